What follows belongs to an exercise in optimizing a design on an open flow for small area and a short achievable clock period; a production flow would make more cautious choices. In this exercise RTL edits were held to simulation tests only and were not proved equivalent to the original. The runs stand in the order in which they began. Some may have run side by side, so a run need not build on the results above it, and the first need not be the original design. Some runs may be left out. An edit can pass the tests and still lose a function that they never use. Power figures rest on the tool's default switching activity, not on a simulated workload.

**design/flow/run.sh**
```bash
#!/bin/bash
# synth_recipe.tcl (not shown) runs the flow's synth.tcl, then flattens the netlist and writes it again
# the make line also repeats each setting of config.mk as NAME=value (left out here)
make -C /OpenROAD-flow-scripts/flow DESIGN_CONFIG=/design/flow/config.mk WORK_HOME=/design/flow/orfs CLKGATE_MAP_FILE= SYNTH_SCRIPT=/design/flow/synth_recipe.tcl finish
```
**design/flow/config.mk**
```make
export PLATFORM = sky130hd
export DESIGN_NAME = Processor
export DESIGN_NICKNAME = Processor
export VERILOG_FILES = /design/flow/design.v
export SDC_FILE = /design/flow/constraint.sdc
export NUM_CORES = 4
export LEC_CHECK = 0
export CAP_MARGIN = 20
export CORE_MARGIN = 2
export CORE_UTILIZATION = 40
export PLACE_DENSITY = 0.6
export SLEW_MARGIN = 20
```
**design/flow/constraint.sdc**
```tcl
create_clock -name core_clock -period 12.0 [get_ports {clk}]
set_input_delay 2.4000 -clock core_clock [delete_from_list [all_inputs] [get_ports {clk}]]
set_output_delay 2.4000 -clock core_clock [all_outputs]
set_load 0.01 [all_outputs]
```
**design/flow/design.v**
```verilog
module Register #(parameter W=16, RST=0)(clk, rst, w_enable, D, Q);
    input clk;
    input rst;
    input w_enable;
    input [W-1:0] D;
    output reg[W-1:0] Q;
    always @(posedge clk) begin
        if (rst) Q <= RST; 
        else if(w_enable) Q <= D;
    end
endmodule 
module Buffer #(parameter W=16)(clk, rst, w_enable, D, Q);
    input clk;
    input rst;
    input w_enable;
    input [W-1:0] D;
    output reg[W-1:0] Q;
    always @(posedge clk) begin
        if (rst) Q <= 0; 
        else if(w_enable) Q <= D;
    end
endmodule
module Register_neg #(parameter W=16, RST=0)(clk, rst, w_enable, D, Q);
    input clk;
    input rst;
    input w_enable;
    input [W-1:0] D;
    output reg[W-1:0] Q;
    always @(negedge clk) begin
        if (rst) Q <= RST; 
        else if(w_enable) Q <= D;
    end
endmodule 
module regFile #(parameter W=16 ) (clk, rst, regWrite, WD, WA, src, dst, Rsrc, Rdst);
    localparam N=3;
    input clk;
    input rst;
    input regWrite;
    input [W-1:0] WD;
    input [N-1:0] WA;
    input [N-1:0] src;
    input [N-1:0] dst;
    output [W-1:0] Rsrc;
    output [W-1:0] Rdst;
    integer i;
    reg [W-1:0] reg_file [2**N-1:0];
    assign Rsrc = reg_file[src];
    assign Rdst = reg_file[dst];
    always @(negedge clk) begin
        if (rst) begin
            for (i = 0; i < 2**N; i=i+1) begin
                reg_file[i] <= 0;
            end
        end
        else if(regWrite) reg_file[WA] <= WD; 
    end
endmodule
module signExtend (in, out);
  input [15:0] in;
  output [31:0] out;
  assign out = (in[15] == 1) ? {16'b1111111111111111, in} : {16'b0000000000000000, in};
endmodule
module HDU (src_F_D, dst_F_D, dst_D_E, MEM_READ, F_D_ENB, PC_ENB, FLUSH_LOAD_USE, HAZARD_POP);
    input [2:0] src_F_D, dst_F_D, dst_D_E;
    input MEM_READ, HAZARD_POP;
    output F_D_ENB, PC_ENB, FLUSH_LOAD_USE;
    wire load_use;
    assign load_use = MEM_READ && ((dst_D_E == src_F_D) || (dst_D_E == dst_F_D)) && HAZARD_POP;
    assign F_D_ENB = load_use? 0: 1;
    assign PC_ENB = load_use? 0: 1;
    assign FLUSH_LOAD_USE = load_use? 1: 0;
endmodule
module FU (src, dst, dst_MEM, dst_WB, WB_MEM, WB_WB, EX_SP_W, MEM_SP_W, WB_SP_W, sel_src, sel_dst);
  input [2:0] src, dst, dst_MEM, dst_WB;
  input WB_MEM, WB_WB, MEM_SP_W, WB_SP_W, EX_SP_W;
  output reg [1:0] sel_src, sel_dst;
  always @ (*) begin
    if(src == dst_MEM && WB_MEM || EX_SP_W && MEM_SP_W) sel_src = 2'b10;  
    else if(src == dst_WB && WB_WB) sel_src = 2'b01;  
    else if(EX_SP_W && WB_SP_W) sel_src = 2'b11;  
    else sel_src = 2'b00;  
    if(dst == dst_MEM && WB_MEM ) sel_dst = 2'b10;  
    else if(dst == dst_WB && WB_WB) sel_dst = 2'b01;  
    else sel_dst = 2'b00;  
  end
endmodule
module Control_Unit (opcode,interrupt,inst_before_call,inter_state_before,ret_state_before,reti_state_before,f_d_buffer_enable,pc_enable,flush,jump_sel,MEM_signals,EX_signals,WB_signals,inter_state_after,ret_state_after,reti_state_after, out_signal);
    localparam NOP =6'b000000;
    localparam SETC=6'b000001;
    localparam CLRC=6'b000010;
    localparam NOT =6'b000011;
    localparam INC =6'b000100;
    localparam DEC =6'b000101;
    localparam PUSH=6'b111100;
    localparam POP =6'b110001;
    localparam ADD =6'b010111;
    localparam SUB =6'b011000; 
    localparam AND =6'b011001;
    localparam OR  =6'B011010;
    localparam MOV =6'b010110;
    localparam SHL =6'b011011;  
    localparam SHR =6'b011111;
    localparam LDM =6'b010010;
    localparam LDD =6'b010011;
    localparam STD =6'b010100;
    localparam JZ  =6'b100000;
    localparam JN  =6'b100001;
    localparam JC  =6'b100010;
    localparam JMP =6'b100100;
    localparam OUT =6'b001100;
    localparam IN  =6'b110011;
    localparam CALL=6'b100101;
    localparam RET =6'b100110;
    localparam RETI=6'b100111;
    localparam NO_INTERRUPT =2'b00;
    localparam PUSH_FLAGS =2'b01;
    localparam PUSH_1 =2'b10;
    localparam NO_RET  =3'b000;
    localparam POP_1_RET =3'b001;
    localparam POP_2_RET =3'b010;
    localparam NOP1_RET =3'b011;
    localparam NOP2_RET =3'b100;
    localparam NOP3_RET=3'b101;
    localparam NO_RETI  =3'b000;
    localparam POP_FLAGS =3'b001;
    localparam POP_1_RETI =3'b010;
    localparam POP_2_RETI =3'b011;
    localparam NOP1_RETI =3'b100;
    localparam NOP2_RETI =3'b101;
    input [5:0] opcode;
    input interrupt,inst_before_call;
    input [1:0] inter_state_before;
    input [2:0] ret_state_before,reti_state_before;
    output reg f_d_buffer_enable,pc_enable,flush;
    output reg [1:0]jump_sel;
    output reg [6:0] MEM_signals;  
    output reg [12:0] EX_signals;   
    output reg [5:0] WB_signals;   
    output reg out_signal;
    output reg [1:0] inter_state_after;
    output reg [2:0] ret_state_after,reti_state_after;
    always @(*) begin
        f_d_buffer_enable=0; pc_enable=0; flush=0; jump_sel=2'b00;
        MEM_signals=7'b0; EX_signals=13'b0; WB_signals=6'b0; out_signal=1'b0;
        inter_state_after=2'b00; ret_state_after=3'b000; reti_state_after=3'b000;
        if( |inter_state_before || interrupt)   
        begin
          ret_state_after=3'b000;
          reti_state_after=3'b000;
        case(inter_state_before)    
         NO_INTERRUPT:begin
         inter_state_after=2'b01;
         f_d_buffer_enable=0;
         pc_enable=0;
         flush=0;
         jump_sel=2'b00;
        EX_signals=13'b0000111011001;
         MEM_signals=7'b0111010;
         WB_signals=6'b100000;
        out_signal = 1'b0;
         end
         PUSH_FLAGS:begin             
        inter_state_after=2'b10;
        f_d_buffer_enable=0;
        pc_enable=1;
        flush=0;
        jump_sel=2'b10;
        EX_signals=13'b0000111011001;
        MEM_signals=7'b0111100;
        WB_signals=6'b100000;
        out_signal = 1'b0;
         end
         PUSH_1:begin                   
        inter_state_after=2'b00;
        f_d_buffer_enable=1;
        pc_enable=1;
        flush=0;
        jump_sel=2'b00;
        EX_signals=13'b0000111011001;
        MEM_signals=7'b0111011;
        WB_signals=6'b100000;
        out_signal = 1'b0;
         end
        endcase
        end
        else if( |ret_state_before || opcode==RET)    
        begin
        reti_state_after=3'b000;   
        inter_state_after=2'b00; 
        case(ret_state_before)
        NO_RET:begin       
        ret_state_after=3'b001;
        f_d_buffer_enable=0;
        pc_enable=0;
        flush=0;
        jump_sel=2'b00;
        EX_signals=13'b0000110111001;
        MEM_signals=7'b1010000;
        WB_signals=6'b101100;  
        out_signal = 1'b0;
       end
       POP_1_RET:begin     
        ret_state_after=3'b010;
        f_d_buffer_enable=0;
        pc_enable=0;
        flush=0;
        jump_sel=2'b00;
        EX_signals=13'b0000110111001;
        MEM_signals=7'b1010000;
        WB_signals=6'b101110;  
        out_signal = 1'b0;
       end
       POP_2_RET:begin      
        ret_state_after=3'b011;
        f_d_buffer_enable=0;
        pc_enable=0;
        flush=0;
        jump_sel=2'b00;
        EX_signals=13'b0000000000000;
        MEM_signals=7'b0000000;
        WB_signals=6'b000000;
        out_signal = 1'b0;
       end
       NOP1_RET:begin    
        ret_state_after=3'b100;
        f_d_buffer_enable=0;
        pc_enable=0;
        flush=0;
        jump_sel=2'b00;
        EX_signals=13'b0000000000000;
        MEM_signals=7'b0000000;
        WB_signals=6'b000000;
        out_signal = 1'b0;
       end
       NOP2_RET:begin     
        ret_state_after=3'b101;
        f_d_buffer_enable=0;
        pc_enable=1;
        flush=0;
        jump_sel=2'b11;
        EX_signals=13'b0000000000000;
        MEM_signals=7'b0000000;
        WB_signals=6'b000000;
        out_signal = 1'b0;
       end
        NOP3_RET:begin    
        ret_state_after=3'b000;
        f_d_buffer_enable=1;
        pc_enable=1;
        flush=0;
        jump_sel=2'b00;
        EX_signals=13'b0000000000000;
        MEM_signals=7'b0000000;
        WB_signals=6'b000000;
        out_signal = 1'b0;
       end
        endcase
        end
        else if( |reti_state_before || opcode==RETI)    
        begin
        ret_state_after=3'b000;
        inter_state_after=2'b00;
         case(reti_state_before)
        NO_RETI:begin      
        reti_state_after=3'b010;
        f_d_buffer_enable=0;
        pc_enable=0;
        flush=0;
        jump_sel=2'b00;
        EX_signals=13'b0000110111001;
        MEM_signals=7'b1010000;
        WB_signals=6'b101101;
        out_signal = 1'b0;
        end
        POP_1_RETI:begin       
        reti_state_after=3'b011;
        f_d_buffer_enable=0;
        pc_enable=0;
        flush=0;
        jump_sel=2'b00;
        EX_signals=13'b0000110111001;
        MEM_signals=7'b1010000;
        WB_signals=6'b101111;
        out_signal = 1'b0;
        end
        POP_2_RETI:begin    
        reti_state_after=3'b001;
        f_d_buffer_enable=0;
        pc_enable=0;
        flush=0;
        jump_sel=2'b00;
        EX_signals=13'b0000110111001;
        MEM_signals=7'b1010000;
        WB_signals=6'b111000;
        out_signal = 1'b0;
        end
        POP_FLAGS:begin    
        reti_state_after=3'b100;
        f_d_buffer_enable=0;
        pc_enable=0;
        flush=0;
        jump_sel=2'b00;
        EX_signals=13'b0000000000000;
        MEM_signals=7'b0000000;
        WB_signals=6'b000000;
        out_signal = 1'b0;
        end
        NOP1_RETI:begin     
        reti_state_after=3'b101;
        f_d_buffer_enable=0;
        pc_enable=1;
        flush=0;
        jump_sel=2'b11;
        EX_signals=13'b0000000000000;
        MEM_signals=7'b0000000;
        WB_signals=6'b000000;
        out_signal = 1'b0;
        end
        NOP2_RETI:begin    
        reti_state_after=3'b000;
        f_d_buffer_enable=1;
        pc_enable=1;
        flush=0;
        jump_sel=2'b00;
        EX_signals=13'b0000000000000;
        MEM_signals=7'b0000000;
        WB_signals=6'b000000;
        out_signal = 1'b0;
        end
        endcase
        end
        else if(inst_before_call)   
        begin 
        ret_state_after=3'b000;
        reti_state_after=3'b000;
        inter_state_after=2'b00;
        f_d_buffer_enable=1;
        pc_enable=1;
        flush=0;
        jump_sel=2'b00;
        EX_signals=13'b0000111011001;
        MEM_signals=7'b0111101;
        WB_signals=6'b100000;
        out_signal = 1'b0;
        end
        else 
        begin  
        ret_state_after=3'b000;
        reti_state_after=3'b000;
        inter_state_after=2'b00; 
        f_d_buffer_enable=1;
        pc_enable=1;
        flush=0; 
        case (opcode)
            NOP: begin                  
        jump_sel=2'b00;
        EX_signals=13'b0000000000000;
        MEM_signals=7'b0000000;
        WB_signals=6'b000000;
        out_signal = 1'b0;
            end
            SETC:begin         
        jump_sel=2'b00;
        EX_signals=13'b0000101000011;
        MEM_signals=7'b0000000;
        WB_signals=6'b000000;
        out_signal = 1'b0;
            end
            CLRC:begin          
        jump_sel=2'b00;
        EX_signals=13'b0000101100011;
        MEM_signals=7'b0000000;
        WB_signals=6'b000000;
        out_signal = 1'b0;
            end
            NOT: begin         
        jump_sel=2'b00;
        EX_signals=13'b0000010100011;
        MEM_signals=7'b0000000;
        WB_signals=6'b000001;
        out_signal = 1'b0;
            end
            INC:begin            
        jump_sel=2'b00;
        EX_signals=13'b0000000000011;
        MEM_signals=7'b0000000;
        WB_signals=6'b000001;
        out_signal = 1'b0;
            end
            DEC:begin       
        jump_sel=2'b00;
        EX_signals=13'b0000000100011;
        MEM_signals=7'b0000000;
        WB_signals=6'b000001;
        out_signal = 1'b0;
            end
            PUSH:begin          
        jump_sel=2'b00;
        EX_signals=13'b0000111011001;
        MEM_signals=7'b0111001;
        WB_signals=6'b100000;
        out_signal = 1'b0;
            end
            POP:begin        
        jump_sel=2'b00;
        EX_signals=13'b0000110111001;
        MEM_signals=7'b1010000;
        WB_signals=6'b101001;
        out_signal = 1'b0;
            end
            ADD: begin              
        jump_sel=2'b00;
        EX_signals=13'b0000001000011;
        MEM_signals=7'b0000000;
        WB_signals=6'b000001;
        out_signal = 1'b0;
            end
            SUB:begin         
        jump_sel=2'b00;
        EX_signals=13'b0000001100011;
        MEM_signals=7'b0000000;
        WB_signals=6'b000001;
        out_signal = 1'b0;
            end
            AND:begin           
        jump_sel=2'b00;
        EX_signals=13'b0000011100011;
        MEM_signals=7'b0000000;
        WB_signals=6'b000001;
        out_signal = 1'b0;
            end
            OR:begin           
        jump_sel=2'b00;
        EX_signals=13'b0000011000011;
        MEM_signals=7'b0000000;
        WB_signals=6'b000001;
        out_signal = 1'b0;
            end
            MOV:begin           
        jump_sel=2'b00;
        EX_signals=13'b0000010000001;
        MEM_signals=7'b0000000;
        WB_signals=6'b000001;
        out_signal = 1'b0;
            end
            SHL:begin              
        jump_sel=2'b00;
        EX_signals=13'b0000100000111;
        MEM_signals=7'b0000000;
        WB_signals=6'b000001;
        out_signal = 1'b0;
            end
            SHR:begin            
        jump_sel=2'b00;
        EX_signals=13'b0000100100111;
        MEM_signals=7'b0000000;
        WB_signals=6'b000001;
        out_signal = 1'b0;
            end
            LDM: begin                
        flush=1;
        jump_sel=2'b00;
        EX_signals=13'b0000010010001;
        MEM_signals=7'b0000000;
        WB_signals=6'b000001;
        out_signal = 1'b0;
            end
            LDD:begin           
        jump_sel=2'b00;
        EX_signals=13'b0000000000000;
        MEM_signals=7'b1000000;
        WB_signals=6'b001001;
        out_signal = 1'b0;
            end
            STD: begin       
        jump_sel=2'b00;
        EX_signals=13'b0000000000000;
        MEM_signals=7'b0101000;
        WB_signals=6'b000000;
        out_signal = 1'b0;
            end
            JZ:begin               
        jump_sel=2'b00;
        EX_signals=13'b0010000000000;
        MEM_signals=7'b0000000;
        WB_signals=6'b000000;    
        out_signal = 1'b0;
            end
            JN:begin                  
        jump_sel=2'b00;
        EX_signals=13'b0100101000000;
        MEM_signals=7'b0000000;
        WB_signals=6'b000000;       
        out_signal = 1'b0;
            end
            JC:begin                   
        jump_sel=2'b00;
        EX_signals=13'b0110101000000;
        MEM_signals=7'b0000000;
        WB_signals=6'b000000;
        out_signal = 1'b0;
            end
            JMP:begin               
        flush=1;
        jump_sel=2'b01;
        EX_signals=13'b1000101000000;
        MEM_signals=7'b0000000;
        WB_signals=6'b000000;
        out_signal = 1'b0;
            end
            OUT:begin              
        jump_sel=2'b00;
        EX_signals=13'b0000110000001;
        MEM_signals=7'b0000000;
        WB_signals=6'b000000;
        out_signal = 1'b1;
            end
            IN:begin             
        jump_sel=2'b00;
        EX_signals=13'b0000010001001;
        MEM_signals=7'b0000000;
        WB_signals=6'b000001;
        out_signal = 1'b0;
            end
            CALL:begin          
        f_d_buffer_enable=0;
        jump_sel=2'b01; 
        EX_signals=13'b0001111011001;
        MEM_signals=7'b0111110;
        WB_signals=6'b100000;
        out_signal = 1'b0;
            end
                default: begin  
        jump_sel=2'b00;
        EX_signals=13'b0000000000000;
        MEM_signals=7'b0000000;
        WB_signals=6'b000000;
        out_signal = 1'b0;
            end
        endcase
        end
    end
endmodule
module Decode(
     clk, rst,
     opcode,interrupt,inst_before_call,src,dst,
     regWrite, WD, WA, Rsrc, Rdst, MEM_signals, EX_signals, 
     WB_signals,flush,branch_signal,detection_signal,sp,sp_value,sp_write_enable, f_d_buffer_enable, pc_enable, jump_sel, out_signal,HAZARD_POP,ret_state_before);
  localparam W = 16;
  localparam N = 3;
  localparam STACK_START = 2**11-1;
  localparam NO_RET  =3'b000;
  localparam NO_RTI  =3'b000;
  input clk, rst, regWrite, interrupt,inst_before_call,sp_write_enable;  
  input [W-1:0] WD;  
  input [5:0] opcode;
  input [N-1:0] src; 
  input [N-1:0] dst;
  input [2:0] WA; 
  input branch_signal;
  input detection_signal;
  input [15:0]sp_value; 
  output [6:0] MEM_signals;   
  output [12:0] EX_signals;
  output [5:0] WB_signals;   
  output [W-1:0]  Rsrc, Rdst;
  output [15:0]sp; 
  output flush;
  output f_d_buffer_enable, pc_enable;
  output [1:0] jump_sel;
  output out_signal;
  output HAZARD_POP;
  output [2:0] ret_state_before;
  wire [1:0] inter_state_before, inter_state_after; 
  wire [2:0] ret_state_before,ret_state_after; 
  wire [2:0] reti_state_before, reti_state_after;
  wire [6:0] MEM_signals_in;   
  wire [12:0] EX_signals_in;
  wire [5:0] WB_signals_in; 
  wire [31:0]sp_total;
  wire [31:0] out;
  wire sel;
Register  #(3)return_state(clk, rst, 1'b1, ret_state_after, ret_state_before);
Register  #(2)interrupt_state(clk, rst, 1'b1, inter_state_after, inter_state_before);
Register  #(3)return_interrupt_state(clk, rst, 1'b1, reti_state_after, reti_state_before);
signExtend signextended(sp_value, out);
Register_neg  #(32, STACK_START)sp_reg(clk, rst, sp_write_enable, out, sp_total);
assign sp=sp_total[15:0];
assign sel = branch_signal || detection_signal;
assign EX_signals  = sel ? 13'b0000000000000 : EX_signals_in;  
assign MEM_signals = sel ? 7'b0000000 : MEM_signals_in;         
assign WB_signals  = sel ? 6'b000000 : WB_signals_in;           
    Control_Unit cu(opcode,interrupt,inst_before_call,inter_state_before,ret_state_before,reti_state_before,f_d_buffer_enable,pc_enable,flush,jump_sel,MEM_signals_in,EX_signals_in,WB_signals_in,inter_state_after,ret_state_after,reti_state_after, out_signal);
    regFile regFile_inst(clk, rst, regWrite, WD, WA, src, dst, Rsrc, Rdst);
    assign HAZARD_POP = (ret_state_before == NO_RET) && (reti_state_before == NO_RTI);
endmodule
module fetch #(parameter W=16)(clk, rst, Rdst_D, Rdst_E, WD, BRANCH, FLUSH, PC_ENB, POP_L_H, JUMP_SEL, imem_data, instr, imm, pc, pc_1, ret_address);
    localparam START_ADDRESS = 2**5;  
    localparam ISR = 32'b0;  
    localparam NOP = 16'b0;
    input clk, rst, BRANCH, FLUSH, PC_ENB;
    input [1:0] JUMP_SEL, POP_L_H;
    input [W-1:0] Rdst_D, Rdst_E, WD;
    input [W-1:0] imem_data;  
    output [W-1:0] instr, imm;
    output [2*W-1:0] pc, pc_1;
    output [31:0] ret_address;
    wire [2:0] pc_select;
    wire [2*W-1:0] pop_in;
    reg  [2*W-1:0] pc_in;
    assign pc_select = BRANCH? 3'b100: {1'b0, JUMP_SEL};
    assign  pop_in = (POP_L_H[0] == 1'b0)? {WD, 16'b0}: {ret_address[31:16], WD};
    Register_neg #(2*W) pc_pop (clk, rst, POP_L_H[1], pop_in, ret_address);
    always @(*) begin
        case (pc_select)
            3'd0: pc_in = pc_1;
            3'd1: pc_in = {16'b0, Rdst_D};
            3'd2: pc_in = ISR;
            3'd3: pc_in = ret_address;
            3'd4: pc_in = {16'b0, Rdst_E};
            default: pc_in = 32'b0;
        endcase
    end
    Register #(2*W, START_ADDRESS) pc_inst(clk, rst, PC_ENB, pc_in, pc);
    assign pc_1 = pc+1;
    assign instr = (FLUSH || BRANCH)? NOP: imem_data;
    assign imm = imem_data;
endmodule
module ALU(
           input [15:0] A,B,                         
           input ALU_EN,                             
           input [3:0] Function_Control,             
           input [3:0] shiftamount,                  
           input [2:0] flags_old,
           output [15:0] ALU_Out,                    
           output CarryOut,NegativeFlag,ZeroFlag     
    );
           localparam INC =4'b0000;   
           localparam DEC =4'b0001;   
           localparam ADD =4'b0010;   
           localparam SUB =4'b0011;   
           localparam MOV =4'b0100;   
           localparam NOT =4'b0101;   
           localparam OR = 4'b0110;   
           localparam AND =4'b0111;   
           localparam SHL =4'b1000;   
           localparam SHR =4'b1001;   
           localparam SETC=4'b1010;   
           localparam CLC =4'b1011;
              localparam OUT  = 4'b1100;
              localparam INC_SP= 4'b1101;
              localparam DEC_SP=4'b1110;
    reg [16:0] ALU_Result;
    reg carry;
    reg negativeFlag;
    reg zeroflag;
    always @(*)
    begin
        ALU_Result=17'b0; carry=1'b0; negativeFlag=1'b0; zeroflag=1'b0;  
        if(ALU_EN==1)
        begin
            carry=1'b0;
            negativeFlag=1'b0;
            zeroflag=1'b0;
            case(Function_Control)
              SETC: 
                begin
                  ALU_Result = 17'b0;
                  carry = 1;
                  negativeFlag=flags_old[1];
                  zeroflag=flags_old[0];
                end
              CLC: 
                begin
                  ALU_Result = 17'b0;
                  carry = 0;
                  negativeFlag=flags_old[1];
                  zeroflag=flags_old[0];
                end
              INC: 
                begin
                  ALU_Result = B + 1;
                  carry = ALU_Result[16];
                  zeroflag=( !ALU_Result[15:0] ) ? 1 : 0;
                end
              DEC: 
                begin
                  ALU_Result = B - 1;
                  negativeFlag = ALU_Result[16];
                  zeroflag=( !ALU_Result[15:0] ) ? 1 : 0; 
                end
              INC_SP: 
                begin
                  ALU_Result = A + 1;
                end
              DEC_SP: 
                begin
                  ALU_Result = A - 1;
                end
              ADD: 
                begin
                  ALU_Result = A + B;
                  carry=ALU_Result[16];
                  zeroflag=( !ALU_Result[15:0] ) ? 1 : 0;
                end
              SUB: 
                begin
                  ALU_Result = A - B;
                  negativeFlag = ALU_Result[16];
                  zeroflag=( !ALU_Result[15:0] ) ? 1 : 0;
                end
              NOT: 
                begin
                  ALU_Result = ~B;
                  zeroflag=( !ALU_Result[15:0] ) ? 1 : 0;
                end
              MOV: 
                begin
                  ALU_Result = A;
                  zeroflag=( !ALU_Result[15:0] ) ? 1 : 0;
                end
              AND: 
                begin
                  ALU_Result = A & B;
                  negativeFlag = ALU_Result[16];
                  zeroflag=( !ALU_Result[15:0] ) ? 1 : 0;
                end
              OR: 
                begin
                  ALU_Result = A | B;
                  negativeFlag = ALU_Result[16];
                  zeroflag=( !ALU_Result[15:0] ) ? 1 : 0;
                end
              SHL:  
                begin
                  carry = A[15];  
                  ALU_Result = A <<< shiftamount ;   
                  negativeFlag = ALU_Result[16];
                  zeroflag=( !ALU_Result[15:0] ) ? 1 : 0;
                end
              SHR:  
                begin
                  carry = A[0]; 
                  ALU_Result = A >>> shiftamount ;  
                  negativeFlag = ALU_Result[16];
                  zeroflag=( !ALU_Result[15:0] ) ? 1 : 0;
                end
              OUT: 
                begin
                  ALU_Result = B;
                end
              default:begin
                ALU_Result= 17'b0;
              end
          endcase
        end
        else begin
           ALU_Result=17'b0;
        end
    end
    assign ALU_Out = ALU_Result[15:0];  
    assign NegativeFlag = negativeFlag;
    assign ZeroFlag = zeroflag;  
    assign CarryOut = carry;  
endmodule
module ExecuteStage (clk,rst,EX,FU_Src_Sel,FU_Dst_Sel,flags_wb,Rsrc,Rdst,shiftamount,Immediate,SP_Low,IN_PORT,ALU_After_E_M,WB,ALU_MW,ALU_Result,flags_out,SP_Before, A, B,f_in);
localparam W = 16;
localparam Rsrc_M1=2'b00;
localparam IN_M1=2'b01;
localparam Imm_M1=2'b10;
localparam sp_M1=2'b11;
localparam Rdst_M2=1'b0;
localparam shamt_M2=1'b1;
localparam Mux_output=2'b00;
localparam wb=2'b01;
localparam ALU_out_after_E_M = 2'b10;
localparam ALU_M_W = 2'b11;
input clk,rst;
input [12:0] EX;             
input [1:0] FU_Src_Sel;      
input [1:0] FU_Dst_Sel;      
input flags_wb;
input [W-1:0] Rsrc;
input [W-1:0] Rdst;
input [3:0] shiftamount;
input [W-1:0] Immediate;
input [W-1:0] SP_Low;
input [W-1:0] IN_PORT;
input [W-1:0] ALU_After_E_M;
input [W-1:0] WB;
input [W-1:0] ALU_MW;
output [W-1:0] ALU_Result;
output [2:0] flags_out;
output [W-1:0] SP_Before;
output [2:0] f_in;
wire [2:0] Flags;        
wire [2:0] f_out;
wire [2:0] f_in;
output reg [W-1:0] A;           
output reg [W-1:0] B;           
reg [W-1:0] M1_output;   
reg [W-1:0] M2_output;
always @(*) begin
    case(EX[4:3])   
        Rsrc_M1:
            begin
                M1_output = Rsrc;
            end
        IN_M1:
            begin
                M1_output = IN_PORT;
            end
        Imm_M1:
            begin
                M1_output = Immediate;
            end
        sp_M1:
            begin
                M1_output = SP_Low;
            end
        default:
            begin
                M1_output = Rsrc;
            end
    endcase
    case(EX[2])   
        Rdst_M2:
            begin
                M2_output = Rdst; 
            end
        shamt_M2:
            begin
                M2_output = {12'b000000000000,shiftamount};
            end   
        default:
            begin
                M2_output = Rdst;
            end
    endcase
    case(FU_Src_Sel)   
        Mux_output:
            begin
                A = M1_output; 
            end
        wb:
            begin
                A = WB;
            end   
        ALU_out_after_E_M:
            begin
                A = ALU_After_E_M;
            end
        ALU_M_W:
            begin
                A = ALU_MW;  
            end
        default:
            begin
                A = M1_output;
            end
    endcase
    case(FU_Dst_Sel)   
        Mux_output:
            begin
                B = M2_output; 
            end
        wb:
            begin
                B = WB;
            end   
        ALU_out_after_E_M:
            begin
                B = ALU_After_E_M;
            end
        default:
            begin
                B = M2_output;
            end
    endcase
end
ALU ourALU(A,B,EX[0],EX[8:5],shiftamount,f_out,ALU_Result,Flags[2],Flags[1],Flags[0]);
Register_neg #(3) flags_inst(clk, rst, EX[1] || flags_wb, f_in, f_out);
assign f_in=(flags_wb)? WB[2:0] : Flags;
assign flags_out = f_out;
assign SP_Before = A;
endmodule
module Branch (branch_type,flags,branch);
localparam JZ = 3'b001;
localparam JN = 3'b010;
localparam JC = 3'b011;
input [2:0] branch_type;
input [2:0] flags;
output branch;
wire C,N,Z;
assign {C,N,Z} = flags;
assign branch=(branch_type==JZ && Z || branch_type==JN && N || branch_type==JC && C )? 1'b1 : 1'b0;
endmodule
module Memo (MEM_READ, MEM_WRITE, MEM_ADDR_SEL, MEM_DATA_SEL, Rsrc, Rdst, ALU, sp, pc, pc_plus, flags, dmem_rdata, dmem_re, dmem_we, dmem_addr, dmem_wdata, RD);
    localparam W = 16;
    input MEM_READ, MEM_WRITE;
    input [1:0] MEM_ADDR_SEL;
    input [2:0] MEM_DATA_SEL, flags;
    input [W-1:0] Rsrc, Rdst, ALU, sp;
    input [2*W-1:0] pc, pc_plus;
    input [W-1:0] dmem_rdata;
    output dmem_re, dmem_we;
    output [10:0] dmem_addr;
    output [W-1:0] dmem_wdata;
    output [W-1:0] RD;
    reg [W-1:0] WA, WD;
    always @(*) begin
        case (MEM_ADDR_SEL)
            2'd0: WA = Rsrc;
            2'd1: WA = Rdst;
            2'd2: WA = ALU;
            default: WA = sp;
        endcase
        case (MEM_DATA_SEL)
            3'd0: WD = Rsrc;
            3'd1: WD = Rdst;
            3'd2: WD = {13'b0, flags};
            3'd3: WD = pc[31:16];
            3'd4: WD = pc[15:0];
            3'd5: WD = pc_plus[31:16];
            3'd6: WD = pc_plus[15:0];
            default: WD = 16'b0;
        endcase
    end
    assign dmem_re    = MEM_READ;
    assign dmem_we    = MEM_WRITE & ~MEM_READ;
    assign dmem_addr  = WA[10:0];
    assign dmem_wdata = WD;
    assign RD         = dmem_rdata;
endmodule
module Processor(clk, rst, interrupt, in_port, imem_addr, imem_data, dmem_re, dmem_we, dmem_addr, dmem_wdata, dmem_rdata, out_valid, out_port);
    localparam W = 16;
    localparam N = 3;
    localparam SIZE = 11;
    localparam EX_SIGS_SIZE = 13;
    localparam MEM_SIGS_SIZE = 7;
    localparam WB_SIGS_SIZE = 6;
    localparam F_D_SIZE = 6*W + 1 + 1;
    localparam D_E_SIZE = 9*W + EX_SIGS_SIZE + MEM_SIGS_SIZE + WB_SIGS_SIZE + 10 + 1;
    localparam E_M_SIZE = 8*W + MEM_SIGS_SIZE + WB_SIGS_SIZE + 6 + 1;
    localparam M_W_SIZE = 2*W + WB_SIGS_SIZE + 3 + 1;
    input clk, rst, interrupt;
    input [W-1: 0] in_port;
    output [31:0] imem_addr;    
    input  [W-1:0] imem_data;   
    output dmem_re, dmem_we;    
    output [SIZE-1:0] dmem_addr;
    output [W-1:0] dmem_wdata;
    input  [W-1:0] dmem_rdata;  
    output out_valid;
    output [W-1:0] out_port;
    wire [2:0] ret_state_before;
    wire [31:0] ret_address;
    wire [2:0] FLAGS_OLD;
    wire F_D_ENB_CU, PC_ENB_CU, FLUSH_LOAD_USE;
    wire ALU_EN, FLAGS_EN, CALL, MEM_READ, MEM_WRITE, WB_SEL, REG_WRITE, SP_WRITE, FLAGS_WRITE;
    wire FLUSH, BRANCH, PC_ENB, F_D_ENB;
    wire RDST_SEL;
    wire [1:0] RSRC_SEL, MEM_ADDR_SEL, POP_L_H, JUMP_SEL;
    wire [2:0] BRANCH_TYPE, MEM_DATA_SEL;
    wire [3:0] ALU_OP;
    wire [EX_SIGS_SIZE-1:0] EX_signals, EX_signals_1;   
    wire [MEM_SIGS_SIZE-1:0] MEM_signals, MEM_signals_1, MEM_signals_2;
    wire [WB_SIGS_SIZE-1:0] WB_signals, WB_signals_1, WB_signals_2, WB_signals_3;
    wire out_signal, out_signal_1, out_signal_2, out_signal_3;
    wire interrupt_1;
    wire [W-1:0] instr;
    wire [5:0] opcode;
    wire [3:0] shamt, shamt_1, shamt_2;
    wire [N-1:0] src, src_1; 
    wire [N-1:0] dst, dst_1, dst_2, dst_3;
    wire [W-1:0] Rsrc, Rdst, Rsrc_1, Rdst_1, Rsrc_2, Rdst_2, Rsrc_3, Rdst_3;
    wire [W-1:0] imm, imm_1, imm_2, in_port_1,in_port_2;
    wire [W-1:0] sp, sp_1, sp_2,sp_3;
    wire [2*W-1:0] pc, pc_1, pc_2, pc_3, pc_plus, pc_plus_1, pc_plus_2, pc_plus_3;
    wire [W-1:0] ALU_out, ALU_out_1, ALU_out_2;
    wire [2:0] flags, flags_1;
    wire [W-1:0] RD, RD_1, WD;
    wire [2:0] WA; 
    wire [F_D_SIZE-1:0] Fetch_in, Fetch_out;
    wire [D_E_SIZE-1:0] Decode_in, Decode_out;
    wire [E_M_SIZE-1:0] Execute_in, Execute_out;
    wire [M_W_SIZE-1:0] Memory_in, Memory_out;
    wire [1:0] FU_src_sel;
    wire [1:0] FU_dst_sel;
    wire HAZARD_POP;
    fetch FetchStage(clk, rst, Rdst, Rdst_1, WD, BRANCH, FLUSH, PC_ENB && PC_ENB_CU , POP_L_H, JUMP_SEL, imem_data, instr, imm, pc, pc_plus,ret_address);
    assign imem_addr = pc;
    assign Fetch_in = {interrupt, instr, pc, pc_plus, in_port};
    Buffer #(F_D_SIZE) F_D_buffer(clk, rst, F_D_ENB_CU && F_D_ENB, Fetch_in, Fetch_out);
    assign {interrupt_1, opcode, src, dst, shamt, pc_1, pc_plus_1, in_port_1} = Fetch_out;
    HDU hdu_inst(src, dst, dst_1, MEM_signals_1[6], F_D_ENB, PC_ENB, FLUSH_LOAD_USE,HAZARD_POP);
    Decode DecodeStage (clk, rst, opcode, interrupt_1, CALL, src, dst, REG_WRITE, WD, WA, Rsrc, Rdst, MEM_signals, EX_signals, WB_signals,
        FLUSH, BRANCH, FLUSH_LOAD_USE, sp, ALU_out_2, SP_WRITE, F_D_ENB_CU, PC_ENB_CU, JUMP_SEL, out_signal,HAZARD_POP,ret_state_before);
    assign Decode_in = {MEM_signals, EX_signals, WB_signals, Rsrc, Rdst, src, dst, shamt, imm, sp, in_port_1, pc_1, pc_plus_1, out_signal};
    Buffer #(D_E_SIZE) D_E_buffer(clk, rst, 1'b1, Decode_in, Decode_out);
    assign  {MEM_signals_1, EX_signals_1, WB_signals_1, Rsrc_1, Rdst_1, src_1, dst_1, shamt_1, imm_1, sp_1, in_port_2, pc_2, pc_plus_2, out_signal_1} = Decode_out;
    assign {BRANCH_TYPE, CALL, ALU_OP, RSRC_SEL, RDST_SEL, FLAGS_EN, ALU_EN} = EX_signals_1;
    ExecuteStage letsCompute (clk, rst, EX_signals_1, FU_src_sel, FU_dst_sel, FLAGS_WRITE, Rsrc_1, Rdst_1, shamt_1, imm_1, sp_1, in_port_2, ALU_out_1, WD,ALU_out_2,ALU_out, flags,sp_2, Rsrc_2, Rdst_2,FLAGS_OLD);
    Branch jmp_Handler(BRANCH_TYPE,flags,BRANCH);
    FU fu (src_1, dst_1, dst_2, WA, WB_signals_2[0], REG_WRITE, WB_signals_1[5], WB_signals_2[5], SP_WRITE, FU_src_sel, FU_dst_sel);
    assign Execute_in = {MEM_signals_1, WB_signals_1, Rsrc_2, Rdst_2, dst_1, ALU_out, flags, sp_2, pc_2, pc_plus_2, out_signal_1};
    Buffer #(E_M_SIZE) E_M_buffer(clk, rst, 1'b1, Execute_in, Execute_out);
    assign {MEM_signals_2, WB_signals_2, Rsrc_3, Rdst_3, dst_2, ALU_out_1, flags_1, sp_3, pc_3, pc_plus_3, out_signal_2} = Execute_out;
    assign {MEM_READ, MEM_WRITE, MEM_ADDR_SEL, MEM_DATA_SEL} = MEM_signals_2;
    Memo memoryStage (MEM_READ, MEM_WRITE, MEM_ADDR_SEL, MEM_DATA_SEL, Rsrc_3, Rdst_3, ALU_out_1, sp_3, pc_3, pc_plus_3, flags_1, dmem_rdata, dmem_re, dmem_we, dmem_addr, dmem_wdata, RD);
    assign Memory_in = {WB_signals_2, RD, ALU_out_1, dst_2, out_signal_2};
    Buffer #(M_W_SIZE) M_E_buffer(clk, rst, 1'b1, Memory_in, Memory_out);
    assign {WB_signals_3, RD_1, ALU_out_2, WA, out_signal_3} = Memory_out;
    assign {SP_WRITE, FLAGS_WRITE, WB_SEL, POP_L_H, REG_WRITE} = WB_signals_3;
    assign WD = WB_SEL ? RD_1 : ALU_out_2;
    assign out_valid = out_signal_3;
    assign out_port = out_signal_3? WD: 16'b0;
endmodule
```
==> flow_summary.json, run 1 <==
{
  "syn_area_sq_mm": 0.0343,
  "gp_congestion": 1.06,
  "holdBufCountCts": 0,
  "pin_count": 129,
  "insertion_delay_ns": 0.67,
  "cp_slowest_cell": "fa_1",
  "worstPathMaxFanout": 13,
  "finalMaxSlewViolations": 0,
  "hold_viol_final": 0,
  "synth_flop_cell": "dfxtp_1",
  "ir_drop_mv": 0.106,
  "end_kind": "flip-flop",
  "path_common_cell": "a21oi_1",
  "cpPeakStageDelay_ns": 0.52,
  "syn_nets": 3747,
  "grt_pass1_wl_um": 190000,
  "cts_tree": "built",
  "io_buffers": 128,
  "startpoint": "D_E_buffer.Q[120]",
  "dr.first_iter.drc_count": 3270,
  "slew_headroom_pct": 22.8,
  "synth.top_cell.area_share_pct": 32.7,
  "cp.arrival_ns": 5.93,
  "start_util_pct": 40.3,
  "tns_ns": 0,
  "ys_ff_latch": 687,
  "coreArea_sq_mm": 0.0850,
  "cp.depth": 19,
  "worst_hold_startpoint": "D_E_buffer.Q[50]",
  "synth_area_leaders": "dfxtp_1 33%, edfxtp_1 11%, mux4_2 6.2%",
  "rsz0062_at_grt": "no",
  "grt_usage_pct": 29.5,
  "die_h_um": 297,
  "worst_pin_slew_ns": 1.16,
  "final_cell_mix": "556 x dfxtp_1, 479 x nor2_1, 295 x nand2_1, 292 x nor2b_1, 242 x inv_1",
  "grt_max_degree": 145,
  "die_area_sq_mm": 0.0880,
  "stdcell_area_sq_mm": 0.0400,
  "num_rows": 107,
  "wl_per_cell_um": 26.0,
  "clock-root-buffer": "clkbuf_16",
  "skew_ns": 0.0722,
  "antenna_found_initial": 8,
  "async_flop_share_pct": 0,
  "synthDistinctLibCells": 104,
  "cts_resized": 0,
  "finalNetCount": 3960,
  "drtAntennaViolNets": 0,
  "cts_buffers": 78,
  "synth_edf_count": 128,
  "startpoint_type": "flip-flop",
  "critPathTopFamily": "compound AO/OA/AOI/OAI gates",
  "first_global_vias": 27700,
  "crit_type": "reg2reg",
  "grt_overflow": 0,
  "dp_hpwl_um": 95500,
  "drc": 0,
  "cts_buffer_depth": 3,
  "drtPass1Iterations": 6,
  "outcome": "finished clean",
  "post_dp_cell_area_sq_mm": 0.0367,
  "synth_top_area_cell": "dfxtp_1",
  "final_common_cell": "dfxtp_1",
  "htreeDepth": 3,
  "die-width_um": 297,
  "viasPerCell": 5.74,
  "r2r_start": "D_E_buffer.Q[120]",
  "postCtsSetupBuffers": 0,
  "path_buf_inv": 3,
  "yosys_warnings": 17,
  "dr_total_vias": 28900,
  "avgSynthCellArea_sq_um": 9.47,
  "area.growth.synth_to_final_pct": 16.9,
  "required_ns": 6.50,
  "cap_violations": 0,
  "wl_um": 131000,
  "p_leak_nw": 15.5,
  "synth-seq-area-share_pct": 43.9,
  "ff2ff_path_depth": 19,
  "hold_path_class": "reg2reg",
  "cts_num_sinks": 687,
  "power.density_mw_per_mm2": 174,
  "synth_cells": 3616,
  "drive_gt1_share_pct": 11.3,
  "setup_viol": 0,
  "hold_depth": 1,
  "cts.clk_slew.worst_paths_ns": 0.07,
  "crit_chain": "xor2_2, o41ai_4, buf_4, and2_1, a2111oi_4, buf_4, inv_1, fa_1, a21o_1, a21oi_1, o21ai_0, a21oi_1, o221ai_1, a41oi_1, o21bai_1, a21oi_1, o21ai_0, a221oi_1, a211oi_1"
}
-- worst register-to-register path: stages (launching register included) --
cell,delay [ns]
dfxtp_1,0.44
xor2_2,0.42
o41ai_4,0.21
buf_4,0.24
and2_1,0.20
a2111oi_4,0.38
buf_4,0.22
inv_1,0.16
fa_1,0.52
a21o_1,0.22
a21oi_1,0.29
o21ai_0,0.17
a21oi_1,0.27
o221ai_1,0.28
a41oi_1,0.39
o21bai_1,0.15
a21oi_1,0.20
o21ai_0,0.17
a221oi_1,0.28
a211oi_1,0.08
-- area by class of cell --
type	count	area, sq um
clock buffer	95	2160
fill	8171	45000
timing repair buffer	240	2140
antenna	1	2.50
sequential	687	15000
multi-input combinational	2563	17800
tap	1144	1430
clock inverter	227	1190
inverter	80	303
-- cell usage after synthesis (77+ instances only) --
cell      number
nand2_1      295
a21oi_1      166
mux4_2        94
o21ai_0      106
xnor2_1       78
nor2_1       481
dfxtp_1      559
clkbuf_1     210
nor2b_1      293
ha_1          77
mux2i_1      140
edfxtp_1     128
-- layer usage --
layer | GRT usage, % | routed length [um] | vias to the layer above
li1 | - | - | 13300
met1 | 39.4 | 54700 | 14000
met2 | 45.8 | 59000 | 1335
met3 | 5.36 | 10100 | 314
met4 | 14.6 | 6980 | 2
met5 | 0 | 14 | -
-- worst paths after layout --
path,to,slack [ns]
worst min-delay path,E_M_buffer.Q[50],0.43
worst max register to register,letsCompute.flags_inst.Q[2],0.56
worst max-delay path,letsCompute.flags_inst.Q[2],0.56
worst min register to register,E_M_buffer.Q[50],0.43
-- where the power goes --
group / internal [W] / switching (W) / leakage, nW
Combinational: 0.000604 / 0.00108 / 7.31
Sequential: 0.00248 / 0.000110 / 5.88
Clock: 0.00151 / 0.00119 / 2.28
-- kinds of logic after synthesis --
| family | synth area share (%) |
|---|---|
| AO/OA/AOI/OAI | 14.3 |
| XOR/XNOR | 3.10 |
| adder cells (fa/ha/maj) | 2.99 |
| buffers and inverters | 4.55 |
| flip-flops | 43.9 |
| multiplexers | 11.3 |
| AND/OR/NAND/NOR | 19.9 |
-- metrics by stage --
stage / power, W / instances / hold slack, ns / worst slack (ns) / utilization (%)
6_report: 0.00698 / 5037 / 0.427 / 0.564 / 47.1
5_1_grt: 0.00726 / 5036 / 0.450 / 0.209 / 47.1
4_1_cts: 0.00697 / 5036 / 0.430 / 0.639 / 47.1
3_5_place_dp: 0.00436 / 4715 / 0.417 / 0.716 / 43.1
3_3_place_gp: 0.00438 / 4715 / 0.417 / 0.705 / 43.1
2_1_floorplan: 0.00372 / 3616 / 0.402 / 1.23 / -
-- registers in the layout, indices dropped and copies added (netlist names), named ones only --
signal,flops
FetchStage.pc_pop.Q,32
letsCompute.flags_inst.Q,3
F_D_buffer.Q,97
DecodeStage.regFile_inst.reg_file,128
D_E_buffer.Q,178
DecodeStage.return_interrupt_state.Q,3
DecodeStage.sp_reg.Q,16
M_E_buffer.Q,42
FetchStage.pc_inst.Q,32
DecodeStage.interrupt_state.Q,2
E_M_buffer.Q,129
DecodeStage.return_state.Q,3
==> run 2, diff against run 1 <==
==> design/flow/design.v (replaced) <==
module Processor(clk, rst, interrupt, in_port, imem_addr, imem_data, dmem_re, dmem_we, dmem_addr, dmem_wdata, dmem_rdata, out_valid, out_port);
    input clk, rst, interrupt;
    input [15:0] in_port;
    output [31:0] imem_addr;
    input  [15:0] imem_data;
    output dmem_re, dmem_we;
    output [10:0] dmem_addr;
    output [15:0] dmem_wdata;
    input  [15:0] dmem_rdata;
    output out_valid;
    output [15:0] out_port;
    reg [31:0] pc;
    reg [31:0] ret;           
    reg [15:0] sp;
    reg [2:0]  flags;         
    reg [1:0]  int_st;
    reg [2:0]  ret_st, reti_st;
    reg [15:0] rf [0:7];
    reg [7:0]  rf_valid;      
    reg        fd_int;
    reg [15:0] fd_instr;
    reg [31:0] fd_pc;
    reg [15:0] fd_in;
    reg        de_mr, de_mw;
    reg [1:0]  de_as;
    reg [2:0]  de_ds;
    reg [1:0]  de_bt;
    reg        de_call;
    reg [3:0]  de_op;         
    reg        de_fe;
    reg        de_spw, de_fw, de_wbsel, de_rw;
    reg [1:0]  de_plh;
    reg        de_out;
    reg [1:0]  de_fa, de_fb;  
    reg [15:0] de_x, de_y;    
    reg [3:0]  de_sh;
    reg [2:0]  de_dst;
    reg        em_re, em_we;
    reg [10:0] em_addr;
    reg [15:0] em_wd;
    reg [15:0] em_alu;
    reg        em_spw, em_fw, em_wbsel, em_rw;
    reg [1:0]  em_plh;
    reg [2:0]  em_dst;
    reg        em_out;
    reg [15:0] mw_wd;
    reg [15:0] mw_alu;
    reg        mw_spw, mw_fw, mw_rw;
    reg [1:0]  mw_plh;
    reg [2:0]  mw_dst;
    reg        mw_out;
    wire [15:0] WD = mw_wd;
    wire [15:0] sp_eff = mw_spw ? mw_alu : sp;
    wire [31:0] ret_eff = mw_plh[1] ? (mw_plh[0] ? {ret[31:16], WD} : {WD, 16'b0}) : ret;
    wire [2:0]  flags_br = mw_fw ? WD[2:0] : flags;    
    wire BRANCH = (de_bt == 2'd1 && flags_br[0]) || (de_bt == 2'd2 && flags_br[1]) || (de_bt == 2'd3 && flags_br[2]);
    wire [5:0] opcode = fd_instr[15:10];
    wire [2:0] f_src  = fd_instr[9:7];
    wire [2:0] f_dst  = fd_instr[6:4];
    wire [3:0] f_sh   = fd_instr[3:0];
    reg fdE, pcE, flush;
    reg [1:0] jsel;
    reg [6:0] MEMc;
    reg [12:0] EXc;
    reg [5:0] WBc;
    reg outc;
    reg [1:0] int_n;
    reg [2:0] ret_n, reti_n;
    always @(*) begin
        fdE = 1'b0; pcE = 1'b0; flush = 1'b0; jsel = 2'b00;
        MEMc = 7'b0; EXc = 13'b0; WBc = 6'b0; outc = 1'b0;
        int_n = 2'b00; ret_n = 3'b000; reti_n = 3'b000;
        if (|int_st || fd_int) begin
            EXc = 13'b0000111011001; WBc = 6'b100000;
            case (int_st)
                2'b00: begin int_n = 2'b01; MEMc = 7'b0111010; end
                2'b01: begin int_n = 2'b10; pcE = 1'b1; jsel = 2'b10; MEMc = 7'b0111100; end
                2'b10: begin fdE = 1'b1; pcE = 1'b1; MEMc = 7'b0111011; end
                default: begin EXc = 13'b0; WBc = 6'b0; end
            endcase
        end else if (|ret_st || opcode == 6'b100110) begin
            case (ret_st)
                3'd0: begin ret_n = 3'd1; EXc = 13'b0000110111001; MEMc = 7'b1010000; WBc = 6'b101100; end
                3'd1: begin ret_n = 3'd2; EXc = 13'b0000110111001; MEMc = 7'b1010000; WBc = 6'b101110; end
                3'd2: ret_n = 3'd3;
                3'd3: ret_n = 3'd4;
                3'd4: begin ret_n = 3'd5; pcE = 1'b1; jsel = 2'b11; end
                3'd5: begin fdE = 1'b1; pcE = 1'b1; end
                default: ;
            endcase
        end else if (|reti_st || opcode == 6'b100111) begin
            case (reti_st)
                3'd0: begin reti_n = 3'd2; EXc = 13'b0000110111001; MEMc = 7'b1010000; WBc = 6'b101101; end
                3'd2: begin reti_n = 3'd3; EXc = 13'b0000110111001; MEMc = 7'b1010000; WBc = 6'b101111; end
                3'd3: begin reti_n = 3'd1; EXc = 13'b0000110111001; MEMc = 7'b1010000; WBc = 6'b111000; end
                3'd1: reti_n = 3'd4;
                3'd4: begin reti_n = 3'd5; pcE = 1'b1; jsel = 2'b11; end
                3'd5: begin fdE = 1'b1; pcE = 1'b1; end
                default: ;
            endcase
        end else if (de_call) begin
            fdE = 1'b1; pcE = 1'b1;
            EXc = 13'b0000111011001; MEMc = 7'b0111101; WBc = 6'b100000;
        end else begin
            fdE = 1'b1; pcE = 1'b1;
            case (opcode)
                6'b000001: EXc = 13'b0000101000011;                                            
                6'b000010: EXc = 13'b0000101100011;                                            
                6'b000011: begin EXc = 13'b0000010100011; WBc = 6'b000001; end                 
                6'b000100: begin EXc = 13'b0000000000011; WBc = 6'b000001; end                 
                6'b000101: begin EXc = 13'b0000000100011; WBc = 6'b000001; end                 
                6'b111100: begin EXc = 13'b0000111011001; MEMc = 7'b0111001; WBc = 6'b100000; end  
                6'b110001: begin EXc = 13'b0000110111001; MEMc = 7'b1010000; WBc = 6'b101001; end  
                6'b010111: begin EXc = 13'b0000001000011; WBc = 6'b000001; end                 
                6'b011000: begin EXc = 13'b0000001100011; WBc = 6'b000001; end                 
                6'b011001: begin EXc = 13'b0000011100011; WBc = 6'b000001; end                 
                6'b011010: begin EXc = 13'b0000011000011; WBc = 6'b000001; end                 
                6'b010110: begin EXc = 13'b0000010000001; WBc = 6'b000001; end                 
                6'b011011: begin EXc = 13'b0000100000111; WBc = 6'b000001; end                 
                6'b011111: begin EXc = 13'b0000100100111; WBc = 6'b000001; end                 
                6'b010010: begin flush = 1'b1; EXc = 13'b0000010010001; WBc = 6'b000001; end   
                6'b010011: begin MEMc = 7'b1000000; WBc = 6'b001001; end                       
                6'b010100: MEMc = 7'b0101000;                                                  
                6'b100000: EXc = 13'b0010000000000;                                            
                6'b100001: EXc = 13'b0100101000000;                                            
                6'b100010: EXc = 13'b0110101000000;                                            
                6'b100100: begin flush = 1'b1; jsel = 2'b01; EXc = 13'b1000101000000; end      
                6'b001100: begin EXc = 13'b0000110000001; outc = 1'b1; end                     
                6'b110011: begin EXc = 13'b0000010001001; WBc = 6'b000001; end                 
                6'b100101: begin fdE = 1'b0; jsel = 2'b01; EXc = 13'b0001111011001; MEMc = 7'b0111110; WBc = 6'b100000; end  
                default: ;
            endcase
        end
    end
    wire hazard_pop = (ret_st == 3'd0) && (reti_st == 3'd0);
    wire load_use = de_mr && ((de_dst == f_src) || (de_dst == f_dst)) && hazard_pop;
    wire sel = BRANCH || load_use;
    wire [3:0] aop = EXc[8:5];
    wire swap = EXc[0] && (aop == 4'd0 || aop == 4'd1 || aop == 4'd5 || aop == 4'd12);
    wire [2:0] xa = swap ? f_dst : f_src;
    wire [15:0] rx = (mw_rw && mw_dst == xa)    ? WD : (rf_valid[xa]    ? rf[xa]    : 16'b0);
    wire [15:0] ry = (mw_rw && mw_dst == f_dst) ? WD : (rf_valid[f_dst] ? rf[f_dst] : 16'b0);
    reg [15:0] x_in;
    always @(*) begin
        case (swap ? 2'b00 : EXc[4:3])
            2'b00: x_in = rx;
            2'b01: x_in = fd_in;
            2'b10: x_in = imem_data;
            default: x_in = sp_eff;
        endcase
    end
    wire [31:0] fd_pcp = fd_pc + 32'd1;
    reg [15:0] y_in;
    always @(*) begin
        case (MEMc[2:0])
            3'd3: y_in = fd_pc[31:16];
            3'd4: y_in = fd_pc[15:0];
            3'd5: y_in = fd_pcp[31:16];
            3'd6: y_in = fd_pcp[15:0];
            default: y_in = ry;
        endcase
    end
    wire spw_c = WBc[5];
    reg [1:0] fa_n, fb_n;
    always @(*) begin
        if ((xa == de_dst && de_rw) || (spw_c && de_spw)) fa_n = 2'b10;
        else if (xa == em_dst && em_rw) fa_n = 2'b01;
        else if (spw_c && em_spw) fa_n = 2'b11;
        else fa_n = 2'b00;
        if (f_dst == de_dst && de_rw) fb_n = 2'b10;
        else if (f_dst == em_dst && em_rw) fb_n = 2'b01;
        else fb_n = 2'b00;
    end
    reg [15:0] X, Y;
    always @(*) begin
        case (de_fa)
            2'b00: X = de_x;
            2'b01: X = WD;
            2'b10: X = em_alu;
            default: X = mw_alu;
        endcase
        case (de_fb)
            2'b00: Y = de_y;
            2'b01: Y = WD;
            default: Y = em_alu;
        endcase
    end
    wire [3:0] op = de_op ^ 4'b1010;
    wire op_inc = (op == 4'd0) || (op == 4'd13);
    wire op_dec = (op == 4'd1) || (op == 4'd14);
    wire op_add = (op == 4'd2);
    wire op_sub = (op == 4'd3);
    wire [15:0] yadd = op_add ? Y : op_sub ? ~Y : op_dec ? 16'hffff : 16'h0000;
    wire cin = op_inc | op_sub;
    wire [16:0] sum = {1'b0, X} + {1'b0, yadd} + {16'b0, cin};
    wire [16:0] shl = {1'b0, X} << de_sh;
    wire [15:0] shr = X >> de_sh;
    reg [15:0] res;
    always @(*) begin
        case (op)
            4'd0, 4'd1, 4'd2, 4'd3, 4'd13, 4'd14: res = sum[15:0];
            4'd4, 4'd12: res = X;
            4'd5: res = ~X;
            4'd6: res = X | Y;
            4'd7: res = X & Y;
            4'd8: res = shl[15:0];
            4'd9: res = shr;
            default: res = 16'b0;
        endcase
    end
    wire zf = (res == 16'b0);
    reg [2:0] aflags;
    always @(*) begin
        case (op)
            4'd0, 4'd2: aflags = {sum[16], 1'b0, zf};
            4'd1, 4'd3: aflags = {1'b0, ~sum[16], zf};
            4'd8: aflags = {X[15], shl[16], zf};
            4'd9: aflags = {X[0], 1'b0, zf};
            4'd10: aflags = {1'b1, flags[1:0]};
            4'd11: aflags = {1'b0, flags[1:0]};
            default: aflags = {2'b0, zf};
        endcase
    end
    wire [10:0] xinc = X[10:0] + 11'd1;
    reg [10:0] addr_n;
    reg [15:0] wd_n;
    always @(*) begin
        case (de_as)
            2'd1: addr_n = Y[10:0];
            2'd2: addr_n = xinc;
            default: addr_n = X[10:0];
        endcase
        case (de_ds)
            3'd0: wd_n = X;
            3'd1: wd_n = Y;
            3'd2: wd_n = {13'b0, flags_br};
            default: wd_n = de_y;
        endcase
    end
    reg [31:0] pc_in;
    always @(*) begin
        if (BRANCH) pc_in = {16'b0, de_y};
        else case (jsel)
            2'd0: pc_in = pc + 32'd1;
            2'd1: pc_in = {16'b0, ry};
            2'd2: pc_in = 32'b0;
            default: pc_in = ret_eff;
        endcase
    end
    wire pc_en = pcE && !load_use;
    wire fd_en = fdE && !load_use;
    wire [15:0] instr = (flush || BRANCH) ? 16'b0 : imem_data;
    assign imem_addr = pc;
    always @(posedge clk) begin
        if (rst) begin
            pc <= 32'd32;
            ret <= 32'b0;
            sp <= 16'd2047;
            flags <= 3'b0;
            int_st <= 2'b0; ret_st <= 3'b0; reti_st <= 3'b0;
            rf_valid <= 8'b0;
            fd_int <= 1'b0; fd_instr[15:10] <= 6'b0;
            de_mr <= 1'b0; de_mw <= 1'b0; de_bt <= 2'b0; de_call <= 1'b0; de_op <= 4'b0; de_fe <= 1'b0;
            de_spw <= 1'b0; de_fw <= 1'b0; de_wbsel <= 1'b0; de_rw <= 1'b0; de_plh <= 2'b0; de_out <= 1'b0;
            de_fa <= 2'b0; de_fb <= 2'b0;
            em_re <= 1'b0; em_we <= 1'b0; em_spw <= 1'b0; em_fw <= 1'b0; em_wbsel <= 1'b0; em_rw <= 1'b0;
            em_plh <= 2'b0; em_out <= 1'b0;
            mw_spw <= 1'b0; mw_fw <= 1'b0; mw_rw <= 1'b0; mw_plh <= 2'b0; mw_out <= 1'b0;
        end else begin
            if (pc_en) pc <= pc_in;
            if (mw_plh[1]) ret <= ret_eff;
            if (mw_spw) sp <= mw_alu;
            if (de_fe || mw_fw) flags <= mw_fw ? WD[2:0] : aflags;
            int_st <= int_n; ret_st <= ret_n; reti_st <= reti_n;
            if (mw_rw) rf_valid[mw_dst] <= 1'b1;
            if (fd_en) begin
                fd_int <= interrupt;
                fd_instr[15:10] <= instr[15:10];
            end
            de_mr <= sel ? 1'b0 : MEMc[6];
            de_mw <= sel ? 1'b0 : MEMc[5];
            de_bt <= sel ? 2'b0 : EXc[11:10];
            de_call <= sel ? 1'b0 : EXc[9];
            de_op <= (sel || !EXc[0]) ? 4'b0 : (EXc[8:5] ^ 4'b1010);
            de_fe <= sel ? 1'b0 : EXc[1];
            de_spw <= sel ? 1'b0 : WBc[5];
            de_fw <= sel ? 1'b0 : WBc[4];
            de_wbsel <= sel ? 1'b0 : WBc[3];
            de_plh <= sel ? 2'b0 : WBc[2:1];
            de_rw <= sel ? 1'b0 : WBc[0];
            de_out <= outc;
            de_fa <= fa_n; de_fb <= fb_n;
            em_re <= de_mr;
            em_we <= de_mw & ~de_mr;
            em_spw <= de_spw; em_fw <= de_fw; em_wbsel <= de_wbsel; em_rw <= de_rw;
            em_plh <= de_plh; em_out <= de_out;
            mw_spw <= em_spw; mw_fw <= em_fw; mw_rw <= em_rw; mw_plh <= em_plh; mw_out <= em_out;
        end
    end
    always @(posedge clk) begin
        if (mw_rw) rf[mw_dst] <= WD;
        if (fd_en) begin
            fd_instr[9:0] <= instr[9:0];
            fd_pc <= pc;
            fd_in <= in_port;
        end
        de_x <= x_in; de_y <= y_in; de_sh <= f_sh; de_dst <= f_dst;
        de_as <= MEMc[4:3]; de_ds <= MEMc[2:0];
        em_addr <= addr_n; em_wd <= wd_n; em_alu <= res; em_dst <= de_dst;
        mw_wd <= em_wbsel ? dmem_rdata : em_alu;
        mw_alu <= em_alu;
        mw_dst <= em_dst;
    end
    assign dmem_re = em_re;
    assign dmem_we = em_we;
    assign dmem_addr = em_addr;
    assign dmem_wdata = em_wd;
    assign out_valid = mw_out;
    assign out_port = mw_wd;
endmodule
==> flow_summary.json, run 2 <==
{
  "syn_area_sq_mm": 0.0255,
  "skew_ns": 0.0291,
  "hold_path_class": "reg2reg",
  "setup_viol": 0,
  "synth_cells": 2606,
  "outcome": "finished clean",
  "slew_headroom_pct": 27.6,
  "num_rows": 92,
  "grt_max_degree": 77,
  "critPathTopFamily": "simple AND/OR/NAND/NOR gates",
  "clkPwrFrac_pct": 29.6,
  "crit_type": "reg2reg",
  "insertion_delay_ns": 0.62,
  "cp_slowest_cell": "dfxtp_1",
  "p_leak_nw": 10.5,
  "fin_ws_ns": 6.52,
  "area.growth.synth_to_final_pct": 14.9,
  "die-width_um": 256,
  "hold_ws_ns": 0.362,
  "yosys_warnings": 1,
  "die_area_sq_mm": 0.0657,
  "synth_area_leaders": "dfxtp_1 23%, edfxtp_1 22%, mux4_2 5.5%",
  "cts_num_sinks": 476,
  "wl_per_cell_um": 27.2,
  "grt_overflow": 0,
  "finalNonFillerCells": 3540,
  "cts_buffer_depth": 3,
  "dr.first_iter.drc_count": 2295,
  "switching_share_pct": 36.6,
  "synth_top_area_cell": "dfxtp_1",
  "grt_usage_pct": 28.5,
  "synthDistinctLibCells": 97,
  "async_flop_share_pct": 0,
  "postCtsSetupBuffers": 0,
  "die_h_um": 256,
  "crit_chain": "nor2b_2, nand2_1, a21o_1, o21ai_0, fa_1, inv_1, fa_1, xor2_1, mux2i_1, nor2_1, nor3_1, nand4b_1, or3_1, nor4_1, nand4b_1, or4_1, o41ai_2",
  "synth_flop_cell": "dfxtp_1",
  "p_comb_share_pct": 32.9,
  "cts_buffers": 53,
  "finalMaxSlewViolations": 0,
  "clock-root-buffer": "clkbuf_16",
  "drtPass1Iterations": 5,
  "ir_drop_mv": 0.103,
  "rsz0062_at_grt": "no",
  "antenna_cells": 0,
  "cpPeakStageDelay_ns": 0.75,
  "tns_ns": 0,
  "wl_um": 96300,
  "holdBufCountCts": 0,
  "synth.top_cell.area_share_pct": 22.8,
  "power.density_mw_per_mm2": 190,
  "htreeDepth": 2,
  "top_register": "rf",
  "cp.arrival_ns": 5.99,
  "drtAntennaViolNets": 0,
  "finalCriticalPeriod_ns": 5.48,
  "io_buffers": 128,
  "period_share_pct": 45.6,
  "cap_violations": 0,
  "drc": 0,
  "gp_congestion": 0.993,
  "final_cell_mix": "287 x dfxtp_1, 243 x nor2_1, 201 x nand2_1, 186 x edfxtp_1, 154 x a21oi_1",
  "grt_pass1_wl_um": 141000,
  "finalNetCount": 2737,
  "dpl.cell_count": 3438,
  "first_global_vias": 21200,
  "synth-seq-area-share_pct": 44.8,
  "worst_pin_slew_ns": 1.08,
  "start_util_pct": 40.4,
  "cts.clk_slew.worst_paths_ns": 0.06,
  "cts_resized": 0,
  "ys_ff_latch": 476,
  "pin_count": 129,
  "dr_total_vias": 22000,
  "netlist_top_cells_count": "290 x dfxtp_1, 243 x nor2_1, 201 x nand2_1",
  "cts_tree": "built",
  "drive_gt1_share_pct": 11.6,
  "path_buf_inv": 1,
  "switching_power_w": 0.00204,
  "viasPerCell": 6.22,
  "synth_edf_count": 186,
  "worstPathMaxFanout": 19,
  "max_freq_mhz": 183,
  "end_kind": "flip-flop",
  "p_int_w": 0.00352,
  "dp_slack_ns": 6.28,
  "dp_hpwl_um": 68100,
  "hold_viol_final": 0,
  "syn_nets": 2692,
  "coreArea_sq_mm": 0.0630,
  "yosysMostFrequentCell": "dfxtp_1",
  "antenna_found_initial": 3,
  "required_ns": 12.51,
  "avgSynthCellArea_sq_um": 9.77,
  "largest_reg_flops": 128,
  "pwr-share-seq_pct": 37.5,
  "startpoint_type": "flip-flop",
  "final_common_cell": "dfxtp_1"
}
[run 2: layout make-up]
| type | instances | area (sq um) |
|---|---|---|
| clock inverters | 29 | 264 |
| multi-input cells | 1885 | 13100 |
| flip-flops and latches | 476 | 11400 |
| repair buffers | 179 | 1680 |
| clock buffers | 69 | 1480 |
| inverters | 56 | 210 |
| fillers | 5900 | 33700 |
| well taps | 846 | 1060 |
[run 2: power by group through the flow]
| stage | registers, W | clock network [W] | logic (W) |
|---|---|---|---|
| final | 0.00209 | 0.00164 | 0.00183 |
| after global routing | 0.00210 | 0.00173 | 0.00192 |
| after CTS | 0.00208 | 0.00166 | 0.00179 |
| after detailed placement | 0.00211 | 0 | 0.00179 |
| after global placement | 0.00211 | 0 | 0.00178 |
| after floorplan | 0.00208 | 0 | 0.00105 |
[run 2: per-stage QoR]
stage,power (W),util [%],area (sq um)
after floorplan,0.00312,-,25500
after global placement,0.00389,43.5,27400
after detailed placement,0.00390,43.6,27400
after CTS,0.00554,46.3,29200
after global routing,0.00575,46.4,29200
final,0.00556,46.4,29200
[run 2: cells by family after synthesis]
logic type | Yosys count | share of synthesized area (%)
AND/OR/NAND/NOR | 839 | 16.2
AO/OA/AOI/OAI | 709 | 18.5
flip-flops | 476 | 44.8
buffers and inverters | 245 | 3.86
multiplexers | 222 | 12.1
XOR/XNOR | 72 | 2.55
adder cells (fa/ha/maj) | 43 | 2.09
[run 2: worst reg2reg max path, delay by kind of cell, from the launching register on]
kind / cells / cell delay, ns
XOR/XNOR: 1 / 0.29
buffers and inverters: 1 / 0.07
AND/OR/NAND/NOR: 9 / 2.77
AO/OA/AOI/OAI: 3 / 0.65
flip-flops: 1 / 0.75
adder cells (fa/ha/maj): 2 / 0.71
multiplexers: 1 / 0.12
[run 2: worst paths after layout]
| path | startpoint | end | slack (ns) | cells past startpoint |
|---|---|---|---|---|
| setup / recovery | de_op[3] | flags[0] | 6.52 | 17 |
| hold / removal | fd_instr[3] | de_sh[3] | 0.36 | 0 |
| setup reg to reg | de_op[3] | flags[0] | 6.52 | 17 |
| hold reg to reg | fd_instr[3] | de_sh[3] | 0.36 | 0 |
[run 2: layer usage]
layer  up-vias  share of wire [%]  global-route usage [%]
li1       9855                  -                       -
met1     11000                 41                    37.6
met2      1005                 47                    46.4
met3       198                7.9                    5.15
met4         6                4.0                    10.8
met5         -              0.039                       0
==> run 3, diff against run 2 <==
--- a/design/flow/design.v
+++ b/design/flow/design.v
@@ -12,7 +12,8 @@
     reg [31:0] pc;
     reg [31:0] ret;           
     reg [15:0] sp;
-    reg [2:0]  flags;         
+    reg        fC, fN, fZ;    
+    reg        zpend;         
     reg [1:0]  int_st;
     reg [2:0]  ret_st, reti_st;
     reg [15:0] rf [0:7];
@@ -31,7 +32,7 @@
     reg        de_spw, de_fw, de_wbsel, de_rw;
     reg [1:0]  de_plh;
     reg        de_out;
-    reg [1:0]  de_fa, de_fb;  
+    reg        de_fa, de_fb;  
     reg [15:0] de_x, de_y;    
     reg [3:0]  de_sh;
     reg [2:0]  de_dst;
@@ -44,16 +45,12 @@
     reg [2:0]  em_dst;
     reg        em_out;
     reg [15:0] mw_wd;
-    reg [15:0] mw_alu;
-    reg        mw_spw, mw_fw, mw_rw;
-    reg [1:0]  mw_plh;
-    reg [2:0]  mw_dst;
-    reg        mw_out;
-    wire [15:0] WD = mw_wd;
-    wire [15:0] sp_eff = mw_spw ? mw_alu : sp;
-    wire [31:0] ret_eff = mw_plh[1] ? (mw_plh[0] ? {ret[31:16], WD} : {WD, 16'b0}) : ret;
-    wire [2:0]  flags_br = mw_fw ? WD[2:0] : flags;    
-    wire BRANCH = (de_bt == 2'd1 && flags_br[0]) || (de_bt == 2'd2 && flags_br[1]) || (de_bt == 2'd3 && flags_br[2]);
+    reg        mw_fw, mw_out;
+    wire [15:0] wdn = em_wbsel ? dmem_rdata : em_alu;
+    wire [15:0] sp_n = em_spw ? em_alu : sp;
+    wire zf_last = (em_alu == 16'b0);
+    wire Z = zpend ? zf_last : fZ;
+    wire BRANCH = (de_bt == 2'd1 && Z) || (de_bt == 2'd2 && fN) || (de_bt == 2'd3 && fC);
     wire [5:0] opcode = fd_instr[15:10];
     wire [2:0] f_src  = fd_instr[9:7];
     wire [2:0] f_dst  = fd_instr[6:4];
@@ -138,21 +135,31 @@
     wire [3:0] aop = EXc[8:5];
     wire swap = EXc[0] && (aop == 4'd0 || aop == 4'd1 || aop == 4'd5 || aop == 4'd12);
     wire [2:0] xa = swap ? f_dst : f_src;
-    wire [15:0] rx = (mw_rw && mw_dst == xa)    ? WD : (rf_valid[xa]    ? rf[xa]    : 16'b0);
-    wire [15:0] ry = (mw_rw && mw_dst == f_dst) ? WD : (rf_valid[f_dst] ? rf[f_dst] : 16'b0);
+    wire [15:0] rx = rf_valid[xa]    ? rf[xa]    : 16'b0;
+    wire [15:0] ry = rf_valid[f_dst] ? rf[f_dst] : 16'b0;
+    wire spw_c = WBc[5];
+    wire xf_em = (xa == de_dst && de_rw) || (spw_c && de_spw);
+    wire xf_mw = xa == em_dst && em_rw;
+    wire xf_sp = spw_c && em_spw;
+    wire y_raw = (EXc[11:10] != 2'b00) || (MEMc[2:0] >= 3'd3);
+    wire yf_em = f_dst == de_dst && de_rw && !y_raw;
+    wire yf_mw = f_dst == em_dst && em_rw && !y_raw;
     reg [15:0] x_in;
     always @(*) begin
-        case (swap ? 2'b00 : EXc[4:3])
+        if (xf_mw) x_in = wdn;
+        else if (xf_sp) x_in = sp_n;
+        else case (swap ? 2'b00 : EXc[4:3])
             2'b00: x_in = rx;
             2'b01: x_in = fd_in;
             2'b10: x_in = imem_data;
-            default: x_in = sp_eff;
+            default: x_in = sp;
         endcase
     end
     wire [31:0] fd_pcp = fd_pc + 32'd1;
     reg [15:0] y_in;
     always @(*) begin
-        case (MEMc[2:0])
+        if (yf_mw) y_in = wdn;
+        else case (MEMc[2:0])
             3'd3: y_in = fd_pc[31:16];
             3'd4: y_in = fd_pc[15:0];
             3'd5: y_in = fd_pcp[31:16];
@@ -160,31 +167,8 @@
             default: y_in = ry;
         endcase
     end
-    wire spw_c = WBc[5];
-    reg [1:0] fa_n, fb_n;
-    always @(*) begin
-        if ((xa == de_dst && de_rw) || (spw_c && de_spw)) fa_n = 2'b10;
-        else if (xa == em_dst && em_rw) fa_n = 2'b01;
-        else if (spw_c && em_spw) fa_n = 2'b11;
-        else fa_n = 2'b00;
-        if (f_dst == de_dst && de_rw) fb_n = 2'b10;
-        else if (f_dst == em_dst && em_rw) fb_n = 2'b01;
-        else fb_n = 2'b00;
-    end
-    reg [15:0] X, Y;
-    always @(*) begin
-        case (de_fa)
-            2'b00: X = de_x;
-            2'b01: X = WD;
-            2'b10: X = em_alu;
-            default: X = mw_alu;
-        endcase
-        case (de_fb)
-            2'b00: Y = de_y;
-            2'b01: Y = WD;
-            default: Y = em_alu;
-        endcase
-    end
+    wire [15:0] X = de_fa ? em_alu : de_x;
+    wire [15:0] Y = de_fb ? em_alu : de_y;
     wire [3:0] op = de_op ^ 4'b1010;
     wire op_inc = (op == 4'd0) || (op == 4'd13);
     wire op_dec = (op == 4'd1) || (op == 4'd14);
@@ -208,19 +192,20 @@
             default: res = 16'b0;
         endcase
     end
-    wire zf = (res == 16'b0);
-    reg [2:0] aflags;
+    reg aC, aN;
     always @(*) begin
         case (op)
-            4'd0, 4'd2: aflags = {sum[16], 1'b0, zf};
-            4'd1, 4'd3: aflags = {1'b0, ~sum[16], zf};
-            4'd8: aflags = {X[15], shl[16], zf};
-            4'd9: aflags = {X[0], 1'b0, zf};
-            4'd10: aflags = {1'b1, flags[1:0]};
-            4'd11: aflags = {1'b0, flags[1:0]};
-            default: aflags = {2'b0, zf};
+            4'd0, 4'd2: begin aC = sum[16]; aN = 1'b0; end
+            4'd1, 4'd3: begin aC = 1'b0; aN = ~sum[16]; end
+            4'd8: begin aC = X[15]; aN = shl[16]; end
+            4'd9: begin aC = X[0]; aN = 1'b0; end
+            4'd10: begin aC = 1'b1; aN = fN; end
+            4'd11: begin aC = 1'b0; aN = fN; end
+            default: begin aC = 1'b0; aN = 1'b0; end
         endcase
     end
+    wire keepZ = (op == 4'd10) || (op == 4'd11);
+    wire alu_fw = de_fe && !mw_fw;    
     wire [10:0] xinc = X[10:0] + 11'd1;
     reg [10:0] addr_n;
     reg [15:0] wd_n;
@@ -233,7 +218,7 @@
         case (de_ds)
             3'd0: wd_n = X;
             3'd1: wd_n = Y;
-            3'd2: wd_n = {13'b0, flags_br};
+            3'd2: wd_n = {13'b0, fC, fN, Z};
             default: wd_n = de_y;
         endcase
     end
@@ -244,7 +229,7 @@
             2'd0: pc_in = pc + 32'd1;
             2'd1: pc_in = {16'b0, ry};
             2'd2: pc_in = 32'b0;
-            default: pc_in = ret_eff;
+            default: pc_in = ret;
         endcase
     end
     wire pc_en = pcE && !load_use;
@@ -256,23 +241,29 @@
             pc <= 32'd32;
             ret <= 32'b0;
             sp <= 16'd2047;
-            flags <= 3'b0;
+            fC <= 1'b0; fN <= 1'b0; fZ <= 1'b0; zpend <= 1'b0;
             int_st <= 2'b0; ret_st <= 3'b0; reti_st <= 3'b0;
             rf_valid <= 8'b0;
             fd_int <= 1'b0; fd_instr[15:10] <= 6'b0;
-            de_mr <= 1'b0; de_mw <= 1'b0; de_bt <= 2'b0; de_call <= 1'b0; de_op <= 4'b0; de_fe <= 1'b0;
+            de_mr <= 1'b0; de_mw <= 1'b0; de_bt <= 2'b0; de_call <= 1'b0; de_fe <= 1'b0;
             de_spw <= 1'b0; de_fw <= 1'b0; de_wbsel <= 1'b0; de_rw <= 1'b0; de_plh <= 2'b0; de_out <= 1'b0;
-            de_fa <= 2'b0; de_fb <= 2'b0;
             em_re <= 1'b0; em_we <= 1'b0; em_spw <= 1'b0; em_fw <= 1'b0; em_wbsel <= 1'b0; em_rw <= 1'b0;
             em_plh <= 2'b0; em_out <= 1'b0;
-            mw_spw <= 1'b0; mw_fw <= 1'b0; mw_rw <= 1'b0; mw_plh <= 2'b0; mw_out <= 1'b0;
+            mw_fw <= 1'b0; mw_out <= 1'b0;
         end else begin
             if (pc_en) pc <= pc_in;
-            if (mw_plh[1]) ret <= ret_eff;
-            if (mw_spw) sp <= mw_alu;
-            if (de_fe || mw_fw) flags <= mw_fw ? WD[2:0] : aflags;
+            if (em_plh[1]) ret <= em_plh[0] ? {ret[31:16], wdn} : {wdn, 16'b0};
+            sp <= sp_n;
+            if (em_fw) begin
+                {fC, fN, fZ} <= wdn[2:0];
+                zpend <= 1'b0;
+            end else begin
+                if (alu_fw) begin fC <= aC; fN <= aN; end
+                fZ <= Z;
+                zpend <= alu_fw && !keepZ;
+            end
             int_st <= int_n; ret_st <= ret_n; reti_st <= reti_n;
-            if (mw_rw) rf_valid[mw_dst] <= 1'b1;
+            if (em_rw) rf_valid[em_dst] <= 1'b1;
             if (fd_en) begin
                 fd_int <= interrupt;
                 fd_instr[15:10] <= instr[15:10];
@@ -281,7 +272,6 @@
             de_mw <= sel ? 1'b0 : MEMc[5];
             de_bt <= sel ? 2'b0 : EXc[11:10];
             de_call <= sel ? 1'b0 : EXc[9];
-            de_op <= (sel || !EXc[0]) ? 4'b0 : (EXc[8:5] ^ 4'b1010);
             de_fe <= sel ? 1'b0 : EXc[1];
             de_spw <= sel ? 1'b0 : WBc[5];
             de_fw <= sel ? 1'b0 : WBc[4];
@@ -289,27 +279,26 @@
             de_plh <= sel ? 2'b0 : WBc[2:1];
             de_rw <= sel ? 1'b0 : WBc[0];
             de_out <= outc;
-            de_fa <= fa_n; de_fb <= fb_n;
             em_re <= de_mr;
             em_we <= de_mw & ~de_mr;
             em_spw <= de_spw; em_fw <= de_fw; em_wbsel <= de_wbsel; em_rw <= de_rw;
             em_plh <= de_plh; em_out <= de_out;
-            mw_spw <= em_spw; mw_fw <= em_fw; mw_rw <= em_rw; mw_plh <= em_plh; mw_out <= em_out;
+            mw_fw <= em_fw; mw_out <= em_out;
         end
     end
     always @(posedge clk) begin
-        if (mw_rw) rf[mw_dst] <= WD;
+        if (em_rw) rf[em_dst] <= wdn;
         if (fd_en) begin
             fd_instr[9:0] <= instr[9:0];
             fd_pc <= pc;
             fd_in <= in_port;
         end
+        de_op <= (sel || !EXc[0]) ? 4'b0 : (EXc[8:5] ^ 4'b1010);
+        de_fa <= xf_em; de_fb <= yf_em;
         de_x <= x_in; de_y <= y_in; de_sh <= f_sh; de_dst <= f_dst;
         de_as <= MEMc[4:3]; de_ds <= MEMc[2:0];
         em_addr <= addr_n; em_wd <= wd_n; em_alu <= res; em_dst <= de_dst;
-        mw_wd <= em_wbsel ? dmem_rdata : em_alu;
-        mw_alu <= em_alu;
-        mw_dst <= em_dst;
+        mw_wd <= wdn;
     end
     assign dmem_re = em_re;
     assign dmem_we = em_we;
==> flow_summary.json, run 3 <==
{
  "async_flop_share_pct": 0,
  "ir_drop_mv": 0.121,
  "skew_ns": 0.0604,
  "hold_viol_final": 0,
  "crit_chain": "nor2b_1, buf_4, nand2_1, o22ai_1, ha_1, a21o_1, a21oi_1, o21bai_1, a21oi_1, o21bai_1, a211o_1, a2111oi_0, o31ai_1, a21oi_1, xor2_1, o221ai_1",
  "io_buffers": 128,
  "cts.clk_slew.worst_paths_ns": 0.06,
  "top_register": "rf",
  "finalNonFillerCells": 3459,
  "path_buf_inv": 1,
  "end_kind": "flip-flop",
  "busiest_layer": "met2",
  "crit_type": "reg2reg",
  "max_freq_mhz": 180,
  "die_area_sq_mm": 0.0632,
  "use_met2_pct": 44.7,
  "final_common_cell": "nor2_1",
  "htreeDepth": 2,
  "start_util_pct": 40.5,
  "power.density_mw_per_mm2": 196,
  "viasPerCell": 6.23,
  "p_leak_nw": 10.4,
  "cpPeakStageDelay_ns": 0.90,
  "synth_top_area_cell": "edfxtp_1",
  "dpl.cell_count": 3362,
  "finalNetCount": 2720,
  "met1_usage_pct": 41.0,
  "power_w": 0.00554,
  "die-width_um": 251,
  "finalMaxSlewViolations": 0,
  "area.growth.synth_to_final_pct": 15.7,
  "coreArea_sq_mm": 0.0605,
  "drtAntennaViolNets": 0,
  "startpoint_type": "flip-flop",
  "synth_flop_cell": "dfxtp_1",
  "cap_violations": 0,
  "first_global_vias": 20400,
  "ys_ff_latch": 452,
  "drive_gt1_share_pct": 10.3,
  "netlist_top_cells_count": "334 x nor2_1, 266 x dfxtp_1, 240 x nand2_1",
  "antenna_found_initial": 5,
  "outcome": "finished clean",
  "dp_hpwl_um": 67900,
  "grt_max_degree": 90,
  "hold_path_class": "reg2reg",
  "dr.first_iter.drc_count": 2814,
  "synth_area_leaders": "edfxtp_1 23%, dfxtp_1 22%, nor2_1 5.1%",
  "wl_um": 94400,
  "rsz0062_at_grt": "no",
  "cts_buffer_depth": 3,
  "path_common_cell": "a21oi_1",
  "wl_per_cell_um": 27.3,
  "synth_edf_count": 186,
  "cp_slowest_cell": "dfxtp_1",
  "cts_tree": "built",
  "pin_count": 129,
  "clock-root-buffer": "clkbuf_16",
  "grt_pass1_wl_um": 137000,
  "num_rows": 90,
  "drc": 0,
  "period_share_pct": 46.4,
  "synth.top_cell.area_share_pct": 22.8,
  "synth-seq-area-share_pct": 44.6,
  "dr_total_vias": 21500,
  "synthDistinctLibCells": 97,
  "yosysMostFrequentCell": "nor2_1",
  "largest_reg_flops": 128,
  "worst_pin_slew_ns": 1.12,
  "grt_usage_pct": 29.2,
  "tns_ns": 0,
  "gp_congestion": 0.976,
  "worstPathMaxFanout": 21,
  "postCtsSetupBuffers": 0,
  "cts_resized": 0,
  "critPathTopFamily": "compound AO/OA/AOI/OAI gates",
  "syn_area_sq_mm": 0.0245,
  "slew_headroom_pct": 23.3,
  "avgSynthCellArea_sq_um": 9.55,
  "grt_overflow": 0,
  "syn_nets": 2650,
  "nFillCells": 5721,
  "holdBufCountCts": 0,
  "cts_num_sinks": 452,
  "drtPass1Iterations": 10,
  "setup_viol": 0,
  "grtUsageMet3_pct": 5.28,
  "cp.arrival_ns": 6.02,
  "insertion_delay_ns": 0.66,
  "yosys_warnings": 1,
  "required_ns": 12.46,
  "final_cell_mix": "334 x nor2_1, 265 x dfxtp_1, 240 x nand2_1, 186 x edfxtp_1, 165 x o21ai_0",
  "die_h_um": 251,
  "synth_cells": 2564,
  "antenna_cells": 0,
  "cts_buffers": 51,
  "finalCriticalPeriod_ns": 5.56
}
-- run 3: cell type report --
type | instances | area [sq um] | share of cell area (%)
repair buffers | 182 | 1690 | 5.97
well taps | 782 | 978 | 3.46
flip-flops and latches | 452 | 10900 | 38.5
clock inverters | 34 | 424 | 1.50
multi-input cells | 1858 | 12600 | 44.5
clock buffers | 62 | 1380 | 4.87
inverters | 89 | 334 | 1.18
-- run 3: cells by family after synthesis --
logic type / share of synthesized area [%]
AO/OA/AOI/OAI: 18.1
XOR/XNOR: 3.08
adder cells (fa/ha/maj): 1.85
buffers and inverters: 4.23
flip-flops: 44.6
multiplexers: 11.4
AND/OR/NAND/NOR: 16.8
-- run 3: metal layers --
layer,up-vias,share of wire (%)
li1,9594,-
met3,182,9.4
met5,-,0.024
met4,4,4.0
met2,1134,44
met1,10600,42
-- run 3: final timing paths --
| kind | from | endpoint | slack (ns) | depth (start not counted) |
|---|---|---|---|---|
| setup / recovery | de_op[3] | em_alu[13] | 6.44 | 16 |
| hold / removal | fd_instr[3] | de_sh[3] | 0.34 | 0 |
| setup reg to reg | de_op[3] | em_alu[13] | 6.44 | 16 |
| hold reg to reg | fd_instr[3] | de_sh[3] | 0.34 | 0 |
-- run 3: worst reg2reg max path: stages (launching register included) --
cell and delay [ns]:
dfxtp_1 0.90, nor2b_1 0.22, buf_4 0.28, nand2_1 0.47
o22ai_1 0.45, ha_1 0.29, a21o_1 0.17, a21oi_1 0.32
o21bai_1 0.11, a21oi_1 0.24, o21bai_1 0.12, a211o_1 0.32
a2111oi_0 0.87, o31ai_1 0.16, a21oi_1 0.21, xor2_1 0.18
o221ai_1 0.12
-- run 3: metrics by stage --
step	setup slack [ns]	hold WS [ns]	util [%]	cell area [sq um]
floorplan	7.34	0.323	-	24500
global placement	6.61	0.334	43.8	26500
detailed placement	6.40	0.337	43.8	26500
CTS	6.37	0.351	46.8	28300
global route	6.13	0.356	46.8	28300
finish	6.44	0.345	46.8	28300
-- run 3: where the power goes --
| part | leakage [nW] | switching [W] | internal [W] |
|---|---|---|---|
| Sequential | 3.96 | 0.000196 | 0.00181 |
| Combinational | 5.59 | 0.00120 | 0.000673 |
| Clock | 0.848 | 0.000717 | 0.000946 |
==> run 4, diff against run 3 <==
--- a/design/flow/design.v
+++ b/design/flow/design.v
@@ -20,14 +20,15 @@
     reg [7:0]  rf_valid;      
     reg        fd_int;
     reg [15:0] fd_instr;
-    reg [31:0] fd_pc;
-    reg [15:0] fd_in;
+    reg [31:0] fd_pc;         
     reg        de_mr, de_mw;
     reg [1:0]  de_as;
     reg [2:0]  de_ds;
     reg [1:0]  de_bt;
     reg        de_call;
-    reg [3:0]  de_op;         
+    reg        de_sum, de_pass, de_not, de_or, de_and, de_shl, de_shr;
+    reg        de_yuse, de_yinv, de_yones, de_cin;
+    reg        de_fcout, de_fncout, de_fsetc, de_fkeep;
     reg        de_fe;
     reg        de_spw, de_fw, de_wbsel, de_rw;
     reg [1:0]  de_plh;
@@ -132,14 +133,13 @@
     wire hazard_pop = (ret_st == 3'd0) && (reti_st == 3'd0);
     wire load_use = de_mr && ((de_dst == f_src) || (de_dst == f_dst)) && hazard_pop;
     wire sel = BRANCH || load_use;
-    wire [3:0] aop = EXc[8:5];
-    wire swap = EXc[0] && (aop == 4'd0 || aop == 4'd1 || aop == 4'd5 || aop == 4'd12);
-    wire [2:0] xa = swap ? f_dst : f_src;
-    wire [15:0] rx = rf_valid[xa]    ? rf[xa]    : 16'b0;
+    wire special = |int_st || fd_int || |ret_st || |reti_st || de_call || opcode == 6'b100110 || opcode == 6'b100111;
+    wire swap = !special && (opcode == 6'b000011 || opcode == 6'b000100 || opcode == 6'b000101 || opcode == 6'b001100);
+    wire [15:0] rs = rf_valid[f_src] ? rf[f_src] : 16'b0;
     wire [15:0] ry = rf_valid[f_dst] ? rf[f_dst] : 16'b0;
     wire spw_c = WBc[5];
-    wire xf_em = (xa == de_dst && de_rw) || (spw_c && de_spw);
-    wire xf_mw = xa == em_dst && em_rw;
+    wire xf_em = ((swap ? f_dst == de_dst : f_src == de_dst) && de_rw) || (spw_c && de_spw);
+    wire xf_mw = (swap ? f_dst == em_dst : f_src == em_dst) && em_rw;
     wire xf_sp = spw_c && em_spw;
     wire y_raw = (EXc[11:10] != 2'b00) || (MEMc[2:0] >= 3'd3);
     wire yf_em = f_dst == de_dst && de_rw && !y_raw;
@@ -147,14 +147,18 @@
     reg [15:0] x_in;
     always @(*) begin
         if (xf_mw) x_in = wdn;
-        else if (xf_sp) x_in = sp_n;
-        else case (swap ? 2'b00 : EXc[4:3])
-            2'b00: x_in = rx;
-            2'b01: x_in = fd_in;
+        else if (xf_sp) x_in = em_alu;
+        else if (swap) x_in = ry;
+        else case (EXc[4:3])
+            2'b00: x_in = rs;
+            2'b01: x_in = fd_pc[15:0];
             2'b10: x_in = imem_data;
             default: x_in = sp;
         endcase
     end
+    wire [3:0] aop = EXc[8:5];
+    wire aen = EXc[0] && !sel;
+    wire c_sum = aen && (aop <= 4'd3 || aop == 4'd13 || aop == 4'd14);
     wire [31:0] fd_pcp = fd_pc + 32'd1;
     reg [15:0] y_in;
     always @(*) begin
@@ -169,50 +173,27 @@
     end
     wire [15:0] X = de_fa ? em_alu : de_x;
     wire [15:0] Y = de_fb ? em_alu : de_y;
-    wire [3:0] op = de_op ^ 4'b1010;
-    wire op_inc = (op == 4'd0) || (op == 4'd13);
-    wire op_dec = (op == 4'd1) || (op == 4'd14);
-    wire op_add = (op == 4'd2);
-    wire op_sub = (op == 4'd3);
-    wire [15:0] yadd = op_add ? Y : op_sub ? ~Y : op_dec ? 16'hffff : 16'h0000;
-    wire cin = op_inc | op_sub;
-    wire [16:0] sum = {1'b0, X} + {1'b0, yadd} + {16'b0, cin};
-    wire [16:0] shl = {1'b0, X} << de_sh;
-    wire [15:0] shr = X >> de_sh;
-    reg [15:0] res;
-    always @(*) begin
-        case (op)
-            4'd0, 4'd1, 4'd2, 4'd3, 4'd13, 4'd14: res = sum[15:0];
-            4'd4, 4'd12: res = X;
-            4'd5: res = ~X;
-            4'd6: res = X | Y;
-            4'd7: res = X & Y;
-            4'd8: res = shl[15:0];
-            4'd9: res = shr;
-            default: res = 16'b0;
-        endcase
-    end
-    reg aC, aN;
-    always @(*) begin
-        case (op)
-            4'd0, 4'd2: begin aC = sum[16]; aN = 1'b0; end
-            4'd1, 4'd3: begin aC = 1'b0; aN = ~sum[16]; end
-            4'd8: begin aC = X[15]; aN = shl[16]; end
-            4'd9: begin aC = X[0]; aN = 1'b0; end
-            4'd10: begin aC = 1'b1; aN = fN; end
-            4'd11: begin aC = 1'b0; aN = fN; end
-            default: begin aC = 1'b0; aN = 1'b0; end
-        endcase
-    end
-    wire keepZ = (op == 4'd10) || (op == 4'd11);
+    wire [15:0] yadd = de_yuse ? (Y ^ {16{de_yinv}}) : {16{de_yones}};
+    wire [16:0] sum = {1'b0, X} + {1'b0, yadd} + {16'b0, de_cin};
+    function [15:0] rev16(input [15:0] v);
+        integer i;
+        for (i = 0; i < 16; i = i + 1) rev16[i] = v[15 - i];
+    endfunction
+    wire [15:0] sh_in = de_shl ? rev16(X) : X;
+    wire [16:0] sh_out = {sh_in, 1'b0} >> de_sh;    
+    wire [15:0] sh = sh_out[16:1];
+    wire [15:0] res = ({16{de_sum}} & sum[15:0]) | ({16{de_pass}} & X) | ({16{de_not}} & ~X)
+                    | ({16{de_or}} & (X | Y)) | ({16{de_and}} & (X & Y))
+                    | ({16{de_shl}} & rev16(sh)) | ({16{de_shr}} & sh);
+    wire aC = (de_fcout & sum[16]) | (de_shl & X[15]) | (de_shr & X[0]) | de_fsetc;
+    wire aN = (de_fncout & ~sum[16]) | (de_shl & sh_out[0]) | (de_fkeep & fN);
     wire alu_fw = de_fe && !mw_fw;    
-    wire [10:0] xinc = X[10:0] + 11'd1;
     reg [10:0] addr_n;
     reg [15:0] wd_n;
     always @(*) begin
         case (de_as)
             2'd1: addr_n = Y[10:0];
-            2'd2: addr_n = xinc;
+            2'd2: addr_n = sum[10:0];    
             default: addr_n = X[10:0];
         endcase
         case (de_ds)
@@ -260,7 +241,7 @@
             end else begin
                 if (alu_fw) begin fC <= aC; fN <= aN; end
                 fZ <= Z;
-                zpend <= alu_fw && !keepZ;
+                zpend <= alu_fw && !de_fkeep;
             end
             int_st <= int_n; ret_st <= ret_n; reti_st <= reti_n;
             if (em_rw) rf_valid[em_dst] <= 1'b1;
@@ -290,10 +271,23 @@
         if (em_rw) rf[em_dst] <= wdn;
         if (fd_en) begin
             fd_instr[9:0] <= instr[9:0];
-            fd_pc <= pc;
-            fd_in <= in_port;
+            fd_pc <= {pc[31:16], (interrupt || instr[15:10] == 6'b100101) ? pc[15:0] : in_port};
         end
-        de_op <= (sel || !EXc[0]) ? 4'b0 : (EXc[8:5] ^ 4'b1010);
+        de_sum <= c_sum;
+        de_pass <= aen && (aop == 4'd4 || aop == 4'd12);
+        de_not <= aen && aop == 4'd5;
+        de_or <= aen && aop == 4'd6;
+        de_and <= aen && aop == 4'd7;
+        de_shl <= aen && aop == 4'd8;
+        de_shr <= aen && aop == 4'd9;
+        de_yuse <= aop == 4'd2 || aop == 4'd3;
+        de_yinv <= aop == 4'd3;
+        de_yones <= aop == 4'd1 || aop == 4'd14;
+        de_cin <= aop == 4'd0 || aop == 4'd3 || aop == 4'd13;
+        de_fcout <= aop == 4'd0 || aop == 4'd2;
+        de_fncout <= aop == 4'd1 || aop == 4'd3;
+        de_fsetc <= aop == 4'd10;
+        de_fkeep <= aop == 4'd10 || aop == 4'd11;
         de_fa <= xf_em; de_fb <= yf_em;
         de_x <= x_in; de_y <= y_in; de_sh <= f_sh; de_dst <= f_dst;
         de_as <= MEMc[4:3]; de_ds <= MEMc[2:0];
==> flow_summary.json, run 4 <==
{
  "hold_viol_final": 0,
  "final_cell_mix": "276 x dfxtp_1, 259 x nor2_1, 195 x nand2_1, 170 x edfxtp_1, 127 x clkdlybuf4s50_1",
  "cp.arrival_ns": 5.26,
  "num_rows": 88,
  "pin_count": 129,
  "dr.first_iter.drc_count": 2372,
  "antenna_found_initial": 8,
  "first_global_vias": 18800,
  "wl_per_cell_um": 27.2,
  "cts_resized": 0,
  "synth.top_cell.area_share_pct": 23.9,
  "syn_nets": 2406,
  "dpl.cell_count": 3104,
  "crit_type": "in2reg",
  "dp_hpwl_um": 62100,
  "slew_headroom_pct": 26.4,
  "drtAntennaViolNets": 0,
  "cp_slowest_cell": "buf_4",
  "wl_um": 86800,
  "drive_gt1_share_pct": 12.2,
  "synth-seq-area-share_pct": 45.8,
  "grt_pass1_wl_um": 127000,
  "coreArea_sq_mm": 0.0578,
  "synth_area_leaders": "dfxtp_1 24%, edfxtp_1 22%, mux4_2 8.0%",
  "die_area_sq_mm": 0.0605,
  "cts_buffers": 50,
  "period_share_pct": 39.5,
  "async_flop_share_pct": 0,
  "pwr-share-seq_pct": 41.9,
  "switching_power_w": 0.00157,
  "critPathTopFamily": "simple AND/OR/NAND/NOR gates",
  "final_common_cell": "dfxtp_1",
  "io_buffers": 128,
  "p_comb_share_pct": 24.9,
  "setup_viol": 0,
  "die_h_um": 246,
  "path_buf_inv": 3,
  "end_kind": "flip-flop",
  "yosys_warnings": 1,
  "cpPeakStageDelay_ns": 0.72,
  "synth_edf_count": 170,
  "gp_congestion": 0.975,
  "skew_ns": 0.0213,
  "clkPwrFrac_pct": 33.2,
  "cts_buffer_depth": 3,
  "htreeDepth": 2,
  "cts_num_sinks": 450,
  "final_core_util_pct": 46.8,
  "worst_pin_slew_ns": 1.10,
  "cap_violations": 0,
  "clock-root-buffer": "clkbuf_16",
  "p_leak_nw": 9.85,
  "tns_ns": 0,
  "grt_usage_pct": 28.4,
  "synth_flop_cell": "dfxtp_1",
  "path_common_cell": "buf_4",
  "ir_drop_mv": 0.114,
  "ys_ff_latch": 450,
  "nFillCells": 5395,
  "finalCriticalPeriod_ns": 4.74,
  "p_int_w": 0.00315,
  "yosysMostFrequentCell": "dfxtp_1",
  "insertion_delay_ns": 0.61,
  "hold_path_class": "reg2reg",
  "holdBufCountCts": 0,
  "drc": 0,
  "synth_cells": 2321,
  "start_util_pct": 40.5,
  "startpoint_type": "input port",
  "netlist_top_cells_count": "280 x dfxtp_1, 260 x nor2_1, 195 x nand2_1",
  "finalMaxSlewViolations": 0,
  "power.density_mw_per_mm2": 174,
  "postCtsSetupBuffers": 0,
  "crit_chain": "buf_4, buf_4, or2_1, inv_2, nor4b_1, nor3_1, o2111ai_1",
  "cts_tree": "built",
  "top_register": "rf",
  "switching_share_pct": 33.3,
  "finalNetCount": 2476,
  "avgSynthCellArea_sq_um": 10.1,
  "max_freq_mhz": 211,
  "die-width_um": 246,
  "finalNonFillerCells": 3197,
  "outcome": "finished clean",
  "grt_overflow": 0,
  "rsz0062_at_grt": "no",
  "largest_reg_flops": 128,
  "area.growth.synth_to_final_pct": 15.7,
  "synth_top_area_cell": "dfxtp_1",
  "syn_area_sq_mm": 0.0234,
  "grt_max_degree": 66,
  "viasPerCell": 6.16,
  "required_ns": 12.52,
  "dr_total_vias": 19700,
  "drtPass1Iterations": 7,
  "synthDistinctLibCells": 89,
  "cts.clk_slew.worst_paths_ns": 0.07,
  "worstPathMaxFanout": 65
}
## run 4: worst reg2reg max path, cell delays in order (launching register included)
cell	delay (ns)
edfxtp_1	0.50
xor2_1	0.19
nor3_1	0.84
o2111a_1	0.39
a21o_4	0.20
clkinv_8	0.25
nand3_1	0.20
a21boi_0	0.39
nor2_1	0.19
inv_1	0.16
ha_1	0.23
or4b_4	0.52
a211oi_2	0.22
nor3_1	0.11
o2111ai_1	0.15
## run 4: logic make-up (layout without fill, tap and decap cells)
| kind of cell | Yosys count | count (layout) | synth area share, % |
|---|---|---|---|
| AO/OA/AOI/OAI | 555 | 555 | 15.7 |
| XOR/XNOR | 89 | 89 | 3.33 |
| adder cells (fa/ha/maj) | 34 | 34 | 1.88 |
| buffers and inverters | 216 | 325 | 3.62 |
| flip-flops | 450 | 450 | 45.8 |
| multiplexers | 226 | 226 | 14.4 |
| other | 0 | 2 | 0 |
| AND/OR/NAND/NOR | 751 | 751 | 15.2 |
## run 4: worst paths after layout
check,startpoint,endpoint,slack [ns],cells after the start
setup / recovery,rst,flip-flop,7.26,7
hold / removal,de_dst[1],em_dst[1],0.40,0
setup reg to reg,fd_instr[7],flip-flop,7.35,14
hold reg to reg,de_dst[1],em_dst[1],0.40,0
## run 4: cell type report
cell class / instances / area (sq um) / share of cell area [%]
Multi-Input combinational cell: 1655 / 11900 / 44.1
Sequential cell: 450 / 10700 / 39.6
Clock buffer: 65 / 1330 / 4.91
Tap cell: 765 / 957 / 3.54
Inverter: 70 / 275 / 1.02
Timing Repair Buffer: 164 / 1550 / 5.72
Clock inverter: 26 / 317 / 1.17
Antenna cell: 2 / 5.00 / 0.0185
## run 4: power by group through the flow
stage	registers, W	logic, W	clock network [W]
after floorplan	0.00190	0.000712	0
after global placement	0.00200	0.00115	0
after detailed placement	0.00200	0.00115	0
after CTS	0.00197	0.00116	0.00159
after global routing	0.00199	0.00124	0.00164
final	0.00198	0.00117	0.00157
## run 4: metrics by stage
stage / setup slack, ns / cell area (sq um) / hold slack, ns / power (W)
2_1_floorplan: 7.40 / 23400 / 0.323 / 0.00261
5_1_grt: 7.10 / 27100 / 0.400 / 0.00487
3_3_place_gp: 6.54 / 25400 / 0.382 / 0.00315
6_report: 7.26 / 27100 / 0.395 / 0.00472
4_1_cts: 7.31 / 27100 / 0.395 / 0.00472
3_5_place_dp: 6.68 / 25400 / 0.385 / 0.00315
## run 4: routing by layer
metal,vias up,track usage (%),part of all wire [%]
met5,-,0,0.052
met4,6,12.8,4.5
met3,186,5.18,8.6
met2,973,44.5,46
met1,9718,38.1,41
li1,8798,-,-
==> run 5, diff against run 4 <==
--- a/design/flow/design.v
+++ b/design/flow/design.v
@@ -174,7 +174,29 @@
     wire [15:0] X = de_fa ? em_alu : de_x;
     wire [15:0] Y = de_fb ? em_alu : de_y;
     wire [15:0] yadd = de_yuse ? (Y ^ {16{de_yinv}}) : {16{de_yones}};
-    wire [16:0] sum = {1'b0, X} + {1'b0, yadd} + {16'b0, de_cin};
+    wire [15:0] ag = X & yadd;
+    wire [15:0] ap = X ^ yadd;
+    wire [15:0] pg [0:4];
+    wire [15:0] pp [0:4];
+    assign pg[0] = {ag[15:1], ag[0] | (ap[0] & de_cin)};
+    assign pp[0] = ap;
+    genvar gl, gi;
+    generate
+        for (gl = 1; gl <= 4; gl = gl + 1) begin : sk_level
+            for (gi = 0; gi < 16; gi = gi + 1) begin : sk_bit
+                if ((gi >> (gl - 1)) % 2 == 1) begin : sk_merge
+                    localparam integer J = ((gi >> (gl - 1)) << (gl - 1)) - 1;
+                    assign pg[gl][gi] = pg[gl-1][gi] | (pp[gl-1][gi] & pg[gl-1][J]);
+                    assign pp[gl][gi] = pp[gl-1][gi] & pp[gl-1][J];
+                end else begin : sk_pass
+                    assign pg[gl][gi] = pg[gl-1][gi];
+                    assign pp[gl][gi] = pp[gl-1][gi];
+                end
+            end
+        end
+    endgenerate
+    wire [16:0] carry = {pg[4], de_cin};
+    wire [16:0] sum = {carry[16], ap ^ carry[15:0]};
     function [15:0] rev16(input [15:0] v);
         integer i;
         for (i = 0; i < 16; i = i + 1) rev16[i] = v[15 - i];
==> flow_summary.json, run 5 <==
{
  "p_leak_nw": 9.73,
  "r2r_start": "de_fb",
  "setup_viol": 0,
  "finalCriticalPeriod_ns": 4.81,
  "switching_power_w": 0.00172,
  "cts_tree": "built",
  "max_freq_mhz": 208,
  "synth_area_leaders": "dfxtp_1 24%, edfxtp_1 22%, mux4_2 7.5%",
  "drc": 0,
  "crit_type": "in2reg",
  "yosys_warnings": 1,
  "cap_violations": 0,
  "area.growth.synth_to_final_pct": 15.8,
  "viasPerCell": 6.19,
  "skew_ns": 0.0402,
  "cts.clk_slew.worst_paths_ns": 0.06,
  "die-width_um": 246,
  "top_register": "rf",
  "grt_overflow": 0,
  "synth_flop_cell": "dfxtp_1",
  "antenna_cells": 0,
  "cts_buffer_depth": 3,
  "hold_path_class": "reg2reg",
  "coreArea_sq_mm": 0.0577,
  "power.density_mw_per_mm2": 184,
  "finalNetCount": 2446,
  "netlist_top_cells_count": "280 x dfxtp_1, 211 x nand2_1, 206 x nor2_1",
  "synth_compound_area_share_pct": 16.3,
  "dr_total_vias": 19600,
  "holdBufCountCts": 0,
  "pin_count": 129,
  "synthXorXnorAreaFrac_pct": 3.37,
  "rsz0062_at_grt": "no",
  "syn_nets": 2369,
  "cts_buffers": 49,
  "synth-seq-area-share_pct": 45.9,
  "yosys.area_share.adder_pct": 2.14,
  "syn_area_sq_mm": 0.0234,
  "first_global_vias": 18600,
  "dp_hpwl_um": 63300,
  "die_h_um": 246,
  "io_buffers": 128,
  "start_util_pct": 40.5,
  "period_share_pct": 40.1,
  "r2r-end": "em_alu[8]",
  "final_common_cell": "dfxtp_1",
  "clkPwrFrac_pct": 31.7,
  "finalMaxSlewViolations": 0,
  "synthSimpleGateAreaFrac_pct": 14.7,
  "ff2ff_path_depth": 14,
  "p_int_w": 0.00325,
  "whs_endpoint": "de_sh[0]",
  "avgSynthCellArea_sq_um": 10.2,
  "async_flop_share_pct": 0,
  "antenna_found_initial": 0,
  "grt_pass1_wl_um": 127000,
  "grt_usage_pct": 28.4,
  "synth.top_cell.area_share_pct": 24.0,
  "startpoint_type": "input port",
  "worst_hold_startpoint": "fd_instr[0]",
  "ir_drop_mv": 0.109,
  "gp_congestion": 1.01,
  "synth_top_family_by_area": "compound AO/OA/AOI/OAI gates",
  "yosysMostFrequentCell": "dfxtp_1",
  "cp.arrival_ns": 5.34,
  "outcome": "finished clean",
  "clock-root-buffer": "clkbuf_16",
  "switching_share_pct": 34.6,
  "tns_ns": 0,
  "hold_viol_final": 0,
  "power_w": 0.00497,
  "slew_headroom_pct": 28.9,
  "dr.first_iter.drc_count": 2420,
  "cts_resized": 0,
  "drtPass1Iterations": 8,
  "ys_ff_latch": 450,
  "grt_max_degree": 55,
  "pwr-share-seq_pct": 40.6,
  "finalNonFillerCells": 3160,
  "num_rows": 88,
  "cts_num_sinks": 450,
  "insertion_delay_ns": 0.62,
  "final_cell_mix": "277 x dfxtp_1, 211 x nand2_1, 206 x nor2_1, 170 x edfxtp_1, 129 x a21oi_1",
  "wl_um": 87000,
  "largest_reg_flops": 128,
  "rrSetupSlack_ns": 7.28,
  "htreeDepth": 2,
  "wl_per_cell_um": 27.5,
  "final_core_util_pct": 46.9,
  "hold_depth": 0,
  "drive_gt1_share_pct": 12.7,
  "p_comb_share_pct": 27.7,
  "worst_pin_slew_ns": 1.07,
  "end_kind": "flip-flop",
  "synth_mux_area_share_pct": 14.2,
  "postCtsSetupBuffers": 0,
  "worstPathMaxFanout": 6,
  "synth_edf_count": 170,
  "drtAntennaViolNets": 0,
  "die_area_sq_mm": 0.0603,
  "dpl.cell_count": 3072,
  "synthDistinctLibCells": 93,
  "required_ns": 12.53,
  "synth_top_area_cell": "dfxtp_1",
  "synth_cells": 2281,
  "startpoint": "imem_data[11]"
}
## run 5: cell types whose count changed after synthesis, moves of 12 or more
cell	before	now
a211o_1	17	5
a22o_1	8	27
a22oi_1	45	25
a31oi_1	51	26
nand2_1	195	211
nor2_1	260	206
nor2b_1	50	38
o211ai_1	10	24
## run 5: layer usage
metal  up-vias  share of wire, %  GRT usage [%]
li1       8705                 -              -
met1      9620                42           39.4
met2      1033                44           43.1
met3       196               8.8           5.26
met4         0               4.9           12.9
met5         -                 0              0
## run 5: critical path, stage by stage
cell,delay (ns)
clkdlybuf4s50_1,0.57
a31oi_1,0.51
or2_1,0.35
ha_1,0.29
inv_1,0.07
o41ai_2,0.59
nand2_1,0.11
o221a_2,0.30
a21oi_1,0.15
## run 5: power by group through the flow
stage	clock [W]	sequential [W]	combinational, W
6_report	0.00157	0.00202	0.00138
5_1_grt	0.00165	0.00203	0.00145
4_1_cts	0.00159	0.00201	0.00135
3_5_place_dp	0	0.00204	0.00134
3_3_place_gp	0	0.00204	0.00133
2_1_floorplan	0	0.00194	0.000793
## run 5: worst max path at each step
stage               slack, ns   endpoint  cells past startpoint
global placement         6.69  flip-flop                      9
CTS                      7.31  flip-flop                      9
detailed placement       6.68  flip-flop                      9
finish                   7.19  flip-flop                      9
global route             7.00         fC                     14
floorplan                7.78  flip-flop                      9
## run 5: through the flow
stage	setup WS [ns]	cell area [sq um]	hold slack (ns)
after CTS	7.31	27000	0.340
final	7.19	27000	0.340
after floorplan	7.78	23400	0.323
after global placement	6.69	25400	0.334
after global routing	7.00	27000	0.344
after detailed placement	6.68	25400	0.327
## run 5: final cells by class
class	count	area, sq um
clock inverters	26	333
well taps	765	957
multi-input cells	1630	11900
clock buffers	62	1330
flip-flops and latches	450	10700
inverters	61	254
repair buffers	166	1560
fillers	5419	30700
## run 5: logic make-up (layout without fill, tap and decap cells)
kind of cell             Yosys count  count (layout)
AND/OR/NAND/NOR                  722             722
AO/OA/AOI/OAI                    556             556
flip-flops                       450             450
multiplexers                     225             225
buffers and inverters            201             315
XOR/XNOR                          90              90
adder cells (fa/ha/maj)           37              37
==> run 6, diff against run 5 <==
--- a/design/flow/design.v
+++ b/design/flow/design.v
@@ -17,7 +17,6 @@
     reg [1:0]  int_st;
     reg [2:0]  ret_st, reti_st;
     reg [15:0] rf [0:7];
-    reg [7:0]  rf_valid;      
     reg        fd_int;
     reg [15:0] fd_instr;
     reg [31:0] fd_pc;         
@@ -135,8 +134,8 @@
     wire sel = BRANCH || load_use;
     wire special = |int_st || fd_int || |ret_st || |reti_st || de_call || opcode == 6'b100110 || opcode == 6'b100111;
     wire swap = !special && (opcode == 6'b000011 || opcode == 6'b000100 || opcode == 6'b000101 || opcode == 6'b001100);
-    wire [15:0] rs = rf_valid[f_src] ? rf[f_src] : 16'b0;
-    wire [15:0] ry = rf_valid[f_dst] ? rf[f_dst] : 16'b0;
+    wire [15:0] rs = rf[f_src];
+    wire [15:0] ry = rf[f_dst];
     wire spw_c = WBc[5];
     wire xf_em = ((swap ? f_dst == de_dst : f_src == de_dst) && de_rw) || (spw_c && de_spw);
     wire xf_mw = (swap ? f_dst == em_dst : f_src == em_dst) && em_rw;
@@ -242,11 +241,10 @@
     always @(posedge clk) begin
         if (rst) begin
             pc <= 32'd32;
-            ret <= 32'b0;
+            ret[31:16] <= 16'b0;
             sp <= 16'd2047;
             fC <= 1'b0; fN <= 1'b0; fZ <= 1'b0; zpend <= 1'b0;
             int_st <= 2'b0; ret_st <= 3'b0; reti_st <= 3'b0;
-            rf_valid <= 8'b0;
             fd_int <= 1'b0; fd_instr[15:10] <= 6'b0;
             de_mr <= 1'b0; de_mw <= 1'b0; de_bt <= 2'b0; de_call <= 1'b0; de_fe <= 1'b0;
             de_spw <= 1'b0; de_fw <= 1'b0; de_wbsel <= 1'b0; de_rw <= 1'b0; de_plh <= 2'b0; de_out <= 1'b0;
@@ -255,7 +253,7 @@
             mw_fw <= 1'b0; mw_out <= 1'b0;
         end else begin
             if (pc_en) pc <= pc_in;
-            if (em_plh[1]) ret <= em_plh[0] ? {ret[31:16], wdn} : {wdn, 16'b0};
+            if (em_plh == 2'b10) ret[31:16] <= wdn;
             sp <= sp_n;
             if (em_fw) begin
                 {fC, fN, fZ} <= wdn[2:0];
@@ -266,7 +264,6 @@
                 zpend <= alu_fw && !de_fkeep;
             end
             int_st <= int_n; ret_st <= ret_n; reti_st <= reti_n;
-            if (em_rw) rf_valid[em_dst] <= 1'b1;
             if (fd_en) begin
                 fd_int <= interrupt;
                 fd_instr[15:10] <= instr[15:10];
@@ -289,8 +286,14 @@
             mw_fw <= em_fw; mw_out <= em_out;
         end
     end
+    wire [15:0] rf_d = rst ? 16'b0 : wdn;
+    wire [7:0]  rf_we = rst ? 8'hff : (em_rw ? (8'b1 << em_dst) : 8'b0);
+    integer ri;
+    always @(posedge clk)
+        for (ri = 0; ri < 8; ri = ri + 1)
+            if (rf_we[ri]) rf[ri] <= rf_d;
     always @(posedge clk) begin
-        if (em_rw) rf[em_dst] <= wdn;
+        if (em_plh == 2'b11) ret[15:0] <= wdn;
         if (fd_en) begin
             fd_instr[9:0] <= instr[9:0];
             fd_pc <= {pc[31:16], (interrupt || instr[15:10] == 6'b100101) ? pc[15:0] : in_port};
==> flow_summary.json, run 6 <==
{
  "fin_ws_ns": 7.15,
  "worstPathMaxFanout": 16,
  "period_share_pct": 40.4,
  "synthSimpleGateAreaFrac_pct": 16.4,
  "dr.first_iter.drc_count": 2445,
  "insertion_delay_ns": 0.60,
  "slew_headroom_pct": 19.7,
  "wl_per_cell_um": 27.6,
  "setup_viol": 0,
  "io_buffers": 128,
  "coreArea_sq_mm": 0.0575,
  "clock-root-buffer": "clkbuf_16",
  "synth_area_leaders": "edfxtp_1 24%, dfxtp_1 22%, nand2_1 3.8%",
  "pin_count": 129,
  "syn_area_sq_mm": 0.0231,
  "gp_congestion": 0.974,
  "cts_resized": 0,
  "cts_num_sinks": 436,
  "cts_buffer_depth": 3,
  "final_cell_mix": "249 x dfxtp_1, 235 x nand2_1, 223 x nor2_1, 186 x edfxtp_1, 137 x a21oi_1",
  "hold_path_class": "reg2reg",
  "ys_ff_latch": 436,
  "grt_overflow": 0,
  "r2r-end": "em_alu[8]",
  "cp.arrival_ns": 5.34,
  "grt_pass1_wl_um": 129000,
  "finalNetCount": 2531,
  "yosys_warnings": 2,
  "worstSetupEndpoint": "em_alu[8]",
  "power.density_mw_per_mm2": 212,
  "startpoint": "de_fa",
  "p_leak_nw": 9.78,
  "antenna_found_initial": 4,
  "crit_type": "reg2reg",
  "num_rows": 88,
  "finalCriticalPeriod_ns": 4.85,
  "synth_flop_cell": "dfxtp_1",
  "wl_um": 89800,
  "dp_hpwl_um": 65300,
  "die-width_um": 244,
  "drc": 0,
  "async_flop_share_pct": 0,
  "startpoint_type": "flip-flop",
  "nFillCells": 5500,
  "syn_nets": 2486,
  "synth_top_family_by_area": "compound AO/OA/AOI/OAI gates",
  "outcome": "finished clean",
  "synth_edf_count": 186,
  "ir_drop_mv": 0.109,
  "yosysMostFrequentCell": "dfxtp_1",
  "hold_viol_final": 0,
  "finalMaxSlewViolations": 0,
  "synthXorXnorAreaFrac_pct": 3.33,
  "yosys.area_share.adder_pct": 1.95,
  "htreeDepth": 2,
  "cap_violations": 0,
  "die_area_sq_mm": 0.0598,
  "drtAntennaViolNets": 0,
  "tns_ns": 0,
  "worst_pin_slew_ns": 1.19,
  "synth_top_area_cell": "edfxtp_1",
  "synth-seq-area-share_pct": 45.8,
  "die_h_um": 244,
  "cts_buffers": 49,
  "viasPerCell": 6.25,
  "dp_slack_ns": 6.81,
  "grt_usage_pct": 29.3,
  "largest_reg_flops": 128,
  "netlist_top_cells_count": "250 x dfxtp_1, 235 x nand2_1, 223 x nor2_1",
  "skew_ns": 0.0215,
  "ff2ff_path_depth": 14,
  "synth_mux_area_share_pct": 9.16,
  "final_common_cell": "dfxtp_1",
  "end_kind": "flip-flop",
  "required_ns": 12.49,
  "start_util_pct": 40.2,
  "top_register": "rf",
  "r2r_start": "de_fa",
  "final_core_util_pct": 46.1,
  "drive_gt1_share_pct": 9.38,
  "synth_cells": 2402,
  "synthDistinctLibCells": 95,
  "rsz0062_at_grt": "no",
  "cts_tree": "built",
  "grt_max_degree": 70,
  "avgSynthCellArea_sq_um": 9.63,
  "synth_compound_area_share_pct": 19.1,
  "dr_total_vias": 20300,
  "synth.top_cell.area_share_pct": 24.1,
  "drtPass1Iterations": 8,
  "max_freq_mhz": 206,
  "postCtsSetupBuffers": 0,
  "holdBufCountCts": 0,
  "rrSetupSlack_ns": 7.15,
  "area.growth.synth_to_final_pct": 14.5,
  "first_global_vias": 19000,
  "cts.clk_slew.worst_paths_ns": 0.07,
  "power_w": 0.00562
}
-- run 6: cell types whose count changed after synthesis, sizes merged, moves of 15 or more --
cell and change:
a211oi +27, a22o -16, a222oi -25, mux4 -49, edfxtp +16, inv +25
dfxtp -30, nor2 +17, mux2 -15, nand2 +23, buf +19
-- run 6: cell type report --
class	instances	area (sq um)	share of cell area (%)
diodes	1	2.50	0.00945
well taps	765	957	3.61
clock buffers	64	1330	5.03
inverters	86	323	1.22
multi-input cells	1718	11600	43.7
flip-flops and latches	436	10600	40.0
clock inverters	25	226	0.855
repair buffers	156	1490	5.62
-- run 6: critical path: stages, from the launching register on --
cell      delay (ns)
dfxtp_1         0.81
mux2_2          0.31
clkinv_1        0.30
fa_1            0.52
fa_1            0.47
nor2b_1         0.13
o21ai_0         0.11
a21boi_0        0.34
o21ai_0         0.24
nor2b_1         0.19
nor2_1          0.09
fa_1            0.55
inv_1           0.06
a221o_1         0.35
a221o_1         0.28
-- run 6: cells by family after synthesis --
kind of cell    after synthesis
xor+xnor                     88
flops                       436
buf+inv                     248
mux                         165
compound gates              643
simple gates                789
fa+ha+maj                    33
-- run 6: power breakdown --
group | internal, W | switching, W
sequential | 0.00186 | 0.000307
clock | 0.000848 | 0.000641
combinational | 0.000731 | 0.00123
total | 0.00344 | 0.00217
-- run 6: worst min-delay path by stage --
stage / from / cells past startpoint / slack [ns] / to
floorplan: fd_instr[0] / 0 / 0.32 / de_sh[0]
global placement: de_dst[0] / 0 / 0.38 / em_dst[0]
detailed placement: de_dst[0] / 0 / 0.38 / em_dst[0]
CTS: de_dst[0] / 0 / 0.39 / em_dst[0]
global route: de_dst[0] / 0 / 0.40 / em_dst[0]
finish: de_dst[0] / 0 / 0.39 / em_dst[0]
-- run 6: metal layers --
| layer | up-vias | wire length [um] | global-route usage [%] |
|---|---|---|---|
| li1 | 8965 | - | - |
| met1 | 10000 | 37500 | 40.2 |
| met2 | 1117 | 39700 | 45.5 |
| met3 | 206 | 8670 | 5.45 |
| met4 | 10 | 3810 | 11.7 |
| met5 | - | 64 | 0 |
-- run 6: through the flow --
step / instances / area (sq um) / hold slack, ns
2_1_floorplan: 2402 / 23100 / 0.323
4_1_cts: 3249 / 26500 / 0.393
5_1_grt: 3250 / 26500 / 0.405
3_5_place_dp: 3160 / 24900 / 0.381
6_report: 3251 / 26500 / 0.391
3_3_place_gp: 3160 / 24900 / 0.385
==> run 7, diff against run 6 <==
--- a/design/flow/design.v
+++ b/design/flow/design.v
@@ -55,80 +55,100 @@
     wire [2:0] f_src  = fd_instr[9:7];
     wire [2:0] f_dst  = fd_instr[6:4];
     wire [3:0] f_sh   = fd_instr[3:0];
-    reg fdE, pcE, flush;
-    reg [1:0] jsel;
-    reg [6:0] MEMc;
-    reg [12:0] EXc;
-    reg [5:0] WBc;
-    reg outc;
-    reg [1:0] int_n;
-    reg [2:0] ret_n, reti_n;
-    always @(*) begin
-        fdE = 1'b0; pcE = 1'b0; flush = 1'b0; jsel = 2'b00;
-        MEMc = 7'b0; EXc = 13'b0; WBc = 6'b0; outc = 1'b0;
-        int_n = 2'b00; ret_n = 3'b000; reti_n = 3'b000;
-        if (|int_st || fd_int) begin
-            EXc = 13'b0000111011001; WBc = 6'b100000;
-            case (int_st)
-                2'b00: begin int_n = 2'b01; MEMc = 7'b0111010; end
-                2'b01: begin int_n = 2'b10; pcE = 1'b1; jsel = 2'b10; MEMc = 7'b0111100; end
-                2'b10: begin fdE = 1'b1; pcE = 1'b1; MEMc = 7'b0111011; end
-                default: begin EXc = 13'b0; WBc = 6'b0; end
-            endcase
-        end else if (|ret_st || opcode == 6'b100110) begin
-            case (ret_st)
-                3'd0: begin ret_n = 3'd1; EXc = 13'b0000110111001; MEMc = 7'b1010000; WBc = 6'b101100; end
-                3'd1: begin ret_n = 3'd2; EXc = 13'b0000110111001; MEMc = 7'b1010000; WBc = 6'b101110; end
-                3'd2: ret_n = 3'd3;
-                3'd3: ret_n = 3'd4;
-                3'd4: begin ret_n = 3'd5; pcE = 1'b1; jsel = 2'b11; end
-                3'd5: begin fdE = 1'b1; pcE = 1'b1; end
-                default: ;
-            endcase
-        end else if (|reti_st || opcode == 6'b100111) begin
-            case (reti_st)
-                3'd0: begin reti_n = 3'd2; EXc = 13'b0000110111001; MEMc = 7'b1010000; WBc = 6'b101101; end
-                3'd2: begin reti_n = 3'd3; EXc = 13'b0000110111001; MEMc = 7'b1010000; WBc = 6'b101111; end
-                3'd3: begin reti_n = 3'd1; EXc = 13'b0000110111001; MEMc = 7'b1010000; WBc = 6'b111000; end
-                3'd1: reti_n = 3'd4;
-                3'd4: begin reti_n = 3'd5; pcE = 1'b1; jsel = 2'b11; end
-                3'd5: begin fdE = 1'b1; pcE = 1'b1; end
-                default: ;
-            endcase
-        end else if (de_call) begin
-            fdE = 1'b1; pcE = 1'b1;
-            EXc = 13'b0000111011001; MEMc = 7'b0111101; WBc = 6'b100000;
-        end else begin
-            fdE = 1'b1; pcE = 1'b1;
-            case (opcode)
-                6'b000001: EXc = 13'b0000101000011;                                            
-                6'b000010: EXc = 13'b0000101100011;                                            
-                6'b000011: begin EXc = 13'b0000010100011; WBc = 6'b000001; end                 
-                6'b000100: begin EXc = 13'b0000000000011; WBc = 6'b000001; end                 
-                6'b000101: begin EXc = 13'b0000000100011; WBc = 6'b000001; end                 
-                6'b111100: begin EXc = 13'b0000111011001; MEMc = 7'b0111001; WBc = 6'b100000; end  
-                6'b110001: begin EXc = 13'b0000110111001; MEMc = 7'b1010000; WBc = 6'b101001; end  
-                6'b010111: begin EXc = 13'b0000001000011; WBc = 6'b000001; end                 
-                6'b011000: begin EXc = 13'b0000001100011; WBc = 6'b000001; end                 
-                6'b011001: begin EXc = 13'b0000011100011; WBc = 6'b000001; end                 
-                6'b011010: begin EXc = 13'b0000011000011; WBc = 6'b000001; end                 
-                6'b010110: begin EXc = 13'b0000010000001; WBc = 6'b000001; end                 
-                6'b011011: begin EXc = 13'b0000100000111; WBc = 6'b000001; end                 
-                6'b011111: begin EXc = 13'b0000100100111; WBc = 6'b000001; end                 
-                6'b010010: begin flush = 1'b1; EXc = 13'b0000010010001; WBc = 6'b000001; end   
-                6'b010011: begin MEMc = 7'b1000000; WBc = 6'b001001; end                       
-                6'b010100: MEMc = 7'b0101000;                                                  
-                6'b100000: EXc = 13'b0010000000000;                                            
-                6'b100001: EXc = 13'b0100101000000;                                            
-                6'b100010: EXc = 13'b0110101000000;                                            
-                6'b100100: begin flush = 1'b1; jsel = 2'b01; EXc = 13'b1000101000000; end      
-                6'b001100: begin EXc = 13'b0000110000001; outc = 1'b1; end                     
-                6'b110011: begin EXc = 13'b0000010001001; WBc = 6'b000001; end                 
-                6'b100101: begin fdE = 1'b0; jsel = 2'b01; EXc = 13'b0001111011001; MEMc = 7'b0111110; WBc = 6'b100000; end  
-                default: ;
-            endcase
-        end
-    end
+    wire intr  = |int_st || fd_int;
+    wire retm  = !intr && (|ret_st || opcode == 6'b100110);
+    wire retim = !intr && !retm && (|reti_st || opcode == 6'b100111);
+    wire call2 = !intr && !retm && !retim && de_call;
+    wire norm  = !intr && !retm && !retim && !de_call;
+    wire cu_t0 = intr && int_st == 2'd0;
+    wire cu_t1 = intr && int_st == 2'd1;
+    wire cu_t2 = intr && int_st == 2'd2;
+    wire cu_t3 = retm && ret_st == 3'd0;
+    wire cu_t4 = retm && ret_st == 3'd1;
+    wire cu_t5 = retm && ret_st == 3'd2;
+    wire cu_t6 = retm && ret_st == 3'd3;
+    wire cu_t7 = retm && ret_st == 3'd4;
+    wire cu_t8 = retm && ret_st == 3'd5;
+    wire cu_t9 = retim && reti_st == 3'd0;
+    wire cu_t10 = retim && reti_st == 3'd2;
+    wire cu_t11 = retim && reti_st == 3'd3;
+    wire cu_t12 = retim && reti_st == 3'd1;
+    wire cu_t13 = retim && reti_st == 3'd4;
+    wire cu_t14 = retim && reti_st == 3'd5;
+    wire cu_t15 = call2;
+    wire cu_t16 = norm && opcode == 6'b000000;
+    wire cu_t17 = norm && opcode == 6'b000001;
+    wire cu_t18 = norm && opcode == 6'b000010;
+    wire cu_t19 = norm && opcode == 6'b000011;
+    wire cu_t20 = norm && opcode == 6'b000100;
+    wire cu_t21 = norm && opcode == 6'b000101;
+    wire cu_t22 = norm && opcode == 6'b111100;
+    wire cu_t23 = norm && opcode == 6'b110001;
+    wire cu_t24 = norm && opcode == 6'b010111;
+    wire cu_t25 = norm && opcode == 6'b011000;
+    wire cu_t26 = norm && opcode == 6'b011001;
+    wire cu_t27 = norm && opcode == 6'b011010;
+    wire cu_t28 = norm && opcode == 6'b010110;
+    wire cu_t29 = norm && opcode == 6'b011011;
+    wire cu_t30 = norm && opcode == 6'b011111;
+    wire cu_t31 = norm && opcode == 6'b010010;
+    wire cu_t32 = norm && opcode == 6'b010011;
+    wire cu_t33 = norm && opcode == 6'b010100;
+    wire cu_t34 = norm && opcode == 6'b100000;
+    wire cu_t35 = norm && opcode == 6'b100001;
+    wire cu_t36 = norm && opcode == 6'b100010;
+    wire cu_t37 = norm && opcode == 6'b100100;
+    wire cu_t38 = norm && opcode == 6'b001100;
+    wire cu_t39 = norm && opcode == 6'b110011;
+    wire cu_t40 = norm && opcode == 6'b100101;
+    wire cu_t41 = norm && opcode != 6'b000000 && opcode != 6'b000001 && opcode != 6'b000010 && opcode != 6'b000011 && opcode != 6'b000100 && opcode != 6'b000101 && opcode != 6'b111100 && opcode != 6'b110001 && opcode != 6'b010111 && opcode != 6'b011000 && opcode != 6'b011001 && opcode != 6'b011010 && opcode != 6'b010110 && opcode != 6'b011011 && opcode != 6'b011111 && opcode != 6'b010010 && opcode != 6'b010011 && opcode != 6'b010100 && opcode != 6'b100000 && opcode != 6'b100001 && opcode != 6'b100010 && opcode != 6'b100100 && opcode != 6'b001100 && opcode != 6'b110011 && opcode != 6'b100101;
+    wire fdE = cu_t2 | cu_t8 | cu_t14 | cu_t15 | cu_t16 | cu_t17 | cu_t18 | cu_t19 | cu_t20 | cu_t21 | cu_t22 | cu_t23 | cu_t24 | cu_t25 | cu_t26 | cu_t27 | cu_t28 | cu_t29 | cu_t30 | cu_t31 | cu_t32 | cu_t33 | cu_t34 | cu_t35 | cu_t36 | cu_t37 | cu_t38 | cu_t39 | cu_t41;
+    wire pcE = cu_t1 | cu_t2 | cu_t7 | cu_t8 | cu_t13 | cu_t14 | cu_t15 | cu_t16 | cu_t17 | cu_t18 | cu_t19 | cu_t20 | cu_t21 | cu_t22 | cu_t23 | cu_t24 | cu_t25 | cu_t26 | cu_t27 | cu_t28 | cu_t29 | cu_t30 | cu_t31 | cu_t32 | cu_t33 | cu_t34 | cu_t35 | cu_t36 | cu_t37 | cu_t38 | cu_t39 | cu_t40 | cu_t41;
+    wire flush = cu_t31 | cu_t37;
+    wire [1:0] jsel;
+    assign jsel[0] = cu_t7 | cu_t13 | cu_t37 | cu_t40;
+    assign jsel[1] = cu_t1 | cu_t7 | cu_t13;
+    wire [6:0] MEMc;
+    assign MEMc[0] = cu_t2 | cu_t15 | cu_t22;
+    assign MEMc[1] = cu_t0 | cu_t2 | cu_t40;
+    assign MEMc[2] = cu_t1 | cu_t15 | cu_t40;
+    assign MEMc[3] = cu_t0 | cu_t1 | cu_t2 | cu_t15 | cu_t22 | cu_t33 | cu_t40;
+    assign MEMc[4] = cu_t0 | cu_t1 | cu_t2 | cu_t3 | cu_t4 | cu_t9 | cu_t10 | cu_t11 | cu_t15 | cu_t22 | cu_t23 | cu_t40;
+    assign MEMc[5] = cu_t0 | cu_t1 | cu_t2 | cu_t15 | cu_t22 | cu_t33 | cu_t40;
+    assign MEMc[6] = cu_t3 | cu_t4 | cu_t9 | cu_t10 | cu_t11 | cu_t23 | cu_t32;
+    wire [12:0] EXc;
+    assign EXc[0] = cu_t0 | cu_t1 | cu_t2 | cu_t3 | cu_t4 | cu_t9 | cu_t10 | cu_t11 | cu_t15 | cu_t17 | cu_t18 | cu_t19 | cu_t20 | cu_t21 | cu_t22 | cu_t23 | cu_t24 | cu_t25 | cu_t26 | cu_t27 | cu_t28 | cu_t29 | cu_t30 | cu_t31 | cu_t38 | cu_t39 | cu_t40;
+    assign EXc[1] = cu_t17 | cu_t18 | cu_t19 | cu_t20 | cu_t21 | cu_t24 | cu_t25 | cu_t26 | cu_t27 | cu_t29 | cu_t30;
+    assign EXc[2] = cu_t29 | cu_t30;
+    assign EXc[3] = cu_t0 | cu_t1 | cu_t2 | cu_t3 | cu_t4 | cu_t9 | cu_t10 | cu_t11 | cu_t15 | cu_t22 | cu_t23 | cu_t39 | cu_t40;
+    assign EXc[4] = cu_t0 | cu_t1 | cu_t2 | cu_t3 | cu_t4 | cu_t9 | cu_t10 | cu_t11 | cu_t15 | cu_t22 | cu_t23 | cu_t31 | cu_t40;
+    assign EXc[5] = cu_t3 | cu_t4 | cu_t9 | cu_t10 | cu_t11 | cu_t18 | cu_t19 | cu_t21 | cu_t23 | cu_t25 | cu_t26 | cu_t30;
+    assign EXc[6] = cu_t0 | cu_t1 | cu_t2 | cu_t15 | cu_t17 | cu_t18 | cu_t22 | cu_t24 | cu_t25 | cu_t26 | cu_t27 | cu_t35 | cu_t36 | cu_t37 | cu_t40;
+    assign EXc[7] = cu_t0 | cu_t1 | cu_t2 | cu_t3 | cu_t4 | cu_t9 | cu_t10 | cu_t11 | cu_t15 | cu_t19 | cu_t22 | cu_t23 | cu_t26 | cu_t27 | cu_t28 | cu_t31 | cu_t38 | cu_t39 | cu_t40;
+    assign EXc[8] = cu_t0 | cu_t1 | cu_t2 | cu_t3 | cu_t4 | cu_t9 | cu_t10 | cu_t11 | cu_t15 | cu_t17 | cu_t18 | cu_t22 | cu_t23 | cu_t29 | cu_t30 | cu_t35 | cu_t36 | cu_t37 | cu_t38 | cu_t40;
+    assign EXc[9] = cu_t40;
+    assign EXc[10] = cu_t34 | cu_t36;
+    assign EXc[11] = cu_t35 | cu_t36;
+    assign EXc[12] = cu_t37;
+    wire [5:0] WBc;
+    assign WBc[0] = cu_t9 | cu_t10 | cu_t19 | cu_t20 | cu_t21 | cu_t23 | cu_t24 | cu_t25 | cu_t26 | cu_t27 | cu_t28 | cu_t29 | cu_t30 | cu_t31 | cu_t32 | cu_t39;
+    assign WBc[1] = cu_t4 | cu_t10;
+    assign WBc[2] = cu_t3 | cu_t4 | cu_t9 | cu_t10;
+    assign WBc[3] = cu_t3 | cu_t4 | cu_t9 | cu_t10 | cu_t11 | cu_t23 | cu_t32;
+    assign WBc[4] = cu_t11;
+    assign WBc[5] = cu_t0 | cu_t1 | cu_t2 | cu_t3 | cu_t4 | cu_t9 | cu_t10 | cu_t11 | cu_t15 | cu_t22 | cu_t23 | cu_t40;
+    wire outc = cu_t38;
+    wire [1:0] int_n;
+    assign int_n[0] = cu_t0;
+    assign int_n[1] = cu_t1;
+    wire [2:0] ret_n;
+    assign ret_n[0] = cu_t3 | cu_t5 | cu_t7;
+    assign ret_n[1] = cu_t4 | cu_t5;
+    assign ret_n[2] = cu_t6 | cu_t7;
+    wire [2:0] reti_n;
+    assign reti_n[0] = cu_t10 | cu_t11 | cu_t13;
+    assign reti_n[1] = cu_t9 | cu_t10;
+    assign reti_n[2] = cu_t12 | cu_t13;
     wire hazard_pop = (ret_st == 3'd0) && (reti_st == 3'd0);
     wire load_use = de_mr && ((de_dst == f_src) || (de_dst == f_dst)) && hazard_pop;
     wire sel = BRANCH || load_use;
==> flow_summary.json, run 7 <==
{
  "outcome": "finished clean",
  "clock-root-buffer": "clkbuf_16",
  "final_cell_mix": "241 x nand2_1, 228 x dfxtp_1, 212 x nor2_1, 186 x edfxtp_1, 153 x a21oi_1",
  "cts_tree": "built",
  "grt_usage_pct": 30.4,
  "postCtsSetupBuffers": 0,
  "met1_usage_pct": 39.1,
  "cts_resized": 0,
  "finalMaxSlewViolations": 0,
  "r2r_start": "de_fb",
  "drtPass1Iterations": 8,
  "rsz0062_at_grt": "no",
  "finalNetCount": 2537,
  "htreeDepth": 2,
  "cpPeakStageDelay_ns": 0.85,
  "cts.clk_slew.worst_paths_ns": 0.06,
  "end_kind": "flip-flop",
  "worstPathMaxFanout": 18,
  "insertion_delay_ns": 0.62,
  "netlist_top_cells_count": "241 x nand2_1, 228 x dfxtp_1, 212 x nor2_1",
  "die-width_um": 243,
  "ir_drop_mv": 0.145,
  "max_freq_mhz": 213,
  "synth.top_cell.area_share_pct": 24.4,
  "wl_um": 91900,
  "dr.first_iter.drc_count": 2575,
  "cp.depth": 15,
  "holdBufCountCts": 0,
  "path_common_cell": "fa_1",
  "gp_congestion": 1.01,
  "slew_headroom_pct": 17.6,
  "wl_per_cell_um": 28.2,
  "num_rows": 87,
  "drc": 0,
  "pin_count": 129,
  "synth-seq-area-share_pct": 44.4,
  "avgSynthCellArea_sq_um": 9.51,
  "power.density_mw_per_mm2": 300,
  "worst_hold_startpoint": "fd_instr[2]",
  "top_register": "rf",
  "synth_area_leaders": "edfxtp_1 24%, dfxtp_1 20%, nand2_1 4.0%",
  "cp_slowest_cell": "dfxtp_1",
  "grt_overflow": 0,
  "dr_total_vias": 20600,
  "synth_top_area_cell": "edfxtp_1",
  "synth_flop_cell": "dfxtp_1",
  "synth_edf_count": 186,
  "syn_area_sq_mm": 0.0229,
  "cp.arrival_ns": 5.16,
  "drive_gt1_share_pct": 10.2,
  "busiest_layer": "met2",
  "crit_chain": "mux2_2, xor2_1, a21oi_1, fa_1, inv_1, fa_1, a211oi_1, o21ai_0, a31oi_1, inv_1, fa_1, xor2_1, a221o_1, a31oi_1, o221ai_1",
  "io_buffers": 128,
  "period_share_pct": 39.1,
  "cap_violations": 0,
  "cts_buffer_depth": 3,
  "cts_buffers": 46,
  "final_common_cell": "nand2_1",
  "rrSetupSlack_ns": 7.31,
  "final_core_util_pct": 46.5,
  "hold_path_class": "reg2reg",
  "skew_ns": 0.0214,
  "yosys_warnings": 2,
  "viasPerCell": 6.34,
  "largest_reg_flops": 128,
  "synth_cells": 2404,
  "path_buf_inv": 2,
  "r2r-end": "em_alu[9]",
  "area.growth.synth_to_final_pct": 14.9,
  "use_met2_pct": 48.2,
  "tns_ns": 0,
  "hold_depth": 0,
  "crit_type": "reg2reg",
  "antenna_found_initial": 1,
  "dp_hpwl_um": 65300,
  "required_ns": 12.47,
  "async_flop_share_pct": 0,
  "first_global_vias": 19600,
  "coreArea_sq_mm": 0.0565,
  "p_leak_nw": 9.51,
  "ys_ff_latch": 414,
  "cts_num_sinks": 414,
  "die_h_um": 243,
  "drtAntennaViolNets": 0,
  "syn_nets": 2481,
  "grt_pass1_wl_um": 134000,
  "worst_pin_slew_ns": 1.22,
  "die_area_sq_mm": 0.0591,
  "whs_endpoint": "de_sh[2]",
  "grtUsageMet3_pct": 4.95,
  "critPathTopFamily": "compound AO/OA/AOI/OAI gates",
  "yosysMostFrequentCell": "nand2_1",
  "start_util_pct": 40.5,
  "startpoint_type": "flip-flop",
  "synthDistinctLibCells": 99,
  "finalCriticalPeriod_ns": 4.69,
  "ff2ff_path_depth": 15,
  "grt_max_degree": 62,
  "hold_viol_final": 0,
  "setup_viol": 0
}
[run 7: worst max path at each step]
stage                             start   endpoint  slack [ns]
final                             de_fb  em_alu[9]        7.31
after global routing              de_fb         fN        6.98
after CTS                         de_fb  em_alu[9]        7.34
after detailed placement  imem_data[15]   fd_pc[4]        7.14
after global placement    imem_data[10]  fd_pc[15]        7.23
after floorplan                   de_fb  em_alu[9]        7.92
[run 7: cells by family (layout without fill, tap and decap cells)]
| family | count (synthesis) | count (layout) | synth area share [%] |
|---|---|---|---|
| xor+xnor | 83 | 83 | 3.18 |
| mux | 168 | 168 | 9.67 |
| simple gates | 766 | 766 | 15.9 |
| flops | 414 | 414 | 44.4 |
| fa+ha+maj | 26 | 26 | 1.59 |
| compound gates | 687 | 687 | 20.7 |
| other cells | 0 | 1 | 0 |
| buf+inv | 260 | 354 | 4.56 |
[run 7: through the flow]
stage                     power (W)  std cells  worst slack [ns]  instance area [sq um]  hold slack, ns
after floorplan             0.00472       2404              7.92                  22900           0.323
after global placement      0.00636       3168              7.23                  24800           0.326
after detailed placement    0.00637       3168              7.14                  24800           0.327
after CTS                   0.00778       3254              7.34                  26300           0.338
after global routing        0.00821       3254              6.98                  26300           0.356
final                       0.00787       3255              7.31                  26300           0.339
[run 7: power breakdown]
group	total (W)	switching [W]	internal (W)	leakage (nW)
logic	0.00403	0.00258	0.00144	5.03
clock network	0.00139	0.000631	0.000757	0.717
registers	0.00246	0.000508	0.00195	3.77
[run 7: area by class of cell]
| cell class | instances | area (sq um) |
|---|---|---|
| Antenna cell | 1 | 2.50 |
| Inverter | 84 | 317 |
| Tap cell | 756 | 946 |
| Clock buffer | 48 | 1160 |
| Timing Repair Buffer | 184 | 1700 |
| Fill cell | 5266 | 30200 |
| Multi-Input combinational cell | 1730 | 11700 |
| Sequential cell | 414 | 10100 |
| Clock inverter | 38 | 302 |
[run 7: routing by layer]
layer	vias up	share of wire (%)	routed length [um]
met5	-	0	0
met4	0	6.4	5870
li1	9129	-	-
met3	240	8.3	7630
met2	1191	46	42000
met1	10100	40	36400
==> run 8, diff against run 7 <==
--- a/design/flow/design.v
+++ b/design/flow/design.v
@@ -10,7 +10,7 @@
     output out_valid;
     output [15:0] out_port;
     reg [31:0] pc;
-    reg [31:0] ret;           
+    reg [15:0] ret_hi;        
     reg [15:0] sp;
     reg        fC, fN, fZ;    
     reg        zpend;         
@@ -178,15 +178,12 @@
     wire [3:0] aop = EXc[8:5];
     wire aen = EXc[0] && !sel;
     wire c_sum = aen && (aop <= 4'd3 || aop == 4'd13 || aop == 4'd14);
-    wire [31:0] fd_pcp = fd_pc + 32'd1;
     reg [15:0] y_in;
     always @(*) begin
         if (yf_mw) y_in = wdn;
         else case (MEMc[2:0])
-            3'd3: y_in = fd_pc[31:16];
-            3'd4: y_in = fd_pc[15:0];
-            3'd5: y_in = fd_pcp[31:16];
-            3'd6: y_in = fd_pcp[15:0];
+            3'd3, 3'd5: y_in = fd_pc[31:16];
+            3'd4, 3'd6: y_in = fd_pc[15:0];
             default: y_in = ry;
         endcase
     end
@@ -244,14 +241,15 @@
             default: wd_n = de_y;
         endcase
     end
+    wire [31:0] pc_plus = pc + 32'd1;
     reg [31:0] pc_in;
     always @(*) begin
         if (BRANCH) pc_in = {16'b0, de_y};
         else case (jsel)
-            2'd0: pc_in = pc + 32'd1;
+            2'd0: pc_in = pc_plus;
             2'd1: pc_in = {16'b0, ry};
             2'd2: pc_in = 32'b0;
-            default: pc_in = ret;
+            default: pc_in = {ret_hi, mw_wd};
         endcase
     end
     wire pc_en = pcE && !load_use;
@@ -261,7 +259,7 @@
     always @(posedge clk) begin
         if (rst) begin
             pc <= 32'd32;
-            ret[31:16] <= 16'b0;
+            ret_hi <= 16'b0;
             sp <= 16'd2047;
             fC <= 1'b0; fN <= 1'b0; fZ <= 1'b0; zpend <= 1'b0;
             int_st <= 2'b0; ret_st <= 3'b0; reti_st <= 3'b0;
@@ -273,7 +271,7 @@
             mw_fw <= 1'b0; mw_out <= 1'b0;
         end else begin
             if (pc_en) pc <= pc_in;
-            if (em_plh == 2'b10) ret[31:16] <= wdn;
+            if (em_plh == 2'b10) ret_hi <= wdn;
             sp <= sp_n;
             if (em_fw) begin
                 {fC, fN, fZ} <= wdn[2:0];
@@ -313,10 +311,11 @@
         for (ri = 0; ri < 8; ri = ri + 1)
             if (rf_we[ri]) rf[ri] <= rf_d;
     always @(posedge clk) begin
-        if (em_plh == 2'b11) ret[15:0] <= wdn;
         if (fd_en) begin
             fd_instr[9:0] <= instr[9:0];
-            fd_pc <= {pc[31:16], (interrupt || instr[15:10] == 6'b100101) ? pc[15:0] : in_port};
+            if (interrupt) fd_pc <= pc;
+            else if (instr[15:10] == 6'b100101) fd_pc <= pc_plus;
+            else fd_pc <= {pc[31:16], in_port};
         end
         de_sum <= c_sum;
         de_pass <= aen && (aop == 4'd4 || aop == 4'd12);
==> flow_summary.json, run 8 <==
{
  "whs_endpoint": "de_sh[0]",
  "dpl.cell_count": 3009,
  "p_leak_nw": 9.06,
  "syn_area_sq_mm": 0.0218,
  "rrSetupSlack_ns": 7.13,
  "antenna_cells": 0,
  "num_rows": 85,
  "clock-root-buffer": "clkbuf_16",
  "postCtsSetupBuffers": 0,
  "worstPathMaxFanout": 17,
  "synth-seq-area-share_pct": 44.3,
  "pwr-share-seq_pct": 30.0,
  "worst_pin_slew_ns": 1.20,
  "io_buffers": 128,
  "critPathTopFamily": "compound AO/OA/AOI/OAI gates",
  "post_dp_cell_area_sq_mm": 0.0235,
  "r2r_start": "de_fb",
  "largest_reg_flops": 128,
  "cts.clk_slew.worst_paths_ns": 0.06,
  "period_share_pct": 40.6,
  "path_buf_inv": 1,
  "first_global_vias": 18900,
  "ff2ff_path_depth": 15,
  "die-width_um": 238,
  "die_area_sq_mm": 0.0564,
  "final_cell_mix": "228 x dfxtp_1, 217 x nand2_1, 196 x nor2_1, 170 x edfxtp_1, 134 x a21oi_1",
  "hold_ws_ns": 0.340,
  "crit_type": "reg2reg",
  "die_h_um": 238,
  "coreArea_sq_mm": 0.0539,
  "synthDistinctLibCells": 93,
  "tns_ns": 0,
  "power.density_mw_per_mm2": 316,
  "top_register": "rf",
  "synth_edf_count": 170,
  "holdBufCountCts": 0,
  "synth.top_cell.area_share_pct": 23.4,
  "yosys_warnings": 2,
  "ys_ff_latch": 398,
  "nFillCells": 5060,
  "netlist_top_cells_count": "228 x dfxtp_1, 217 x nand2_1, 197 x nor2_1",
  "startpoint_type": "flip-flop",
  "rsz0062_at_grt": "no",
  "required_ns": 12.48,
  "grt_max_degree": 61,
  "power_w": 0.00789,
  "pin_count": 129,
  "synth_area_leaders": "edfxtp_1 23%, dfxtp_1 21%, mux2i_1 3.9%",
  "synth_cells": 2328,
  "wl_per_cell_um": 27.4,
  "ir_drop_mv": 0.186,
  "stdcell_area_sq_mm": 0.0250,
  "antenna_found_initial": 0,
  "dr.first_iter.drc_count": 2438,
  "finalNonFillerCells": 3087,
  "outcome": "finished clean",
  "cpPeakStageDelay_ns": 0.89,
  "drc": 0,
  "cp.arrival_ns": 5.35,
  "wl_um": 84500,
  "grt_usage_pct": 29.3,
  "end_kind": "flip-flop",
  "hold_path_class": "reg2reg",
  "hold_depth": 0,
  "largest_registers": "rf (128), fd_pc (32), pc (32)",
  "area.growth.synth_to_final_pct": 14.5,
  "slew_headroom_pct": 19.6,
  "max_freq_mhz": 205,
  "yosysMostFrequentCell": "dfxtp_1",
  "cap_violations": 0,
  "viasPerCell": 6.42,
  "drtPass1Iterations": 5,
  "drtAntennaViolNets": 0,
  "path_common_cell": "fa_1",
  "grt_overflow": 0,
  "worst_hold_startpoint": "fd_instr[0]",
  "setup_viol": 0,
  "start_util_pct": 40.5,
  "cp_slowest_cell": "dfxtp_1",
  "syn_nets": 2404,
  "hold_viol_final": 0,
  "crit_chain": "mux2_2, xor2_1, a21oi_1, fa_1, inv_1, fa_1, a211oi_1, nor2_1, o41a_1, a21o_1, fa_1, xor2_1, a22oi_1, o211ai_1, a221o_1",
  "cts_buffers": 44,
  "drive_gt1_share_pct": 8.36,
  "finalCriticalPeriod_ns": 4.87,
  "switching_share_pct": 47.2,
  "finalNetCount": 2435,
  "cts_num_sinks": 398,
  "cts_buffer_depth": 3,
  "async_flop_share_pct": 0,
  "p_int_w": 0.00416,
  "p_comb_share_pct": 52.4,
  "dp_hpwl_um": 59600,
  "switching_power_w": 0.00373,
  "cts_tree": "built",
  "skew_ns": 0.0183,
  "final_common_cell": "dfxtp_1",
  "finalMaxSlewViolations": 0,
  "gp_congestion": 0.949,
  "clkPwrFrac_pct": 17.5,
  "avgSynthCellArea_sq_um": 9.37,
  "insertion_delay_ns": 0.60,
  "synth_top_area_cell": "edfxtp_1",
  "grt_pass1_wl_um": 124000,
  "cts_resized": 0,
  "dr_total_vias": 19800,
  "r2r-end": "em_alu[9]",
  "htreeDepth": 2,
  "synth_flop_cell": "dfxtp_1"
}
==> run 8: changes by cell type in the layout (fill, tap and decap cells not counted), moves of 16 or more <==
cell      previous run  this run
o31ai_1             23         3
nand2_1            241       217
nor2_1             212       196
o211ai_1            10        45
a21oi_1            153       134
edfxtp_1           186       170
buf_4               57        34
o22ai_1             22        46
==> run 8: how the worst max path moves through the flow <==
stage | start | cells past startpoint | end
after floorplan | de_fb | 17 | em_alu[9]
final | de_fb | 15 | em_alu[9]
after detailed placement | imem_data[13] | 8 | fd_pc[28]
after global routing | de_fb | 15 | em_alu[9]
after CTS | de_fb | 15 | em_alu[9]
after global placement | imem_data[14] | 8 | fd_pc[30]
==> run 8: cell type report <==
cell class                      instances  area (sq um)  area share, %
Timing Repair Buffer                  162          1530           6.13
Clock inverter                         16           184          0.736
Clock buffer                           62          1260           5.05
Sequential cell                       398          9670           38.7
Multi-Input combinational cell       1656         11100           44.4
Tap cell                              696           871           3.49
Inverter                               97           364           1.46
==> run 8: through the flow <==
stage / setup slack (ns) / utilization [%]
after detailed placement: 7.15 / 43.6
after global placement: 7.23 / 43.6
after global routing: 6.95 / 46.3
after floorplan: 7.47 / -
final: 7.13 / 46.3
after CTS: 7.17 / 46.3
==> run 8: kinds of logic after synthesis <==
logic type / Yosys count / share of synthesized area [%]
AO/OA/AOI/OAI: 664 / 20.9
XOR/XNOR: 76 / 3.05
adder cells (fa/ha/maj): 25 / 1.61
buffers and inverters: 274 / 4.92
flip-flops: 398 / 44.3
multiplexers: 146 / 8.65
AND/OR/NAND/NOR: 745 / 16.6
==> run 8: layer usage <==
metal  vias to the layer above  wire [um]  global-route usage [%]
li1                       8729          -                       -
met1                      9661      34500                    39.4
met2                      1216      37100                    44.7
met3                       209       8080                    5.78
met4                         0       4700                    15.6
met5                         -          0                       0
==> run 8: power groups by stage <==
stage / Combinational, W / Clock, W / Sequential [W]
3_3_place_gp: 0.00397 / 0 / 0.00236
2_1_floorplan: 0.00267 / 0 / 0.00211
3_5_place_dp: 0.00399 / 0 / 0.00236
6_report: 0.00413 / 0.00138 / 0.00237
5_1_grt: 0.00438 / 0.00145 / 0.00239
4_1_cts: 0.00402 / 0.00140 / 0.00234
==> run 9, diff against run 8 <==
--- a/design/flow/design.v
+++ b/design/flow/design.v
@@ -314,7 +314,7 @@
         if (fd_en) begin
             fd_instr[9:0] <= instr[9:0];
             if (interrupt) fd_pc <= pc;
-            else if (instr[15:10] == 6'b100101) fd_pc <= pc_plus;
+            else if (imem_data[15:10] == 6'b100101) fd_pc <= pc_plus;    
             else fd_pc <= {pc[31:16], in_port};
         end
         de_sum <= c_sum;
==> design/flow/flow/run.sh (new file) <==
#!/bin/bash
# Own layout flow: the standard layout (standard.sh) with
#  - port buffers of buf_2 cells instead of the default delay-buffer cells,
#  - repair_timing aiming for a setup slack of SETUP_MARGIN ns at the design's clock period.
# Each tool's full output goes to a log file in the work folder.
set -euo pipefail
WORK=$(cd "$(dirname "$0")/.." && pwd)
cd "$WORK"
SETUP_MARGIN=$(cat flow/setup_margin.txt)
ORIG=$(grep -o "SYNTH_SCRIPT=[^ ]*" standard.sh | head -1 | cut -d= -f2- | tr -d "'")
test -f "$ORIG"
cat > "$WORK/synth_abc.tcl" <<EOT
proc abc {args} {
  set i [lsearch -exact \$args -script]
  if { \$i >= 0 } {
    lset args [expr {\$i + 1}] $WORK/flow/abc_area_delay.script
  }
  yosys abc {*}\$args
}
source $ORIG
EOT
sed -e "s#SYNTH_SCRIPT=[^ ]*#SYNTH_SCRIPT=$WORK/synth_abc.tcl #" standard.sh > flow_standard.sh
grep -q "SYNTH_SCRIPT=$WORK/synth_abc.tcl" flow_standard.sh
bash flow_standard.sh \
  "BUFFER_PORTS_ARGS=-buffer_cell sky130_fd_sc_hd__buf_2" \
  "SETUP_SLACK_MARGIN=$SETUP_MARGIN" \
  finish > "$WORK/flow_make.log" 2>&1
test -f out/final.def
==> design/flow/flow/abc_area_delay.script (new file) <==
&get -n
&st
&dch
&nf
&put
buffer -c
topo
stime -c
upsize -c
dnsize -c
==> design/flow/flow/setup_margin.txt (new file) <==
8.3
==> design/flow/standard.sh (new file) <==
#!/bin/bash
# synth_recipe.tcl (not shown) runs the flow's synth.tcl, then flattens the netlist and writes it again
# the make line also repeats each setting of config.mk as NAME=value (left out here)
make -C /OpenROAD-flow-scripts/flow DESIGN_CONFIG=/design/flow/config.mk WORK_HOME=/design/flow/orfs CLKGATE_MAP_FILE= SYNTH_SCRIPT=/design/flow/synth_recipe.tcl "${@:-finish}"
removed: design/flow/run.sh
==> flow_summary.json, run 9 <==
{
  "outcome": "finished clean",
  "ir_drop_mv": 0.253,
  "rrSetupSlack_ns": 8.37,
  "wl_um": 79200,
  "drive_gt1_share_pct": 17.3,
  "crit_chain": "buf_2",
  "critPathTopFamily": "flip-flops",
  "cts.clk_slew.worst_paths_ns": 0.07,
  "largest_reg_flops": 128,
  "cap_violations": 0,
  "die-width_um": 232,
  "antenna_cells": 0,
  "r2r_start": "fd_instr[11]",
  "ff2ff_path_depth": 11,
  "top_register": "rf",
  "insertion_delay_ns": 0.61,
  "synthXorXnorAreaFrac_pct": 2.65,
  "clock-root-buffer": "clkbuf_16",
  "finalNetCount": 2378,
  "power.density_mw_per_mm2": 303,
  "final_common_cell": "nor2_1",
  "drtPass1Iterations": 7,
  "r2r-end": "de_x[11]",
  "hold_viol_final": 0,
  "gp_congestion": 0.982,
  "synthSimpleGateAreaFrac_pct": 16.7,
  "max_freq_mhz": 270,
  "busiest_layer": "met2",
  "async_flop_share_pct": 0,
  "dr.first_iter.drc_count": 2381,
  "synth_compound_area_share_pct": 21.9,
  "skew_ns": 0.0236,
  "synth-seq-area-share_pct": 46.5,
  "yosys.area_share.adder_pct": 1.68,
  "drtAntennaViolNets": 0,
  "ys_ff_latch": 398,
  "drc": 0,
  "die_h_um": 232,
  "synth_top_area_cell": "edfxtp_1",
  "netlist_top_cells_count": "228 x dfxtp_1, 227 x nor2_1, 215 x a21oi_1",
  "dp_hpwl_um": 56200,
  "rsz0062_at_grt": "yes",
  "use_met2_pct": 42.6,
  "tns_ns": 0,
  "antenna_found_initial": 0,
  "start_util_pct": 40.5,
  "cts_buffer_depth": 3,
  "yosysMostFrequentCell": "dfxtp_1",
  "finalCriticalPeriod_ns": 3.70,
  "io_buffers": 128,
  "grtUsageMet3_pct": 5.10,
  "cts_tree": "built",
  "syn_area_sq_mm": 0.0208,
  "synth_edf_count": 170,
  "synth.top_cell.area_share_pct": 24.5,
  "die_area_sq_mm": 0.0539,
  "grt_max_degree": 69,
  "pin_count": 129,
  "required_ns": 9.60,
  "grt_usage_pct": 28.8,
  "hold_depth": 0,
  "crit_type": "reg2out",
  "p_leak_nw": 9.36,
  "fin_ws_ns": 8.30,
  "synth_flop_cell": "dfxtp_1",
  "met1_usage_pct": 41.3,
  "htreeDepth": 2,
  "whs_endpoint": "de_sh[2]",
  "num_rows": 83,
  "worst_hold_startpoint": "fd_instr[2]",
  "startpoint_type": "flip-flop",
  "cp.arrival_ns": 1.30,
  "grt_pass1_wl_um": 115000,
  "largest_registers": "rf (128), fd_pc (32), pc (32)",
  "period_share_pct": 30.8,
  "synth_cells": 2229,
  "synth_mux_area_share_pct": 5.43,
  "slew_headroom_pct": 24.1,
  "final_cell_mix": "225 x nor2_1, 215 x a21oi_1, 204 x dfxtp_1, 184 x nand2_1, 170 x edfxtp_1",
  "path_buf_inv": 1,
  "cts_num_sinks": 398,
  "grt_overflow": 0,
  "setup_viol": 0,
  "cts_buffers": 47,
  "avgSynthCellArea_sq_um": 9.34,
  "viasPerCell": 6.21,
  "dr_total_vias": 18700,
  "first_global_vias": 17100,
  "hold_path_class": "reg2reg",
  "dp_slack_ns": 7.18,
  "cp_slowest_cell": "dfxtp_1",
  "finalMaxSlewViolations": 0,
  "cpPeakStageDelay_ns": 0.50,
  "worstPathMaxFanout": 6,
  "syn_nets": 2305,
  "area.growth.synth_to_final_pct": 15.1,
  "coreArea_sq_mm": 0.0514,
  "synthDistinctLibCells": 94,
  "end_kind": "output port",
  "synth_top_family_by_area": "compound AO/OA/AOI/OAI gates",
  "worst_pin_slew_ns": 1.13,
  "wl_per_cell_um": 26.2,
  "synth_area_leaders": "edfxtp_1 25%, dfxtp_1 22%, a21oi_1 5.2%",
  "yosys_warnings": 2
}
## run 9: cell count changes in the layout (fill, tap and decap cells not counted), sizes merged, moves of 32 or more
cell / delta
buf: +156
clkdlybuf4s50: -127
a21oi: +83
a22oi: +44
o211ai: -33
nand2: -32
## run 9: worst max-delay path by stage
stage	slack, ns	cells after the start	end	from
after floorplan	8.30	16	em_alu[9]	de_fb
after global placement	7.18	6	fd_pc[31]	imem_data[11]
after detailed placement	7.18	6	fd_pc[31]	imem_data[11]
after CTS	8.30	13	em_alu[9]	de_fa
after global routing	8.19	14	em_alu[4]	de_fb
final	8.30	1	imem_addr[5]	pc[5]
## run 9: cell families (layout without fill, tap and decap cells)
kind of cell	after synthesis	in the layout
and+or+nand+nor	719	720
xor gates and xnor gates	63	63
DFF	398	398
muxes	109	109
buffers and inverters	246	356
AOI/OAI and AO/OA	669	669
adders and majority gates	25	25
## run 9: where the power goes
group	internal (W)	leakage, nW	total [W]	switching (W)
registers	0.00188	3.64	0.00233	0.000456
logic	0.00121	4.94	0.00344	0.00223
clock network	0.000879	0.776	0.00148	0.000599
## run 9: cell type report
cell class	count	area, sq um
multi-input combinational	1586	10300
sequential	398	9710
fill	4830	27500
inverter	78	293
clock buffer	70	1360
clock inverter	17	231
timing repair buffer	191	1210
tap	680	851
## run 9: stage by stage
step	area [sq um]	power [W]	hold WS [ns]	utilization, %	instances
final	24000	0.00725	0.336	46.6	3020
after global routing	24000	0.00758	0.351	46.6	3020
after CTS	23800	0.00712	0.334	46.2	3005
after detailed placement	21900	0.00560	0.329	42.7	2908
after global placement	21900	0.00557	0.328	42.6	2907
after floorplan	20800	0.00440	0.323	-	2229
## run 9: worst register-to-register path: stages, from the launching register on
cell       delay (ns)
dfxtp_1          0.59
nand4bb_1        0.33
o211a_1          0.44
and3_1           0.32
nor4_4           0.29
buf_4            0.20
nand4_4          0.11
buf_12           0.20
nor3_2           0.45
a221o_1          0.32
o21ai_1          0.12
a22oi_1          0.19
## run 9: timing repair
item                                   in CTS  in global routing
setup endpoints to repair                  91                149
pin swaps                                   4                  1
hold buffers                                0                  0
buffers inserted                            9                 15
cloned                                      1                  0
resized for setup                          37                 26
endpoints found under the hold margin       0                  0
## run 9: routing by layer
metal,vias to the layer above,wire (um)
met5,-,0
met4,0,3270
li1,8380,-
met1,9021,33400
met3,148,8460
met2,1195,34000
==> run 10, diff against run 9 <==
--- a/design/flow/design.v
+++ b/design/flow/design.v
@@ -156,11 +156,12 @@
     wire swap = !special && (opcode == 6'b000011 || opcode == 6'b000100 || opcode == 6'b000101 || opcode == 6'b001100);
     wire [15:0] rs = rf[f_src];
     wire [15:0] ry = rf[f_dst];
-    wire spw_c = WBc[5];
+    wire sp_op = special || opcode == 6'b111100 || opcode == 6'b110001 || opcode == 6'b100101;
+    wire spw_c = sp_op;
     wire xf_em = ((swap ? f_dst == de_dst : f_src == de_dst) && de_rw) || (spw_c && de_spw);
     wire xf_mw = (swap ? f_dst == em_dst : f_src == em_dst) && em_rw;
     wire xf_sp = spw_c && em_spw;
-    wire y_raw = (EXc[11:10] != 2'b00) || (MEMc[2:0] >= 3'd3);
+    wire y_raw = special || opcode == 6'b100000 || opcode == 6'b100001 || opcode == 6'b100010 || opcode == 6'b100101;
     wire yf_em = f_dst == de_dst && de_rw && !y_raw;
     wire yf_mw = f_dst == em_dst && em_rw && !y_raw;
     reg [15:0] x_in;
@@ -168,12 +169,10 @@
         if (xf_mw) x_in = wdn;
         else if (xf_sp) x_in = em_alu;
         else if (swap) x_in = ry;
-        else case (EXc[4:3])
-            2'b00: x_in = rs;
-            2'b01: x_in = fd_pc[15:0];
-            2'b10: x_in = imem_data;
-            default: x_in = sp;
-        endcase
+        else if (sp_op) x_in = sp;
+        else if (opcode == 6'b110011) x_in = fd_pc[15:0];    
+        else if (opcode == 6'b010010) x_in = imem_data;      
+        else x_in = rs;
     end
     wire [3:0] aop = EXc[8:5];
     wire aen = EXc[0] && !sel;
==> flow_summary.json, run 10 <==
{
  "outcome": "finished clean",
  "clock-root-buffer": "clkbuf_16",
  "async_flop_share_pct": 0,
  "stdcell_area_sq_mm": 0.0239,
  "largest_reg_flops": 128,
  "wl_per_cell_um": 26.3,
  "cap_violations": 0,
  "syn_nets": 2277,
  "critPathTopFamily": "flip-flops",
  "cts_num_sinks": 398,
  "crit_type": "reg2out",
  "setup_viol": 0,
  "worst_pin_slew_ns": 1.20,
  "htreeDepth": 2,
  "grt_overflow": 0,
  "first_global_vias": 17500,
  "drc": 0,
  "drtAntennaViolNets": 0,
  "syn_area_sq_mm": 0.0206,
  "dp_hpwl_um": 54600,
  "grtUsageMet3_pct": 6.15,
  "largest_registers": "rf (128), fd_pc (32), pc (32)",
  "power.density_mw_per_mm2": 298,
  "synth_cells": 2201,
  "drive_gt1_share_pct": 17.1,
  "post_dp_cell_area_sq_mm": 0.0219,
  "period_share_pct": 30.8,
  "ir_drop_mv": 0.250,
  "power_w": 0.00711,
  "grt_pass1_wl_um": 115000,
  "grt_usage_pct": 28.7,
  "wl_um": 78700,
  "worstPathMaxFanout": 6,
  "hold_ws_ns": 0.333,
  "gp_congestion": 0.941,
  "antenna_found_initial": 0,
  "hold_path_class": "reg2reg",
  "num_rows": 83,
  "die_h_um": 231,
  "drtPass1Iterations": 6,
  "slew_headroom_pct": 19.5,
  "cts_buffer_depth": 3,
  "insertion_delay_ns": 0.61,
  "finalNetCount": 2355,
  "holdBufCountCts": 0,
  "finalCriticalPeriod_ns": 3.70,
  "synth_area_leaders": "edfxtp_1 25%, dfxtp_1 22%, a21oi_1 4.9%",
  "dr.first_iter.drc_count": 2173,
  "p_leak_nw": 9.18,
  "grt_max_degree": 60,
  "antenna_cells": 0,
  "rsz0062_at_grt": "yes",
  "hold_viol_final": 0,
  "max_freq_mhz": 270,
  "required_ns": 9.60,
  "synth_top_area_cell": "edfxtp_1",
  "synth_edf_count": 170,
  "synth.top_cell.area_share_pct": 24.7,
  "viasPerCell": 6.27,
  "cp_slowest_cell": "dfxtp_1",
  "cts_buffers": 45,
  "cts_tree": "built",
  "finalMaxSlewViolations": 0,
  "synthDistinctLibCells": 87,
  "synth-seq-area-share_pct": 46.8,
  "synth_flop_cell": "dfxtp_1",
  "nFillCells": 4820,
  "pin_count": 129,
  "skew_ns": 0.0432,
  "tns_ns": 0,
  "area.growth.synth_to_final_pct": 15.8,
  "startpoint_type": "flip-flop",
  "yosys_warnings": 2,
  "die-width_um": 231,
  "path_buf_inv": 1,
  "netlist_top_cells_count": "228 x dfxtp_1, 222 x nor2_1, 202 x a21oi_1",
  "cpPeakStageDelay_ns": 0.49,
  "busiest_layer": "met2",
  "dr_total_vias": 18800,
  "end_kind": "output port",
  "use_met2_pct": 44.8,
  "crit_chain": "buf_2",
  "io_buffers": 128,
  "top_register": "rf",
  "met1_usage_pct": 37.5,
  "final_common_cell": "nor2_1",
  "cts.clk_slew.worst_paths_ns": 0.06,
  "cp.arrival_ns": 1.30,
  "start_util_pct": 40.3,
  "die_area_sq_mm": 0.0534,
  "final_cell_mix": "217 x nor2_1, 203 x dfxtp_1, 198 x a21oi_1, 170 x edfxtp_1, 163 x nand2_1",
  "yosysMostFrequentCell": "dfxtp_1",
  "ys_ff_latch": 398,
  "coreArea_sq_mm": 0.0512,
  "avgSynthCellArea_sq_um": 9.38
}
run 10: stage by stage:
step,setup slack (ns),instances,utilization (%)
3_5_place_dp,7.37,2886,42.8
2_1_floorplan,8.30,2201,-
6_report,8.30,2994,46.7
4_1_cts,8.10,2976,46.2
5_1_grt,8.10,2994,46.7
3_3_place_gp,7.40,2886,42.8
run 10: cell type report:
type                            count  area, sq um  area share [%]
Clock buffer                       59         1210            5.06
Clock inverter                     23          394            1.65
Inverter                           90          342            1.43
Multi-Input combinational cell   1547        10200            42.6
Sequential cell                   398         9710            40.6
Tap cell                          680          851            3.56
Timing Repair Buffer              197         1200            5.04
run 10: metal layers:
metal | up-vias | share of wire [%]
li1 | 8368 | -
met1 | 9183 | 40
met2 | 1004 | 45
met3 | 218 | 9.1
met4 | 0 | 5.4
met5 | - | 0
run 10: path summary, 6_finish.rpt:
check	start	end	slack, ns	cells past startpoint
setup reg to reg	de_fb	em_alu[8]	8.31	14
hold / removal	fd_instr[3]	de_sh[3]	0.33	0
setup / recovery	pc[28]	imem_addr[28]	8.30	1
hold reg to reg	fd_instr[3]	de_sh[3]	0.33	0
run 10: cells by family (layout without fill, tap and decap cells):
group                      after synthesis  after routing  share of synthesized area, %
AOI/OAI and AO/OA                      675            676                          22.1
xor gates and xnor gates                64             64                          2.71
adders and majority gates               25             25                          1.70
buffers and inverters                  258            369                          4.85
DFF                                    398            398                          46.8
muxes                                  105            105                          5.68
and+or+nand+nor                        676            677                          16.2
run 10: repair_timing:
item / 4_1_cts / 5_1_grt
cloned: 1 / 1
setup buffers: 7 / 17
hold endpoints to repair: 0 / 0
gates resized for setup: 33 / 26
endpoints found under the setup margin: 173 / 109
pin swaps: 4 / 4
run 10: report_power, final:
group,leakage (nW),internal (W),switching (W),total [W]
registers,3.64,0.00185,0.000426,0.00228
logic,4.76,0.00119,0.00213,0.00333
clock network,0.778,0.000909,0.000594,0.00150
total,9.18,0.00396,0.00315,0.00711
==> run 11, diff against run 10 <==
==> design/flow/flow/setup_margin.txt (replaced) <==
8.7
==> flow_summary.json, run 11 <==
{
  "cts_tree": "built",
  "rsz0062_at_grt": "yes",
  "netlist_top_cells_count": "228 x dfxtp_1, 222 x nor2_1, 202 x a21oi_1",
  "r2r_start": "de_fb",
  "drtPass1Iterations": 6,
  "crit_type": "reg2out",
  "dr.first_iter.drc_count": 2600,
  "synth_edf_count": 170,
  "dr_total_vias": 19200,
  "drive_gt1_share_pct": 24.6,
  "holdBufCountCts": 0,
  "gp_congestion": 0.917,
  "period_share_pct": 29.5,
  "synthDistinctLibCells": 87,
  "pin_count": 129,
  "die-width_um": 231,
  "viasPerCell": 6.26,
  "ys_ff_latch": 398,
  "worstPathMaxFanout": 2,
  "avgSynthCellArea_sq_um": 9.38,
  "required_ns": 9.60,
  "drc": 0,
  "cts_num_sinks": 398,
  "cts_buffer_depth": 3,
  "end_kind": "output port",
  "coreArea_sq_mm": 0.0512,
  "io_buffers": 128,
  "syn_area_sq_mm": 0.0206,
  "startpoint": "em_re",
  "drtAntennaViolNets": 0,
  "grt_usage_pct": 29.1,
  "slew_headroom_pct": 21.6,
  "ff2ff_path_depth": 14,
  "area.growth.synth_to_final_pct": 23.6,
  "startpoint_type": "flip-flop",
  "largest_reg_flops": 128,
  "final_core_util_pct": 49.8,
  "skew_ns": 0.0296,
  "crit_chain": "buf_12, buf_8",
  "cp.arrival_ns": 1.14,
  "grt_pass1_wl_um": 117000,
  "insertion_delay_ns": 0.60,
  "cp_slowest_cell": "dfxtp_2",
  "top_register": "rf",
  "hold_depth": 0,
  "clock-root-buffer": "clkbuf_16",
  "antenna_cells": 0,
  "grt_overflow": 0,
  "syn_nets": 2277,
  "die_h_um": 231,
  "cap_violations": 0,
  "r2r-end": "em_alu[8]",
  "dp_hpwl_um": 53900,
  "setup_viol": 0,
  "cpPeakStageDelay_ns": 0.32,
  "hold_viol_final": 0,
  "tns_ns": 0,
  "final_cell_mix": "200 x nor2_1, 192 x a21oi_1, 170 x edfxtp_1, 162 x nand2_1, 152 x dfxtp_1",
  "final_common_cell": "nor2_1",
  "wl_per_cell_um": 26.5,
  "htreeDepth": 2,
  "nFillCells": 4657,
  "start_util_pct": 40.3,
  "yosys_warnings": 2,
  "synth_top_area_cell": "edfxtp_1",
  "finalCriticalPeriod_ns": 3.54,
  "synth_area_leaders": "edfxtp_1 25%, dfxtp_1 22%, a21oi_1 4.9%",
  "finalNetCount": 2425,
  "wl_um": 81200,
  "finalMaxSlewViolations": 0,
  "worstSetupEndpoint": "dmem_re",
  "cts.clk_slew.worst_paths_ns": 0.06,
  "multi_input_area_sq_mm": 0.0107,
  "largest_registers": "rf (128), fd_pc (32), pc (32)",
  "seq_area_sq_mm": 0.00987,
  "grt_max_degree": 72,
  "cts_buffers": 46,
  "yosysMostFrequentCell": "dfxtp_1",
  "num_rows": 83,
  "hold_path_class": "reg2reg",
  "synth_cells": 2201,
  "synth-seq-area-share_pct": 46.8,
  "die_area_sq_mm": 0.0534,
  "outcome": "finished clean",
  "p_leak_nw": 9.72,
  "ir_drop_mv": 0.173,
  "worst_pin_slew_ns": 1.14,
  "synth.top_cell.area_share_pct": 24.7,
  "antenna_found_initial": 0,
  "synth_flop_cell": "dfxtp_1",
  "power.density_mw_per_mm2": 289,
  "max_freq_mhz": 283,
  "rrSetupSlack_ns": 8.63,
  "async_flop_share_pct": 0,
  "first_global_vias": 17900
}
## run 11: cell counts after synthesis
No cell type changed its count.
## run 11: area by class of cell
type | count | area share [%]
Multi-Input combinational cell | 1546 | 41.8
Sequential cell | 398 | 38.7
Timing Repair Buffer | 267 | 8.96
Clock buffer | 62 | 4.99
Tap cell | 680 | 3.34
Inverter | 90 | 1.35
Clock inverter | 24 | 0.849
## run 11: cells by family (layout without fill, tap and decap cells)
kind of cell	after synthesis	count (layout)	synth area share, %
XOR/XNOR	64	64	2.71
AND/OR/NAND/NOR	676	677	16.2
buffers and inverters	258	443	4.85
flip-flops	398	398	46.8
adder cells (fa/ha/maj)	25	25	1.70
multiplexers	105	105	5.68
AO/OA/AOI/OAI	675	675	22.1
## run 11: worst max-delay path: cells and delay by family, from the launching register on
kind	cells	cell delay (ns)
flops	1	0.32
buf+inv	2	0.24
## run 11: how the worst min path moves through the flow
stage / start / endpoint
floorplan: fd_instr[0] / de_sh[0]
global placement: fd_instr[3] / de_sh[3]
detailed placement: fd_instr[2] / de_sh[2]
CTS: fd_instr[1] / de_sh[1]
global route: fd_instr[2] / de_sh[2]
finish: fd_instr[1] / de_sh[1]
## run 11: stage by stage
stage	setup slack (ns)	instances	power, W	hold WS [ns]	instance area [sq um]
final	8.46	3067	0.00737	0.345	25500
after global routing	8.44	3067	0.00768	0.361	25500
after CTS	8.45	3024	0.00699	0.343	24700
after detailed placement	7.30	2879	0.00540	0.335	22000
after global placement	7.38	2879	0.00538	0.347	22000
after floorplan	8.34	2201	0.00421	0.323	20900
## run 11: power by group
| group | switching, W | internal [W] |
|---|---|---|
| clock network | 0.000585 | 0.000810 |
| logic | 0.00228 | 0.00141 |
| registers | 0.000422 | 0.00186 |
| total | 0.00329 | 0.00408 |
## run 11: timing repair
action,in CTS,in global routing
hold endpoints to repair,0,0
gates resized for setup,214,95
setup buffers,58,40
pin swaps,7,23
setup endpoints to repair,352,211
gates cloned,1,3
## run 11: layer usage
metal  GRT usage, %  part of all wire (%)  routed length [um]  up-vias
li1               -                     -                   -     8519
met3           5.41                   9.3                7540      240
met1           38.0                    39               31900     9316
met2           46.5                    46               37300     1127
met5              0                     0                   0        -
met4           14.4                   5.6                4520        0
==> run 12, diff against run 11 <==
--- a/design/flow/design.v
+++ b/design/flow/design.v
@@ -154,25 +154,23 @@
     wire sel = BRANCH || load_use;
     wire special = |int_st || fd_int || |ret_st || |reti_st || de_call || opcode == 6'b100110 || opcode == 6'b100111;
     wire swap = !special && (opcode == 6'b000011 || opcode == 6'b000100 || opcode == 6'b000101 || opcode == 6'b001100);
-    wire [15:0] rs = rf[f_src];
+    wire [2:0]  xa = swap ? f_dst : f_src;
+    wire [15:0] rx = rf[xa];
     wire [15:0] ry = rf[f_dst];
     wire sp_op = special || opcode == 6'b111100 || opcode == 6'b110001 || opcode == 6'b100101;
     wire spw_c = sp_op;
-    wire xf_em = ((swap ? f_dst == de_dst : f_src == de_dst) && de_rw) || (spw_c && de_spw);
-    wire xf_mw = (swap ? f_dst == em_dst : f_src == em_dst) && em_rw;
-    wire xf_sp = spw_c && em_spw;
+    wire xf_em = (xa == de_dst && de_rw) || (spw_c && de_spw);
+    wire xf_mw = xa == em_dst && em_rw;
     wire y_raw = special || opcode == 6'b100000 || opcode == 6'b100001 || opcode == 6'b100010 || opcode == 6'b100101;
     wire yf_em = f_dst == de_dst && de_rw && !y_raw;
     wire yf_mw = f_dst == em_dst && em_rw && !y_raw;
     reg [15:0] x_in;
     always @(*) begin
         if (xf_mw) x_in = wdn;
-        else if (xf_sp) x_in = em_alu;
-        else if (swap) x_in = ry;
-        else if (sp_op) x_in = sp;
+        else if (sp_op) x_in = sp_n;                         
         else if (opcode == 6'b110011) x_in = fd_pc[15:0];    
         else if (opcode == 6'b010010) x_in = imem_data;      
-        else x_in = rs;
+        else x_in = rx;
     end
     wire [3:0] aop = EXc[8:5];
     wire aen = EXc[0] && !sel;
@@ -235,9 +233,8 @@
         endcase
         case (de_ds)
             3'd0: wd_n = X;
-            3'd1: wd_n = Y;
             3'd2: wd_n = {13'b0, fC, fN, Z};
-            default: wd_n = de_y;
+            default: wd_n = Y;
         endcase
     end
     wire [31:0] pc_plus = pc + 32'd1;
==> design/flow/flow/setup_margin.txt (replaced) <==
8.5
==> flow_summary.json, run 12 <==
{
  "power.density_mw_per_mm2": 298,
  "cap_violations": 0,
  "ff2ff_path_depth": 13,
  "hold_depth": 0,
  "syn_nets": 2266,
  "synth-seq-area-share_pct": 47.5,
  "dr.first_iter.drc_count": 2783,
  "finalNonFillerCells": 3041,
  "cts_num_sinks": 398,
  "crit_type": "in2reg",
  "stdcell_area_sq_mm": 0.0248,
  "synth_flop_cell": "dfxtp_1",
  "yosysMostFrequentCell": "dfxtp_1",
  "synth_top_area_cell": "edfxtp_1",
  "htreeDepth": 2,
  "antenna_cells": 0,
  "finalCriticalPeriod_ns": 3.56,
  "final_common_cell": "nor2_1",
  "coreArea_sq_mm": 0.0502,
  "synth_area_leaders": "edfxtp_1 25%, dfxtp_1 22%, a21oi_1 4.9%",
  "rsz0062_at_grt": "yes",
  "viasPerCell": 6.27,
  "cpPeakStageDelay_ns": 0.90,
  "cts.clk_slew.worst_paths_ns": 0.06,
  "drc": 0,
  "die_h_um": 229,
  "skew_ns": 0.0588,
  "required_ns": 12.24,
  "routed.top_layer": "met4",
  "drtAntennaViolNets": 0,
  "area.growth.synth_to_final_pct": 22.1,
  "io_buffers": 128,
  "pin_count": 129,
  "antenna_found_initial": 0,
  "nFillCells": 4675,
  "final_cell_mix": "213 x nor2_1, 187 x nand2_1, 183 x a21oi_1, 170 x edfxtp_1, 168 x dfxtp_1",
  "clock-root-buffer": "clkbuf_16",
  "dr_total_vias": 19100,
  "avgSynthCellArea_sq_um": 9.29,
  "setup_viol": 0,
  "largest_reg_flops": 128,
  "async_flop_share_pct": 0,
  "end_kind": "flip-flop",
  "cp_slowest_cell": "mux2i_1",
  "wl_per_cell_um": 26.6,
  "wl_met2_um": 35500,
  "die-width_um": 229,
  "cts_buffers": 44,
  "top_register": "rf",
  "num_rows": 82,
  "worst_pin_slew_ns": 1.16,
  "wl_met3_um": 8340,
  "p_leak_nw": 9.40,
  "slew_headroom_pct": 20.2,
  "rrSetupSlack_ns": 8.48,
  "largest_registers": "rf (128), fd_pc (32), pc (32)",
  "netlist_top_cells_count": "228 x dfxtp_1, 215 x nor2_1, 200 x a21oi_1",
  "power_w": 0.00741,
  "die_area_sq_mm": 0.0527,
  "hold_path_class": "reg2reg",
  "insertion_delay_ns": 0.61,
  "yosys_warnings": 2,
  "startpoint_type": "input port",
  "dp_hpwl_um": 54800,
  "grt_usage_pct": 29.8,
  "first_global_vias": 17800,
  "m1WireLength_um": 33200,
  "grt_overflow": 0,
  "whs_endpoint": "de_sh[3]",
  "finalMaxSlewViolations": 0,
  "worst_hold_startpoint": "fd_instr[3]",
  "worstPathMaxFanout": 8,
  "cts_tree": "built",
  "r2r-end": "em_alu[8]",
  "dpl.cell_count": 2858,
  "grt_max_degree": 71,
  "synth_cells": 2190,
  "outcome": "finished clean",
  "wl_um": 80900,
  "synthDistinctLibCells": 83,
  "synth.top_cell.area_share_pct": 25.1,
  "drive_gt1_share_pct": 22.1,
  "ys_ff_latch": 398,
  "crit_chain": "buf_2, mux2i_1, nor2_1",
  "gp_congestion": 0.964,
  "start_util_pct": 40.5,
  "syn_area_sq_mm": 0.0203,
  "hold_viol_final": 0,
  "synth_edf_count": 170,
  "cp.arrival_ns": 3.81,
  "finalNetCount": 2410,
  "cts_buffer_depth": 3,
  "hold_ws_ns": 0.344,
  "grt_pass1_wl_um": 118000,
  "period_share_pct": 29.7,
  "max_freq_mhz": 281,
  "r2r_start": "de_fb",
  "post_dp_cell_area_sq_mm": 0.0215,
  "drtPass1Iterations": 7,
  "ir_drop_mv": 0.232,
  "tns_ns": 0
}
## run 12: repair_timing
action	CTS	global route
resized for setup	195	60
cloned	4	2
pin swaps	23	23
setup buffers	75	21
hold buffers	0	0
setup endpoints to repair	466	119
## run 12: area by class of cell
class / instances / area, sq um / share of cell area, %
Clock buffer: 62 / 1230 / 4.95
Clock inverter: 19 / 267 / 1.07
Inverter: 67 / 251 / 1.01
Multi-Input combinational cell: 1568 / 10400 / 41.8
Sequential cell: 398 / 9870 / 39.7
Tap cell: 672 / 841 / 3.38
Timing Repair Buffer: 255 / 2000 / 8.06
## run 12: per-layer routing
metal	GRT usage (%)	vias up
li1	-	8413
met1	40.7	9270
met2	45.4	1183
met3	6.14	210
met4	12.9	0
met5	0	-
## run 12: worst max-delay path by stage
stage / endpoint / cells after the start / startpoint
floorplan: fd_pc[5] / 6 / imem_data[11]
global placement: de_x[1] / 9 / fd_instr[11]
global route: em_alu[8] / 13 / de_fb
CTS: out_port[7] / 1 / mw_wd[7]
finish: rf[4][2] / 3 / dmem_rdata[2]
detailed placement: fN / 4 / rst
## run 12: through the flow
stage	setup slack (ns)	utilization, %
2_1_floorplan	8.37	-
3_3_place_gp	7.40	42.9
3_5_place_dp	7.42	42.9
4_1_cts	8.48	48.6
5_1_grt	8.35	49.5
6_report	8.44	49.5
## run 12: cell families after synthesis
group,share of synthesized area (%)
xor gates and xnor gates,2.63
AOI/OAI and AO/OA,21.1
muxes,4.26
and+or+nand+nor,18.1
buffers and inverters,4.63
adders and majority gates,1.72
DFF,47.5
## run 12: worst max-delay path, delay by kind of cell
kind	cells	cell delay, ns
simple gates	1	0.38
mux	1	0.90
buf+inv	1	0.12
## run 12: report_power, final
group          switching (W)  internal (W)
clock network       0.000591      0.000811
logic                0.00232       0.00136
registers           0.000439       0.00188
total                0.00335       0.00406
==> run 13, diff against run 12 <==
--- a/design/flow/design.v
+++ b/design/flow/design.v
@@ -255,9 +255,6 @@
     always @(posedge clk) begin
         if (rst) begin
             pc <= 32'd32;
-            ret_hi <= 16'b0;
-            sp <= 16'd2047;
-            fC <= 1'b0; fN <= 1'b0; fZ <= 1'b0; zpend <= 1'b0;
             int_st <= 2'b0; ret_st <= 3'b0; reti_st <= 3'b0;
             fd_int <= 1'b0; fd_instr[15:10] <= 6'b0;
             de_mr <= 1'b0; de_mw <= 1'b0; de_bt <= 2'b0; de_call <= 1'b0; de_fe <= 1'b0;
@@ -267,16 +264,6 @@
             mw_fw <= 1'b0; mw_out <= 1'b0;
         end else begin
             if (pc_en) pc <= pc_in;
-            if (em_plh == 2'b10) ret_hi <= wdn;
-            sp <= sp_n;
-            if (em_fw) begin
-                {fC, fN, fZ} <= wdn[2:0];
-                zpend <= 1'b0;
-            end else begin
-                if (alu_fw) begin fC <= aC; fN <= aN; end
-                fZ <= Z;
-                zpend <= alu_fw && !de_fkeep;
-            end
             int_st <= int_n; ret_st <= ret_n; reti_st <= reti_n;
             if (fd_en) begin
                 fd_int <= interrupt;
@@ -300,8 +287,28 @@
             mw_fw <= em_fw; mw_out <= em_out;
         end
     end
-    wire [15:0] rf_d = rst ? 16'b0 : wdn;
-    wire [7:0]  rf_we = rst ? 8'hff : (em_rw ? (8'b1 << em_dst) : 8'b0);
+    reg rst_q;
+    always @(posedge clk) rst_q <= rst;
+    always @(posedge clk) begin
+        if (rst_q) begin
+            ret_hi <= 16'b0;
+            sp <= 16'd2047;
+            fC <= 1'b0; fN <= 1'b0; fZ <= 1'b0; zpend <= 1'b0;
+        end else begin
+            if (em_plh == 2'b10) ret_hi <= wdn;
+            sp <= sp_n;
+            if (em_fw) begin
+                {fC, fN, fZ} <= wdn[2:0];
+                zpend <= 1'b0;
+            end else begin
+                if (alu_fw) begin fC <= aC; fN <= aN; end
+                fZ <= Z;
+                zpend <= alu_fw && !de_fkeep;
+            end
+        end
+    end
+    wire [15:0] rf_d = rst_q ? 16'b0 : wdn;
+    wire [7:0]  rf_we = rst_q ? 8'hff : (em_rw ? (8'b1 << em_dst) : 8'b0);
     integer ri;
     always @(posedge clk)
         for (ri = 0; ri < 8; ri = ri + 1)
==> design/flow/flow/setup_margin.txt (replaced) <==
8.3
--- a/design/flow/config.mk
+++ b/design/flow/config.mk
@@ -8,5 +8,7 @@
 export CAP_MARGIN = 20
 export CORE_MARGIN = 2
 export CORE_UTILIZATION = 40
+export CTS_CLUSTER_DIAMETER = 100
+export CTS_CLUSTER_SIZE = 20
 export PLACE_DENSITY = 0.6
 export SLEW_MARGIN = 20
==> flow_summary.json, run 13 <==
{
  "grt_pass1_wl_um": 109000,
  "hold_depth": 0,
  "ys_ff_latch": 399,
  "cap_violations": 0,
  "yosysMostFrequentCell": "nand2_1",
  "r2r_start": "ret_st[1]",
  "antenna_found_initial": 0,
  "die-width_um": 229,
  "ff2ff_path_depth": 12,
  "drtPass1Iterations": 6,
  "worst_hold_startpoint": "fd_instr[1]",
  "end_kind": "flip-flop",
  "gp_congestion": 0.966,
  "synth_area_leaders": "edfxtp_1 25%, dfxtp_1 23%, a21oi_1 5.3%",
  "worstPathMaxFanout": 14,
  "wl_um": 74700,
  "slew_headroom_pct": 29.7,
  "grt_overflow": 0,
  "syn_nets": 2256,
  "synth.top_cell.area_share_pct": 25.2,
  "setup_viol": 0,
  "power.density_mw_per_mm2": 280,
  "critPathTopFamily": "compound AO/OA/AOI/OAI gates",
  "cts_tree": "built",
  "dp_hpwl_um": 53100,
  "final_cell_mix": "233 x nand2_1, 206 x a21oi_1, 192 x nor2_1, 192 x dfxtp_1, 170 x edfxtp_1",
  "synth_compound_area_share_pct": 20.2,
  "outcome": "finished clean",
  "whs_endpoint": "de_sh[1]",
  "r2r-end": "de_x[0]",
  "fin_ws_ns": 8.28,
  "coreArea_sq_mm": 0.0501,
  "num_rows": 82,
  "finalMaxSlewViolations": 0,
  "drtAntennaViolNets": 0,
  "ir_drop_mv": 0.169,
  "crit_chain": "or3_4, nor4_4, o221a_4, buf_4, mux2_4, nor3_4, buf_12, a22oi_1, and3_1, a21oi_1, o221ai_1, a31oi_1",
  "drc": 0,
  "skew_ns": 0.0400,
  "finalNetCount": 2317,
  "pin_count": 129,
  "startpoint_type": "flip-flop",
  "dr.first_iter.drc_count": 2283,
  "final_common_cell": "nand2_1",
  "synthSimpleGateAreaFrac_pct": 18.5,
  "grt_usage_pct": 27.4,
  "synth-seq-area-share_pct": 47.8,
  "io_buffers": 128,
  "netlist_top_cells_count": "233 x nand2_1, 229 x dfxtp_1, 213 x a21oi_1",
  "power_w": 0.00638,
  "dp_slack_ns": 7.35,
  "viasPerCell": 6.16,
  "cp_slowest_cell": "or3_4",
  "worst_pin_slew_ns": 1.05,
  "max_freq_mhz": 269,
  "wl_per_cell_um": 25.5,
  "top_register": "rf",
  "hold_path_class": "reg2reg",
  "synth_top_area_cell": "edfxtp_1",
  "synthDistinctLibCells": 84,
  "synth_edf_count": 170,
  "async_flop_share_pct": 0,
  "cts_num_sinks": 399,
  "synth_cells": 2180,
  "path_buf_inv": 2,
  "die_h_um": 229,
  "cpPeakStageDelay_ns": 0.45,
  "area.growth.synth_to_final_pct": 12.4,
  "die_area_sq_mm": 0.0525,
  "avgSynthCellArea_sq_um": 9.30,
  "largest_reg_flops": 128,
  "cts_buffers": 25,
  "antenna_cells": 0,
  "yosys_warnings": 2,
  "cp.arrival_ns": 4.23,
  "yosys.area_share.adder_pct": 1.73,
  "insertion_delay_ns": 0.61,
  "rsz0062_at_grt": "yes",
  "cts_buffer_depth": 3,
  "nFillCells": 4825,
  "rrSetupSlack_ns": 8.28,
  "finalCriticalPeriod_ns": 3.72,
  "required_ns": 12.51,
  "hold_viol_final": 0,
  "hold_ws_ns": 0.345,
  "htreeDepth": 1,
  "synth_mux_area_share_pct": 4.49,
  "drive_gt1_share_pct": 16.4,
  "cts.clk_slew.worst_paths_ns": 0.09,
  "dr_total_vias": 18000,
  "first_global_vias": 16400,
  "cp.depth": 12,
  "p_leak_nw": 8.56,
  "grt_max_degree": 61,
  "largest_registers": "rf (128), fd_pc (32), pc (32)",
  "crit_type": "reg2reg",
  "start_util_pct": 40.5,
  "synth_top_family_by_area": "compound AO/OA/AOI/OAI gates",
  "synth_flop_cell": "dfxtp_1",
  "tns_ns": 0,
  "period_share_pct": 31.0,
  "syn_area_sq_mm": 0.0203,
  "synthXorXnorAreaFrac_pct": 2.68,
  "clock-root-buffer": "clkbuf_16"
}
## run 13: kinds of logic after synthesis
kind of cell | after synthesis
buffers and inverters | 226
AND/OR/NAND/NOR | 761
multiplexers | 81
flip-flops | 399
AO/OA/AOI/OAI | 626
XOR/XNOR | 62
adder cells (fa/ha/maj) | 25
## run 13: worst max-delay path by stage
stage,startpoint,slack (ns),to
finish,ret_st[1],8.28,de_x[0]
global route,de_fb,8.26,em_alu[8]
CTS,de_fb,8.24,em_alu[8]
detailed placement,imem_data[11],7.35,fd_pc[16]
global placement,imem_data[11],7.40,fd_pc[30]
floorplan,de_fb,8.29,em_alu[8]
## run 13: what timing repair did
| item | in CTS | in global routing |
|---|---|---|
| hold endpoints to repair | 0 | 0 |
| setup endpoints to repair | 159 | 106 |
| hold buffers | 0 | 0 |
| pin swaps | 9 | 11 |
| setup buffers | 26 | 7 |
| cloned | 0 | 2 |
| resized for setup | 45 | 50 |
## run 13: metrics by stage
| stage | area [sq um] | util (%) | std cells |
|---|---|---|---|
| 2_1_floorplan | 20300 | - | 2180 |
| 3_3_place_gp | 21400 | 42.7 | 2850 |
| 3_5_place_dp | 21400 | 42.7 | 2851 |
| 4_1_cts | 22500 | 45.0 | 2920 |
| 5_1_grt | 22800 | 45.5 | 2929 |
| 6_report | 22800 | 45.5 | 2929 |
## run 13: cell type report
type,instances,area (sq um),share of cell area [%]
tap,672,841,3.69
clock buffer,38,674,2.96
inverter,68,255,1.12
sequential,399,9740,42.8
clock inverter,5,67.6,0.297
timing repair buffer,190,1210,5.32
multi-input combinational,1557,9990,43.8
## run 13: where the power goes
group	switching (W)	total [W]	leakage (nW)	internal, W
combinational	0.00210	0.00324	4.55	0.00114
clock	0.000490	0.000892	0.357	0.000401
sequential	0.000400	0.00225	3.65	0.00185
total	0.00299	0.00638	8.56	0.00338
## run 13: layer usage
layer	share of wire (%)	wire length [um]	GRT usage [%]	vias to the layer above
met1	42	31700	39.0	8715
li1	-	-	-	8145
met3	9.9	7410	4.51	155
met4	4.3	3190	10.3	0
met5	0	0	0	-
met2	43	32400	41.7	1034
==> run 14, diff against run 13 <==
--- a/design/flow/config.mk
+++ b/design/flow/config.mk
@@ -7,8 +7,8 @@
 export LEC_CHECK = 0
 export CAP_MARGIN = 20
 export CORE_MARGIN = 2
-export CORE_UTILIZATION = 40
+export CORE_UTILIZATION = 55
 export CTS_CLUSTER_DIAMETER = 100
 export CTS_CLUSTER_SIZE = 20
-export PLACE_DENSITY = 0.6
+export PLACE_DENSITY = 0.7
 export SLEW_MARGIN = 20
==> flow_summary.json, run 14 <==
{
  "largest_reg_flops": 128,
  "avgSynthCellArea_sq_um": 9.30,
  "grt_max_degree": 61,
  "synth.top_cell.area_share_pct": 25.2,
  "ir_drop_mv": 0.233,
  "power_w": 0.00631,
  "gp_congestion": 1.01,
  "die-width_um": 196,
  "dr.first_iter.drc_count": 2851,
  "wl_per_cell_um": 26.6,
  "worstPathMaxFanout": 4,
  "period_share_pct": 30.9,
  "synth_top_area_cell": "edfxtp_1",
  "insertion_delay_ns": 0.59,
  "max_freq_mhz": 270,
  "crit_type": "reg2reg",
  "finalMaxSlewViolations": 0,
  "grt_overflow": 0,
  "netlist_top_cells_count": "233 x nand2_1, 229 x dfxtp_1, 213 x a21oi_1",
  "final_common_cell": "nand2_1",
  "grt_usage_pct": 36.7,
  "cts.clk_slew.worst_paths_ns": 0.09,
  "wl_um": 72600,
  "finalNetCount": 2326,
  "synthDistinctLibCells": 84,
  "coreArea_sq_mm": 0.0364,
  "rsz0062_at_grt": "yes",
  "top_register": "rf",
  "clock-root-buffer": "clkbuf_16",
  "holdBufCountCts": 0,
  "hold_viol_final": 0,
  "cts_tree": "built",
  "async_flop_share_pct": 0,
  "outcome": "finished clean",
  "syn_nets": 2256,
  "end_kind": "flip-flop",
  "antenna_found_initial": 1,
  "dr_total_vias": 18600,
  "final_cell_mix": "233 x nand2_1, 209 x a21oi_1, 195 x dfxtp_1, 192 x nor2_1, 170 x edfxtp_1",
  "tns_ns": 0,
  "die_area_sq_mm": 0.0384,
  "setup_viol": 0,
  "cts_num_sinks": 399,
  "synth_edf_count": 170,
  "grt_pass1_wl_um": 107000,
  "yosys_warnings": 2,
  "drtPass1Iterations": 8,
  "yosysMostFrequentCell": "nand2_1",
  "cts_buffer_depth": 3,
  "cp.arrival_ns": 4.16,
  "synth_area_leaders": "edfxtp_1 25%, dfxtp_1 23%, a21oi_1 5.3%",
  "cap_violations": 0,
  "htreeDepth": 1,
  "pin_count": 129,
  "synth_cells": 2180,
  "hold_path_class": "reg2reg",
  "start_util_pct": 55.7,
  "drive_gt1_share_pct": 16.7,
  "ys_ff_latch": 399,
  "p_leak_nw": 8.59,
  "viasPerCell": 6.80,
  "die_h_um": 196,
  "cts_buffers": 24,
  "worst_pin_slew_ns": 1.20,
  "drc": 0,
  "synth-seq-area-share_pct": 47.8,
  "num_rows": 70,
  "synth_flop_cell": "dfxtp_1",
  "syn_area_sq_mm": 0.0203,
  "first_global_vias": 16700,
  "startpoint_type": "flip-flop",
  "io_buffers": 128,
  "slew_headroom_pct": 17.7,
  "dp_hpwl_um": 50800,
  "area.growth.synth_to_final_pct": 11.0,
  "skew_ns": 0.0277,
  "power.density_mw_per_mm2": 280,
  "finalCriticalPeriod_ns": 3.70,
  "drtAntennaViolNets": 0,
  "largest_registers": "rf (128), fd_pc (32), pc (32)",
  "required_ns": 12.46
}
## run 14: cell count changes in the layout (fill, tap and decap cells not counted), moves of 2 or more
cell     change
inv_8        -2
inv_2        +2
mux2i_2      +3
a21oi_1      +3
dfxtp_2      -4
nor4_2       +3
dfxtp_1      +3
nor4_1       -3
buf_4       +13
mux2i_1      -2
a21oi_2      -2
inv_1        -2
## run 14: per-layer routing
layer,routed length [um],GRT usage [%]
met2,31600,56.5
met4,4520,17.3
met1,28600,51.3
met3,7890,5.59
met5,0,0
## run 14: critical path, cell delays in order, from the launching register on
cell,delay (ns)
dfxtp_4,0.40
mux2i_4,0.27
xor2_1,0.17
a21o_1,0.16
fa_2,0.21
inv_2,0.04
fa_2,0.38
a21o_1,0.22
a21oi_4,0.17
o311a_4,0.21
buf_6,0.10
inv_2,0.03
fa_1,0.47
a222oi_1,0.33
o21ai_1,0.11
a221o_1,0.29
## run 14: worst paths after layout
kind                            cells after the start        end  slack, ns         from
worst min register to register                      0   de_sh[1]       0.34  fd_instr[1]
worst max register to register                     15  em_alu[8]       8.30        de_fb
worst min-delay path                                0   de_sh[1]       0.34  fd_instr[1]
worst max-delay path                               15  em_alu[8]       8.30        de_fb
## run 14: report_power, final
group	switching (W)	internal (W)
Combinational	0.00207	0.00113
Sequential	0.000418	0.00185
Clock	0.000472	0.000381
## run 14: logic make-up (layout without fill, tap and decap cells)
family,count (synthesis),count (layout),synth area share [%]
AND/OR/NAND/NOR,761,762,18.5
AO/OA/AOI/OAI,626,626,20.2
flip-flops,399,399,47.8
other,0,1,0
adder cells (fa/ha/maj),25,25,1.73
XOR/XNOR,62,62,2.68
buffers and inverters,226,308,4.62
multiplexers,81,81,4.49
## run 14: area by class of cell
class                   count  area (sq um)
clock buffers              36           646
flip-flops and latches    399          9740
diodes                      1          2.50
repair buffers            201          1280
fillers                  3115         13900
multi-input cells        1556          9950
clock inverters             3          55.1
inverters                  68           255
well taps                 468           586
## run 14: through the flow
step | cell area (sq um) | std cells | hold slack [ns] | util (%) | setup slack [ns]
after floorplan | 20300 | 2180 | 0.323 | - | 8.29
final | 22500 | 2732 | 0.345 | 61.8 | 8.30
after global placement | 21100 | 2645 | 0.324 | 57.9 | 7.47
after CTS | 22200 | 2719 | 0.347 | 61.1 | 8.27
after detailed placement | 21100 | 2645 | 0.327 | 57.9 | 7.40
after global routing | 22500 | 2732 | 0.356 | 61.8 | 8.27
## run 14: what timing repair did
action / in CTS / in global routing
pin swaps: 12 / 19
gates cloned: 0 / 1
gates resized for setup: 37 / 55
buffers inserted: 35 / 11
setup endpoints to repair: 155 / 147
==> run 15, diff against run 14 <==
--- a/design/flow/design.v
+++ b/design/flow/design.v
@@ -16,6 +16,7 @@
     reg        zpend;         
     reg [1:0]  int_st;
     reg [2:0]  ret_st, reti_st;
+    reg        in_seq;        
     reg [15:0] rf [0:7];
     reg        fd_int;
     reg [15:0] fd_instr;
@@ -27,7 +28,7 @@
     reg        de_call;
     reg        de_sum, de_pass, de_not, de_or, de_and, de_shl, de_shr;
     reg        de_yuse, de_yinv, de_yones, de_cin;
-    reg        de_fcout, de_fncout, de_fsetc, de_fkeep;
+    reg        de_fsetc, de_fkeep;
     reg        de_fe;
     reg        de_spw, de_fw, de_wbsel, de_rw;
     reg [1:0]  de_plh;
@@ -152,8 +153,8 @@
     wire hazard_pop = (ret_st == 3'd0) && (reti_st == 3'd0);
     wire load_use = de_mr && ((de_dst == f_src) || (de_dst == f_dst)) && hazard_pop;
     wire sel = BRANCH || load_use;
-    wire special = |int_st || fd_int || |ret_st || |reti_st || de_call || opcode == 6'b100110 || opcode == 6'b100111;
-    wire swap = !special && (opcode == 6'b000011 || opcode == 6'b000100 || opcode == 6'b000101 || opcode == 6'b001100);
+    wire special = in_seq || opcode == 6'b100110 || opcode == 6'b100111;
+    wire swap = !in_seq && (opcode == 6'b000011 || opcode == 6'b000100 || opcode == 6'b000101 || opcode == 6'b001100);
     wire [2:0]  xa = swap ? f_dst : f_src;
     wire [15:0] rx = rf[xa];
     wire [15:0] ry = rf[f_dst];
@@ -220,8 +221,9 @@
     wire [15:0] res = ({16{de_sum}} & sum[15:0]) | ({16{de_pass}} & X) | ({16{de_not}} & ~X)
                     | ({16{de_or}} & (X | Y)) | ({16{de_and}} & (X & Y))
                     | ({16{de_shl}} & rev16(sh)) | ({16{de_shr}} & sh);
-    wire aC = (de_fcout & sum[16]) | (de_shl & X[15]) | (de_shr & X[0]) | de_fsetc;
-    wire aN = (de_fncout & ~sum[16]) | (de_shl & sh_out[0]) | (de_fkeep & fN);
+    wire sub_like = de_yinv | de_yones;
+    wire aC = (de_sum & ~sub_like & sum[16]) | (de_shl & X[15]) | (de_shr & X[0]) | de_fsetc;
+    wire aN = (de_sum & sub_like & ~sum[16]) | (de_shl & sh_out[0]) | (de_fkeep & fN);
     wire alu_fw = de_fe && !mw_fw;    
     reg [10:0] addr_n;
     reg [15:0] wd_n;
@@ -255,7 +257,7 @@
     always @(posedge clk) begin
         if (rst) begin
             pc <= 32'd32;
-            int_st <= 2'b0; ret_st <= 3'b0; reti_st <= 3'b0;
+            int_st <= 2'b0; ret_st <= 3'b0; reti_st <= 3'b0; in_seq <= 1'b0;
             fd_int <= 1'b0; fd_instr[15:10] <= 6'b0;
             de_mr <= 1'b0; de_mw <= 1'b0; de_bt <= 2'b0; de_call <= 1'b0; de_fe <= 1'b0;
             de_spw <= 1'b0; de_fw <= 1'b0; de_wbsel <= 1'b0; de_rw <= 1'b0; de_plh <= 2'b0; de_out <= 1'b0;
@@ -265,6 +267,7 @@
         end else begin
             if (pc_en) pc <= pc_in;
             int_st <= int_n; ret_st <= ret_n; reti_st <= reti_n;
+            in_seq <= |int_n || |ret_n || |reti_n || (fd_en ? interrupt : fd_int) || (!sel && EXc[9]);
             if (fd_en) begin
                 fd_int <= interrupt;
                 fd_instr[15:10] <= instr[15:10];
@@ -331,8 +334,6 @@
         de_yinv <= aop == 4'd3;
         de_yones <= aop == 4'd1 || aop == 4'd14;
         de_cin <= aop == 4'd0 || aop == 4'd3 || aop == 4'd13;
-        de_fcout <= aop == 4'd0 || aop == 4'd2;
-        de_fncout <= aop == 4'd1 || aop == 4'd3;
         de_fsetc <= aop == 4'd10;
         de_fkeep <= aop == 4'd10 || aop == 4'd11;
         de_fa <= xf_em; de_fb <= yf_em;
--- a/design/flow/config.mk
+++ b/design/flow/config.mk
@@ -7,8 +7,8 @@
 export LEC_CHECK = 0
 export CAP_MARGIN = 20
 export CORE_MARGIN = 2
-export CORE_UTILIZATION = 55
+export CORE_UTILIZATION = 40
 export CTS_CLUSTER_DIAMETER = 100
 export CTS_CLUSTER_SIZE = 20
-export PLACE_DENSITY = 0.7
+export PLACE_DENSITY = 0.6
 export SLEW_MARGIN = 20
==> flow_summary.json, run 15 <==
{
  "drtAntennaViolNets": 0,
  "yosys_warnings": 2,
  "synth.top_cell.area_share_pct": 25.0,
  "drtPass1Iterations": 6,
  "cts.clk_slew.worst_paths_ns": 0.09,
  "synth_top_area_cell": "edfxtp_1",
  "path_buf_inv": 1,
  "grt_usage_pct": 27.4,
  "synth_flop_cell": "dfxtp_1",
  "tns_ns": 0,
  "nFillCells": 4896,
  "worst_pin_slew_ns": 1.20,
  "drive_gt1_share_pct": 16.3,
  "grt_overflow": 0,
  "wl_met2_um": 34100,
  "cpPeakStageDelay_ns": 0.48,
  "hold_ws_ns": 0.348,
  "required_ns": 9.60,
  "dr.first_iter.drc_count": 2508,
  "cp_slowest_cell": "dfxtp_1",
  "end_kind": "output port",
  "p_leak_nw": 8.52,
  "htreeDepth": 1,
  "wl_per_cell_um": 25.9,
  "dp_slack_ns": 7.51,
  "start_util_pct": 40.5,
  "power.density_mw_per_mm2": 281,
  "final_core_util_pct": 45.1,
  "viasPerCell": 6.28,
  "fin_ws_ns": 8.33,
  "cap_violations": 0,
  "synthDistinctLibCells": 85,
  "largest_reg_flops": 128,
  "largest_registers": "rf (128), fd_pc (32), pc (32)",
  "area.growth.synth_to_final_pct": 11.4,
  "slew_headroom_pct": 19.6,
  "crit_type": "reg2out",
  "max_freq_mhz": 273,
  "rsz0062_at_grt": "yes",
  "synth_edf_count": 170,
  "die_h_um": 230,
  "worstPathMaxFanout": 7,
  "cts_buffers": 24,
  "wl_met3_um": 6750,
  "yosysMostFrequentCell": "dfxtp_1",
  "crit_chain": "buf_2",
  "stdcell_area_sq_mm": 0.0227,
  "cp.arrival_ns": 1.27,
  "die_area_sq_mm": 0.0528,
  "wl_um": 75100,
  "setup_viol": 0,
  "final_cell_mix": "208 x nor2_1, 200 x dfxtp_1, 187 x a21oi_1, 183 x nand2_1, 170 x edfxtp_1",
  "insertion_delay_ns": 0.61,
  "avgSynthCellArea_sq_um": 9.47,
  "async_flop_share_pct": 0,
  "clock-root-buffer": "clkbuf_16",
  "cts_buffer_depth": 3,
  "cts_num_sinks": 398,
  "finalNetCount": 2285,
  "skew_ns": 0.0349,
  "ir_drop_mv": 0.237,
  "outcome": "finished clean",
  "final_common_cell": "nor2_1",
  "antenna_cells": 0,
  "startpoint_type": "flip-flop",
  "pin_count": 129,
  "period_share_pct": 30.6,
  "critPathTopFamily": "flip-flops",
  "m1WireLength_um": 30300,
  "synth_cells": 2153,
  "coreArea_sq_mm": 0.0503,
  "drc": 0,
  "finalMaxSlewViolations": 0,
  "dr_total_vias": 18200,
  "netlist_top_cells_count": "228 x dfxtp_1, 214 x nor2_1, 188 x a21oi_1",
  "hold_path_class": "reg2reg",
  "dp_hpwl_um": 53700,
  "first_global_vias": 16800,
  "die-width_um": 230,
  "ys_ff_latch": 398,
  "holdBufCountCts": 0,
  "syn_area_sq_mm": 0.0204,
  "cts_tree": "built",
  "io_buffers": 128,
  "antenna_found_initial": 2,
  "finalCriticalPeriod_ns": 3.67,
  "num_rows": 82,
  "top_register": "rf",
  "syn_nets": 2229,
  "synth_area_leaders": "edfxtp_1 25%, dfxtp_1 22%, a21oi_1 4.6%",
  "grt_max_degree": 64,
  "post_dp_cell_area_sq_mm": 0.0216,
  "gp_congestion": 0.943,
  "routed.top_layer": "met5",
  "grt_pass1_wl_um": 110000,
  "hold_viol_final": 0,
  "synth-seq-area-share_pct": 47.4
}
==> run 15: changes by cell type in the layout (fill, tap and decap cells not counted), sizes merged, moves of 8 or more <==
cell / delta
mux2i: +11
a221oi: +15
a22oi: -12
a211oi: +16
nand3: -29
nand2: -48
buf: -19
a21oi: -24
nand2b: +10
o21ai: +9
nor2: +19
o22ai: -8
nor2b: +8
==> run 15: metal layers <==
layer	global-route usage [%]	vias up
li1	-	8097
met1	37.8	8825
met2	43.4	1085
met3	3.19	173
met4	12.0	2
met5	0	-
==> run 15: where the power goes <==
part	total [W]	switching, W	internal, W
clock	0.000866	0.000476	0.000390
combinational	0.00321	0.00204	0.00117
sequential	0.00231	0.000447	0.00186
==> run 15: path summary, 6_finish.rpt <==
kind                                   from            end  slack (ns)  cells after the start
worst max-delay path                 pc[24]  imem_addr[24]        8.33                      1
worst max register to register        de_fa      em_alu[8]        8.39                     11
worst min-delay path            fd_instr[3]       de_sh[3]        0.35                      0
worst min register to register  fd_instr[3]       de_sh[3]        0.35                      0
==> run 15: metrics by stage <==
| stage | std cells | total power [W] |
|---|---|---|
| final | 2894 | 0.00638 |
| after global routing | 2894 | 0.00667 |
| after CTS | 2881 | 0.00623 |
| after detailed placement | 2833 | 0.00531 |
| after global placement | 2833 | 0.00527 |
| after floorplan | 2153 | 0.00422 |
==> run 15: timing repair <==
action	4_1_cts	5_1_grt
cloned	1	0
setup buffers	8	13
resized for setup	34	46
endpoints found under the setup margin	141	89
pin swaps	2	3
==> run 15: cells by family (layout without fill, tap and decap cells) <==
kind of cell / count (synthesis) / after routing / share of synthesized area (%)
AO/OA/AOI/OAI: 639 / 639 / 21.3
multiplexers: 98 / 98 / 5.33
adder cells (fa/ha/maj): 25 / 25 / 1.72
AND/OR/NAND/NOR: 707 / 708 / 17.1
XOR/XNOR: 61 / 61 / 2.62
flip-flops: 398 / 398 / 47.4
buffers and inverters: 225 / 293 / 4.41
==> run 15: cell type report <==
class	instances	area, sq um	area share, %
Clock buffer	35	642	2.83
Multi-Input combinational cell	1531	10100	44.5
Tap cell	672	841	3.70
Inverter	72	270	1.19
Clock inverter	4	72.6	0.320
Timing Repair Buffer	182	1070	4.70
Sequential cell	398	9710	42.8
==> run 16, diff against run 15 <==
--- a/design/flow/design.v
+++ b/design/flow/design.v
@@ -320,8 +320,7 @@
         if (fd_en) begin
             fd_instr[9:0] <= instr[9:0];
             if (interrupt) fd_pc <= pc;
-            else if (imem_data[15:10] == 6'b100101) fd_pc <= pc_plus;    
-            else fd_pc <= {pc[31:16], in_port};
+            else fd_pc <= {pc_plus[31:16], imem_data[14] ? in_port : pc_plus[15:0]};
         end
         de_sum <= c_sum;
         de_pass <= aen && (aop == 4'd4 || aop == 4'd12);
==> flow_summary.json, run 16 <==
{
  "synth_edf_count": 170,
  "syn_area_sq_mm": 0.0204,
  "multi_input_area_sq_mm": 0.00999,
  "antenna_cells": 0,
  "outcome": "finished clean",
  "rsz0062_at_grt": "yes",
  "cts.clk_slew.worst_paths_ns": 0.09,
  "drtAntennaViolNets": 0,
  "synth_area_leaders": "edfxtp_1 25%, dfxtp_1 22%, mux2i_1 3.8%",
  "cpPeakStageDelay_ns": 0.49,
  "dr.first_iter.drc_count": 2522,
  "hold_depth": 0,
  "syn_nets": 2230,
  "wl_um": 81100,
  "whs_endpoint": "de_sh[1]",
  "p_int_w": 0.00354,
  "ir_drop_mv": 0.133,
  "slew_headroom_pct": 25.6,
  "htreeDepth": 1,
  "gp_congestion": 0.984,
  "antenna_found_initial": 1,
  "avgSynthCellArea_sq_um": 9.45,
  "synth_flop_cell": "dfxtp_1",
  "period_share_pct": 30.7,
  "die_area_sq_mm": 0.0527,
  "cp_slowest_cell": "dfxtp_2",
  "worst_pin_slew_ns": 1.08,
  "post_dp_cell_area_sq_mm": 0.0216,
  "start_util_pct": 40.6,
  "ff2ff_path_depth": 10,
  "finalMaxSlewViolations": 0,
  "wl_per_cell_um": 27.8,
  "area.growth.synth_to_final_pct": 13.0,
  "dr_total_vias": 18500,
  "dp_hpwl_um": 57900,
  "largest_reg_flops": 128,
  "drtPass1Iterations": 10,
  "grt_usage_pct": 30.0,
  "required_ns": 9.60,
  "tns_ns": 0,
  "drive_gt1_share_pct": 16.6,
  "worstPathMaxFanout": 9,
  "die_h_um": 230,
  "grt_pass1_wl_um": 118000,
  "skew_ns": 0.0397,
  "synth_top_area_cell": "edfxtp_1",
  "cap_violations": 0,
  "largest_registers": "rf (128), fd_pc (32), pc (32)",
  "finalCriticalPeriod_ns": 3.68,
  "io_buffers": 128,
  "synth_cells": 2154,
  "yosys_warnings": 2,
  "nFillCells": 4759,
  "switching_share_pct": 47.6,
  "hold_viol_final": 0,
  "critPathTopFamily": "flip-flops",
  "r2r-end": "de_x[15]",
  "max_freq_mhz": 271,
  "path_buf_inv": 1,
  "viasPerCell": 6.35,
  "top_register": "rf",
  "cts_buffers": 24,
  "synthDistinctLibCells": 81,
  "pwr-share-seq_pct": 34.4,
  "final_cell_mix": "193 x nand2_1, 191 x nor2_1, 189 x dfxtp_1, 170 x edfxtp_1, 142 x a21oi_1",
  "async_flop_share_pct": 0,
  "end_kind": "output port",
  "p_leak_nw": 8.64,
  "grt_max_degree": 66,
  "stdcell_area_sq_mm": 0.0230,
  "pin_count": 129,
  "hold_path_class": "reg2reg",
  "yosysMostFrequentCell": "dfxtp_1",
  "clkPwrFrac_pct": 12.8,
  "coreArea_sq_mm": 0.0502,
  "cp.arrival_ns": 1.28,
  "synth.top_cell.area_share_pct": 25.1,
  "die-width_um": 230,
  "crit_type": "reg2out",
  "power.density_mw_per_mm2": 294,
  "cts_tree": "built",
  "startpoint_type": "flip-flop",
  "clock-root-buffer": "clkbuf_16",
  "r2r_start": "fd_instr[10]",
  "first_global_vias": 17500,
  "setup_viol": 0,
  "drc": 0,
  "holdBufCountCts": 0,
  "seq_area_sq_mm": 0.00974,
  "grt_overflow": 0,
  "cts_buffer_depth": 3,
  "synth-seq-area-share_pct": 47.5,
  "num_rows": 82,
  "worst_hold_startpoint": "fd_instr[1]",
  "p_comb_share_pct": 52.8,
  "rrSetupSlack_ns": 8.34,
  "ys_ff_latch": 398,
  "finalNetCount": 2309,
  "insertion_delay_ns": 0.61,
  "netlist_top_cells_count": "228 x dfxtp_1, 193 x nand2_1, 192 x nor2_1",
  "cts_num_sinks": 398,
  "crit_chain": "buf_2",
  "final_common_cell": "nand2_1",
  "switching_power_w": 0.00322
}
[run 16: how the worst max path moves through the flow]
stage	from	end	slack [ns]	cells after the start
final	pc[10]	imem_addr[10]	8.32	1
after global routing	fd_instr[14]	in_seq	8.28	10
after CTS	em_alu[0]	fC	8.22	15
after detailed placement	de_fa	fC	7.26	13
after global placement	de_fa	fC	7.34	13
after floorplan	de_fb	em_alu[8]	8.35	14
[run 16: timing repair]
action,CTS,global route
buffers inserted,35,5
pin swaps,7,2
setup endpoints to repair,139,130
resized for setup,40,43
cloned,4,0
[run 16: kinds of logic after synthesis]
| logic type | synth area share, % |
|---|---|
| AO/OA/AOI/OAI | 20.5 |
| AND/OR/NAND/NOR | 18.0 |
| buffers and inverters | 4.45 |
| multiplexers | 5.37 |
| XOR/XNOR | 2.50 |
| flip-flops | 47.5 |
| adder cells (fa/ha/maj) | 1.72 |
[run 16: layer usage]
metal,track usage (%),routed length (um),vias to the layer above
li1,-,-,8181
met1,40.8,33000,8937
met2,45.7,35000,1195
met3,5.30,8160,232
met4,15.2,4930,2
met5,0,11,-
[run 16: layout make-up]
class | count | area share, %
repair buffers | 209 | 6.19
clock inverters | 4 | 0.256
inverters | 72 | 1.19
multi-input cells | 1525 | 43.4
well taps | 672 | 3.66
flip-flops and latches | 398 | 42.3
repair inverters | 3 | 0.0979
clock buffers | 38 | 2.84
[run 16: power by group through the flow]
stage	Combinational, W	Clock, W	Sequential (W)
3_5_place_dp	0.00311	0	0.00232
2_1_floorplan	0.00212	0	0.00205
5_1_grt	0.00379	0.000925	0.00235
6_report	0.00357	0.000864	0.00233
3_3_place_gp	0.00308	0	0.00232
4_1_cts	0.00338	0.000871	0.00229
[run 16: metrics by stage]
| step | power, W | hold slack, ns | instances | worst slack, ns | utilization (%) |
|---|---|---|---|---|---|
| 2_1_floorplan | 0.00416 | 0.323 | 2154 | 8.35 | - |
| 5_1_grt | 0.00706 | 0.353 | 2921 | 8.28 | 45.8 |
| 4_1_cts | 0.00654 | 0.347 | 2916 | 8.22 | 45.5 |
| 3_5_place_dp | 0.00543 | 0.327 | 2835 | 7.26 | 43.0 |
| 3_3_place_gp | 0.00540 | 0.326 | 2835 | 7.34 | 43.0 |
| 6_report | 0.00676 | 0.346 | 2921 | 8.32 | 45.8 |
==> run 17, diff against run 16 <==
==> design/flow/flow/setup_margin.txt (replaced) <==
8.4
==> flow_summary.json, run 17 <==
{
  "drtAntennaViolNets": 0,
  "multi_input_area_sq_mm": 0.0101,
  "synth_area_leaders": "edfxtp_1 25%, dfxtp_1 22%, mux2i_1 3.8%",
  "netlist_top_cells_count": "228 x dfxtp_1, 193 x nand2_1, 192 x nor2_1",
  "path_buf_inv": 1,
  "drtPass1Iterations": 7,
  "clkPwrFrac_pct": 12.9,
  "hold_viol_final": 0,
  "synth-seq-area-share_pct": 47.5,
  "r2r_start": "em_alu[4]",
  "grt_max_degree": 66,
  "p_leak_nw": 8.73,
  "p_comb_share_pct": 52.2,
  "rrSetupSlack_ns": 8.50,
  "stdcell_area_sq_mm": 0.0232,
  "gp_congestion": 0.957,
  "ff2ff_path_depth": 12,
  "cp.arrival_ns": 1.18,
  "busiest_layer": "met2",
  "finalMaxSlewViolations": 0,
  "grtUsageMet3_pct": 4.20,
  "antenna_cells": 0,
  "hold_path_class": "reg2reg",
  "drc": 0,
  "worst_hold_startpoint": "fd_instr[0]",
  "rsz0062_at_grt": "yes",
  "largest_reg_flops": 128,
  "crit_type": "reg2out",
  "seq_area_sq_mm": 0.00982,
  "switching_share_pct": 47.5,
  "area.growth.synth_to_final_pct": 14.1,
  "dp_hpwl_um": 58200,
  "synthDistinctLibCells": 81,
  "finalNetCount": 2321,
  "synth_edf_count": 170,
  "die-width_um": 230,
  "synth.top_cell.area_share_pct": 25.1,
  "synth_top_area_cell": "edfxtp_1",
  "avgSynthCellArea_sq_um": 9.45,
  "p_int_w": 0.00349,
  "power.density_mw_per_mm2": 286,
  "slew_headroom_pct": 22.7,
  "ir_drop_mv": 0.145,
  "worstPathMaxFanout": 2,
  "drive_gt1_share_pct": 18.6,
  "cts.clk_slew.worst_paths_ns": 0.08,
  "nFillCells": 4765,
  "first_global_vias": 17400,
  "async_flop_share_pct": 0,
  "cp_slowest_cell": "dfxtp_1",
  "startpoint": "mw_wd[10]",
  "largest_registers": "rf (128), fd_pc (32), pc (32)",
  "num_rows": 82,
  "post_dp_cell_area_sq_mm": 0.0215,
  "io_buffers": 128,
  "cts_num_sinks": 398,
  "startpoint_type": "flip-flop",
  "cts_buffers": 24,
  "viasPerCell": 6.39,
  "coreArea_sq_mm": 0.0502,
  "pin_count": 129,
  "yosysMostFrequentCell": "dfxtp_1",
  "required_ns": 9.60,
  "insertion_delay_ns": 0.61,
  "grt_overflow": 0,
  "cp.depth": 1,
  "cts_tree": "built",
  "dpl.cell_count": 2829,
  "pwr-share-seq_pct": 34.8,
  "end_kind": "output port",
  "cpPeakStageDelay_ns": 0.41,
  "outcome": "finished clean",
  "syn_nets": 2230,
  "switching_power_w": 0.00316,
  "cap_violations": 0,
  "final_common_cell": "nand2_1",
  "synth_flop_cell": "dfxtp_1",
  "start_util_pct": 40.6,
  "holdBufCountCts": 0,
  "top_register": "rf",
  "r2r-end": "em_alu[8]",
  "wl_um": 82000,
  "grt_usage_pct": 30.0,
  "period_share_pct": 29.9,
  "yosys_warnings": 2,
  "crit_chain": "buf_2",
  "final_cell_mix": "192 x nand2_1, 190 x nor2_1, 176 x dfxtp_1, 170 x edfxtp_1, 135 x a21oi_1",
  "synth_cells": 2154,
  "finalNonFillerCells": 2932,
  "dr.first_iter.drc_count": 3110,
  "antenna_found_initial": 0,
  "finalCriticalPeriod_ns": 3.58,
  "critPathTopFamily": "flip-flops",
  "wl_per_cell_um": 28.0,
  "ys_ff_latch": 398,
  "grt_pass1_wl_um": 118000,
  "worstSetupEndpoint": "out_port[10]",
  "setup_viol": 0,
  "clock-root-buffer": "clkbuf_16",
  "htreeDepth": 1,
  "tns_ns": 0,
  "met1_usage_pct": 41.6,
  "skew_ns": 0.0436,
  "die_area_sq_mm": 0.0527,
  "max_freq_mhz": 279,
  "cts_buffer_depth": 3,
  "dr_total_vias": 18700,
  "syn_area_sq_mm": 0.0204,
  "use_met2_pct": 47.0,
  "worst_pin_slew_ns": 1.13,
  "die_h_um": 230
}
==> run 17: cell counts after synthesis <==
Identical to the previous run, type by type.
==> run 17: final cells by class <==
class / count / share of cell area (%)
Clock buffer: 36 / 2.78
Timing Repair inverter: 3 / 0.0970
Timing Repair Buffer: 222 / 6.23
Tap cell: 672 / 3.62
Multi-Input combinational cell: 1524 / 43.5
Inverter: 72 / 1.18
Sequential cell: 398 / 42.3
Clock inverter: 5 / 0.259
==> run 17: worst min-delay path by stage <==
stage               cells after the start        to  slack, ns
floorplan                               0  de_sh[0]       0.32
global placement                        0  de_sh[0]       0.32
detailed placement                      0  de_sh[0]       0.33
CTS                                     0  de_sh[0]       0.35
global route                            0  de_sh[2]       0.36
finish                                  0  de_sh[0]       0.34
==> run 17: timing repair <==
| item | 4_1_cts | 5_1_grt |
|---|---|---|
| buffers inserted | 35 | 23 |
| setup endpoints to repair | 167 | 132 |
| gates cloned | 3 | 1 |
| pin swaps | 8 | 17 |
| endpoints found under the hold margin | 0 | 0 |
| resized for setup | 91 | 72 |
==> run 17: kinds of logic after synthesis <==
group | Yosys count | share of synthesized area [%]
and+or+nand+nor | 724 | 18.0
DFF | 398 | 47.5
adders and majority gates | 25 | 1.72
muxes | 99 | 5.37
AOI/OAI and AO/OA | 618 | 20.5
buffers and inverters | 232 | 4.45
xor gates and xnor gates | 58 | 2.50
==> run 17: power by group through the flow <==
stage	registers (W)	logic [W]	clock network [W]
finish	0.00232	0.00347	0.000859
global route	0.00234	0.00370	0.000924
CTS	0.00230	0.00324	0.000871
detailed placement	0.00233	0.00303	0
global placement	0.00233	0.00301	0
floorplan	0.00205	0.00212	0
==> run 17: per-stage QoR <==
step,utilization (%),total power (W),hold slack (ns),worst slack [ns]
global placement,42.9,0.00534,0.324,7.72
finish,46.3,0.00665,0.345,8.42
global route,46.3,0.00696,0.356,8.30
CTS,45.4,0.00641,0.347,8.27
floorplan,-,0.00416,0.323,8.40
detailed placement,42.9,0.00536,0.328,7.64
==> run 17: per-layer routing <==
metal,vias up,wire length [um]
met5,-,0
met4,0,4360
met3,203,7920
met2,1215,36300
met1,9113,33500
li1,8210,-
==> run 18, diff against run 17 <==
==> design/flow/flow/abc_area_delay.script (replaced) <==
&get -n
&st
&dch -f
&nf
&put
buffer -c
topo
stime -c
upsize -c
dnsize -c
==> flow_summary.json, run 18 <==
{
  "finalMaxSlewViolations": 0,
  "dr_total_vias": 18100,
  "ir_drop_mv": 0.182,
  "top_register": "rf",
  "power.density_mw_per_mm2": 279,
  "fin_ws_ns": 8.42,
  "outcome": "finished clean",
  "gp_congestion": 0.968,
  "grt_pass1_wl_um": 111000,
  "holdBufCountCts": 0,
  "first_global_vias": 16700,
  "num_rows": 82,
  "coreArea_sq_mm": 0.0500,
  "largest_reg_flops": 128,
  "die_h_um": 229,
  "hold_path_class": "reg2reg",
  "netlist_top_cells_count": "228 x dfxtp_1, 226 x nand2_1, 195 x nor2_1",
  "dp_hpwl_um": 53000,
  "end_kind": "output port",
  "synth_flop_cell": "dfxtp_1",
  "wl_per_cell_um": 26.3,
  "die-width_um": 229,
  "cp_slowest_cell": "dfxtp_1",
  "dp_slack_ns": 7.39,
  "finalCriticalPeriod_ns": 3.58,
  "grt_usage_pct": 28.0,
  "required_ns": 9.60,
  "dr.first_iter.drc_count": 2485,
  "io_buffers": 128,
  "path_buf_inv": 1,
  "finalNonFillerCells": 2876,
  "synth.top_cell.area_share_pct": 25.3,
  "stdcell_area_sq_mm": 0.0228,
  "ys_ff_latch": 398,
  "yosys_warnings": 2,
  "worst_pin_slew_ns": 1.21,
  "synthDistinctLibCells": 84,
  "cp.arrival_ns": 1.18,
  "post_dp_cell_area_sq_mm": 0.0213,
  "syn_area_sq_mm": 0.0202,
  "grt_max_degree": 66,
  "pin_count": 129,
  "avgSynthCellArea_sq_um": 9.46,
  "critPathTopFamily": "flip-flops",
  "insertion_delay_ns": 0.59,
  "rsz0062_at_grt": "yes",
  "die_area_sq_mm": 0.0522,
  "cap_violations": 0,
  "syn_nets": 2207,
  "drtPass1Iterations": 8,
  "clock-root-buffer": "clkbuf_16",
  "startpoint_type": "flip-flop",
  "yosysMostFrequentCell": "dfxtp_1",
  "drc": 0,
  "synth_cells": 2131,
  "drive_gt1_share_pct": 17.3,
  "worstPathMaxFanout": 2,
  "cts_tree": "built",
  "area.growth.synth_to_final_pct": 12.9,
  "synth-seq-area-share_pct": 48.0,
  "hold_viol_final": 0,
  "cts_buffers": 24,
  "period_share_pct": 29.8,
  "cts_num_sinks": 398,
  "synth_area_leaders": "edfxtp_1 25%, dfxtp_1 23%, nand2_1 4.2%",
  "wl_um": 75500,
  "synth_top_area_cell": "edfxtp_1",
  "start_util_pct": 40.4,
  "nFillCells": 4755,
  "skew_ns": 0.0257,
  "p_leak_nw": 8.51,
  "tns_ns": 0,
  "cpPeakStageDelay_ns": 0.42,
  "antenna_found_initial": 2,
  "final_common_cell": "nand2_1",
  "async_flop_share_pct": 0,
  "setup_viol": 0,
  "cts.clk_slew.worst_paths_ns": 0.10,
  "drtAntennaViolNets": 0,
  "synth_edf_count": 170,
  "crit_chain": "buf_2",
  "finalNetCount": 2262,
  "dpl.cell_count": 2798,
  "viasPerCell": 6.28,
  "cts_buffer_depth": 3,
  "final_core_util_pct": 45.6,
  "largest_registers": "rf (128), fd_pc (32), pc (32)",
  "htreeDepth": 1,
  "final_cell_mix": "224 x nand2_1, 188 x nor2_1, 183 x dfxtp_1, 170 x edfxtp_1, 142 x a21oi_1",
  "slew_headroom_pct": 17.1,
  "max_freq_mhz": 279,
  "grt_overflow": 0,
  "crit_type": "reg2out"
}
==> run 18: cell types whose count changed after synthesis, moves of 8 or more <==
cell / previous run / this run
nand2_1: 193 / 226
a22oi_1: 69 / 90
a211oi_1: 55 / 36
a221oi_1: 37 / 18
nor3_1: 47 / 28
nor2b_1: 29 / 18
o211ai_1: 10 / 20
buf_2: 6 / 15
inv_1: 72 / 63
mux2_2: 12 / 20
==> run 18: cells by family after synthesis <==
group | after synthesis | synth area share (%)
AOI/OAI and AO/OA | 624 | 21.1
xor gates and xnor gates | 61 | 2.65
adders and majority gates | 25 | 1.74
buffers and inverters | 220 | 4.28
DFF | 398 | 48.0
muxes | 102 | 5.37
and+or+nand+nor | 701 | 16.9
==> run 18: power by group <==
group | internal [W] | switching, W | total (W)
Sequential | 0.00184 | 0.000415 | 0.00226
Combinational | 0.00117 | 0.00206 | 0.00323
Clock | 0.000395 | 0.000474 | 0.000869
Total | 0.00341 | 0.00295 | 0.00636
==> run 18: metrics by stage <==
stage / hold slack, ns / power [W]
6_report: 0.346 / 0.00636
4_1_cts: 0.347 / 0.00618
5_1_grt: 0.356 / 0.00666
3_3_place_gp: 0.331 / 0.00515
2_1_floorplan: 0.323 / 0.00406
3_5_place_dp: 0.327 / 0.00516
==> run 18: layout make-up <==
type	instances	area (sq um)	area share, %
diodes	1	2.50	0.0110
clock buffers	41	686	3.01
clock inverters	2	25.0	0.110
inverters	63	236	1.04
multi-input cells	1513	9950	43.7
flip-flops and latches	398	9780	43.0
well taps	672	841	3.69
repair buffers	186	1240	5.46
==> run 18: per-layer routing <==
| layer | track usage (%) | vias to the layer above | share of wire (%) |
|---|---|---|---|
| met2 | 44.7 | 1160 | 46 |
| met3 | 3.78 | 146 | 9.9 |
| met5 | 0 | - | 0.024 |
| met4 | 9.64 | 2 | 4.0 |
| li1 | - | 8019 | - |
| met1 | 38.9 | 8737 | 40 |
==> run 18: what timing repair did <==
item                                    in CTS  in global routing
gates cloned                                 0                  0
setup buffers                               22                 12
gates resized for setup                     75                 54
endpoints found under the setup margin     162                117
pin swaps                                   11                 12
==> run 18: path summary, 6_finish.rpt <==
path	start	endpoint	slack [ns]	depth (start not counted)
worst max-delay path	mw_wd[9]	out_port[9]	8.42	1
worst min-delay path	fd_instr[2]	de_sh[2]	0.35	0
worst max register to register	fd_instr[10]	de_x[6]	8.43	13
worst min register to register	fd_instr[2]	de_sh[2]	0.35	0
==> run 19, diff against run 18 <==
==> design/flow/flow/abc_area_delay.script (replaced) <==
&get -n
&st
&dch
&nf
&put
buffer -c
topo
stime -c
upsize -c
dnsize -c
--- a/design/flow/config.mk
+++ b/design/flow/config.mk
@@ -8,7 +8,7 @@
 export CAP_MARGIN = 20
 export CORE_MARGIN = 2
 export CORE_UTILIZATION = 40
-export CTS_CLUSTER_DIAMETER = 100
-export CTS_CLUSTER_SIZE = 20
+export CTS_CLUSTER_DIAMETER = 110
+export CTS_CLUSTER_SIZE = 25
 export PLACE_DENSITY = 0.6
 export SLEW_MARGIN = 20
==> flow_summary.json, run 19 <==
{
  "die-width_um": 230,
  "drc": 0,
  "holdBufCountCts": 0,
  "dr_total_vias": 18500,
  "startpoint": "mw_wd[13]",
  "synth_flop_cell": "dfxtp_1",
  "syn_area_sq_mm": 0.0204,
  "grt_pass1_wl_um": 118000,
  "antenna_found_initial": 2,
  "cp.depth": 1,
  "worstSetupEndpoint": "out_port[13]",
  "antenna_cells": 0,
  "power.density_mw_per_mm2": 287,
  "syn_nets": 2230,
  "hold_path_class": "reg2reg",
  "finalNetCount": 2308,
  "die_area_sq_mm": 0.0527,
  "rrSetupSlack_ns": 8.44,
  "switching_power_w": 0.00315,
  "num_rows": 82,
  "largest_reg_flops": 128,
  "yosysMostFrequentCell": "dfxtp_1",
  "cp_slowest_cell": "dfxtp_2",
  "hold_viol_final": 0,
  "ir_drop_mv": 0.177,
  "synth_cells": 2154,
  "cts_num_sinks": 398,
  "critPathTopFamily": "flip-flops",
  "worst_pin_slew_ns": 1.11,
  "startpoint_type": "flip-flop",
  "ys_ff_latch": 398,
  "post_dp_cell_area_sq_mm": 0.0215,
  "crit_chain": "buf_2",
  "insertion_delay_ns": 0.59,
  "cts_buffers": 21,
  "area.growth.synth_to_final_pct": 13.1,
  "viasPerCell": 6.35,
  "drive_gt1_share_pct": 18.1,
  "async_flop_share_pct": 0,
  "outcome": "finished clean",
  "synth-seq-area-share_pct": 47.5,
  "top_register": "rf",
  "synthDistinctLibCells": 81,
  "cp.arrival_ns": 1.20,
  "wl_um": 81700,
  "synth_area_leaders": "edfxtp_1 25%, dfxtp_1 22%, mux2i_1 3.8%",
  "cts.clk_slew.worst_paths_ns": 0.10,
  "htreeDepth": 1,
  "avgSynthCellArea_sq_um": 9.45,
  "finalMaxSlewViolations": 0,
  "path_buf_inv": 1,
  "worstPathMaxFanout": 2,
  "max_freq_mhz": 278,
  "setup_viol": 0,
  "wl_per_cell_um": 28.0,
  "die_h_um": 230,
  "final_cell_mix": "192 x nand2_1, 190 x nor2_1, 177 x dfxtp_1, 170 x edfxtp_1, 136 x a21oi_1",
  "largest_registers": "rf (128), fd_pc (32), pc (32)",
  "slew_headroom_pct": 23.9,
  "dp_hpwl_um": 58200,
  "drtAntennaViolNets": 0,
  "r2r-end": "de_x[9]",
  "finalCriticalPeriod_ns": 3.60,
  "ff2ff_path_depth": 12,
  "p_comb_share_pct": 52.3,
  "drtPass1Iterations": 10,
  "end_kind": "output port",
  "final_common_cell": "nand2_1",
  "skew_ns": 0.0286,
  "grt_max_degree": 66,
  "yosys_warnings": 2,
  "cap_violations": 0,
  "gp_congestion": 0.957,
  "period_share_pct": 30.0,
  "start_util_pct": 40.6,
  "tns_ns": 0,
  "hold_ws_ns": 0.350,
  "required_ns": 9.60,
  "clkPwrFrac_pct": 12.5,
  "synth_top_area_cell": "edfxtp_1",
  "switching_share_pct": 47.7,
  "rsz0062_at_grt": "yes",
  "coreArea_sq_mm": 0.0502,
  "stdcell_area_sq_mm": 0.0230,
  "cpPeakStageDelay_ns": 0.42,
  "dr.first_iter.drc_count": 3074,
  "cts_buffer_depth": 3,
  "netlist_top_cells_count": "228 x dfxtp_1, 193 x nand2_1, 192 x nor2_1",
  "io_buffers": 128,
  "cts_tree": "built",
  "clock-root-buffer": "clkbuf_16",
  "synth_edf_count": 170,
  "r2r_start": "fd_instr[13]",
  "pwr-share-seq_pct": 35.2,
  "crit_type": "reg2out",
  "pin_count": 129,
  "p_int_w": 0.00345,
  "p_leak_nw": 8.63,
  "first_global_vias": 17400,
  "synth.top_cell.area_share_pct": 25.1,
  "grt_overflow": 0,
  "grt_usage_pct": 29.9
}
==> run 19: worst min path at each step <==
| stage | startpoint | to | slack, ns | cells past startpoint |
|---|---|---|---|---|
| detailed placement | fd_instr[0] | de_sh[0] | 0.33 | 0 |
| floorplan | fd_instr[0] | de_sh[0] | 0.32 | 0 |
| CTS | fd_instr[0] | de_sh[0] | 0.35 | 0 |
| global placement | fd_instr[0] | de_sh[0] | 0.32 | 0 |
| global route | fd_instr[2] | de_sh[2] | 0.36 | 0 |
| finish | fd_instr[0] | de_sh[0] | 0.35 | 0 |
==> run 19: stage by stage <==
stage          setup slack (ns)  std cells  util, %  total power, W
2_1_floorplan              8.40       2154        -         0.00416
3_3_place_gp               7.72       2829     42.9         0.00534
3_5_place_dp               7.64       2829     42.9         0.00536
4_1_cts                    8.28       2901     45.2         0.00637
5_1_grt                    8.32       2917     45.9         0.00691
6_report                   8.40       2917     45.9         0.00660
==> run 19: repair_timing <==
item                                    4_1_cts  5_1_grt
gates resized for setup                      83       66
gates cloned                                  3        1
endpoints found under the hold margin         0        0
endpoints found under the setup margin      167      128
pin swaps                                     9       15
buffers inserted                             33       15
==> run 19: power groups by stage <==
stage	logic (W)	registers, W	clock network (W)
after floorplan	0.00212	0.00205	0
after global placement	0.00301	0.00233	0
after detailed placement	0.00303	0.00233	0
after CTS	0.00324	0.00230	0.000833
after global routing	0.00368	0.00234	0.000885
final	0.00346	0.00232	0.000826
==> run 19: per-layer routing <==
layer / vias to the layer above / global-route usage [%] / routed length (um) / part of all wire (%)
met4: 2 / 11.6 / 3950 / 4.8
met5: - / 0 / 13 / 0.016
met1: 9009 / 41.5 / 33800 / 41
met3: 193 / 4.52 / 7620 / 9.3
met2: 1162 / 46.9 / 36300 / 44
li1: 8169 / - / - / -
==> run 19: cell families after synthesis <==
family                   synth area share (%)
XOR/XNOR                                 2.50
adder cells (fa/ha/maj)                  1.72
multiplexers                             5.37
AND/OR/NAND/NOR                          18.0
flip-flops                               47.5
buffers and inverters                    4.45
AO/OA/AOI/OAI                            20.5
==> run 19: final cells by class <==
class	instances	area (sq um)
fill	4806	27100
multi-input combinational	1524	10100
sequential	398	9800
clock inverter	5	68.8
timing repair buffer	212	1360
inverter	72	274
clock buffer	31	563
timing repair inverter	3	22.5
tap	672	841
==> run 20, diff against run 19 <==
==> design/flow/flow/abc_area_delay.script (replaced) <==
&get -n
&st
&dch -f
&nf
&put
buffer -c
topo
stime -c
upsize -c
dnsize -c
==> design/flow/flow/setup_margin.txt (replaced) <==
8.5
--- a/design/flow/config.mk
+++ b/design/flow/config.mk
@@ -8,7 +8,7 @@
 export CAP_MARGIN = 20
 export CORE_MARGIN = 2
 export CORE_UTILIZATION = 40
-export CTS_CLUSTER_DIAMETER = 110
-export CTS_CLUSTER_SIZE = 25
+export CTS_CLUSTER_DIAMETER = 100
+export CTS_CLUSTER_SIZE = 20
 export PLACE_DENSITY = 0.6
 export SLEW_MARGIN = 20
==> flow_summary.json, run 20 <==
{
  "dp_hpwl_um": 54000,
  "cts_buffers": 24,
  "grt_max_degree": 66,
  "ir_drop_mv": 0.159,
  "cts_num_sinks": 398,
  "avgSynthCellArea_sq_um": 9.46,
  "insertion_delay_ns": 0.61,
  "holdBufCountCts": 0,
  "final_common_cell": "nand2_1",
  "p_leak_nw": 8.97,
  "final_core_util_pct": 47.5,
  "grt_overflow": 0,
  "wl_per_cell_um": 26.8,
  "grt_pass1_wl_um": 115000,
  "io_buffers": 128,
  "netlist_top_cells_count": "228 x dfxtp_1, 226 x nand2_1, 195 x nor2_1",
  "cpPeakStageDelay_ns": 0.33,
  "htreeDepth": 1,
  "end_kind": "output port",
  "yosys_warnings": 2,
  "finalCriticalPeriod_ns": 3.53,
  "ys_ff_latch": 398,
  "area.growth.synth_to_final_pct": 17.7,
  "antenna_cells": 0,
  "finalMaxSlewViolations": 0,
  "synth-seq-area-share_pct": 48.0,
  "grt_usage_pct": 28.9,
  "synth_edf_count": 170,
  "largest_registers": "rf (128), fd_pc (32), pc (32)",
  "drtPass1Iterations": 8,
  "cp_slowest_cell": "dfxtp_2",
  "critPathTopFamily": "flip-flops",
  "num_rows": 82,
  "drive_gt1_share_pct": 21.1,
  "die_h_um": 229,
  "period_share_pct": 29.4,
  "synth_area_leaders": "edfxtp_1 25%, dfxtp_1 23%, nand2_1 4.2%",
  "synth.top_cell.area_share_pct": 25.3,
  "top_register": "rf",
  "startpoint_type": "flip-flop",
  "first_global_vias": 17400,
  "rsz0062_at_grt": "yes",
  "cts_buffer_depth": 3,
  "cts_tree": "built",
  "antenna_found_initial": 1,
  "max_freq_mhz": 283,
  "yosysMostFrequentCell": "dfxtp_1",
  "cts.clk_slew.worst_paths_ns": 0.10,
  "synth_top_area_cell": "edfxtp_1",
  "async_flop_share_pct": 0,
  "drc": 0,
  "hold_ws_ns": 0.366,
  "worst_pin_slew_ns": 1.12,
  "dp_slack_ns": 7.53,
  "m1WireLength_um": 31700,
  "dr_total_vias": 18500,
  "syn_nets": 2207,
  "syn_area_sq_mm": 0.0202,
  "setup_viol": 0,
  "cap_violations": 0,
  "power.density_mw_per_mm2": 278,
  "nFillCells": 4722,
  "slew_headroom_pct": 23.0,
  "routed.top_layer": "met5",
  "wl_um": 79000,
  "dr.first_iter.drc_count": 2570,
  "viasPerCell": 6.29,
  "synth_flop_cell": "dfxtp_1",
  "finalNetCount": 2336,
  "die_area_sq_mm": 0.0522,
  "power_w": 0.00661,
  "cp.arrival_ns": 1.13,
  "wl_met2_um": 35200,
  "worstPathMaxFanout": 2,
  "required_ns": 9.60,
  "clock-root-buffer": "clkbuf_16",
  "crit_chain": "buf_12, buf_6",
  "hold_viol_final": 0,
  "start_util_pct": 40.4,
  "synthDistinctLibCells": 84,
  "gp_congestion": 0.950,
  "coreArea_sq_mm": 0.0500,
  "pin_count": 129,
  "path_buf_inv": 2,
  "synth_cells": 2131,
  "crit_type": "reg2out",
  "outcome": "finished clean",
  "hold_path_class": "reg2reg",
  "largest_reg_flops": 128,
  "skew_ns": 0.0348,
  "wl_met3_um": 8160,
  "die-width_um": 229,
  "tns_ns": 0,
  "fin_ws_ns": 8.47,
  "final_cell_mix": "224 x nand2_1, 186 x nor2_1, 170 x edfxtp_1, 169 x dfxtp_1, 144 x a21oi_1",
  "drtAntennaViolNets": 0
}
[run 20: layout make-up]
cell class              count  area, sq um  area share [%]
clock buffers              37          649            2.74
well taps                 672          841            3.54
multi-input cells        1513        10000            42.2
clock inverters             4         62.6           0.264
inverters                  63          236           0.996
flip-flops and latches    398         9860            41.5
repair buffers            260         2080            8.78
[run 20: worst reg2reg max path: stages (launching register included)]
cell and delay, ns:
dfxtp_4 0.38, mux2i_4 0.28, xor2_1 0.17, a21o_1 0.15, fa_2 0.20, inv_2 0.04, fa_2 0.35, a21o_1 0.22
a21oi_4 0.16, o211ai_1 0.17, nand3_1 0.16, o21ai_2 0.08, buf_4 0.14, and2_1 0.17, o21a_1 0.19, or3b_2 0.47
nand4b_1 0.11
[run 20: kinds of logic (layout without fill, tap and decap cells)]
kind of cell               after synthesis  count (layout)  share of synthesized area, %
DFF                                    398             398                          48.0
buffers and inverters                  220             364                          4.28
and+or+nand+nor                        701             701                          16.9
xor gates and xnor gates                61              61                          2.65
adders and majority gates               25              25                          1.74
AOI/OAI and AO/OA                      624             624                          21.1
muxes                                  102             102                          5.37
[run 20: routing by layer]
metal / up-vias / GRT usage [%]
met5: - / 0
met4: 2 / 12.0
met3: 210 / 4.94
met2: 1190 / 45.3
met1: 8961 / 39.5
li1: 8165 / -
[run 20: what timing repair did]
action,4_1_cts,5_1_grt
endpoints found under the setup margin,190,111
setup buffers,66,29
pin swaps,15,37
gates cloned,0,3
gates resized for setup,163,65
[run 20: final timing paths]
kind / end / depth (start not counted) / startpoint / slack (ns)
setup / recovery: dmem_re / 2 / em_re / 8.47
hold / removal: de_sh[2] / 0 / fd_instr[2] / 0.37
setup reg to reg: em_alu[13] / 16 / de_fb / 8.50
hold reg to reg: de_sh[2] / 0 / fd_instr[2] / 0.37
[run 20: metrics by stage]
stage / instances / area [sq um]
3_5_place_dp: 2808 / 21400
2_1_floorplan: 2131 / 20200
6_report: 2947 / 23700
4_1_cts: 2915 / 23200
5_1_grt: 2947 / 23700
3_3_place_gp: 2807 / 21300
[run 20: where the power goes]
part	leakage [nW]	switching (W)	internal (W)
Clock	0.334	0.000478	0.000382
Combinational	4.97	0.00219	0.00132
Sequential	3.67	0.000390	0.00185
Total	8.97	0.00306	0.00355
==> run 21, diff against run 20 <==
==> design/flow/flow/setup_margin.txt (replaced) <==
8.4
--- a/design/flow/config.mk
+++ b/design/flow/config.mk
@@ -5,10 +5,10 @@
 export SDC_FILE = /design/flow/constraint.sdc
 export NUM_CORES = 4
 export LEC_CHECK = 0
-export CAP_MARGIN = 20
+export CAP_MARGIN = 10
 export CORE_MARGIN = 2
 export CORE_UTILIZATION = 40
 export CTS_CLUSTER_DIAMETER = 100
 export CTS_CLUSTER_SIZE = 20
 export PLACE_DENSITY = 0.6
-export SLEW_MARGIN = 20
+export SLEW_MARGIN = 10
==> flow_summary.json, run 21 <==
{
  "syn_nets": 2207,
  "insertion_delay_ns": 0.62,
  "cts_num_sinks": 398,
  "dp_slack_ns": 7.41,
  "end_kind": "output port",
  "p_leak_nw": 8.57,
  "power.density_mw_per_mm2": 282,
  "coreArea_sq_mm": 0.0500,
  "ys_ff_latch": 398,
  "synth_area_leaders": "edfxtp_1 25%, dfxtp_1 23%, nand2_1 4.2%",
  "first_global_vias": 16700,
  "synth_top_area_cell": "edfxtp_1",
  "crit_type": "reg2out",
  "drc": 0,
  "cp_slowest_cell": "dfxtp_4",
  "dp_hpwl_um": 53000,
  "yosys_warnings": 2,
  "finalCriticalPeriod_ns": 3.60,
  "htreeDepth": 1,
  "synth_cells": 2131,
  "synthDistinctLibCells": 84,
  "final_cell_mix": "224 x nand2_1, 187 x nor2_1, 182 x dfxtp_1, 170 x edfxtp_1, 141 x a21oi_1",
  "worst_pin_slew_ns": 1.28,
  "critPathTopFamily": "flip-flops",
  "die_h_um": 229,
  "finalNetCount": 2269,
  "avgSynthCellArea_sq_um": 9.46,
  "cts_buffer_depth": 3,
  "cts_buffers": 24,
  "area.growth.synth_to_final_pct": 13.5,
  "hold_path_class": "reg2reg",
  "synth.top_cell.area_share_pct": 25.3,
  "wl_per_cell_um": 26.4,
  "viasPerCell": 6.30,
  "wl_um": 76100,
  "largest_registers": "rf (128), fd_pc (32), pc (32)",
  "finalMaxSlewViolations": 0,
  "cts_tree": "built",
  "yosysMostFrequentCell": "dfxtp_1",
  "start_util_pct": 40.4,
  "cp.arrival_ns": 1.20,
  "path_buf_inv": 1,
  "ir_drop_mv": 0.232,
  "synth_edf_count": 170,
  "top_register": "rf",
  "cap_violations": 0,
  "grt_usage_pct": 27.8,
  "cts.clk_slew.worst_paths_ns": 0.09,
  "outcome": "finished clean",
  "worstPathMaxFanout": 7,
  "period_share_pct": 30.0,
  "dr_total_vias": 18200,
  "antenna_found_initial": 1,
  "cpPeakStageDelay_ns": 0.44,
  "required_ns": 9.60,
  "synth_flop_cell": "dfxtp_1",
  "num_rows": 82,
  "die-width_um": 229,
  "die_area_sq_mm": 0.0522,
  "largest_reg_flops": 128,
  "hold_viol_final": 0,
  "pin_count": 129,
  "slew_headroom_pct": 14.8,
  "dr.first_iter.drc_count": 2602,
  "io_buffers": 128,
  "grt_overflow": 0,
  "synth-seq-area-share_pct": 48.0,
  "startpoint_type": "flip-flop",
  "rsz0062_at_grt": "yes",
  "grt_pass1_wl_um": 111000,
  "final_common_cell": "nand2_1",
  "grt_max_degree": 66,
  "async_flop_share_pct": 0,
  "crit_chain": "buf_2",
  "clock-root-buffer": "clkbuf_16",
  "fin_ws_ns": 8.40,
  "max_freq_mhz": 277,
  "skew_ns": 0.0501,
  "drtAntennaViolNets": 0,
  "syn_area_sq_mm": 0.0202,
  "drtPass1Iterations": 7,
  "drive_gt1_share_pct": 17.9,
  "setup_viol": 0,
  "netlist_top_cells_count": "228 x dfxtp_1, 226 x nand2_1, 195 x nor2_1",
  "gp_congestion": 0.968,
  "tns_ns": 0
}
==> run 21: cell counts after synthesis <==
No cell type changed its count.
==> run 21: power breakdown <==
part	switching [W]	internal, W
clock	0.000483	0.000409
combinational	0.00212	0.00119
sequential	0.000406	0.00184
total	0.00300	0.00344
==> run 21: worst paths after layout <==
kind | startpoint | end | slack [ns] | cells after the start
setup / recovery | pc[0] | imem_addr[0] | 8.40 | 1
hold / removal | fd_instr[2] | de_sh[2] | 0.32 | 0
setup reg to reg | fd_instr[12] | de_x[12] | 8.42 | 12
hold reg to reg | fd_instr[2] | de_sh[2] | 0.32 | 0
==> run 21: cell families after synthesis <==
kind of cell / after synthesis / share of synthesized area (%)
AOI/OAI and AO/OA: 624 / 21.1
xor gates and xnor gates: 61 / 2.65
adders and majority gates: 25 / 1.74
buffers and inverters: 220 / 4.28
DFF: 398 / 48.0
muxes: 102 / 5.37
and+or+nand+nor: 701 / 16.9
==> run 21: through the flow <==
stage	power [W]	hold slack, ns	instances	instance area, sq um	util (%)
global route	0.00672	0.341	2880	22900	45.8
floorplan	0.00406	0.323	2131	20200	-
CTS	0.00620	0.337	2863	22500	45.0
global placement	0.00515	0.331	2798	21300	42.6
finish	0.00645	0.318	2881	22900	45.8
detailed placement	0.00516	0.327	2798	21300	42.6
==> run 21: area by class of cell <==
| cell class | count | area (sq um) |
|---|---|---|
| Clock inverter | 3 | 76.3 |
| Tap cell | 672 | 841 |
| Inverter | 63 | 236 |
| Fill cell | 4755 | 27100 |
| Antenna cell | 1 | 2.50 |
| Timing Repair Buffer | 193 | 1290 |
| Multi-Input combinational cell | 1513 | 9960 |
| Clock buffer | 38 | 663 |
| Sequential cell | 398 | 9800 |
==> run 21: repair_timing <==
action | CTS | global route
setup buffers | 24 | 16
setup endpoints to repair | 161 | 137
resized for setup | 79 | 69
pin swaps | 9 | 18
hold buffers | 0 | 0
gates cloned | 0 | 1
==> run 21: routing by layer <==
layer	routed length, um	track usage [%]
met5	0	0
met4	3720	10.7
met3	7270	2.79
met2	34200	44.3
met1	30800	39.0

[what the ideal ports hide]
Ports are ideal in the flow. The routed layouts listed here were re-timed in OpenROAD.
Step 1 sets driving cells, clkbuf_16 on the clock port and buf_2 on the other inputs (assumed; they add their load-dependent delay and slew).
Step 2 also shifts input and output timing later by t, the mid clock arrival at the registers, as if the neighbouring blocks saw the same clock.
Slacks: no drivers / after step 1 / after step 2; pairs: no drivers / after step 1.
run | t (ns) | slack for setup (ns) | worst register clock-pin slew, ns
run 2 | 0.675 | 6.525 / 6.525 / 6.525 | 0.07 / 0.07
run 3 | 0.686 | 6.436 / 6.436 / 6.436 | 0.07 / 0.07
run 4 | 0.660 | 7.256 / 7.288 / 6.628 | 0.07 / 0.07
run 5 | 0.659 | 7.190 / 7.225 / 6.566 | 0.07 / 0.07
run 6 | 0.661 | 7.151 / 7.151 / 6.828 | 0.07 / 0.07
run 7 | 0.671 | 7.310 / 7.310 / 7.119 | 0.07 / 0.07
run 8 | 0.659 | 7.131 / 7.131 / 7.103 | 0.07 / 0.07
run 9 | 0.653 | 8.303 / 8.244 / 7.835 | 0.07 / 0.07
run 10 | 0.653 | 8.303 / 8.239 / 7.764 | 0.07 / 0.07
run 11 | 0.647 | 8.465 / 8.404 / 8.025 | 0.06 / 0.06
run 12 | 0.633 | 8.437 / 8.453 / 7.834 | 0.06 / 0.06
run 13 | 0.651 | 8.283 / 8.266 / 7.891 | 0.10 / 0.10
run 14 | 0.634 | 8.297 / 8.269 / 7.884 | 0.10 / 0.10
run 15 | 0.651 | 8.332 / 8.271 / 7.768 | 0.09 / 0.09
run 16 | 0.648 | 8.316 / 8.255 / 7.854 | 0.09 / 0.09
run 17 | 0.653 | 8.418 / 8.356 / 7.879 | 0.09 / 0.09
run 18 | 0.631 | 8.419 / 8.362 / 7.840 | 0.10 / 0.10
run 19 | 0.637 | 8.402 / 8.344 / 7.866 | 0.11 / 0.11
run 20 | 0.647 | 8.468 / 8.409 / 7.909 | 0.10 / 0.10
run 21 | 0.651 | 8.395 / 8.337 / 7.831 | 0.10 / 0.10
After both steps setup and hold are still met in every run listed. The setup slack of run 4, which loses most, moves by +0.032 ns with the drivers and by -0.628 ns with both steps.
